Context: an optimization exercise on an open-source flow, tuned for small area. The choices shown serve that exercise and are no tape-out recipe. At most, simulation tests tie the RTL to the original design; equivalence was not proved. Runs are listed by start time; runs that overlapped did not see each other's results, and the first one shown may already differ from the original design. The series may have gaps, and a smaller design here may also do less where the tests do not look. The RTL of run 1 was laid out without a check of its function. No activity file was given, so power comes from the tool's default toggle rates.

File: flow/design.v
`default_nettype none
module Inverter
#(
    parameter       WORD_WIDTH         = 0
)
(
    input   wire                       invert,
    input   wire    [WORD_WIDTH-1:0]   in,
    output  reg     [WORD_WIDTH-1:0]   out
);
    always @(*) begin
        out = (invert == 1'b1) ? ~in : in;
    end
endmodule
`default_nettype none
module Addressed_Mux
#(
    parameter       WORD_WIDTH          = 0,
    parameter       ADDR_WIDTH          = 0,
    parameter       INPUT_COUNT         = 0,
    parameter   TOTAL_WIDTH = WORD_WIDTH * INPUT_COUNT
)
(
    input   wire    [ADDR_WIDTH-1:0]    addr,    
    input   wire    [TOTAL_WIDTH-1:0]   in,
    output  reg     [WORD_WIDTH-1:0]    out
);
    integer i;
    always @(*) begin
        out = {WORD_WIDTH{1'b0}};
        for (i = 0; i < INPUT_COUNT; i = i + 1) begin
            if (addr == i[ADDR_WIDTH-1:0]) begin
                out = in[(i * WORD_WIDTH) +: WORD_WIDTH];
            end
        end
    end
endmodule
`default_nettype none
module Bitwise_2to1_Mux
#(
    parameter WORD_WIDTH = 0
)
(
    input   wire    [WORD_WIDTH-1:0]    select_mask,
    input   wire    [WORD_WIDTH-1:0]    in1,
    input   wire    [WORD_WIDTH-1:0]    in2,
    output  wire    [WORD_WIDTH-1:0]    out
);
    generate
        genvar j;
        for(j = 0; j < WORD_WIDTH; j = j+1) begin: per_bit
            Addressed_Mux
            #(
                .WORD_WIDTH     (1),
                .ADDR_WIDTH     (1),
                .INPUT_COUNT    (2)
            )
            Mux
            (
                .addr           (select_mask[j]),    
                .in             ({in2[j],in1[j]}),
                .out            (out[j])
            );
        end
    endgenerate
endmodule
`default_nettype none
module Dyadic_Boolean_Operator
#(
    parameter WORD_WIDTH                        = 0
)
(
    input   wire    [4-1:0]    op,
    input   wire    [WORD_WIDTH-1:0]            a,
    input   wire    [WORD_WIDTH-1:0]            b,
    output  wire    [WORD_WIDTH-1:0]            o
);
    generate
        genvar i;
        for(i = 0; i < WORD_WIDTH; i = i+1) begin: per_bit
            Addressed_Mux
            #(
                .WORD_WIDTH     (1),
                .ADDR_WIDTH     (2),
                .INPUT_COUNT    (4)
            )
            Operator
            (
                .addr           ({a[i],b[i]}),    
                .in             (op),
                .out            (o[i])
            );
        end
    endgenerate
endmodule
`default_nettype none
module Carryin_Calculator
#(
    parameter WORD_WIDTH = 0
)
(
    input   wire    [WORD_WIDTH-1:0]    A,
    input   wire    [WORD_WIDTH-1:0]    B,
    input   wire    [WORD_WIDTH-1:0]    S,
    output  reg     [WORD_WIDTH-1:0]    Cin
);
    always @(*) begin
        Cin = A ^ B ^ S;
    end
endmodule
`default_nettype none
module AddSub_Ripple_Carry_NoCarry
#(
    parameter               WORD_WIDTH          = 0
)
(
    input   wire    signed  [WORD_WIDTH-1:0]    A,
    input   wire                                A_negative,
    input   wire    signed  [WORD_WIDTH-1:0]    B,
    input   wire                                B_negative,
    output  reg     signed  [WORD_WIDTH-1:0]    sum,
    output  reg                                 carry_out,
    output  reg                                 overflow
);
    localparam ZERO = {WORD_WIDTH{1'b0}};
    wire [WORD_WIDTH-1:0] A_signed;
    wire [WORD_WIDTH-1:0] B_signed;
    Inverter
    #(
        .WORD_WIDTH (WORD_WIDTH)
    )
    A_inv
    (
        .invert     (A_negative),
        .in         (A),
        .out        (A_signed)
    );
    Inverter
    #(
        .WORD_WIDTH (WORD_WIDTH)
    )
    B_inv
    (
        .invert     (B_negative),
        .in         (B),
        .out        (B_signed)
    );
    reg [WORD_WIDTH-1:0] A_negative_ext;
    reg [WORD_WIDTH-1:0] B_negative_ext;
    always @(*) begin
        A_negative_ext = {{WORD_WIDTH-1{1'b0}},A_negative};
        B_negative_ext = {{WORD_WIDTH-1{1'b0}},B_negative};
    end
    always @(*) begin
        {carry_out,sum} = A_signed + B_signed + A_negative_ext + B_negative_ext;
    end
    wire carry_in;
    Carryin_Calculator
    #(
        .WORD_WIDTH (1)
    )
    MSB_Cin
    (
        .A          (A_signed[WORD_WIDTH-1]),
        .B          (B_signed[WORD_WIDTH-1]),
        .S          (sum     [WORD_WIDTH-1]),
        .Cin        (carry_in)
    );
    always @(*) begin
        overflow = carry_in ^ carry_out;  
    end
endmodule
`default_nettype none
module Delay_Line 
#(
    parameter       DEPTH           = 0, 
    parameter       WIDTH           = 0
) 
(
    /*verilator lint_off UNUSED*/
    input   wire                    clock,
    /*verilator lint_on UNUSED*/
    input   wire    [WIDTH-1:0]     in,
    output  reg     [WIDTH-1:0]     out
);
    localparam ZERO = {WIDTH{1'b0}};
    generate
        if (DEPTH == 0) begin
            always @(*) begin
                out = in;
            end
        end
        else begin
            integer i;
            reg [WIDTH-1:0] stage [DEPTH-1:0];
            always @(posedge clock) begin
                stage[0] <= in;
                for(i = 1; i < DEPTH; i = i + 1) begin
                    stage[i] <= stage[i-1];
                end
            end
            always @(*) begin
                out = stage[DEPTH-1];
            end
        end
    endgenerate
endmodule
`default_nettype none
module UpDown_Counter
#(
    parameter WORD_WIDTH      = 0,
    parameter INITIAL_COUNT   = 0   
)
(
    input   wire                        clock,
    input   wire                        up_down,         
    input   wire                        run,             
    input   wire                        wren,            
    input   wire    [WORD_WIDTH-1:0]    write_data,
    output  reg     [WORD_WIDTH-1:0]    count,
    output  reg     [WORD_WIDTH-1:0]    next_count       
);
    localparam ZERO         = {WORD_WIDTH{1'b0}};
    localparam ONE          = {{WORD_WIDTH-1{1'b0}},1'b1};
    localparam MINUS_ONE    = ~ZERO;
    reg [WORD_WIDTH-1:0] increment;
    always @(*) begin
        increment   = (up_down == 1'b1) ? ONE : MINUS_ONE;
        next_count  = (wren    == 1'b1) ? write_data : (count + increment);
    end
    always @(posedge clock) begin
        count <= ((run == 1'b1) || (wren == 1'b1)) ? next_count : count;
    end
endmodule
`default_nettype none
module Thread_Number
#(
    parameter   INITIAL_THREAD                  = 0,
    parameter   THREAD_COUNT                    = 0,
    parameter   THREAD_COUNT_WIDTH              = 0  
)
(
    input   wire                                clock,
    output  wire    [THREAD_COUNT_WIDTH-1:0]    current_thread,
    output  wire    [THREAD_COUNT_WIDTH-1:0]    next_thread
);
    localparam ZERO        = {THREAD_COUNT_WIDTH{1'b0}};
    localparam LAST_THREAD = THREAD_COUNT - 1;
    reg last_thread;
    always @(*) begin
        last_thread = (current_thread == LAST_THREAD [THREAD_COUNT_WIDTH-1:0]);
    end
    UpDown_Counter
    #(
        .WORD_WIDTH     (THREAD_COUNT_WIDTH),
        .INITIAL_COUNT  (INITIAL_THREAD)
    )
    Thread
    (
        .clock          (clock),
        .up_down        (1'b1),          
        .run            (1'b1),          
        .wren           (last_thread),   
        .write_data     (ZERO),
        .count          (current_thread),
        .next_count     (next_thread)
    );
endmodule
`default_nettype none
module RAM_SDP 
#(
    parameter       WORD_WIDTH          = 0,
    parameter       ADDR_WIDTH          = 0,
    parameter       DEPTH               = 0,
    parameter       RAMSTYLE            = "",
    parameter       READ_NEW_DATA       = 0,
    parameter       USE_INIT_FILE       = 0,
    parameter       INIT_FILE           = ""
)
(
    input  wire                         clock,
    input  wire                         wren,
    input  wire     [ADDR_WIDTH-1:0]    write_addr,
    input  wire     [WORD_WIDTH-1:0]    write_data,
    input  wire                         rden,
    input  wire     [ADDR_WIDTH-1:0]    read_addr, 
    output reg      [WORD_WIDTH-1:0]    read_data
);
    localparam ZERO = {WORD_WIDTH{1'b0}};
    reg [WORD_WIDTH-1:0] ram [DEPTH-1:0];
    generate
        if (READ_NEW_DATA == 0) begin
            always @(posedge clock) begin
                if(wren == 1'b1) begin
                    ram[write_addr] <= write_data;
                end
                if(rden == 1'b1) begin
                    read_data <= ram[read_addr];
                end
            end
        end
        /*verilator lint_off BLKSEQ*/
        else begin
            always @(posedge clock) begin
                if(wren == 1'b1) begin
                    ram[write_addr] = write_data;
                end
                if(rden == 1'b1) begin
                    read_data = ram[read_addr];
                end
            end
        end
        /*verilator lint_on BLKSEQ*/
    endgenerate
endmodule
`default_nettype none
module Address_Range_Decoder_Static
#(
    parameter       ADDR_WIDTH          = 0,
    parameter       ADDR_BASE           = 0,
    parameter       ADDR_BOUND          = 0
)
(
    input   wire                        enable,
    input   wire    [ADDR_WIDTH-1:0]    addr,
    output  reg                         hit 
);
    localparam ADDR_COUNT = ADDR_BOUND - ADDR_BASE + 1;
    localparam COUNT_ZERO = {ADDR_COUNT{1'b0}};
    integer                     i;
    reg     [ADDR_COUNT-1:0]    per_addr_match;
    always @(*) begin
        for(i = ADDR_BASE; i <= ADDR_BOUND; i = i + 1) begin : addr_decode
            per_addr_match[i-ADDR_BASE] = (addr == i[ADDR_WIDTH-1:0]);
        end
    end
    reg hit_raw;
    always @(*) begin : is_hit
        hit_raw = | per_addr_match;
        hit     = hit_raw & enable;
    end 
endmodule
`default_nettype none
module R_Flags
#(
    parameter WORD_WIDTH = 0
)
(
    input   wire  [WORD_WIDTH-1:0]  R,
    output  reg                     R_zero,
    output  reg                     R_negative
);
    always @(*) begin
        R_zero     = ~|R;
        R_negative = R[WORD_WIDTH-1];
    end
endmodule
`default_nettype none
module Triadic_ALU_Forward_Path
#(
    parameter       WORD_WIDTH                      = 0
)
(
    input   wire                                    clock,
    input   wire    [20-1:0]   control,     
    input   wire    [WORD_WIDTH-1:0]                A,           
    input   wire    [WORD_WIDTH-1:0]                B,           
    input   wire    [WORD_WIDTH-1:0]                R,           
    input   wire                                    R_zero,      
    input   wire                                    R_negative,  
    input   wire    [WORD_WIDTH-1:0]                S,           
    output  reg     [WORD_WIDTH-1:0]                Ra,          
    output  reg     [WORD_WIDTH-1:0]                Rb,          
    output  wire                                    carry_out,   
    output  wire                                    overflow     
);
    localparam PIPELINE_STAGES              = 4;
    localparam DYADIC_CTRL_WIDTH            = 4;
    localparam R_SELECTOR_CTRL_WIDTH        = 2;
    localparam R_SELECTOR_INPUT_COUNT       = 2**R_SELECTOR_CTRL_WIDTH;
    localparam ADD_SUB_CTRL_WIDTH           = 2;
    localparam ADD_SUB_PIPE_DEPTH           = 2;
    localparam SHIFT_SELECTOR_CTRL_WIDTH    = 2;
    localparam SHIFT_SELECTOR_INPUT_COUNT   = 2**SHIFT_SELECTOR_CTRL_WIDTH;
    localparam SPLIT_SELECTOR_CTRL_WIDTH    = 1;
    localparam SPLIT_SELECTOR_INPUT_COUNT   = 2**SPLIT_SELECTOR_CTRL_WIDTH;
    localparam TRIADIC_DUAL_WIDTH           = 1;
    integer i;
    reg [20-1:0] control_pipeline [PIPELINE_STAGES-1:0];
    always @(*) begin
        control_pipeline[0] = control;
    end
    always @(posedge clock) begin
        for(i = 1; i < PIPELINE_STAGES; i = i+1) begin
            control_pipeline[i] <= control_pipeline[i-1];
        end
    end
    reg [R_SELECTOR_CTRL_WIDTH-1:0]     R_selector      [PIPELINE_STAGES-1:0];
    reg [SPLIT_SELECTOR_CTRL_WIDTH-1:0] split_selector  [PIPELINE_STAGES-1:0];
    reg [SHIFT_SELECTOR_CTRL_WIDTH-1:0] shift_selector  [PIPELINE_STAGES-1:0];
    reg [DYADIC_CTRL_WIDTH-1:0]         dyadic_1        [PIPELINE_STAGES-1:0];
    reg [DYADIC_CTRL_WIDTH-1:0]         dyadic_2        [PIPELINE_STAGES-1:0];
    reg [DYADIC_CTRL_WIDTH-1:0]         dyadic_3        [PIPELINE_STAGES-1:0];
    reg [ADD_SUB_CTRL_WIDTH-1:0]        add_sub         [PIPELINE_STAGES-1:0];
    reg [TRIADIC_DUAL_WIDTH-1:0]        triadic_dual    [PIPELINE_STAGES-1:0];
    always @(*) begin
        for(i = 0; i < PIPELINE_STAGES; i = i+1) begin
            {split_selector[i],shift_selector[i],dyadic_3[i],add_sub[i],triadic_dual[i],dyadic_2[i],dyadic_1[i],R_selector[i]} = control_pipeline[i];
        end
    end
    reg [WORD_WIDTH-1:0] R_zero_mask;
    reg [WORD_WIDTH-1:0] R_negative_mask;
    always @(*) begin
        R_zero_mask     = {WORD_WIDTH{R_zero}};
        R_negative_mask = {WORD_WIDTH{R_negative}};
    end
    wire [WORD_WIDTH-1:0] selected_R_raw;
    Addressed_Mux
    #(
        .WORD_WIDTH     (WORD_WIDTH),
        .ADDR_WIDTH     (R_SELECTOR_CTRL_WIDTH),
        .INPUT_COUNT    (R_SELECTOR_INPUT_COUNT)
    )
    Select_R
    (
        .addr           (R_selector[0]),    
        .in             ({S,R_negative_mask,R_zero_mask,R}),
        .out            (selected_R_raw)
    );
    reg [WORD_WIDTH-1:0] selected_R;
    always @(posedge clock) begin
        selected_R <= selected_R_raw;
    end
    wire [WORD_WIDTH-1:0] D1_raw;
    Dyadic_Boolean_Operator
    #(
        .WORD_WIDTH     (WORD_WIDTH)
    )
    D1
    (
        .op             (dyadic_1[0]),
        .a              (A),
        .b              (B),
        .o              (D1_raw)
    );
    reg [WORD_WIDTH-1:0] D1_out;
    always @(posedge clock) begin
        D1_out <= D1_raw;
    end
    wire [WORD_WIDTH-1:0] D2_raw;
    Dyadic_Boolean_Operator
    #(
        .WORD_WIDTH     (WORD_WIDTH)
    )
    D2
    (
        .op             (dyadic_2[0]),
        .a              (A),
        .b              (B),
        .o              (D2_raw)
    );
    reg [WORD_WIDTH-1:0] D2_out;
    always @(posedge clock) begin
        D2_out <= D2_raw;
    end
    wire [WORD_WIDTH-1:0]   sum_raw;
    wire                    carry_out_raw;
    wire                    overflow_raw;
    AddSub_Ripple_Carry_NoCarry
    #(
        .WORD_WIDTH      (WORD_WIDTH)
    )
    AddSub
    (
        .A              (A),
        .A_negative     (add_sub[0][0]),
        .B              (B),
        .B_negative     (add_sub[0][1]),
        .sum            (sum_raw),
        .carry_out      (carry_out_raw),
        .overflow       (overflow_raw)
    );
    wire [WORD_WIDTH-1:0] sum;
    Delay_Line 
    #(
        .DEPTH  (ADD_SUB_PIPE_DEPTH), 
        .WIDTH  (WORD_WIDTH)
    ) 
    AddSub_pipeline
    (
        .clock  (clock),
        .in     (sum_raw),
        .out    (sum)
    );
    Delay_Line 
    #(
        .DEPTH  (PIPELINE_STAGES), 
        .WIDTH  (2)
    ) 
    Predicates_pipeline
    (
        .clock  (clock),
        .in     ({carry_out_raw,overflow_raw}),
        .out    ({carry_out,overflow})
    );
    wire [WORD_WIDTH-1:0] selected_dyadic_1_raw;
    Bitwise_2to1_Mux
    #(
        .WORD_WIDTH     (WORD_WIDTH)
    )
    SD1
    (
        .select_mask     (selected_R),
        .in1             (D1_out),
        .in2             (D2_out), 
        .out             (selected_dyadic_1_raw)
    );
    reg [WORD_WIDTH-1:0] selected_dyadic_1;
    always @(posedge clock) begin
        selected_dyadic_1 <= selected_dyadic_1_raw;
    end
    wire [WORD_WIDTH-1:0] selected_R_inverted;
    Inverter
    #(
        .WORD_WIDTH     (WORD_WIDTH)
    )
    Triadic_Mode
    (
        .invert (triadic_dual[1]),
        .in     (selected_R),
        .out    (selected_R_inverted)
    );
    wire [WORD_WIDTH-1:0] selected_dyadic_2_raw;
    Bitwise_2to1_Mux
    #(
        .WORD_WIDTH     (WORD_WIDTH)
    )
    SD2
    (
        .select_mask     (selected_R_inverted),
        .in1             (D1_out),
        .in2             (D2_out), 
        .out             (selected_dyadic_2_raw)
    );
    reg [WORD_WIDTH-1:0] selected_dyadic_2;
    always @(posedge clock) begin
        selected_dyadic_2 <= selected_dyadic_2_raw;
    end
    wire [WORD_WIDTH-1:0] D3_raw;
    Dyadic_Boolean_Operator
    #(
        .WORD_WIDTH     (WORD_WIDTH)
    )
    D3
    (
        .op             (dyadic_3[2]),
        .a              (selected_dyadic_2),
        .b              (sum),
        .o              (D3_raw)
    );
    reg [WORD_WIDTH-1:0] D3_out;
    always @(posedge clock) begin
        D3_out <= D3_raw;
    end
    reg [WORD_WIDTH-1:0] selected_dyadic_1_2;
    always @(posedge clock) begin
        selected_dyadic_1_2 <= selected_dyadic_1;
    end
    wire [WORD_WIDTH-1:0] D3_shifted;
    Addressed_Mux
    #(
        .WORD_WIDTH     (WORD_WIDTH),
        .ADDR_WIDTH     (SHIFT_SELECTOR_CTRL_WIDTH),
        .INPUT_COUNT    (SHIFT_SELECTOR_INPUT_COUNT)
    )
    Shift
    (
        .addr           (shift_selector[3]),    
        .in             ({D3_out << 1, $signed(D3_out) >>> 1, $unsigned(D3_out) >>> 1, D3_out}),
        .out            (D3_shifted)
    );
    always @(posedge clock) begin
        Rb <= D3_shifted;
    end
    wire [WORD_WIDTH-1:0] selected_dyadic_1_3;
    Addressed_Mux
    #(
        .WORD_WIDTH     (WORD_WIDTH),
        .ADDR_WIDTH     (SPLIT_SELECTOR_CTRL_WIDTH),
        .INPUT_COUNT    (SPLIT_SELECTOR_INPUT_COUNT)
    )
    Split
    (
        .addr           (split_selector[3]),    
        .in             ({selected_dyadic_1_2,D3_shifted}),
        .out            (selected_dyadic_1_3)
    );
    always @(posedge clock) begin
        Ra <= selected_dyadic_1_3;
    end
endmodule
`default_nettype none
module Triadic_ALU_Feedback_Path
#(
    parameter       WORD_WIDTH          = 0,
    parameter       ADDR_WIDTH          = 0,
    parameter       S_WRITE_ADDR        = 0,
    parameter       S_RAMSTYLE          = "",
    parameter       S_READ_NEW_DATA     = 0,
    parameter       THREAD_COUNT        = 0,
    parameter       THREAD_COUNT_WIDTH  = 0
)
(
    input   wire                        clock,
    input   wire    [WORD_WIDTH-1:0]    Ra,          
    input   wire    [WORD_WIDTH-1:0]    Rb,          
    input   wire    [ADDR_WIDTH-1:0]    DB,          
    input   wire                        IO_Ready,
    input   wire                        Cancel,
    output  wire    [WORD_WIDTH-1:0]    R,           
    output  wire                        R_zero,      
    output  wire                        R_negative,  
    output  wire    [WORD_WIDTH-1:0]    S            
);
    localparam INPUT_SYNC_DEPTH  = 2;
    localparam INPUT_SYNC_WIDTH  = 1 + 1 + ADDR_WIDTH + WORD_WIDTH + WORD_WIDTH;
    localparam OUTPUT_SYNC_DEPTH = 1;
    localparam OUTPUT_SYNC_WIDTH = 1 + 1 + WORD_WIDTH + WORD_WIDTH;
    wire                    IO_Ready_stage2;
    wire                    Cancel_stage2;
    wire [ADDR_WIDTH-1:0]   DB_stage2;
    wire [WORD_WIDTH-1:0]   Ra_stage2;
    wire [WORD_WIDTH-1:0]   Rb_stage2;
    Delay_Line 
    #(
        .DEPTH  (INPUT_SYNC_DEPTH-1), 
        .WIDTH  (INPUT_SYNC_WIDTH)
    ) 
    Input_Sync_Stage3
    (
        .clock  (clock),
        .in     ({IO_Ready,          Cancel,         DB,         Ra,         Rb}),
        .out    ({IO_Ready_stage2,   Cancel_stage2,  DB_stage2,  Ra_stage2,  Rb_stage2})
    );
    reg not_nop;
    always @(*) begin
        not_nop = (IO_Ready_stage2 == 1'b1) & (Cancel_stage2 == 1'b0);
    end
    wire S_wren_stage2;
    Address_Range_Decoder_Static
    #(
        .ADDR_WIDTH     (ADDR_WIDTH),
        .ADDR_BASE      (S_WRITE_ADDR),
        .ADDR_BOUND     (S_WRITE_ADDR) 
    )
    S_ADDR_MATCH
    (
        .enable         (not_nop),
        .addr           (DB_stage2),
        .hit            (S_wren_stage2)   
    );
    wire                    S_wren_stage1;
    wire [WORD_WIDTH-1:0]   Ra_stage1;
    wire [WORD_WIDTH-1:0]   Rb_stage1;
    Delay_Line 
    #(
        .DEPTH  (1), 
        .WIDTH  (WORD_WIDTH + WORD_WIDTH + 1)
    ) 
    Input_Sync_Stage2
    (
        .clock  (clock),
        .in     ({S_wren_stage2,  Ra_stage2,  Rb_stage2}),
        .out    ({S_wren_stage1,  Ra_stage1,  Rb_stage1})
    );
    wire [THREAD_COUNT_WIDTH-1:0] S_thread_write;
    wire [THREAD_COUNT_WIDTH-1:0] S_thread_read;
    Thread_Number
    #(
        .INITIAL_THREAD     (0),
        .THREAD_COUNT       (THREAD_COUNT),
        .THREAD_COUNT_WIDTH (THREAD_COUNT_WIDTH)
    )
    TN_S
    (
        .clock              (clock),
        .current_thread     (S_thread_write),
        .next_thread        (S_thread_read)
    );
    wire [WORD_WIDTH-1:0] S_stage0;
    RAM_SDP 
    #(
        .WORD_WIDTH     (WORD_WIDTH),
        .ADDR_WIDTH     (THREAD_COUNT_WIDTH),
        .DEPTH          (THREAD_COUNT),
        .RAMSTYLE       (S_RAMSTYLE),
        .READ_NEW_DATA  (S_READ_NEW_DATA),
        .USE_INIT_FILE  (0),
        .INIT_FILE      ()
    )
    S_Register
    (
        .clock          (clock),
        .wren           (S_wren_stage1),
        .write_addr     (S_thread_write),
        .write_data     (Rb_stage1),
        .rden           (1'b1),
        .read_addr      (S_thread_read), 
        .read_data      (S_stage0)
    );
    wire R_zero_raw;
    wire R_negative_raw;
    R_Flags
    #(
        .WORD_WIDTH (WORD_WIDTH)
    )
    R_Flags
    (
        .R          (Ra_stage1),
        .R_zero     (R_zero_raw),
        .R_negative (R_negative_raw)
    );
    reg  R_zero_stage0;
    reg  R_negative_stage0;
    always @(posedge clock) begin
        R_zero_stage0       <= R_zero_raw;
        R_negative_stage0   <= R_negative_raw;
    end
    reg [WORD_WIDTH-1:0] Ra_stage0;
    always @(posedge clock) begin
        Ra_stage0 <= Ra_stage1;
    end
    Delay_Line 
    #(
        .DEPTH  (OUTPUT_SYNC_DEPTH), 
        .WIDTH  (OUTPUT_SYNC_WIDTH)
    ) 
    Output_Sync
    (
        .clock  (clock),
        .in     ({Ra_stage0, R_zero_stage0,  R_negative_stage0,  S_stage0}),
        .out    ({R,         R_zero,         R_negative,         S})
    );
endmodule
`default_nettype none
module Triadic_ALU
#(
    parameter       WORD_WIDTH                      = 36,
    parameter       ADDR_WIDTH                      = 12,
    parameter       S_WRITE_ADDR                    = 3072,
    parameter       S_RAMSTYLE                      = "",
    parameter       S_READ_NEW_DATA                 = 0,
    parameter       THREAD_COUNT                    = 8,
    parameter       THREAD_COUNT_WIDTH              = 3,
    parameter       WRITE_RETIME_STAGES             = 3
)
(
    input   wire                                    clock,
    input   wire                                    IO_Ready,
    input   wire                                    Cancel,
    input   wire    [ADDR_WIDTH-1:0]                DB,          
    input   wire    [20-1:0]   control,     
    input   wire    [WORD_WIDTH-1:0]                A,           
    input   wire    [WORD_WIDTH-1:0]                B,           
    output  wire    [WORD_WIDTH-1:0]                Ra,          
    output  wire    [WORD_WIDTH-1:0]                Rb,          
    output  wire                                    carry_out,   
    output  wire                                    overflow     
);
    wire [WORD_WIDTH-1:0]   R;
    wire                    R_zero;
    wire                    R_negative;
    wire [WORD_WIDTH-1:0]   S;
    Triadic_ALU_Forward_Path
    #(
        .WORD_WIDTH  (WORD_WIDTH)
    )
    TALU_FWD
    (
        .clock      (clock),
        .control    (control),       
        .A          (A),             
        .B          (B),             
        .R          (R),             
        .R_zero     (R_zero),        
        .R_negative (R_negative),    
        .S          (S),             
        .Ra         (Ra),            
        .Rb         (Rb),            
        .carry_out  (carry_out),     
        .overflow   (overflow)       
    );
    wire [ADDR_WIDTH-1:0] DB_retimed;
    Delay_Line 
    #(
        .DEPTH  (WRITE_RETIME_STAGES), 
        .WIDTH  (ADDR_WIDTH)
    ) 
    DL_retime
    (
        .clock  (clock),
        .in     (DB),
        .out    (DB_retimed)
    );
    Triadic_ALU_Feedback_Path
    #(
        .WORD_WIDTH         (WORD_WIDTH),
        .ADDR_WIDTH         (ADDR_WIDTH),
        .S_WRITE_ADDR       (S_WRITE_ADDR),
        .S_RAMSTYLE         (S_RAMSTYLE),
        .S_READ_NEW_DATA    (S_READ_NEW_DATA),
        .THREAD_COUNT       (THREAD_COUNT),
        .THREAD_COUNT_WIDTH (THREAD_COUNT_WIDTH)
    )
    TALU_FBK
    (
        .clock          (clock),
        .Ra             (Ra),            
        .Rb             (Rb),            
        .DB             (DB_retimed),    
        .IO_Ready       (IO_Ready),
        .Cancel         (Cancel),
        .R              (R),             
        .R_zero         (R_zero),        
        .R_negative     (R_negative),    
        .S              (S)              
    );
endmodule
File: flow/run.sh
#!/bin/bash
# synth_recipe.tcl (not shown) runs the flow's synth.tcl, then flattens the netlist and writes it again
# the make line also repeats each setting of config.mk as NAME=value (left out here)
make -C /OpenROAD-flow-scripts/flow DESIGN_CONFIG=/design/flow/config.mk WORK_HOME=/design/flow/orfs CLKGATE_MAP_FILE= SYNTH_SCRIPT=/design/flow/synth_recipe.tcl finish
File: flow/config.mk
export PLATFORM = sky130hd
export DESIGN_NAME = Triadic_ALU
export DESIGN_NICKNAME = Triadic_ALU
export VERILOG_FILES = /design/flow/design.v
export SDC_FILE = /design/flow/constraint.sdc
export NUM_CORES = 4
export LEC_CHECK = 0
export CAP_MARGIN = 20
export CORE_MARGIN = 2
export CORE_UTILIZATION = 40
export SLEW_MARGIN = 20
File: flow/constraint.sdc
create_clock -name core_clock -period 3.7 [get_ports {clock}]
set_input_delay 0.7400 -clock core_clock [delete_from_list [all_inputs] [get_ports {clock}]]
set_output_delay 0.7400 -clock core_clock [all_outputs]
set_load 0.01 [all_outputs]
==> impl_metrics.tcl, run 1 <==
set metrics [dict create \
    finalSetupViolations 0 \
    utilization 0.496 \
    drtAntennaViolNets 0 \
    row_count 108 \
    critPathMaxFanout 4 \
    syn-mean-instance-area_um2 16.7 \
    status "no timing/DRC/antenna violations" \
    dr.pass1.iters 4 \
    synth_most_common_cell "dfxtp_1" \
    vias_per_cell 4.84 \
    holdCritPathClass "reg -> reg" \
    drt-wirelength-per-cell_um 20.1 \
    critPathKind "in -> reg" \
    drt-initial-drc-count 915 \
    slew_headroom 0.381 \
    die-area_um2 90300 \
    finalCritPeriodShare 0.947 \
    synthFlopType "dfxtp_1" \
    grt-busiest-layer "met2" \
    numPortBuffers 180 \
    nFillCells 7239 \
    root_buffer "clkbuf_16" \
    vdd_ir_drop_max_mv 0.337 \
    grt_antenna_before_repair 1 \
    use_met1 0.221 \
    yosys-top-cells-count "dfxtp_1 (766), edfxtp_1 (288), mux4_2 (213)" \
    cts_tree "done" \
    mappedNetlistArea_um2 35200 \
    yosys.area.top_type_share 0.436 \
    ios 181 \
    period_minus_slack_ns 3.50 \
    ys_seq_area_frac 0.682 \
    startpoint "B[0]" \
    die_w_um 301 \
    path_clk_slew_ns 0.06 \
    worstSetupEndpoint "TALU_FWD.Predicates_pipeline.genblk1.stage[0][0]" \
    numCtsBuffers 101 \
    maxSlewViolCount 0 \
    synthArstFlopShare 0 \
    rsz0062_at_grt "no" \
    tightest_slew_ns 0.929 \
    cp-end-kind "register" \
    wl_mm 74.5 \
    skew_ns 0.0227 \
    drv_cap 0 \
    htreeDepth 3 \
    synth_top_area_cell "dfxtp_1" \
    p_leak_nw 16.2 \
    track_usage 0.166 \
    yosys_warnings 44 \
    gp_congestion 0.868 \
    regToRegSetupSlack_ns 1.61 \
    clock_latency_ns 0.64 \
    dpl.hpwl_mm 52.3 \
    cts_sinks 1054 \
    cts_setup_buffers 0 \
    hold_violations 0 \
    synth_area_leaders "dfxtp_1 (44%), edfxtp_1 (25%), mux4_2 (14%)" \
    grt_use_met2 0.274 \
    dp.cells 3519 \
    r2r_cells 3 \
    drc 0 \
    cts_buffer_depth 3 \
    ys_types 55 \
    area_delta_synth_final_pct 22.8 \
    worst_ep_arrival_time_ns 4.03 \
    synthesis.nets 2291 \
    drive_gt1_frac 0.297 \
    max_freq_ghz 0.285 \
    required_ns 4.22 \
    ys_seq_elements 1054 \
    r2r_end "TALU_FBK.S_Register.read_data[15]" \
    grt_pass1_vias 19101 \
    overflow 0 \
    grtUsageMet3 0.0328 \
    cp-start-kind "input pin" \
    core-area_um2 87000 \
    start_util 0.404 \
    reg2reg_from "TALU_FBK.TN_S.Thread.count[0]" \
    powerDensity_nw_per_um2 684 \
    final_cells 3709 \
    synth-edff-count 288 \
    grt_max_degree 74 \
    final_nets 2651 \
    grt_pass1_wl_mm 114 \
    syn-instance-count 2107 \
    vias 17970 \
    die_height_um 301 \
]
[metal layers]
layer / vias to the layer above / routed length, µm
met1: 8895 / 33700
met3: 111 / 3540
met4: 0 / 1710
met2: 403 / 35600
li1: 8561 / -
met5: - / 0
[cell usage in the layout, fill, tap and decap left out, drive strengths merged, types with 23 or more instances in the layout]
master / n
dfxtp: 766
edfxtp: 288
mux4: 213
buf: 188
clkdlybuf4s50: 176
mux2: 145
clkbuf: 144
xor2: 119
o21ai: 91
ha: 76
a21oi: 48
nand2b: 37
o211ai: 34
nand2: 33
nor2: 25
clkinv: 24
xnor2: 23
[per-stage QoR]
step	hold slack, ns	setup slack (ns)	TNS (ns)	total power, mW	area, µm²
after floorplan	0.310	0.00164	0	17.2	35300
final	0.323	0.196	0	29.5	43200
after CTS	0.320	0.0912	0	29.8	43200
after global routing	0.325	0.0164	0	30.8	43200
after global placement	0.310	-0.488	-4.44	19.2	39600
after detailed placement	0.312	-0.589	-5.44	19.3	39700
[cells by family (layout without fill, tap and decap cells)]
kind of cell | Yosys count | in the layout | synth area share
simple gates | 139 | 139 | 0.0207
mux | 362 | 362 | 0.184
flops | 1054 | 1054 | 0.682
compound gates | 214 | 214 | 0.0373
xor+xnor | 143 | 143 | 0.0360
buf+inv | 118 | 564 | 0.0127
other cells | 0 | 1 | 0
fa+ha+maj | 77 | 77 | 0.0276
[repair_timing]
item                       in CTS  in global routing
setup endpoints to repair       0                  1
hold buffers                    0                  0
resized for setup               0                  3
[worst min-delay path by stage]
stage | cells past startpoint | start | endpoint
6_report | 0 | TALU_FBK.Input_Sync_Stage3.genblk1.stage[0][48] | TALU_FBK.Input_Sync_Stage2.genblk1.stage[0][48]
4_1_cts | 0 | TALU_FBK.Input_Sync_Stage3.genblk1.stage[0][56] | TALU_FBK.Input_Sync_Stage2.genblk1.stage[0][56]
3_3_place_gp | 0 | TALU_FBK.Input_Sync_Stage3.genblk1.stage[0][21] | TALU_FBK.Input_Sync_Stage2.genblk1.stage[0][21]
3_5_place_dp | 0 | TALU_FBK.R_zero_stage0 | TALU_FBK.Output_Sync.genblk1.stage[0][37]
5_1_grt | 0 | TALU_FBK.Input_Sync_Stage3.genblk1.stage[0][41] | TALU_FBK.Input_Sync_Stage2.genblk1.stage[0][41]
2_1_floorplan | 0 | DL_retime.genblk1.stage[0][0] | DL_retime.genblk1.stage[1][0]
[registers in the layout, summed over array words and instances, names as in the netlist, 8 cells and up]
name,flops
TALU_FWD.Rb,36
TALU_FBK.S_Register.read_data,36
TALU_FBK.Output_Sync.genblk1.stage,73
TALU_FWD.D1_out,36
TALU_FWD.AddSub_pipeline.genblk1.stage,72
TALU_FWD.selected_dyadic_2,36
DL_retime.genblk1.stage,36
TALU_FBK.Input_Sync_Stage2.genblk1.stage,73
TALU_FWD.selected_R,36
TALU_FBK.Ra_stage0,36
TALU_FWD.Ra,36
TALU_FWD.Predicates_pipeline.genblk1.stage,8
TALU_FWD.selected_dyadic_1,36
TALU_FBK.Input_Sync_Stage3.genblk1.stage,86
TALU_FWD.D2_out,36
TALU_FWD.selected_dyadic_1_2,36
TALU_FWD.D3_out,36
TALU_FBK.S_Register.ram,288
TALU_FWD.control_pipeline,18
[cell type report]
cell class                      count  area, µm²  area share
Inverter                           11       41.3    0.000956
Clock inverter                     45        507      0.0117
Multi-Input combinational cell    935      10900       0.252
Clock buffer                      144       3000      0.0695
Tap cell                         1155       1450      0.0335
Antenna cell                        1       2.50   0.0000579
Timing Repair Buffer              364       3300      0.0764
Sequential cell                  1054      24000       0.556
[critical path: stages]
cell and delay (ns):
clkdlybuf4s50_1 0.57, mux2_2 0.40, fa_2 0.38, a21oi_2 0.14, o21ai_1 0.14, a21oi_2 0.19
a211oi_2 0.09, buf_4 0.16, o311ai_4 0.29, nand2_2 0.15, a31oi_2 0.17, xnor2_1 0.17
xnor3_1 0.43
[power by group]
part	internal (mW)	switching (mW)
clock	6.25	4.25
combinational	2.21	1.50
sequential	14.1	1.28
==> run 2: changes to the inputs <==
--- a/flow/design.v
+++ b/flow/design.v
@@ -769,60 +769,73 @@
 );
-    wire [WORD_WIDTH-1:0]   R;
-    wire                    R_zero;
-    wire                    R_negative;
-    wire [WORD_WIDTH-1:0]   S;
-    Triadic_ALU_Forward_Path
-    #(
-        .WORD_WIDTH  (WORD_WIDTH)
-    )
-    TALU_FWD
-    (
-        .clock      (clock),
-        .control    (control),       
-        .A          (A),             
-        .B          (B),             
-        .R          (R),             
-        .R_zero     (R_zero),        
-        .R_negative (R_negative),    
-        .S          (S),             
-        .Ra         (Ra),            
-        .Rb         (Rb),            
-        .carry_out  (carry_out),     
-        .overflow   (overflow)       
-    );
-    wire [ADDR_WIDTH-1:0] DB_retimed;
-    Delay_Line 
-    #(
-        .DEPTH  (WRITE_RETIME_STAGES), 
-        .WIDTH  (ADDR_WIDTH)
-    ) 
-    DL_retime
-    (
-        .clock  (clock),
-        .in     (DB),
-        .out    (DB_retimed)
-    );
-    Triadic_ALU_Feedback_Path
-    #(
-        .WORD_WIDTH         (WORD_WIDTH),
-        .ADDR_WIDTH         (ADDR_WIDTH),
-        .S_WRITE_ADDR       (S_WRITE_ADDR),
-        .S_RAMSTYLE         (S_RAMSTYLE),
-        .S_READ_NEW_DATA    (S_READ_NEW_DATA),
-        .THREAD_COUNT       (THREAD_COUNT),
-        .THREAD_COUNT_WIDTH (THREAD_COUNT_WIDTH)
-    )
-    TALU_FBK
-    (
-        .clock          (clock),
-        .Ra             (Ra),            
-        .Rb             (Rb),            
-        .DB             (DB_retimed),    
-        .IO_Ready       (IO_Ready),
-        .Cancel         (Cancel),
-        .R              (R),             
-        .R_zero         (R_zero),        
-        .R_negative     (R_negative),    
-        .S              (S)              
-    );
+    localparam W = WORD_WIDTH;
+    wire [1:0]  R_selector   = control[1:0];
+    wire [3:0]  dyadic_1     = control[5:2];
+    wire [3:0]  dyadic_2     = control[9:6];
+    wire        triadic_dual = control[10];
+    wire [1:0]  add_sub      = control[12:11];
+    wire [3:0]  dyadic_3     = control[16:13];
+    wire [1:0]  shift        = control[18:17];
+    wire        split        = control[19];
+    reg [8*W-1:0]   Ra_line;     
+    reg [7*W-1:0]   Rb_line;     
+    reg [7:0]       pred_line;   
+    reg [8*W-1:0]   S_ring;      
+    reg [2:0]       S_addr_hit;  
+    reg [2:0]       S_wren;      
+    wire [W-1:0] R          = Ra_line[8*W-1:7*W];
+    wire         R_zero     = ~|R;
+    wire         R_negative = R[W-1];
+    wire [W-1:0] S          = S_ring[8*W-1:7*W];
+    reg [W-1:0] X;
+    always @(*) begin
+        case (R_selector)
+            2'd0:      X = R;
+            2'd1: X = {W{R_zero}};
+            2'd2:  X = {W{R_negative}};
+            default:        X = S;
+        endcase
+    end
+    reg [W-1:0] D1, D2, T1, T2, D3;
+    integer i;
+    always @(*) begin
+        for (i = 0; i < W; i = i + 1) begin
+            D1[i] = dyadic_1[{A[i], B[i]}];
+            D2[i] = dyadic_2[{A[i], B[i]}];
+        end
+        T1 = (D2 & X) | (D1 & ~X);
+        T2 = (D2 & (X ^ {W{triadic_dual}})) | (D1 & ~(X ^ {W{triadic_dual}}));
+    end
+    wire [W-1:0] A_signed = A ^ {W{add_sub[0]}};
+    wire [W-1:0] B_signed = B ^ {W{add_sub[1]}};
+    wire [W:0]   sum_full = A_signed + B_signed + add_sub[0] + add_sub[1];
+    wire [W-1:0] sum      = sum_full[W-1:0];
+    wire         co       = sum_full[W];
+    wire         ov       = A_signed[W-1] ^ B_signed[W-1] ^ sum[W-1] ^ co;
+    always @(*) begin
+        for (i = 0; i < W; i = i + 1) begin
+            D3[i] = dyadic_3[{T2[i], sum[i]}];
+        end
+    end
+    reg [W-1:0] D3_shifted;
+    always @(*) begin
+        case (shift)
+            2'd0:         D3_shifted = D3;
+            2'd1:        D3_shifted = {1'b0, D3[W-1:1]};
+            2'd2: D3_shifted = {D3[W-1], D3[W-1:1]};
+            default:             D3_shifted = {D3[W-2:0], 1'b0};
+        endcase
+    end
+    wire [W-1:0] Ra_new = split ? T1 : D3_shifted;
+    wire [W-1:0] Rb_new = D3_shifted;
+    always @(posedge clock) begin
+        Ra_line    <= {Ra_line[7*W-1:0], Ra_new};
+        Rb_line    <= {Rb_line[6*W-1:0], Rb_new};
+        pred_line  <= {pred_line[5:0], co, ov};
+        S_addr_hit <= {S_addr_hit[1:0], DB == S_WRITE_ADDR[ADDR_WIDTH-1:0]};
+        S_wren     <= {S_wren[1:0], S_addr_hit[2] & IO_Ready & ~Cancel};
+        S_ring     <= {S_ring[7*W-1:0], S_wren[2] ? Rb_line[7*W-1:6*W] : S};
+    end
+    assign Ra                   = Ra_line[4*W-1:3*W];
+    assign Rb                   = Rb_line[4*W-1:3*W];
+    assign {carry_out,overflow} = pred_line[7:6];
 endmodule
==> run 2 against run 1 <==
Now fails the layout checks on setup timing. Die area decreased by 21%. First-iteration DRC count decreased by 1.1%. Clock power decreased by 28%. Final area decreased by 14%. Flip-flop and latch count decreased by 212. Worst hold slack got worse by 0.014 ns. Critical endpoint is now Rb_line[34]. Largest power group unchanged.
==> impl_metrics.tcl, run 2 <==
set metrics [dict create \
    mappedNetlistArea_um2 27900 \
    ys_seq_area_frac 0.605 \
    grt_antenna_before_repair 2 \
    numPortBuffers 180 \
    die_w_um 268 \
    p_leak_nw 15.6 \
    cp-end-kind "register" \
    met2_length_mm 30.9 \
    syn-mean-instance-area_um2 12.5 \
    holdCritPathClass "reg -> reg" \
    drv_cap 0 \
    yosys.area.top_type_share 0.605 \
    wl_mm 67.3 \
    grt_pass1_vias 17657 \
    critPathMaxFanout 5 \
    regToRegSetupSlack_ns -0.06 \
    final_cells 3654 \
    fin_hold_ws_ns 0.309 \
    cts_tree "done" \
    core-area_um2 68700 \
    vias_per_cell 4.78 \
    die_height_um 268 \
    met3_length_mm 3.09 \
    highest_layer "met4" \
    grt_pass1_wl_mm 101 \
    path_buf_inv 2 \
    drive_gt1_frac 0.327 \
    area_delta_synth_final_pct 32.6 \
    critPathMaxStageDelay_ns 0.49 \
    setup_ws_ns -0.152 \
    so_faults "setup timing" \
    required_ns 4.18 \
    synth-edff-count 0 \
    clock_latency_ns 0.61 \
    row_count 96 \
    yosys-top-cells-count "dfxtp_1 (842), nand2_1 (133), xor2_1 (116)" \
    drc 0 \
    worst_ep_arrival_time_ns 4.33 \
    track_usage 0.186 \
    ios 181 \
    critPathKind "in -> reg" \
    powerDensity_nw_per_um2 680 \
    status "failed layout checks" \
    crit_family "compound AO/OA/AOI/OAI gates" \
    root_buffer "clkbuf_16" \
    skew_ns 0.0294 \
    cts.hold.buffers_added 0 \
    synthFlopType "dfxtp_1" \
    ys_types 76 \
    synth_most_common_cell "dfxtp_1" \
    synthArstFlopShare 0 \
    final_nets 2842 \
    synthesis.nets 2399 \
    drt-met1-wl_mm 32.1 \
    most-common-layout-cells "dfxtp_1 (841), buf_4 (344), clkdlybuf4s50_1 (121)" \
    synth_top_area_cell "dfxtp_1" \
    ys_seq_elements 842 \
    grt_max_degree 47 \
    dpl.hpwl_mm 51.4 \
    synth_area_leaders "dfxtp_1 (61%), mux4_2 (7.2%), mux2i_1 (3.9%)" \
    overflow 0 \
    start_util 0.405 \
    yosys_warnings 1 \
    max_freq_ghz 0.260 \
    drt-initial-drc-count 905 \
    post-route-cell-area_um2 36900 \
    finalCritPeriodShare 1.04 \
    path_clk_slew_ns 0.07 \
    maxSlewViolCount 0 \
    dr.pass1.iters 5 \
    dp.cells 3477 \
    htreeDepth 3 \
    cts_sinks 842 \
    reg.largest.list "Ra_line: 288 flops, S_ring: 288 flops, Rb_line: 252 flops" \
    layout_commonest_cell "dfxtp_1" \
    dpl_cell_area_um2 32700 \
    cp_cell_sequence "clkdlybuf4s50_1 -> xor2_1 -> ha_1 -> ha_4 -> nand4_1 -> nor2_4 -> nand3_1 -> o221ai_2 -> nor2_2 -> buf_4 -> o41a_1 -> mux2i_1 -> o2bb2a_4 -> and2_1 -> o32a_1" \
    slowest_stage "clkdlybuf4s50_1" \
    rsz0062_at_grt "yes" \
    period_minus_slack_ns 3.85 \
    utilization 0.537 \
    finalPower_mw 25.1 \
    die-area_um2 71800 \
    drtAntennaViolNets 0 \
    syn-instance-count 2220 \
    finalSetupViolations 27 \
    cp-start-kind "input pin" \
    slew_headroom 0.322 \
    gp_congestion 0.881 \
    vias 17477 \
    hold_violations 0 \
    vdd_ir_drop_max_mv 0.354 \
    tightest_slew_ns 1.02 \
    numCtsBuffers 73 \
    drt-wirelength-per-cell_um 18.4 \
    cts_buffer_depth 3 \
]
## run 2: cell types whose count changed after synthesis, sizes merged, moves of 64 or more
cell / before / now
nor2: 25 / 89
buf: 24 / 103
edfxtp: 288 / 0
nand2: 33 / 133
mux2: 145 / 62
mux4: 213 / 89
dfxtp: 766 / 842
mux2i: 4 / 109
## run 2: path summary, 6_finish.rpt
| path | from | end | depth (start not counted) |
|---|---|---|---|
| setup / recovery | B[22] | Rb_line[34] | 15 |
| hold / removal | Ra_line[51] | Ra_line[87] | 0 |
| setup reg to reg | Ra_line[256] | Ra_line[31] | 14 |
| hold reg to reg | Ra_line[51] | Ra_line[87] | 0 |
## run 2: logic make-up (layout without fill, tap and decap cells)
kind of cell / after synthesis / in the layout / synth area share
fa+ha+maj: 72 / 72 / 0.0326
mux: 260 / 260 / 0.136
buf+inv: 211 / 713 / 0.0396
xor+xnor: 138 / 138 / 0.0434
flops: 842 / 842 / 0.605
other cells: 0 / 1 / 0
compound gates: 302 / 302 / 0.0759
simple gates: 395 / 395 / 0.0671
## run 2: repair_timing
item | CTS | global route
pin swaps | 71 | 86
buffers inserted | 24 | 18
resized for setup | 143 | 179
cloned | 1 | 1
setup endpoints to repair | 58 | 58
## run 2: cell type report
cell class                 count  area (µm²)
fill                        5906       31800
sequential                   842       16900
multi-input combinational   1167       11400
timing repair buffer         562        4980
clock buffer                  99        2110
tap                          931        1160
clock inverter                35         367
inverter                      17        63.8
antenna                        1        2.50
## run 2: routing by layer
metal | up-vias | track usage
li1 | 8553 | -
met1 | 8470 | 0.258
met2 | 363 | 0.298
met3 | 91 | 0.0359
met4 | 0 | 0.0459
met5 | - | 0
## run 2: report_power, final
part	internal [mW]	switching, mW	leakage [nW]
sequential	10.8	0.581	6.99
combinational	3.27	2.88	7.38
clock	4.34	3.23	1.20
total	18.4	6.69	15.6
## run 2: stage by stage
stage                     setup TNS, ns  worst slack (ns)
after floorplan                   -7.37            -0.437
after global placement           -57.77             -1.29
after detailed placement         -61.12             -1.44
after CTS                         -5.26            -0.231
after global routing              -4.78            -0.254
final                             -2.18            -0.152
==> run 3: changes to the inputs <==
--- a/flow/design.v
+++ b/flow/design.v
@@ -778,4 +778,4 @@
     wire        split        = control[19];
-    reg [8*W-1:0]   Ra_line;     
-    reg [7*W-1:0]   Rb_line;     
+    reg [7*W-1:0]   Ra_line;     
+    reg [6*W-1:0]   Rb_line;     
     reg [7:0]       pred_line;   
@@ -784,3 +784,3 @@
     reg [2:0]       S_wren;      
-    wire [W-1:0] R          = Ra_line[8*W-1:7*W];
+    wire [W-1:0] R          = Ra_line[7*W-1:6*W];
     wire         R_zero     = ~|R;
@@ -818,16 +818,22 @@
     end
-    reg [W-1:0] D3_shifted;
+    reg [W-1:0] Ra_1, Rb_1;
+    reg [1:0]   shift_1;
+    reg         split_1;
+    reg [W-1:0] Rb_shifted;
     always @(*) begin
-        case (shift)
-            2'd0:         D3_shifted = D3;
-            2'd1:        D3_shifted = {1'b0, D3[W-1:1]};
-            2'd2: D3_shifted = {D3[W-1], D3[W-1:1]};
-            default:             D3_shifted = {D3[W-2:0], 1'b0};
+        case (shift_1)
+            2'd0:         Rb_shifted = Rb_1;
+            2'd1:        Rb_shifted = {1'b0, Rb_1[W-1:1]};
+            2'd2: Rb_shifted = {Rb_1[W-1], Rb_1[W-1:1]};
+            default:             Rb_shifted = {Rb_1[W-2:0], 1'b0};
         endcase
     end
-    wire [W-1:0] Ra_new = split ? T1 : D3_shifted;
-    wire [W-1:0] Rb_new = D3_shifted;
+    wire [W-1:0] Ra_2 = split_1 ? Ra_1 : Rb_shifted;
     always @(posedge clock) begin
-        Ra_line    <= {Ra_line[7*W-1:0], Ra_new};
-        Rb_line    <= {Rb_line[6*W-1:0], Rb_new};
+        Ra_1       <= T1;
+        Rb_1       <= D3;
+        shift_1    <= shift;
+        split_1    <= split;
+        Ra_line    <= {Ra_line[6*W-1:0], Ra_2};
+        Rb_line    <= {Rb_line[5*W-1:0], Rb_shifted};
         pred_line  <= {pred_line[5:0], co, ov};
@@ -835,6 +841,6 @@
         S_wren     <= {S_wren[1:0], S_addr_hit[2] & IO_Ready & ~Cancel};
-        S_ring     <= {S_ring[7*W-1:0], S_wren[2] ? Rb_line[7*W-1:6*W] : S};
+        S_ring     <= {S_ring[7*W-1:0], S_wren[2] ? Rb_line[6*W-1:5*W] : S};
     end
-    assign Ra                   = Ra_line[4*W-1:3*W];
-    assign Rb                   = Rb_line[4*W-1:3*W];
+    assign Ra                   = Ra_line[3*W-1:2*W];
+    assign Rb                   = Rb_line[3*W-1:2*W];
     assign {carry_out,overflow} = pred_line[7:6];
==> flow/flow/run.sh (new file) <==
#!/bin/bash
# The standard layout (standard.sh) with these changes, set through ORFS's
# own variables: input and output ports buffered with buf_1 instead of the
# default delay cell, and clock tree synthesis without dummy loads and with
# larger sink clusters. Each tool's output goes to orfs/logs; make's own output
# goes to make.log here.
set -euo pipefail
source flow/knobs.sh
bash standard.sh > make.log 2>&1
==> flow/flow/knobs.sh (new file) <==
export BUFFER_PORTS_ARGS="-buffer_cell sky130_fd_sc_hd__buf_1"
export CTS_ARGS="-sink_clustering_enable -repair_clock_nets -dont_use_dummy_load -sink_clustering_size 32 -sink_clustering_max_diameter 100"
==> flow/standard.sh (new file) <==
#!/bin/bash
# synth_recipe.tcl (not shown) runs the flow's synth.tcl, then flattens the netlist and writes it again
# the make line also repeats each setting of config.mk as NAME=value (left out here)
make -C /OpenROAD-flow-scripts/flow DESIGN_CONFIG=/design/flow/config.mk WORK_HOME=/design/flow/orfs CLKGATE_MAP_FILE= SYNTH_SCRIPT=/design/flow/synth_recipe.tcl "${@:-finish}"
removed: flow/run.sh
==> run 3 against run 2 <==
Routed wire length fell by 11%. Worst setup slack improved by 0.29 ns. Now clean on timing, DRC and antenna. Die area fell by 3.2%. Critical path depth did not move. Final area fell by 17%. Largest power group unchanged. Worst hold slack got worse by 0.059 ns. First-iteration DRC count fell by 3.1%. Global-route usage fell by 1.6 points. Register-to-register slack improved by 0.79 ns. Synthesized cell count fell by 6.9%. Critical path type unchanged. Flip-flop and latch count rose by 3. Via count fell by 13%.
==> impl_metrics.tcl, run 3 <==
set metrics [dict create \
    setup_ws_ns 0.138 \
    maxSlewViolCount 0 \
    cts_buffer_depth 3 \
    synth_xor_area_frac 0.0477 \
    dp_worst_setup_slack_ns -0.460 \
    htreeDepth 2 \
    yosys-top-cells-count "dfxtp_1 (845), xor2_1 (121), nand2_1 (100)" \
    die-area_um2 69400 \
    status "no timing/DRC/antenna violations" \
    die_w_um 264 \
    max_freq_ghz 0.281 \
    critPathKind "in -> reg" \
    vdd_ir_drop_max_mv 0.323 \
    start_util 0.403 \
    numCtsBuffers 35 \
    core-area_um2 66900 \
    largest-register "S_ring" \
    seq_power_share 0.584 \
    power.share.combinational 0.207 \
    synthAdderAreaFrac 0.0337 \
    layout_commonest_cell "dfxtp_1" \
    regArea_um2 16900 \
    yosys_warnings 1 \
    slew_headroom 0.315 \
    syn-mean-instance-area_um2 13.0 \
    finalSetupViolations 0 \
    drv_cap 0 \
    drtAntennaViolNets 0 \
    grt_max_degree 73 \
    synth_area_leaders "dfxtp_1 (63%), mux4_2 (7.3%), xor2_1 (3.9%)" \
    setup_tns_ns 0 \
    area_delta_synth_final_pct 13.6 \
    whs_path_depth 0 \
    ys_types 62 \
    synthFlopType "dfxtp_1" \
    nFillCells 6060 \
    p_switching_mw 5.45 \
    p_int_mw 14.7 \
    cp-end-kind "register" \
    dr.pass1.iters 7 \
    drive_gt1_frac 0.206 \
    cts_tree "done" \
    clock_latency_ns 0.58 \
    powerDensity_nw_per_um2 659 \
    regToRegSetupSlack_ns 0.73 \
    synth_top_area_cell "dfxtp_1" \
    synthArstFlopShare 0 \
    grt_pass1_wl_mm 90.8 \
    period_minus_slack_ns 3.56 \
    mappedNetlistArea_um2 26900 \
    dp.cells 3169 \
    overflow 0 \
    synth_most_common_cell "dfxtp_1" \
    p_leak_nw 12.6 \
    ys_seq_elements 845 \
    ys_seq_area_frac 0.628 \
    tightest_slew_ns 1.03 \
    wl_mm 59.9 \
    multi_input_area_um2 9170 \
    cts.hold.buffers_added 0 \
    holdCritPathClass "reg -> reg" \
    skew_ns 0.0915 \
    die_height_um 264 \
    synth_top_family_by_area "multiplexers" \
    drc 0 \
    largest_reg_flops 288 \
    p_clk_frac 0.210 \
    synth-edff-count 0 \
    cp-start-kind "input pin" \
    syn-instance-count 2067 \
    root_buffer "clkbuf_16" \
    final_cells 3207 \
    synth_mux_area_frac 0.133 \
    drt-wirelength-per-cell_um 18.7 \
    cts_sinks 845 \
    vias_per_cell 4.74 \
    gp_congestion 0.879 \
    critPathMaxFanout 13 \
    vias 15202 \
    finalCritPeriodShare 0.963 \
    path_clk_slew_ns 0.10 \
    worst_ep_arrival_time_ns 3.97 \
    required_ns 4.11 \
    grt_antenna_before_repair 1 \
    ios 181 \
    dpl.hpwl_mm 46.6 \
    utilization 0.457 \
    r2r_cells 10 \
    reg.largest.list "S_ring: 288 flops, Ra_line: 252 flops, Rb_line: 216 flops" \
    hold_violations 0 \
    fin_hold_ws_ns 0.250 \
    track_usage 0.170 \
    synth-compound-area-share 0.0611 \
    grt_pass1_vias 15233 \
    switching_share 0.270 \
    row_count 95 \
    diodes 0 \
    numPortBuffers 180 \
    drt-initial-drc-count 877 \
    final_nets 2515 \
    yosys.area.top_type_share 0.628 \
    synthesis.nets 2246 \
    most-common-layout-cells "dfxtp_1 (843), buf_4 (225), buf_1 (175)" \
    yosys.area_share.simple 0.0589 \
]
-- run 3: through the flow --
step / total power, mW / instance area [µm²]
after floorplan: 14.5 / 27100
after global placement: 16.1 / 29700
after detailed placement: 16.1 / 29700
after CTS: 20.3 / 30500
after global routing: 21.2 / 30600
final: 20.2 / 30600
-- run 3: cell families after synthesis --
group,Yosys count
xor+xnor,143
simple gates,335
compound gates,238
flops,845
mux,238
buf+inv,196
fa+ha+maj,72
-- run 3: power groups by stage --
stage	Combinational [mW]	Clock, mW	Sequential, mW
2_1_floorplan	2.82	0	11.6
3_5_place_dp	4.13	0	12.0
6_report	4.17	4.23	11.8
5_1_grt	4.53	4.68	12.0
4_1_cts	4.15	4.40	11.8
3_3_place_gp	4.10	0	12.0
-- run 3: per-layer routing --
metal,up-vias,global-route usage,part of all wire
met4,0,0.0445,0.024
li1,7595,-,-
met2,263,0.266,0.44
met3,67,0.0222,0.033
met1,7277,0.247,0.50
met5,-,0,0
-- run 3: final timing paths --
check,start,endpoint
setup / recovery,control[11],Rb_1[34]
setup reg to reg,Ra_line[237],Rb_1[24]
hold reg to reg,Ra_line[42],Ra_line[78]
hold / removal,Ra_line[42],Ra_line[78]
-- run 3: cell type report --
cell class | count | area share
tap | 873 | 0.0357
inverter | 17 | 0.00208
clock buffer | 35 | 0.0286
multi-input combinational | 1026 | 0.300
timing repair buffer | 411 | 0.0814
sequential | 845 | 0.553
-- run 3: repair_timing --
item	in CTS	in global routing
endpoints found under the setup margin	0	8
hold endpoints to repair	0	0
buffers inserted	0	3
resized for setup	0	11
-- run 3: worst max-delay path: stages --
cell	delay, ns
clkbuf_2	0.10
buf_12	0.15
xor2_1	0.16
ha_1	0.31
ha_1	0.35
nor2b_2	0.18
o2111ai_1	0.25
nand2_1	0.13
o41a_1	0.38
o21a_1	0.24
o2111a_1	0.26
a211oi_2	0.22
buf_4	0.18
mux2i_1	0.20
mux2i_1	0.09
==> run 4: changes to the inputs <==
--- a/flow/config.mk
+++ b/flow/config.mk
@@ -9,3 +9,4 @@
 export CORE_MARGIN = 2
-export CORE_UTILIZATION = 40
+export CORE_UTILIZATION = 60
+export PLACE_DENSITY = 0.75
 export SLEW_MARGIN = 20
==> run 4 against run 3 <==
Sequential share of layout area grew 0.36 points. Sequential power hardly changed. Still clean. Synthesized cell count unchanged. Critical path type unchanged. Combinational power is essentially flat. Largest power group unchanged. Register-to-register slack lost 0.08 ns.
==> impl_metrics.tcl, run 4 <==
set metrics [dict create \
    p_leak_nw 12.7 \
    synth-edff-count 0 \
    grt_pass1_vias 15547 \
    yosys-top-cells-count "dfxtp_1 (845), xor2_1 (121), nand2_1 (100)" \
    most-common-layout-cells "dfxtp_1 (843), buf_4 (228), buf_1 (166)" \
    yosys_warnings 1 \
    cts_tree "done" \
    track_usage 0.255 \
    vdd_ir_drop_max_mv 0.634 \
    die-area_um2 46600 \
    die_w_um 216 \
    synthFlopType "dfxtp_1" \
    yosys.area.top_type_share 0.628 \
    finalSetupViolations 0 \
    overflow 0 \
    clock_latency_ns 0.59 \
    drtAntennaViolNets 0 \
    synthesis.nets 2246 \
    cp_cell_sequence "buf_6 -> buf_12 -> buf_12 -> buf_4 -> xor2_1 -> ha_1 -> ha_1 -> a21oi_1 -> o21a_1 -> o22ai_2 -> a211o_4 -> a31oi_4 -> o41a_4 -> xnor2_4 -> mux4_2" \
    synth_area_leaders "dfxtp_1 (63%), mux4_2 (7.3%), xor2_1 (3.9%)" \
    cp-end-kind "register" \
    skew_ns 0.0955 \
    maxSlewViolCount 0 \
    vias_per_cell 5.32 \
    wl_mm 59.9 \
    synth_top_area_cell "dfxtp_1" \
    cp-start-kind "input pin" \
    area_delta_synth_final_pct 12.9 \
    drv_cap 0 \
    ys_types 62 \
    grt_max_degree 72 \
    synthArstFlopShare 0 \
    numPortBuffers 180 \
    die_height_um 216 \
    setup_tns_ns 0 \
    cts_buffer_depth 3 \
    tightest_slew_ns 1.04 \
    htreeDepth 2 \
    core-area_um2 44300 \
    syn-mean-instance-area_um2 13.0 \
    slowest_stage "o41a_4" \
    dr.pass1.iters 5 \
    dp_worst_setup_slack_ns -0.469 \
    holdCritPathClass "in -> reg" \
    drc 0 \
    ios 181 \
    gp_congestion 0.902 \
    vias 15612 \
    drive_gt1_frac 0.215 \
    critPathKind "in -> reg" \
    ys_seq_area_frac 0.628 \
    cts_sinks 845 \
    setup_ws_ns 0.0676 \
    numCtsBuffers 34 \
    reg.largest.list "S_ring: 288 flops, Ra_line: 252 flops, Rb_line: 216 flops" \
    layout_commonest_cell "dfxtp_1" \
    final_nets 2519 \
    multi_input_area_um2 9280 \
    largest-register "S_ring" \
    critPathMaxStageDelay_ns 0.52 \
    row_count 77 \
    status "no timing/DRC/antenna violations" \
    ys_seq_elements 845 \
    crit_family "compound AO/OA/AOI/OAI gates" \
    slew_headroom 0.305 \
    nFillCells 3161 \
    start_util 0.608 \
    grt_antenna_before_repair 4 \
    dpl.hpwl_mm 44.7 \
    regArea_um2 16900 \
    synth_most_common_cell "dfxtp_1" \
    powerDensity_nw_per_um2 663 \
    largest_reg_flops 288 \
    worst_ep_arrival_time_ns 4.00 \
    post-route-cell-area_um2 30400 \
    max_freq_ghz 0.275 \
    hold_violations 0 \
    mappedNetlistArea_um2 26900 \
    root_buffer "clkbuf_16" \
    required_ns 4.06 \
    syn-instance-count 2067 \
    drt-wirelength-per-cell_um 20.4 \
    period_minus_slack_ns 3.63 \
    dpl_cell_area_um2 29300 \
    finalCritPeriodShare 0.982 \
    path_buf_inv 4 \
    grt_pass1_wl_mm 90.2 \
    critPathMaxFanout 8 \
    path_clk_slew_ns 0.10 \
    drt-initial-drc-count 865 \
]
run 4: metal layers:
metal,GRT usage,up-vias,share of wire
li1,-,7598,-
met4,0.0692,4,0.021
met1,0.364,7569,0.47
met3,0.0379,73,0.047
met2,0.408,368,0.46
met5,0,-,0.00048
run 4: layout make-up:
type / instances / area share
Antenna cell: 2 / 0.000165
Clock buffer: 34 / 0.0280
Inverter: 17 / 0.00210
Multi-Input combinational cell: 1026 / 0.305
Sequential cell: 845 / 0.556
Tap cell: 592 / 0.0244
Timing Repair Buffer: 416 / 0.0842
run 4: cell families (layout without fill, tap and decap cells):
kind of cell | count (synthesis) | in the layout | synth area share
multiplexers | 238 | 238 | 0.133
AND/OR/NAND/NOR | 335 | 335 | 0.0589
other | 0 | 2 | 0
flip-flops | 845 | 845 | 0.628
AO/OA/AOI/OAI | 238 | 238 | 0.0611
XOR/XNOR | 143 | 143 | 0.0477
adder cells (fa/ha/maj) | 72 | 72 | 0.0337
buffers and inverters | 196 | 467 | 0.0380
run 4: final timing paths:
path / startpoint / endpoint / slack, ns / depth (start not counted)
max: control[12] / Rb_1[35] / 0.07 / 15
min: control[19] / split_1 / 0.28 / 1
max reg2reg: Ra_line[237] / Rb_1[21] / 0.65 / 11
min reg2reg: Ra_line[4] / Ra_line[40] / 0.30 / 0
run 4: what timing repair did:
| item | 4_1_cts | 5_1_grt |
|---|---|---|
| resized for setup | 0 | 32 |
| setup buffers | 0 | 10 |
| hold buffers | 0 | 0 |
| setup endpoints to repair | 0 | 5 |
| endpoints found under the hold margin | 0 | 0 |
run 4: report_power, final:
part           switching, mW  internal (mW)
sequential             0.773           11.0
combinational           2.17           2.03
clock                   2.48           1.67
total                   5.43           14.7
run 4: stage by stage:
step | util | power [mW] | instances | hold slack (ns)
2_1_floorplan | - | 14.5 | 2067 | 0.310
3_3_place_gp | 0.661 | 15.9 | 2886 | 0.309
3_5_place_dp | 0.661 | 16.1 | 2886 | 0.312
4_1_cts | 0.681 | 20.1 | 2920 | 0.256
5_1_grt | 0.686 | 21.0 | 2930 | 0.262
6_report | 0.686 | 20.2 | 2932 | 0.279
==> run 5: changes to the inputs <==
==> flow/flow/run.sh (replaced) <==
#!/bin/bash
# The standard layout (standard.sh) with these changes:
#  - after the standard synthesis, the combinational cells are mapped again by
#    ABC for area (flip-flops, their names and the ports are kept as they are);
#  - input and output ports buffered with buf_1 instead of the default delay cell;
#  - clock tree synthesis without dummy loads and with larger sink clusters.
# Logs: make_synth.log, remap.log and make.log here; each ORFS step in orfs/logs.
set -euo pipefail
source flow/knobs.sh
R=orfs/results/sky130hd/Triadic_ALU/base
bash standard.sh synth > make_synth.log 2>&1
cp $R/1_2_yosys.v $R/1_2_yosys_standard.v
yosys -l remap.log -s flow/remap.ys > /dev/null 2>&1
mv $R/1_2_yosys_remap.v $R/1_2_yosys.v
rm -f $R/1_synth.odb $R/1_synth.sdc
bash standard.sh > make.log 2>&1
==> flow/flow/knobs.sh (replaced) <==
export BUFFER_PORTS_ARGS="-buffer_cell sky130_fd_sc_hd__buf_1"
export CTS_ARGS="-sink_clustering_enable -repair_clock_nets -dont_use_dummy_load -sink_clustering_size 24 -sink_clustering_max_diameter 100"
==> flow/flow/remap.abc (new file) <==
&get -n
&st
&synch2
&nf
&put
==> flow/flow/remap.ys (new file) <==
# Map the standard synthesis's combinational logic again, for area. The
# flip-flop cells stay as they are (kept as submodules, then blackboxed), so
# their instance names, cell types and connections do not change.
read_liberty -ignore_miss_func /OpenROAD-flow-scripts/flow/platforms/sky130hd/lib/sky130_fd_sc_hd__tt_025C_1v80.lib
read_verilog orfs/results/sky130hd/Triadic_ALU/base/1_2_yosys_standard.v
hierarchy -top Triadic_ALU
setattr -mod -set keep_hierarchy 1 sky130_fd_sc_hd__df*
flatten
opt_clean
abc -script flow/remap.abc -liberty /OpenROAD-flow-scripts/flow/platforms/sky130hd/lib/sky130_fd_sc_hd__tt_025C_1v80.lib -dont_use sky130_fd_sc_hd__probe_p_8 -dont_use sky130_fd_sc_hd__probec_p_8 -dont_use sky130_fd_sc_hd__lpflow_bleeder_1 -dont_use sky130_fd_sc_hd__lpflow_clkbufkapwr_1 -dont_use sky130_fd_sc_hd__lpflow_clkbufkapwr_16 -dont_use sky130_fd_sc_hd__lpflow_clkbufkapwr_2 -dont_use sky130_fd_sc_hd__lpflow_clkbufkapwr_4 -dont_use sky130_fd_sc_hd__lpflow_clkbufkapwr_8 -dont_use sky130_fd_sc_hd__lpflow_clkinvkapwr_1 -dont_use sky130_fd_sc_hd__lpflow_clkinvkapwr_16 -dont_use sky130_fd_sc_hd__lpflow_clkinvkapwr_2 -dont_use sky130_fd_sc_hd__lpflow_clkinvkapwr_4 -dont_use sky130_fd_sc_hd__lpflow_clkinvkapwr_8 -dont_use sky130_fd_sc_hd__lpflow_decapkapwr_12 -dont_use sky130_fd_sc_hd__lpflow_decapkapwr_3 -dont_use sky130_fd_sc_hd__lpflow_decapkapwr_4 -dont_use sky130_fd_sc_hd__lpflow_decapkapwr_6 -dont_use sky130_fd_sc_hd__lpflow_decapkapwr_8 -dont_use sky130_fd_sc_hd__lpflow_inputiso0n_1 -dont_use sky130_fd_sc_hd__lpflow_inputiso0p_1 -dont_use sky130_fd_sc_hd__lpflow_inputiso1n_1 -dont_use sky130_fd_sc_hd__lpflow_inputiso1p_1 -dont_use sky130_fd_sc_hd__lpflow_inputisolatch_1 -dont_use sky130_fd_sc_hd__lpflow_isobufsrc_1 -dont_use sky130_fd_sc_hd__lpflow_isobufsrc_16 -dont_use sky130_fd_sc_hd__lpflow_isobufsrc_2 -dont_use sky130_fd_sc_hd__lpflow_isobufsrc_4 -dont_use sky130_fd_sc_hd__lpflow_isobufsrc_8 -dont_use sky130_fd_sc_hd__lpflow_isobufsrckapwr_16 -dont_use sky130_fd_sc_hd__lpflow_lsbuf_lh_hl_isowell_tap_1 -dont_use sky130_fd_sc_hd__lpflow_lsbuf_lh_hl_isowell_tap_2 -dont_use sky130_fd_sc_hd__lpflow_lsbuf_lh_hl_isowell_tap_4 -dont_use sky130_fd_sc_hd__lpflow_lsbuf_lh_isowell_4 -dont_use sky130_fd_sc_hd__lpflow_lsbuf_lh_isowell_tap_1 -dont_use sky130_fd_sc_hd__lpflow_lsbuf_lh_isowell_tap_2 -dont_use sky130_fd_sc_hd__lpflow_lsbuf_lh_isowell_tap_4
opt_clean -purge
hilomap -singleton -hicell sky130_fd_sc_hd__conb_1 HI -locell sky130_fd_sc_hd__conb_1 LO
blackbox sky130_fd_sc_hd__*
stat -liberty /OpenROAD-flow-scripts/flow/platforms/sky130hd/lib/sky130_fd_sc_hd__tt_025C_1v80.lib
write_verilog -noattr -noexpr -nohex -nodec orfs/results/sky130hd/Triadic_ALU/base/1_2_yosys_remap.v
--- a/flow/config.mk
+++ b/flow/config.mk
@@ -9,4 +9,3 @@
 export CORE_MARGIN = 2
-export CORE_UTILIZATION = 60
-export PLACE_DENSITY = 0.75
+export CORE_UTILIZATION = 40
 export SLEW_MARGIN = 20
==> run 5 against run 4 <==
Synthesized area shrank 5.3%. Sequential power is essentially flat. Die area grew 41%. Power grew 1.6%. Clock skew shrank 0.055 ns. Critical path depth grew 1. Non-clock buffer count grew 18. Via count grew 1.7%. Global-route usage shrank 6.9 points. Sequential share of layout area shrank 0.31 points. Critical endpoint is now Rb_1[31]. Largest power group unchanged.
==> impl_metrics.tcl, run 5 <==
set metrics [dict create \
    status "no timing/DRC/antenna violations" \
    syn-mean-instance-area_um2 13.3 \
    cts_buffer_depth 3 \
    maxSlewViolCount 0 \
    synthesis.nets 2027 \
    die_height_um 257 \
    cts_sinks 845 \
    die_w_um 257 \
    drt-initial-drc-count 893 \
    start_util 0.404 \
    grt_pass1_wl_mm 94.2 \
    numCtsBuffers 41 \
    drt-wirelength-per-cell_um 19.0 \
    area_delta_synth_final_pct 19.9 \
    largest_reg_flops 288 \
    slowest_stage "mux4_2" \
    utilization 0.485 \
    ios 181 \
    reg.largest.list "S_ring: 288 flops, Ra_line: 252 flops, Rb_line: 216 flops" \
    met3_length_mm 3.68 \
    core-area_um2 63100 \
    cts_tree "done" \
    hold_violations 0 \
    largest-register "S_ring" \
    layout_commonest_cell "dfxtp_1" \
    dr.pass1.iters 5 \
    final_cells 3244 \
    critPathMaxStageDelay_ns 0.52 \
    grt_pass1_vias 16350 \
    reg2reg_from "Ra_line[235]" \
    mappedNetlistArea_um2 25500 \
    required_ns 4.16 \
    root_buffer "clkbuf_16" \
    path_buf_inv 6 \
    cp_cell_sequence "clkbuf_2 -> buf_12 -> buf_6 -> xnor2_2 -> xnor2_2 -> xor2_1 -> or2_0 -> nor2_2 -> buf_4 -> clkinv_1 -> o41ai_2 -> buf_4 -> and2_0 -> a21oi_1 -> xnor2_1 -> mux4_2" \
    dpl.hpwl_mm 42.5 \
    drc 0 \
    startpoint "control[12]" \
    worst_ep_arrival_time_ns 3.96 \
    critPathMaxFanout 18 \
    wl_mm 61.8 \
    cp-start-kind "input pin" \
    row_count 92 \
    vias 15880 \
    powerDensity_nw_per_um2 670 \
    most-common-layout-cells "dfxtp_1 (843), buf_4 (245), buf_1 (176)" \
    max_freq_ghz 0.286 \
    vdd_ir_drop_max_mv 0.478 \
    dp.cells 3198 \
    final_nets 2504 \
    drive_gt1_frac 0.177 \
    tightest_slew_ns 1.02 \
    finalCritPeriodShare 0.947 \
    slew_headroom 0.320 \
    htreeDepth 2 \
    holdCritPathClass "in -> reg" \
    die-area_um2 65800 \
    p_leak_nw 12.2 \
    hold_start "control[19]" \
    nFillCells 5753 \
    drt-met1-wl_mm 26.8 \
    grt_max_degree 45 \
    overflow 0 \
    period_minus_slack_ns 3.50 \
    track_usage 0.186 \
    crit_family "buffers and inverters" \
    cts.hold.buffers_added 0 \
    finalSetupViolations 0 \
    drtAntennaViolNets 0 \
    clock_latency_ns 0.60 \
    gp_congestion 0.850 \
    met2_length_mm 28.9 \
    fin_hold_ws_ns 0.261 \
    numPortBuffers 180 \
    vias_per_cell 4.90 \
    cp-end-kind "register" \
    critPathKind "in -> reg" \
    syn-instance-count 1920 \
    yosys_warnings 1 \
    highest_layer "met5" \
    drv_cap 0 \
    grt_antenna_before_repair 14 \
    skew_ns 0.0406 \
    path_clk_slew_ns 0.09 \
]
-- run 5: power breakdown --
group          switching [mW]  leakage, nW  internal (mW)
registers               0.782         7.01           11.1
clock network            2.64        0.505           1.99
logic                    2.08         4.71           1.89
-- run 5: final cells by class --
class | instances | area (µm²) | area share
repair buffers | 434 | 2680 | 0.0877
inverters | 8 | 30.0 | 0.000982
clock buffers | 41 | 1030 | 0.0335
flip-flops and latches | 845 | 16900 | 0.553
diodes | 3 | 7.51 | 0.000245
multi-input cells | 1067 | 8860 | 0.290
well taps | 846 | 1060 | 0.0346
-- run 5: what timing repair did --
action / in CTS / in global routing
setup buffers: 0 / 1
gates resized for setup: 0 / 46
setup endpoints to repair: 0 / 8
-- run 5: final timing paths --
path                  to  slack [ns]  cells after the start
min reg2reg  S_ring[126]        0.31                      0
max reg2reg     Rb_1[18]        0.74                     13
max             Rb_1[31]        0.20                     16
min              split_1        0.26                      1
-- run 5: stage by stage --
step | TNS (ns) | setup WS (ns) | power [mW] | cell area [µm²]
final | 0 | 0.198 | 20.5 | 30600
after global routing | -0.0165 | -0.0165 | 21.5 | 30600
after CTS | 0 | 0.0181 | 20.6 | 30300
after detailed placement | -6.24 | -0.596 | 16.0 | 29200
after global placement | -3.80 | -0.513 | 15.9 | 29200
after floorplan | 0 | 0.0394 | 14.0 | 25500
-- run 5: worst register-to-register path, delay by kind of cell (launching register included) --
family,cells,cell delay [ns]
simple gates,6,0.74
compound gates,3,0.71
flops,1,0.52
mux,1,0.36
buf+inv,2,0.32
xor+xnor,1,0.20
-- run 5: layer usage --
metal | vias to the layer above | GRT usage
li1 | 7633 | -
met1 | 7677 | 0.234
met2 | 397 | 0.310
met4 | 22 | 0.0678
met3 | 151 | 0.0461
met5 | - | 0
==> run 6: changes to the inputs <==
--- a/flow/config.mk
+++ b/flow/config.mk
@@ -10,2 +10,4 @@
 export CORE_UTILIZATION = 40
+export GPL_TIMING_DRIVEN = 0
+export SETUP_SLACK_MARGIN = 0.1
 export SLEW_MARGIN = 20
==> run 6 against run 5 <==
Still clean. Combinational power down 7.6%. Final area down 1.9%. Synthesized area unchanged. First-iteration DRC count down 6.8%. Maximum frequency down 0.99%. Critical path type unchanged. Critical endpoint is now Rb_1[35]. Highest routed layer unchanged.
==> impl_metrics.tcl, run 6 <==
set metrics [dict create \
    status "no timing/DRC/antenna violations" \
    vias 15256 \
    p_clk_frac 0.231 \
    post-route-cell-area_um2 30000 \
    vias_per_cell 5.01 \
    whs_path_depth 1 \
    path_clk_slew_ns 0.09 \
    cts_buffer_depth 3 \
    largest_reg_flops 288 \
    die-area_um2 65800 \
    die_height_um 257 \
    critPathKind "in -> reg" \
    row_count 92 \
    crit_family "compound AO/OA/AOI/OAI gates" \
    seq_power_share 0.587 \
    drv_cap 0 \
    nFillCells 5614 \
    grt_pass1_vias 15557 \
    numPortBuffers 180 \
    r2r_cells 13 \
    required_ns 4.18 \
    gp_congestion 0.855 \
    vdd_ir_drop_max_mv 0.316 \
    grt_antenna_before_repair 22 \
    wl_mm 60.6 \
    critPathMaxFanout 19 \
    holdCritPathClass "in -> reg" \
    dr.pass1.iters 5 \
    p_switching_mw 5.45 \
    period_minus_slack_ns 3.54 \
    reg2reg_from "Ra_line[235]" \
    largest-register "S_ring" \
    max_freq_ghz 0.283 \
    path_buf_inv 3 \
    powerDensity_nw_per_um2 673 \
    r2r_end "Rb_1[14]" \
    core-area_um2 63100 \
    final_nets 2302 \
    most-common-layout-cells "dfxtp_1 (843), buf_1 (162), nor2_1 (161)" \
    grt_max_degree 45 \
    slew_headroom 0.460 \
    cp-end-kind "register" \
    drc 0 \
    cts_tree "done" \
    yosys_warnings 1 \
    mappedNetlistArea_um2 25500 \
    setup_tns_ns 0 \
    layout_commonest_cell "dfxtp_1" \
    hold_start "control[18]" \
    root_buffer "clkbuf_16" \
    slowest_stage "o31a_1" \
    power.share.combinational 0.182 \
    skew_ns 0.0379 \
    critPathMaxStageDelay_ns 0.39 \
    dpl.hpwl_mm 43.1 \
    htreeDepth 2 \
    cp-start-kind "input pin" \
    p_leak_nw 11.7 \
    regToRegSetupSlack_ns 0.35 \
    grt_pass1_wl_mm 91.5 \
    syn-mean-instance-area_um2 13.3 \
    syn-instance-count 1920 \
    tightest_slew_ns 0.803 \
    cts_sinks 845 \
    finalCritPeriodShare 0.956 \
    cp_cell_sequence "buf_12 -> buf_16 -> xnor2_2 -> xnor2_2 -> xor2_2 -> buf_4 -> nor3_2 -> nand3_1 -> a21oi_2 -> nor2_1 -> o211a_1 -> o31a_1 -> o31ai_4 -> xnor2_2 -> mux2i_2" \
    reg.largest.list "S_ring: 288 flops, Ra_line: 252 flops, Rb_line: 216 flops" \
    area_delta_synth_final_pct 17.6 \
    hold_violations 0 \
    clock_latency_ns 0.58 \
    cp_common_cell "xnor2_2" \
    drive_gt1_frac 0.134 \
    p_int_mw 14.7 \
    maxSlewViolCount 0 \
    drt-initial-drc-count 832 \
    start_util 0.404 \
    switching_share 0.270 \
    rsz0062_at_grt "yes" \
    overflow 0 \
    utilization 0.476 \
    dpl_cell_area_um2 28000 \
    worst_ep_arrival_time_ns 4.01 \
    finalPower_mw 20.2 \
    track_usage 0.182 \
    min_to "shift_1[1]" \
    numCtsBuffers 42 \
    synthesis.nets 2027 \
    die_w_um 257 \
    drtAntennaViolNets 0 \
    drt-wirelength-per-cell_um 19.9 \
    finalSetupViolations 0 \
    ios 181 \
]
[run 6: how the worst max path moves through the flow]
stage	from	end	cells after the start	slack, ns
global placement	control[0]	Rb_1[18]	9	-3.59
detailed placement	control[11]	Rb_1[23]	14	-1.15
global route	control[12]	pred_line[0]	15	0.04
floorplan	A[1]	Rb_1[23]	12	0.10
CTS	control[11]	Rb_1[29]	13	0.1
finish	control[12]	Rb_1[35]	15	0.16
[run 6: area by class of cell]
| class | count | area, µm² | share of cell area |
|---|---|---|---|
| Tap cell | 846 | 1060 | 0.0353 |
| Antenna cell | 7 | 17.5 | 0.000584 |
| Inverter | 8 | 30.0 | 0.00100 |
| Clock buffer | 42 | 1050 | 0.0350 |
| Sequential cell | 845 | 16900 | 0.564 |
| Timing Repair Buffer | 231 | 1630 | 0.0542 |
| Multi-Input combinational cell | 1067 | 9290 | 0.310 |
[run 6: metal layers]
| metal | part of all wire | global-route usage |
|---|---|---|
| met1 | 0.43 | 0.228 |
| met2 | 0.48 | 0.304 |
| met5 | 0.0029 | 0 |
| met4 | 0.031 | 0.0694 |
| met3 | 0.060 | 0.0430 |
[run 6: stage by stage]
step                setup slack [ns]  cells  hold slack (ns)
CTS                           0.0991   3025            0.235
detailed placement             -1.15   2971            0.312
finish                         0.163   3046            0.268
floorplan                      0.104   1920            0.310
global route                  0.0378   3045            0.240
global placement               -3.59   2946            0.310
[run 6: power groups by stage]
stage	registers, mW	clock network [mW]	logic, mW
floorplan	11.9	0	2.11
global placement	12.0	0	3.19
detailed placement	12.1	0	3.31
CTS	11.9	4.81	3.48
global route	12.1	5.15	3.99
finish	11.9	4.66	3.67
[run 6: timing repair]
item,4_1_cts,5_1_grt
gates resized for setup,43,72
setup endpoints to repair,24,16
hold buffers,0,0
buffers inserted,10,13
hold endpoints to repair,0,0
pin swaps,13,21
cloned,2,1
==> run 7: changes to the inputs <==
==> flow/flow/knobs.sh (replaced) <==
export BUFFER_PORTS_ARGS="-buffer_cell sky130_fd_sc_hd__buf_1"
export CTS_ARGS="-sink_clustering_enable -repair_clock_nets -dont_use_dummy_load -sink_clustering_size 24 -sink_clustering_max_diameter 100"
export GLOBAL_PLACEMENT_ARGS="-keep_resize_below_overflow 0"
--- a/flow/config.mk
+++ b/flow/config.mk
@@ -9,5 +9,4 @@
 export CORE_MARGIN = 2
-export CORE_UTILIZATION = 40
-export GPL_TIMING_DRIVEN = 0
-export SETUP_SLACK_MARGIN = 0.1
+export CORE_UTILIZATION = 55
+export SETUP_SLACK_MARGIN = 0.05
 export SLEW_MARGIN = 20
==> run 7 against run 6 <==
Still clean. Routed wire length is 7.3% lower. Utilization is 16 points higher. Sequential share of layout area is 1.7 points higher. Count of clock-buffer cells in the layout is 1 lower. Clock power is 2% lower. Via count is 2.3% lower.
==> impl_metrics.tcl, run 7 <==
set metrics [dict create \
    status "no timing/DRC/antenna violations" \
    critPathKind "in -> reg" \
    area_delta_synth_final_pct 14.2 \
    rsz0062_at_grt "yes" \
    wl_mm 56.2 \
    core-area_um2 45600 \
    slew_headroom 0.409 \
    cp_common_cell "xnor2_1" \
    numPortBuffers 180 \
    finalCritPeriodShare 0.960 \
    final_nets 2286 \
    crit_family "XOR/XNOR gates" \
    use_met1 0.304 \
    layout_commonest_cell "dfxtp_1" \
    grt-busiest-layer "met2" \
    cp-start-kind "input pin" \
    ios 181 \
    required_ns 4.17 \
    yosys_warnings 1 \
    hold_violations 0 \
    start_util 0.560 \
    cp-end-kind "register" \
    drive_gt1_frac 0.108 \
    vias 14899 \
    drt-initial-drc-count 806 \
    grt_antenna_before_repair 6 \
    syn-mean-instance-area_um2 13.3 \
    dp_worst_setup_slack_ns -1.17 \
    path_clk_slew_ns 0.09 \
    grtUsageMet3 0.0449 \
    setup_tns_ns 0 \
    dpl_cell_area_um2 27600 \
    row_count 78 \
    cts_sinks 845 \
    setup_ws_ns 0.146 \
    hold_start "control[18]" \
    cts.hold.buffers_added 0 \
    cp_cell_sequence "buf_12 -> bufbuf_16 -> xnor2_1 -> xnor2_1 -> xor2_1 -> or2_0 -> nor2_1 -> a211oi_1 -> and3b_1 -> o41ai_4 -> and2_4 -> a21oi_1 -> xnor2_1 -> mux4_2" \
    drv_cap 0 \
    root_buffer "clkbuf_16" \
    die_w_um 219 \
    drc 0 \
    synthesis.nets 2027 \
    grt_pass1_wl_mm 83.9 \
    grt_pass1_vias 14837 \
    reg2reg_from "Ra_line[226]" \
    vdd_ir_drop_max_mv 0.637 \
    startpoint "control[11]" \
    dpl.hpwl_mm 40.3 \
    cts_tree "done" \
    critPathMaxFanout 20 \
    holdCritPathClass "in -> reg" \
    mappedNetlistArea_um2 25500 \
    period_minus_slack_ns 3.55 \
    finalPower_mw 19.9 \
    numCtsBuffers 41 \
    path_buf_inv 2 \
    drtAntennaViolNets 0 \
    cts_buffer_depth 3 \
    die_height_um 219 \
    critPathMaxStageDelay_ns 0.51 \
    tightest_slew_ns 0.878 \
    worst_ep_arrival_time_ns 4.03 \
    track_usage 0.232 \
    htreeDepth 2 \
    powerDensity_nw_per_um2 683 \
    most-common-layout-cells "dfxtp_1 (843), buf_1 (164), nor2_1 (162)" \
    final_cells 2781 \
    overflow 0 \
    dp.cells 2723 \
    grt_use_met2 0.385 \
    syn-instance-count 1920 \
    dr.pass1.iters 5 \
    maxSlewViolCount 0 \
    skew_ns 0.0400 \
    vias_per_cell 5.36 \
    clock_latency_ns 0.59 \
    post-route-cell-area_um2 29100 \
    grt_max_degree 40 \
    slowest_stage "mux4_2" \
    p_leak_nw 11.4 \
    finalSetupViolations 0 \
    drt-wirelength-per-cell_um 20.2 \
    largest_reg_flops 288 \
    max_freq_ghz 0.281 \
    gp_congestion 0.894 \
    reg.largest.list "S_ring: 288 flops, Ra_line: 252 flops, Rb_line: 216 flops" \
    largest-register "S_ring" \
    die-area_um2 48100 \
]
run 7: worst paths after layout:
check | end | slack [ns] | cells past startpoint
worst max-delay path | Rb_1[31] | 0.15 | 14
worst max register to register | Rb_1[0] | 0.41 | 12
worst min register to register | S_ring[215] | 0.29 | 0
worst min-delay path | shift_1[1] | 0.25 | 1
run 7: area by class of cell:
type	instances	area (µm²)
multi-input combinational	1067	8940
fill	3510	16400
inverter	8	30.0
tap	600	751
antenna	4	10.0
clock buffer	41	1030
sequential	845	16900
timing repair buffer	216	1450
run 7: timing repair:
| item | CTS | global route |
|---|---|---|
| resized for setup | 17 | 49 |
| setup buffers | 5 | 6 |
| hold endpoints to repair | 0 | 0 |
| endpoints found under the setup margin | 25 | 13 |
| cloned | 1 | 1 |
| pin swaps | 6 | 14 |
run 7: power breakdown:
part	switching (mW)	internal (mW)
combinational	1.94	1.49
sequential	0.788	11.1
clock	2.59	1.99
run 7: per-layer routing:
metal | wire (µm) | up-vias
li1 | - | 7204
met1 | 24700 | 7196
met2 | 26300 | 389
met3 | 3370 | 104
met4 | 1690 | 6
met5 | 41 | -
run 7: per-stage QoR:
stage | utilization | hold slack [ns]
2_1_floorplan | - | 0.310
3_3_place_gp | 0.591 | 0.310
3_5_place_dp | 0.605 | 0.312
4_1_cts | 0.631 | 0.221
5_1_grt | 0.639 | 0.233
6_report | 0.639 | 0.254
==> run 8: changes to the inputs <==
--- a/flow/config.mk
+++ b/flow/config.mk
@@ -9,3 +9,3 @@
 export CORE_MARGIN = 2
-export CORE_UTILIZATION = 55
+export CORE_UTILIZATION = 40
 export SETUP_SLACK_MARGIN = 0.05
==> run 8 against run 7 <==
Sequential share of layout area shrank 0.35 points. Synthesized cell count unchanged. Synthesized area stayed put. Sequential power about the same. Power grew 0.11%. Register-to-register slack worse by 0.09 ns. Utilization fell by 17 points. Critical endpoint is now Rb_1[29]. Clock power is essentially flat. Highest routed layer unchanged. Worst hold slack gained 0.0072 ns.
==> impl_metrics.tcl, run 8 <==
set metrics [dict create \
    die-area_um2 65800 \
    cts_sinks 845 \
    drt-met1-wl_mm 26.1 \
    vdd_ir_drop_max_mv 0.332 \
    p_switching_mw 5.38 \
    grt_pass1_vias 15315 \
    cp_cell_sequence "buf_8 -> xnor2_1 -> xnor2_2 -> xor2_2 -> o211ai_1 -> a31oi_2 -> o211ai_1 -> a31oi_4 -> o21a_2 -> a211oi_4 -> o31ai_1 -> xnor2_1 -> mux4_2" \
    drt-wirelength-per-cell_um 19.7 \
    dr.pass1.iters 5 \
    slowest_stage "mux4_2" \
    start_util 0.404 \
    highest_layer "met5" \
    slew_headroom 0.512 \
    cp-end-kind "register" \
    critPathKind "in -> reg" \
    drive_gt1_frac 0.0958 \
    hold_violations 0 \
    dp_worst_setup_slack_ns -1.06 \
    dpl.hpwl_mm 43.4 \
    finalCritPeriodShare 0.946 \
    cp-start-kind "input pin" \
    die_w_um 257 \
    overflow 0 \
    reg.largest.list "S_ring: 288 flops, Ra_line: 252 flops, Rb_line: 216 flops" \
    largest_reg_flops 288 \
    grt_pass1_wl_mm 90.4 \
    vias_per_cell 5.02 \
    ios 181 \
    die_height_um 257 \
    power.share.combinational 0.172 \
    htreeDepth 2 \
    vias 15203 \
    setup_ws_ns 0.200 \
    final_nets 2281 \
    row_count 92 \
    cts.hold.buffers_added 0 \
    critPathMaxFanout 18 \
    core-area_um2 63100 \
    synthesis.nets 2027 \
    skew_ns 0.0434 \
    numPortBuffers 180 \
    powerDensity_nw_per_um2 680 \
    cts_buffer_depth 3 \
    area_delta_synth_final_pct 14.9 \
    met2_length_mm 27.8 \
    syn-instance-count 1920 \
    drc 0 \
    holdCritPathClass "in -> reg" \
    gp_congestion 0.910 \
    switching_share 0.270 \
    syn-mean-instance-area_um2 13.3 \
    worst_ep_arrival_time_ns 3.97 \
    utilization 0.465 \
    largest-register "S_ring" \
    max_freq_ghz 0.286 \
    drtAntennaViolNets 0 \
    period_minus_slack_ns 3.50 \
    p_int_mw 14.6 \
    path_clk_slew_ns 0.10 \
    tightest_slew_ns 0.727 \
    layout_commonest_cell "dfxtp_1" \
    status "no timing/DRC/antenna violations" \
    critPathMaxStageDelay_ns 0.52 \
    root_buffer "clkbuf_16" \
    required_ns 4.17 \
    maxSlewViolCount 0 \
    wl_mm 59.6 \
    grt_antenna_before_repair 24 \
    p_clk_frac 0.231 \
    yosys_warnings 1 \
    numCtsBuffers 41 \
    p_leak_nw 11.3 \
    clock_latency_ns 0.59 \
    track_usage 0.179 \
    cts_tree "done" \
    rsz0062_at_grt "yes" \
    drt-initial-drc-count 933 \
    seq_power_share 0.596 \
    most-common-layout-cells "dfxtp_1 (843), xnor2_1 (164), nor2_1 (164), buf_1 (164), a21oi_1 (125)" \
    setup_tns_ns 0 \
    finalSetupViolations 0 \
    mappedNetlistArea_um2 25500 \
    grt_max_degree 41 \
    met3_length_mm 3.50 \
    drv_cap 0 \
]
==> run 8: layer usage <==
metal,GRT usage,vias up
li1,-,7206
met1,0.227,7450
met2,0.292,380
met3,0.0462,135
met4,0.0707,32
met5,0,-
==> run 8: path summary, 6_finish.rpt <==
kind                startpoint           to  slack, ns  cells after the start
hold reg to reg     S_ring[89]  S_ring[125]       0.29                      0
setup / recovery   control[11]     Rb_1[29]       0.20                     13
setup reg to reg  Ra_line[240]     Rb_1[27]       0.32                     13
hold / removal     control[17]   shift_1[0]       0.26                      1
==> run 8: power by group through the flow <==
stage	Clock (mW)	Sequential [mW]	Combinational (mW)
floorplan	0	11.9	2.10
global placement	0	12.0	3.18
detailed placement	0	12.1	3.30
CTS	4.76	11.9	3.37
global route	5.08	12.1	3.76
finish	4.61	11.9	3.44
==> run 8: through the flow <==
stage / cells / total power [mW] / area (µm²) / hold WS, ns
after floorplan: 1920 / 14.0 / 25500 / 0.310
after global placement: 2946 / 15.2 / 27200 / 0.310
after detailed placement: 2972 / 15.4 / 28000 / 0.312
after CTS: 3015 / 20.0 / 29100 / 0.240
after global routing: 3026 / 20.9 / 29300 / 0.244
final: 3026 / 19.9 / 29300 / 0.262
==> run 8: critical path, delay by kind of cell <==
family	cells	cell delay (ns)
AO/OA/AOI/OAI	7	1.57
multiplexers	1	0.52
buffers and inverters	1	0.16
XOR/XNOR	4	0.96
==> run 8: area by class of cell <==
cell class | count | area (µm²)
antenna | 8 | 20.0
clock buffer | 41 | 1030
fill | 5693 | 33800
inverter | 8 | 30.0
multi-input combinational | 1067 | 8800
sequential | 845 | 16900
tap | 846 | 1060
timing repair buffer | 211 | 1450
==> run 8: repair_timing <==
item | in CTS | in global routing
gates resized for setup | 15 | 28
pin swaps | 2 | 9
setup buffers | 1 | 2
endpoints found under the hold margin | 0 | 0
gates cloned | 1 | 1
endpoints found under the setup margin | 17 | 19
==> run 9: changes to the inputs <==
==> flow/flow/remap.abc (replaced) <==
&get -n
&st
&dch
&nf
&st
&dch
&nf
&put
==> run 9 against run 8 <==
Still clean. Clock power rose by 0.9%. First-iteration DRC count shrank 19%. Worst hold slack worse by 0.012 ns. Final cell count is 2.2% higher. Flip-flop and latch count unchanged. Utilization is 1.2 points higher. Die area increased by 0.84%. Synthesized area increased by 0.85%. Highest routed layer unchanged.
==> impl_metrics.tcl, run 9 <==
set metrics [dict create \
    status "no timing/DRC/antenna violations" \
    mappedNetlistArea_um2 25700 \
    drtAntennaViolNets 0 \
    grt_pass1_vias 15559 \
    finalSetupViolations 0 \
    hold_violations 0 \
    slowest_stage "a311oi_2" \
    reg.largest.list "S_ring: 288 flops, Ra_line: 252 flops, Rb_line: 216 flops" \
    cts_tree "done" \
    p_leak_nw 11.8 \
    seq_power_share 0.588 \
    grt_pass1_wl_mm 89.8 \
    gp_congestion 0.871 \
    core-area_um2 63300 \
    start_util 0.406 \
    syn-instance-count 1960 \
    tightest_slew_ns 0.802 \
    grt_max_degree 40 \
    power.share.combinational 0.180 \
    wl_mm 59.3 \
    numPortBuffers 180 \
    critPathKind "in -> reg" \
    period_minus_slack_ns 3.54 \
    p_clk_frac 0.232 \
    p_switching_mw 5.37 \
    die-area_um2 66300 \
    max_freq_ghz 0.283 \
    overflow 0 \
    numCtsBuffers 42 \
    slew_headroom 0.461 \
    yosys_warnings 1 \
    htreeDepth 2 \
    final_nets 2347 \
    drive_gt1_frac 0.136 \
    worst_ep_arrival_time_ns 4.02 \
    layout_commonest_cell "dfxtp_1" \
    required_ns 4.18 \
    cts.hold.buffers_added 0 \
    drt-wirelength-per-cell_um 19.2 \
    largest-register "S_ring" \
    dr.pass1.iters 5 \
    cp_cell_sequence "buf_16 -> buf_16 -> xnor2_4 -> xor2_2 -> xnor2_2 -> nor4_4 -> buf_4 -> a211oi_4 -> o211a_1 -> o21ai_2 -> a311oi_2 -> a211oi_2 -> or2_1 -> o2111ai_2 -> nor2_1 -> o32ai_1" \
    switching_share 0.268 \
    dpl_cell_area_um2 28000 \
    setup_tns_ns 0 \
    rsz0062_at_grt "yes" \
    vias_per_cell 4.99 \
    p_int_mw 14.6 \
    final_cells 3093 \
    path_clk_slew_ns 0.08 \
    vias 15420 \
    die_w_um 258 \
    nFillCells 5657 \
    skew_ns 0.0481 \
    cp-start-kind "input pin" \
    root_buffer "clkbuf_16" \
    vdd_ir_drop_max_mv 0.287 \
    area_delta_synth_final_pct 17.2 \
    finalCritPeriodShare 0.956 \
    holdCritPathClass "in -> reg" \
    finalPower_mw 20.0 \
    fin_hold_ws_ns 0.250 \
    setup_ws_ns 0.163 \
    cts_sinks 845 \
    dp.cells 3009 \
    ios 181 \
    cts_buffer_depth 3 \
    grt_antenna_before_repair 21 \
    cp-end-kind "register" \
    syn-mean-instance-area_um2 13.1 \
    cp_common_cell "buf_16" \
    drc 0 \
    drt-initial-drc-count 759 \
    die_height_um 258 \
    critPathMaxFanout 6 \
    post-route-cell-area_um2 30100 \
    clock_latency_ns 0.59 \
    largest_reg_flops 288 \
    dpl.hpwl_mm 41.0 \
    powerDensity_nw_per_um2 664 \
    track_usage 0.175 \
    maxSlewViolCount 0 \
    drv_cap 0 \
    critPathMaxStageDelay_ns 0.37 \
    utilization 0.476 \
    synthesis.nets 2067 \
    dp_worst_setup_slack_ns -1.40 \
    row_count 92 \
    most-common-layout-cells "dfxtp_1 (843), nor2_1 (180), buf_1 (160)" \
]
-- run 9: layer usage --
metal / GRT usage / vias to the layer above / share of wire
met3: 0.0450 / 149 / 0.057
met4: 0.0637 / 24 / 0.032
met5: 0 / - / 0.0025
li1: - / 7379 / -
met2: 0.281 / 378 / 0.46
met1: 0.228 / 7490 / 0.44
-- run 9: critical path: cells and delay by family --
family                 cells  cell delay (ns)
AND/OR/NAND/NOR            3             0.47
XOR/XNOR                   3             0.72
AO/OA/AOI/OAI              7             1.65
buffers and inverters      3             0.43
-- run 9: path summary, 6_finish.rpt --
path | from | to | slack (ns) | cells past startpoint
max reg2reg | Ra_line[218] | Rb_1[24] | 0.31 | 11
max | control[11] | Rb_1[34] | 0.16 | 16
min reg2reg | Rb_line[109] | Rb_line[145] | 0.31 | 0
min | control[19] | split_1 | 0.25 | 1
-- run 9: power groups by stage --
| stage | registers (mW) | logic (mW) | clock network [mW] |
|---|---|---|---|
| 6_report | 11.8 | 3.60 | 4.65 |
| 5_1_grt | 12.0 | 3.95 | 5.16 |
| 4_1_cts | 11.8 | 3.41 | 4.84 |
| 3_5_place_dp | 12.0 | 3.25 | 0 |
| 3_3_place_gp | 11.9 | 3.17 | 0 |
| 2_1_floorplan | 11.8 | 2.10 | 0 |
-- run 9: cell type report --
| class | count | area [µm²] | area share |
|---|---|---|---|
| multi-input combinational | 1107 | 9440 | 0.313 |
| clock buffer | 42 | 1050 | 0.0349 |
| antenna | 9 | 22.5 | 0.000747 |
| tap | 846 | 1060 | 0.0351 |
| inverter | 8 | 30.0 | 0.000996 |
| sequential | 845 | 16900 | 0.561 |
| timing repair buffer | 236 | 1620 | 0.0539 |
-- run 9: timing repair --
| item | 4_1_cts | 5_1_grt |
|---|---|---|
| gates resized for setup | 52 | 76 |
| hold endpoints to repair | 0 | 0 |
| endpoints found under the setup margin | 24 | 16 |
| gates cloned | 0 | 5 |
| buffers inserted | 15 | 13 |
| pin swaps | 16 | 33 |
==> run 10: changes to the inputs <==
==> flow/flow/knobs.sh (replaced) <==
export BUFFER_PORTS_ARGS="-buffer_cell sky130_fd_sc_hd__buf_1"
export CTS_ARGS="-sink_clustering_enable -repair_clock_nets -dont_use_dummy_load -sink_clustering_size 16 -sink_clustering_max_diameter 60 -buf_list sky130_fd_sc_hd__clkbuf_8"
export GLOBAL_PLACEMENT_ARGS="-keep_resize_below_overflow 0"
==> flow/flow/remap.abc (replaced) <==
&get -n
&st
&synch2
&nf
&put
==> run 10 against run 9 <==
Power fell by 2.0%. Largest power group unchanged. Critical path depth decreased by 3. Via count is 0.67% lower. Final cell count decreased by 1.3%. Still clean. Synthesized area is 0.84% lower.
==> impl_metrics.tcl, run 10 <==
set metrics [dict create \
    cts_tree "done" \
    post-route-cell-area_um2 29200 \
    regArea_um2 16900 \
    multi_input_area_um2 8790 \
    final_nets 2308 \
    syn-instance-count 1920 \
    layout_commonest_cell "dfxtp_1" \
    vdd_ir_drop_max_mv 0.265 \
    hold_violations 0 \
    largest-register "S_ring" \
    start_util 0.404 \
    grt_pass1_vias 15528 \
    tightest_slew_ns 1.05 \
    dr.pass1.iters 5 \
    syn-mean-instance-area_um2 13.3 \
    die-area_um2 65800 \
    wl_mm 60.0 \
    nFillCells 5725 \
    dpl.hpwl_mm 43.4 \
    die_w_um 257 \
    p_leak_nw 11.3 \
    drv_cap 0 \
    path_clk_slew_ns 0.09 \
    skew_ns 0.0665 \
    track_usage 0.181 \
    cp-end-kind "register" \
    drt-initial-drc-count 889 \
    dpl_cell_area_um2 28000 \
    drive_gt1_frac 0.106 \
    critPathMaxFanout 15 \
    cts.hold.buffers_added 0 \
    slew_headroom 0.292 \
    required_ns 4.18 \
    finalCritPeriodShare 0.966 \
    gp_congestion 0.910 \
    grt_max_degree 41 \
    die_height_um 257 \
    setup_ws_ns 0.127 \
    numCtsBuffers 68 \
    most-common-layout-cells "dfxtp_1 (843), xnor2_1 (164), nor2_1 (164), buf_1 (164), a21oi_1 (126)" \
    row_count 92 \
    p_switching_mw 5.41 \
    seq_power_share 0.605 \
    critPathKind "reg -> reg" \
    status "no timing/DRC/antenna violations" \
    drc 0 \
    worst_ep_arrival_time_ns 4.06 \
    vias_per_cell 5.02 \
    dp_worst_setup_slack_ns -1.06 \
    numPortBuffers 180 \
    cts_sinks 845 \
    area_delta_synth_final_pct 14.5 \
    period_minus_slack_ns 3.57 \
    root_buffer "clkbuf_8" \
    switching_share 0.276 \
    power.share.combinational 0.175 \
    maxSlewViolCount 0 \
    drt-wirelength-per-cell_um 19.6 \
    reg.largest.list "S_ring: 288 flops, Ra_line: 252 flops, Rb_line: 216 flops" \
    htreeDepth 3 \
    mappedNetlistArea_um2 25500 \
    grt_pass1_wl_mm 91.2 \
    yosys_warnings 1 \
    synthesis.nets 2027 \
    grt_antenna_before_repair 23 \
    max_freq_ghz 0.280 \
    powerDensity_nw_per_um2 672 \
    ios 181 \
    cp-start-kind "register" \
    holdCritPathClass "in -> reg" \
    drtAntennaViolNets 0 \
    rsz0062_at_grt "yes" \
    finalSetupViolations 0 \
    vias 15317 \
    p_int_mw 14.2 \
    cts_buffer_depth 3 \
    clock_latency_ns 0.67 \
    largest_reg_flops 288 \
    p_clk_frac 0.220 \
    core-area_um2 63100 \
    overflow 0 \
]
-- run 10: power by group through the flow --
| stage | clock (mW) | sequential, mW | combinational [mW] |
|---|---|---|---|
| after floorplan | 0 | 11.9 | 2.10 |
| after global placement | 0 | 12.0 | 3.18 |
| after detailed placement | 0 | 12.1 | 3.30 |
| after CTS | 4.49 | 11.9 | 3.36 |
| after global routing | 4.81 | 12.1 | 3.76 |
| final | 4.32 | 11.9 | 3.42 |
-- run 10: stage by stage --
stage	hold WS (ns)	TNS [ns]	utilization	power [mW]	std cells
6_report	0.181	0	0.463	19.6	3053
4_1_cts	0.122	0	0.459	19.8	3042
5_1_grt	0.168	-0.0163	0.463	20.7	3053
3_5_place_dp	0.312	-21.31	0.443	15.4	2972
2_1_floorplan	0.310	0	-	14.0	1920
3_3_place_gp	0.310	-328.93	0.432	15.2	2946
-- run 10: path summary, 6_finish.rpt --
check / start / end / slack, ns / depth (start not counted)
setup / recovery: Ra_line[221] / Rb_1[27] / 0.13 / 13
hold / removal: control[17] / shift_1[0] / 0.18 / 1
setup reg to reg: Ra_line[221] / Rb_1[27] / 0.13 / 13
hold reg to reg: Ra_line[215] / Ra_line[251] / 0.27 / 0
-- run 10: per-layer routing --
| metal | vias to the layer above | part of all wire | track usage |
|---|---|---|---|
| met5 | - | 0.0031 | 0 |
| met4 | 30 | 0.032 | 0.0809 |
| met3 | 142 | 0.064 | 0.0456 |
| met2 | 445 | 0.47 | 0.294 |
| met1 | 7456 | 0.43 | 0.229 |
| li1 | 7244 | - | - |
-- run 10: timing repair --
action / in CTS / in global routing
gates resized for setup: 11 / 30
pin swaps: 2 / 10
endpoints found under the setup margin: 14 / 15
cloned: 1 / 1
buffers inserted: 1 / 2
-- run 10: cell type report --
class | count | area share
multi-input combinational | 1067 | 0.301
timing repair buffer | 211 | 0.0498
inverter | 8 | 0.00103
sequential | 845 | 0.579
tap | 846 | 0.0362
antenna | 8 | 0.000685
clock buffer | 68 | 0.0320
-- run 10: worst max-delay path, cell delays in order (launching register included) --
cell	delay, ns
dfxtp_1	0.32
nor4_1	0.90
nand4_1	0.21
nor3_2	0.27
nor2_4	0.15
buf_16	0.20
buf_16	0.16
nor2_1	0.13
a21oi_1	0.09
xnor2_1	0.20
mux2i_1	0.35
nor2b_1	0.08
a211oi_1	0.24
a21oi_1	0.07
==> run 11: changes to the inputs <==
==> flow/flow/knobs.sh (replaced) <==
export BUFFER_PORTS_ARGS="-buffer_cell sky130_fd_sc_hd__buf_1"
export CTS_ARGS="-sink_clustering_enable -repair_clock_nets -dont_use_dummy_load -sink_clustering_size 24 -sink_clustering_max_diameter 100"
export GLOBAL_PLACEMENT_ARGS="-keep_resize_below_overflow 0"
--- a/flow/config.mk
+++ b/flow/config.mk
@@ -7,3 +7,3 @@
 export LEC_CHECK = 0
-export CAP_MARGIN = 20
+export CAP_MARGIN = 0
 export CORE_MARGIN = 2
@@ -11,2 +11,2 @@
 export SETUP_SLACK_MARGIN = 0.05
-export SLEW_MARGIN = 20
+export SLEW_MARGIN = 0
==> run 11 against run 10 <==
Still clean. Utilization down 0.23 points. Final area down 0.50%. Flip-flop and latch count did not move. Sequential power hardly changed. Register-to-register slack better by 0.23 ns. Critical path type is now in -> reg. Critical endpoint is now Rb_1[31]. Largest cell class unchanged. Largest power group unchanged.
==> impl_metrics.tcl, run 11 <==
set metrics [dict create \
    cp-end-kind "register" \
    hold_violations 0 \
    largest-register "S_ring" \
    p_int_mw 14.6 \
    holdCritPathClass "in -> reg" \
    p_switching_mw 5.39 \
    grt_pass1_wl_mm 89.6 \
    powerDensity_nw_per_um2 687 \
    cts_tree "done" \
    slew_headroom 0.347 \
    vias 15117 \
    grt_pass1_vias 15017 \
    syn-instance-count 1920 \
    period_minus_slack_ns 3.53 \
    layout_commonest_cell "dfxtp_1" \
    min_to "split_1" \
    reg.largest.list "S_ring: 288 flops, Ra_line: 252 flops, Rb_line: 216 flops" \
    maxSlewViolCount 0 \
    drc 0 \
    critPathKind "in -> reg" \
    skew_ns 0.0573 \
    area_delta_synth_final_pct 14.0 \
    clock_latency_ns 0.59 \
    numCtsBuffers 42 \
    switching_share 0.270 \
    grt_antenna_before_repair 19 \
    gp_congestion 0.910 \
    dpl_cell_area_um2 27500 \
    r2r_end "Rb_1[0]" \
    hold_start "control[19]" \
    regToRegSetupSlack_ns 0.36 \
    root_buffer "clkbuf_16" \
    dp.cells 2956 \
    drtAntennaViolNets 0 \
    track_usage 0.178 \
    yosys_warnings 1 \
    required_ns 4.11 \
    wl_mm 59.7 \
    ios 181 \
    power.share.combinational 0.171 \
    cts.hold.buffers_added 0 \
    die-area_um2 65800 \
    grt_max_degree 41 \
    final_cells 3015 \
    p_clk_frac 0.234 \
    seq_power_share 0.595 \
    overflow 0 \
    post-route-cell-area_um2 29100 \
    whs_path_depth 1 \
    row_count 92 \
    critPathMaxFanout 15 \
    syn-mean-instance-area_um2 13.3 \
    fin_hold_ws_ns 0.266 \
    setup_ws_ns 0.168 \
    p_leak_nw 11.2 \
    core-area_um2 63100 \
    numPortBuffers 180 \
    drt-wirelength-per-cell_um 19.8 \
    cts_buffer_depth 3 \
    final_nets 2272 \
    dp_worst_setup_slack_ns -0.996 \
    largest_reg_flops 288 \
    dr.pass1.iters 5 \
    drv_cap 0 \
    status "no timing/DRC/antenna violations" \
    max_freq_ghz 0.283 \
    reg2reg_from "Ra_line[221]" \
    path_clk_slew_ns 0.09 \
    cp-start-kind "input pin" \
    drive_gt1_frac 0.0975 \
    synthesis.nets 2027 \
    rsz0062_at_grt "yes" \
    mappedNetlistArea_um2 25500 \
    most-common-layout-cells "dfxtp_1 (843), nor2_1 (163), buf_1 (163)" \
    finalPower_mw 20.0 \
    finalSetupViolations 0 \
    setup_tns_ns 0 \
    vias_per_cell 5.01 \
    tightest_slew_ns 0.977 \
    drt-initial-drc-count 806 \
    die_w_um 257 \
    r2r_cells 12 \
    vdd_ir_drop_max_mv 0.298 \
    worst_ep_arrival_time_ns 3.95 \
    die_height_um 257 \
    dpl.hpwl_mm 40.7 \
    cts_sinks 845 \
    utilization 0.461 \
    finalCritPeriodShare 0.955 \
    htreeDepth 2 \
    start_util 0.404 \
]
run 11: repair_timing:
item                                    4_1_cts  5_1_grt
gates resized for setup                      17       38
pin swaps                                     4       12
buffers inserted                              1        6
gates cloned                                  2        2
endpoints found under the setup margin       13       20
hold endpoints to repair                      0        0
run 11: per-layer routing:
layer	wire, µm	vias to the layer above	track usage	share of wire
met5	176	-	0	0.0029
met2	27700	410	0.288	0.46
li1	-	7170	-	-
met1	26100	7377	0.227	0.44
met3	3920	132	0.0485	0.066
met4	1800	28	0.0652	0.030
run 11: worst max path at each step:
stage                 from       end  cells past startpoint
3_5_place_dp   control[12]  Rb_1[31]                     14
5_1_grt        control[12]  Rb_1[31]                     14
6_report       control[12]  Rb_1[31]                     14
2_1_floorplan         A[1]  Rb_1[31]                     12
4_1_cts        control[11]  Rb_1[31]                     14
3_3_place_gp    control[0]   Rb_1[9]                      9
run 11: power by group through the flow:
stage | Clock, mW | Combinational (mW) | Sequential [mW]
2_1_floorplan | 0 | 2.10 | 11.9
3_3_place_gp | 0 | 3.18 | 12.0
4_1_cts | 4.82 | 3.31 | 11.9
6_report | 4.67 | 3.41 | 11.9
3_5_place_dp | 0 | 3.24 | 12.1
5_1_grt | 5.15 | 3.73 | 12.1
run 11: worst max-delay path: stages:
cell and delay [ns]:
buf_8 0.16, buf_12 0.17, xnor2_1 0.21, xor2_1 0.31, xnor2_2 0.16, o21ai_4 0.22
a21oi_2 0.11, o211ai_1 0.26, a31oi_4 0.18, o41ai_4 0.41, and2_4 0.22, a21oi_1 0.07
xnor2_1 0.22, mux4_2 0.51
run 11: layout make-up:
type                       instances  area, µm²
antenna                            6       15.0
clock buffer                      42       1050
fill                            5764      34000
inverter                           8       30.0
multi-input combinational       1067       8880
sequential                       845      16900
tap                              846       1060
timing repair buffer             201       1110
==> run 12: changes to the inputs <==
==> flow/flow/knobs.sh (replaced) <==
export BUFFER_PORTS_ARGS="-buffer_cell sky130_fd_sc_hd__buf_1"
export CTS_ARGS="-sink_clustering_enable -repair_clock_nets -dont_use_dummy_load -sink_clustering_size 10 -sink_clustering_max_diameter 50 -buf_list sky130_fd_sc_hd__clkbuf_4"
export GLOBAL_PLACEMENT_ARGS="-keep_resize_below_overflow 0"
--- a/flow/config.mk
+++ b/flow/config.mk
@@ -7,3 +7,3 @@
 export LEC_CHECK = 0
-export CAP_MARGIN = 0
+export CAP_MARGIN = 20
 export CORE_MARGIN = 2
@@ -11,2 +11,2 @@
 export SETUP_SLACK_MARGIN = 0.05
-export SLEW_MARGIN = 0
+export SLEW_MARGIN = 20
==> run 12 against run 11 <==
Worst hold slack better by 0.0022 ns. Maximum frequency increased by 2.2%. Flip-flop and latch count stayed put. Clock skew rose by 0.047 ns. Worst setup slack improved by 0.075 ns. Sequential share of layout area is 0.27 points higher. First-iteration DRC count increased by 13%. Synthesized cell count did not move. Register-to-register slack worse by 0.08 ns. Utilization is 0.20 points lower. Synthesized area did not move. Via count is 2.2% higher.
==> impl_metrics.tcl, run 12 <==
set metrics [dict create \
    maxSlewViolCount 0 \
    drtAntennaViolNets 0 \
    die_height_um 257 \
    rsz0062_at_grt "no" \
    cp_common_cell "buf_16" \
    finalPower_mw 19.1 \
    ios 181 \
    syn-mean-instance-area_um2 13.3 \
    syn-instance-count 1920 \
    powerDensity_nw_per_um2 660 \
    gp_congestion 0.910 \
    dr.pass1.iters 5 \
    hold_violations 0 \
    final_cells 3090 \
    regArea_um2 16900 \
    finalSetupViolations 0 \
    grtUsageMet3 0.0508 \
    required_ns 4.38 \
    dpl.hpwl_mm 43.4 \
    vdd_ir_drop_max_mv 0.255 \
    vias_per_cell 5.00 \
    drt-initial-drc-count 908 \
    multi_input_area_um2 8690 \
    numPortBuffers 180 \
    tightest_slew_ns 0.727 \
    clock_latency_ns 0.90 \
    wl_mm 59.6 \
    cp-end-kind "register" \
    grt_max_degree 41 \
    row_count 92 \
    max_freq_ghz 0.289 \
    die-area_um2 65800 \
    grt_pass1_wl_mm 91.5 \
    grt_antenna_before_repair 26 \
    period_minus_slack_ns 3.46 \
    overflow 0 \
    most-common-layout-cells "dfxtp_1 (843), xnor2_1 (172), nor2_1 (164), buf_1 (164), a21oi_1 (128)" \
    numCtsBuffers 100 \
    grt_pass1_vias 15765 \
    drt-wirelength-per-cell_um 19.3 \
    final_nets 2344 \
    layout_commonest_cell "dfxtp_1" \
    use_met1 0.226 \
    holdCritPathClass "reg -> reg" \
    skew_ns 0.105 \
    nFillCells 5777 \
    status "no timing/DRC/antenna violations" \
    track_usage 0.182 \
    critPathMaxFanout 20 \
    grt_use_met2 0.294 \
    largest-register "S_ring" \
    critPathMaxStageDelay_ns 0.47 \
    drive_gt1_frac 0.111 \
    cts_buffer_depth 3 \
    drv_cap 0 \
    cts_sinks 845 \
    core-area_um2 63100 \
    area_delta_synth_final_pct 13.5 \
    die_w_um 257 \
    dp.cells 2972 \
    synthesis.nets 2027 \
    reg.largest.list "S_ring: 288 flops, Ra_line: 252 flops, Rb_line: 216 flops" \
    worst_ep_arrival_time_ns 4.13 \
    htreeDepth 3 \
    cts_tree "done" \
    setup_ws_ns 0.242 \
    path_clk_slew_ns 0.11 \
    grt-busiest-layer "met2" \
    slowest_stage "nor4b_1" \
    regToRegSetupSlack_ns 0.28 \
    finalCritPeriodShare 0.935 \
    start_util 0.404 \
    yosys_warnings 1 \
    mappedNetlistArea_um2 25500 \
    setup_tns_ns 0 \
    dp_worst_setup_slack_ns -1.06 \
    utilization 0.459 \
    root_buffer "clkbuf_4" \
    drc 0 \
    cp_cell_sequence "clkbuf_4 -> buf_16 -> nor4b_1 -> nand4_1 -> nor3_2 -> nor2_4 -> buf_16 -> buf_16 -> nor2_1 -> a21oi_1 -> xnor2_1 -> mux2i_1 -> nor2b_1 -> a211oi_1 -> a21oi_1" \
    p_leak_nw 11.2 \
    largest_reg_flops 288 \
    cp-start-kind "input pin" \
    critPathKind "in -> reg" \
    vias 15453 \
    slew_headroom 0.514 \
]
## run 12: worst paths after layout
kind	start	endpoint	cells after the start
setup / recovery	control[0]	Rb_1[27]	15
hold / removal	Rb_line[71]	Rb_line[107]	0
setup reg to reg	Ra_line[240]	Rb_1[27]	13
hold reg to reg	Rb_line[71]	Rb_line[107]	0
## run 12: through the flow
| step | hold slack [ns] | area (µm²) |
|---|---|---|
| 2_1_floorplan | 0.310 | 25500 |
| 3_3_place_gp | 0.310 | 27200 |
| 3_5_place_dp | 0.312 | 28000 |
| 4_1_cts | 0.274 | 28800 |
| 5_1_grt | 0.282 | 28900 |
| 6_report | 0.269 | 28900 |
## run 12: cell type report
type                            instances  area share
Sequential cell                       845       0.585
Multi-Input combinational cell       1067       0.300
Timing Repair Buffer                  215      0.0505
Tap cell                              846      0.0366
Clock buffer                          100      0.0259
Inverter                                8     0.00104
Antenna cell                            9    0.000778
## run 12: per-layer routing
layer / up-vias / share of wire
met5: - / 0.0037
met4: 34 / 0.036
met1: 7481 / 0.43
met3: 153 / 0.063
met2: 429 / 0.46
li1: 7356 / -
## run 12: critical path, delay by kind of cell
kind / cells / cell delay (ns)
AND/OR/NAND/NOR: 6 / 1.46
XOR/XNOR: 1 / 0.20
buffers and inverters: 4 / 0.90
AO/OA/AOI/OAI: 3 / 0.41
multiplexers: 1 / 0.36
## run 12: where the power goes
group          switching (mW)  internal (mW)  total [mW]
clock network            2.62           1.24        3.86
registers               0.772           11.1        11.9
logic                    1.95           1.42        3.37
total                    5.34           13.8        19.1
## run 12: repair_timing
action / in CTS / in global routing
hold buffers: 7 / 0
gates cloned: 0 / 1
resized for setup: 5 / 14
pin swaps: 0 / 2
buffers inserted: 0 / 1
endpoints found under the hold margin: 5 / 0
endpoints found under the setup margin: 10 / 13
==> run 13: changes to the inputs <==
==> flow/flow/knobs.sh (replaced) <==
export BUFFER_PORTS_ARGS="-buffer_cell sky130_fd_sc_hd__buf_1"
export CTS_ARGS="-sink_clustering_enable -repair_clock_nets -dont_use_dummy_load -sink_clustering_size 16 -sink_clustering_max_diameter 60 -buf_list sky130_fd_sc_hd__clkbuf_8"
export GLOBAL_PLACEMENT_ARGS="-keep_resize_below_overflow 0"
--- a/flow/config.mk
+++ b/flow/config.mk
@@ -7,3 +7,3 @@
 export LEC_CHECK = 0
-export CAP_MARGIN = 20
+export CAP_MARGIN = 0
 export CORE_MARGIN = 2
@@ -11,2 +11,2 @@
 export SETUP_SLACK_MARGIN = 0.05
-export SLEW_MARGIN = 20
+export SLEW_MARGIN = 0
==> run 13 against run 12 <==
Flip-flop and latch count unchanged. Sequential power barely moved. Combinational power about the same. Sequential share of layout area rose by 0.40 points. Still clean. Clock skew fell by 0.040 ns. Die area stayed put. Clock power up 11%. Final area down 0.70%.
==> impl_metrics.tcl, run 13 <==
set metrics [dict create \
    status "no timing/DRC/antenna violations" \
    cp-end-kind "register" \
    skew_ns 0.0646 \
    largest_reg_flops 288 \
    max_freq_ghz 0.286 \
    area_delta_synth_final_pct 12.7 \
    syn-instance-count 1920 \
    grt_antenna_before_repair 18 \
    reg.largest.list "S_ring: 288 flops, Ra_line: 252 flops, Rb_line: 216 flops" \
    cts_buffer_depth 3 \
    hold_violations 0 \
    cp-start-kind "input pin" \
    holdCritPathClass "in -> reg" \
    setup_tns_ns 0 \
    grt_pass1_vias 15268 \
    row_count 92 \
    gp_congestion 0.910 \
    period_minus_slack_ns 3.50 \
    vias 15236 \
    vdd_ir_drop_max_mv 0.341 \
    slew_headroom 0.316 \
    cts_tree "done" \
    critPathKind "in -> reg" \
    dr.pass1.iters 5 \
    p_leak_nw 11.1 \
    grt_pass1_wl_mm 90.4 \
    drtAntennaViolNets 0 \
    largest-register "S_ring" \
    numCtsBuffers 67 \
    most-common-layout-cells "dfxtp_1 (843), xnor2_1 (167), nor2_1 (164), buf_1 (164), a21oi_1 (127)" \
    finalPower_mw 19.5 \
    layout_commonest_cell "dfxtp_1" \
    drive_gt1_frac 0.0976 \
    required_ns 4.25 \
    die-area_um2 65800 \
    root_buffer "clkbuf_8" \
    core-area_um2 63100 \
    overflow 0 \
    critPathMaxFanout 16 \
    drc 0 \
    synthesis.nets 2027 \
    dpl_cell_area_um2 27500 \
    cts_sinks 845 \
    finalCritPeriodShare 0.946 \
    powerDensity_nw_per_um2 679 \
    die_height_um 257 \
    drt-initial-drc-count 825 \
    yosys_warnings 1 \
    die_w_um 257 \
    dpl.hpwl_mm 40.7 \
    worst_ep_arrival_time_ns 4.05 \
    mappedNetlistArea_um2 25500 \
    clock_latency_ns 0.67 \
    post-route-cell-area_um2 28700 \
    maxSlewViolCount 0 \
    grt_max_degree 41 \
    rsz0062_at_grt "yes" \
    drt-wirelength-per-cell_um 19.7 \
    numPortBuffers 180 \
    final_nets 2292 \
    start_util 0.404 \
    tightest_slew_ns 1.02 \
    wl_mm 59.7 \
    vias_per_cell 5.02 \
    fin_hold_ws_ns 0.182 \
    ios 181 \
    path_clk_slew_ns 0.09 \
    syn-mean-instance-area_um2 13.3 \
    track_usage 0.180 \
    finalSetupViolations 0 \
    drv_cap 0 \
    htreeDepth 3 \
]
[run 13: layout make-up]
type                    instances  area [µm²]
flip-flops and latches        845       16900
multi-input cells            1067        8760
repair buffers                196        1030
diodes                          5        12.5
well taps                     846        1060
fillers                      5803       34300
clock buffers                  67         922
inverters                       8        30.0
[run 13: through the flow]
stage / std cells / utilization / setup WS, ns
3_3_place_gp: 2946 / 0.432 / -3.69
4_1_cts: 3025 / 0.453 / 0.0740
6_report: 3034 / 0.455 / 0.200
2_1_floorplan: 1920 / - / 0.0394
3_5_place_dp: 2956 / 0.436 / -0.996
5_1_grt: 3033 / 0.455 / -0.0217
[run 13: final timing paths]
path | startpoint | to | slack, ns | cells after the start
worst max-delay path | control[11] | Rb_1[23] | 0.20 | 14
worst min register to register | Ra_line[179] | Ra_line[215] | 0.29 | 0
worst min-delay path | control[18] | shift_1[1] | 0.18 | 1
worst max register to register | Ra_line[240] | Rb_1[15] | 0.42 | 12
[run 13: critical path, cell delays in order]
cell,delay [ns]
buf_6,0.20
buf_12,0.20
xnor2_1,0.17
xnor2_1,0.14
maj3_2,0.36
o21ai_4,0.20
a21oi_2,0.10
o211ai_1,0.27
a31oi_4,0.19
o21a_2,0.28
o21ai_0,0.32
a21oi_1,0.14
xnor2_1,0.20
mux4_2,0.51
[run 13: power breakdown]
group,total (mW),internal [mW],switching (mW),leakage [nW]
Combinational,3.35,1.40,1.95,3.57
Sequential,11.9,11.1,0.778,7.01
Clock,4.28,1.63,2.65,0.482
Total,19.5,14.1,5.38,11.1
[run 13: layer usage]
| metal | vias up | global-route usage | part of all wire |
|---|---|---|---|
| met5 | - | 0 | 0.0030 |
| met4 | 28 | 0.0801 | 0.036 |
| met3 | 151 | 0.0470 | 0.062 |
| met2 | 442 | 0.290 | 0.46 |
| met1 | 7414 | 0.227 | 0.44 |
| li1 | 7201 | - | - |
[run 13: repair_timing]
item                       in CTS  in global routing
setup buffers                   0                  4
cloned                          2                  0
setup endpoints to repair       9                 22
resized for setup               8                 25
pin swaps                       0                 10
hold buffers                    0                  0
==> run 14: changes to the inputs <==
==> flow/flow/knobs.sh (replaced) <==
export BUFFER_PORTS_ARGS="-buffer_cell sky130_fd_sc_hd__buf_1"
export CTS_ARGS="-sink_clustering_enable -repair_clock_nets -dont_use_dummy_load -sink_clustering_size 9 -sink_clustering_max_diameter 50 -buf_list sky130_fd_sc_hd__clkbuf_4"
export GLOBAL_PLACEMENT_ARGS="-keep_resize_below_overflow 0"
==> run 14 against run 13 <==
Routed wire length up 0.15%. Critical path depth unchanged. Global-route usage up 0.087 points. Sequential power about the same. Via count up 1.5%. Worst hold slack better by 0.085 ns. Worst setup slack better by 0.056 ns. Count of clock-buffer cells in the layout up 43.
==> impl_metrics.tcl, run 14 <==
set metrics [dict create \
    status "no timing/DRC/antenna violations" \
    largest_reg_flops 288 \
    cts_sinks 845 \
    die_height_um 257 \
    hold_violations 0 \
    clock_latency_ns 0.90 \
    finalCritPeriodShare 0.931 \
    htreeDepth 3 \
    die_w_um 257 \
    worst_ep_arrival_time_ns 4.20 \
    skew_ns 0.0929 \
    layout_commonest_cell "dfxtp_1" \
    drive_gt1_frac 0.110 \
    die-area_um2 65800 \
    max_freq_ghz 0.290 \
    syn-mean-instance-area_um2 13.3 \
    period_minus_slack_ns 3.44 \
    p_leak_nw 11.1 \
    vdd_ir_drop_max_mv 0.299 \
    dpl.hpwl_mm 40.7 \
    reg.largest.list "S_ring: 288 flops, Ra_line: 252 flops, Rb_line: 216 flops" \
    dr.pass1.iters 5 \
    most-common-layout-cells "dfxtp_1 (843), xnor2_1 (172), nor2_1 (164), buf_1 (164), a21oi_1 (127)" \
    vias 15462 \
    grt_pass1_wl_mm 91.1 \
    cp-end-kind "register" \
    root_buffer "clkbuf_4" \
    maxSlewViolCount 0 \
    setup_tns_ns 0 \
    drc 0 \
    ios 181 \
    yosys_warnings 1 \
    row_count 92 \
    gp_congestion 0.910 \
    mappedNetlistArea_um2 25500 \
    grt_pass1_vias 15717 \
    wl_mm 59.8 \
    drt-wirelength-per-cell_um 19.4 \
    path_clk_slew_ns 0.09 \
    cp-start-kind "input pin" \
    holdCritPathClass "reg -> reg" \
    drt-initial-drc-count 792 \
    slew_headroom 0.300 \
    numCtsBuffers 110 \
    rsz0062_at_grt "no" \
    dp_worst_setup_slack_ns -0.996 \
    start_util 0.404 \
    critPathMaxFanout 16 \
    vias_per_cell 5.01 \
    required_ns 4.46 \
    largest-register "S_ring" \
    finalSetupViolations 0 \
    tightest_slew_ns 1.05 \
    critPathKind "in -> reg" \
    overflow 0 \
    numPortBuffers 180 \
    core-area_um2 63100 \
    final_nets 2340 \
    drtAntennaViolNets 0 \
    area_delta_synth_final_pct 12.2 \
    grt_max_degree 41 \
    grt_antenna_before_repair 22 \
    track_usage 0.181 \
    cts_tree "done" \
    syn-instance-count 1920 \
    drv_cap 0 \
    powerDensity_nw_per_um2 672 \
    synthesis.nets 2027 \
    cts_buffer_depth 3 \
    setup_ws_ns 0.255 \
]
## run 14: routing by layer
metal	share of wire	vias up	global-route usage	routed length (µm)
met3	0.072	146	0.0536	4280
met1	0.43	7465	0.225	25800
li1	-	7348	-	-
met2	0.46	473	0.291	27600
met5	0.0032	-	0	190
met4	0.033	30	0.0816	1960
## run 14: area by class of cell
class / instances / area, µm²
repair buffers: 201 / 1060
fillers: 5861 / 34500
multi-input cells: 1067 / 8710
flip-flops and latches: 845 / 16900
well taps: 846 / 1060
clock buffers: 110 / 826
diodes: 7 / 17.5
inverters: 8 / 30.0
## run 14: worst max-delay path: stages
cell	delay, ns
buf_4	0.29
buf_12	0.21
xnor2_1	0.17
xnor2_1	0.14
maj3_1	0.43
o21ai_4	0.21
a21oi_2	0.11
o211ai_1	0.27
a31oi_4	0.20
o41ai_4	0.40
and2_1	0.22
a21oi_1	0.09
xnor2_1	0.20
mux4_2	0.51
## run 14: what timing repair did
action | in CTS | in global routing
gates cloned | 0 | 2
hold buffers | 8 | 0
hold endpoints to repair | 5 | 0
setup buffers | 0 | 1
gates resized for setup | 2 | 23
endpoints found under the setup margin | 3 | 18
pin swaps | 0 | 4
## run 14: metrics by stage
stage / cells / power [mW] / cell area (µm²) / utilization / hold slack (ns)
after CTS: 3074 / 19.4 / 28400 / 0.451 / 0.255
after detailed placement: 2956 / 15.3 / 27500 / 0.436 / 0.312
after global routing: 3084 / 20.3 / 28600 / 0.454 / 0.268
final: 3084 / 19.2 / 28600 / 0.454 / 0.267
after floorplan: 1920 / 14.0 / 25500 / - / 0.310
after global placement: 2946 / 15.2 / 27200 / 0.432 / 0.310
## run 14: power breakdown
part	internal [mW]	total, mW	switching (mW)
registers	11.1	11.9	0.774
clock network	1.36	4.03	2.67
logic	1.38	3.32	1.94
total	13.8	19.2	5.38
## run 14: final timing paths
path | start | endpoint | slack [ns] | cells after the start
worst min register to register | Rb_line[0] | Rb_line[36] | 0.27 | 0
worst min-delay path | Rb_line[0] | Rb_line[36] | 0.27 | 0
worst max register to register | Ra_line[236] | Rb_1[9] | 0.26 | 12
worst max-delay path | control[11] | Rb_1[31] | 0.26 | 14
==> run 15: changes to the inputs <==
==> flow/flow/remap.abc (replaced) <==
&get -n
&st
&dc2
&synch2
&nf
&put
--- a/flow/config.mk
+++ b/flow/config.mk
@@ -10,2 +10,3 @@
 export CORE_UTILIZATION = 40
+export PLACE_DENSITY = 0.8
 export SETUP_SLACK_MARGIN = 0.05
==> run 15 against run 14 <==
Routed wire length about the same. Clock skew up 0.017 ns. Critical path depth up 2. Final area about the same. Largest cell class unchanged. Final cell count down 2.5%. Worst setup slack worse by 0.13 ns. Flip-flop and latch count unchanged. Sequential power about the same. Highest routed layer unchanged. Synthesized area down 0.66%. Largest power group unchanged.
==> impl_metrics.tcl, run 15 <==
set metrics [dict create \
    p_leak_nw 11.1 \
    power.share.combinational 0.173 \
    die_height_um 256 \
    root_buffer "clkbuf_4" \
    vdd_ir_drop_max_mv 0.457 \
    max_freq_ghz 0.280 \
    drv_cap 0 \
    largest_reg_flops 288 \
    layout_commonest_cell "dfxtp_1" \
    overflow 0 \
    slowest_stage "mux4_2" \
    yosys_warnings 1 \
    fin_hold_ws_ns 0.0932 \
    largest-register "S_ring" \
    die-area_um2 65400 \
    setup_tns_ns 0 \
    rsz0062_at_grt "yes" \
    finalSetupViolations 0 \
    skew_ns 0.110 \
    most-common-layout-cells "dfxtp_1 (843), nor2_1 (173), buf_1 (162)" \
    numPortBuffers 180 \
    finalCritPeriodShare 0.965 \
    numCtsBuffers 107 \
    row_count 92 \
    grt_pass1_vias 15271 \
    cts_buffer_depth 3 \
    core-area_um2 62900 \
    htreeDepth 3 \
    tightest_slew_ns 0.878 \
    switching_share 0.276 \
    drive_gt1_frac 0.134 \
    p_switching_mw 5.31 \
    dpl.hpwl_mm 41.2 \
    cts_sinks 845 \
    drc 0 \
    slew_headroom 0.413 \
    grt_max_degree 37 \
    worst_ep_arrival_time_ns 4.31 \
    critPathMaxFanout 16 \
    cp-start-kind "input pin" \
    clock_latency_ns 0.91 \
    wl_mm 59.7 \
    cp_cell_sequence "buf_12 -> buf_12 -> buf_4 -> xnor2_1 -> xnor2_2 -> xor2_1 -> nand3_1 -> o21a_1 -> o21ai_2 -> a41oi_1 -> o31ai_2 -> nand2_1 -> a41oi_2 -> a31oi_1 -> xnor2_1 -> mux4_2" \
    grt_pass1_wl_mm 90.9 \
    holdCritPathClass "in -> reg" \
    start_util 0.403 \
    grt_antenna_before_repair 14 \
    hold_violations 0 \
    syn-instance-count 1844 \
    die_w_um 256 \
    ios 181 \
    drt-initial-drc-count 1280 \
    cts_tree "done" \
    dr.pass1.iters 5 \
    maxSlewViolCount 0 \
    final_nets 2264 \
    drt-wirelength-per-cell_um 19.9 \
    vias 15145 \
    p_clk_frac 0.206 \
    critPathMaxStageDelay_ns 0.53 \
    required_ns 4.44 \
    gp_congestion 0.919 \
    nFillCells 5554 \
    period_minus_slack_ns 3.57 \
    drtAntennaViolNets 0 \
    reg.largest.list "S_ring: 288 flops, Ra_line: 252 flops, Rb_line: 216 flops" \
    powerDensity_nw_per_um2 672 \
    critPathKind "in -> reg" \
    mappedNetlistArea_um2 25300 \
    cp-end-kind "register" \
    vias_per_cell 5.04 \
    seq_power_share 0.620 \
    status "no timing/DRC/antenna violations" \
    path_clk_slew_ns 0.09 \
    syn-mean-instance-area_um2 13.7 \
    area_delta_synth_final_pct 13.1 \
    p_int_mw 13.9 \
    synthesis.nets 1951 \
    track_usage 0.180 \
]
## run 15: worst paths after layout
| path | start | to | slack [ns] | cells past startpoint |
|---|---|---|---|---|
| setup reg to reg | Ra_line[248] | Rb_1[10] | 0.32 | 12 |
| hold reg to reg | Rb_line[45] | Rb_line[81] | 0.24 | 0 |
| setup / recovery | control[12] | Rb_1[29] | 0.13 | 16 |
| hold / removal | IO_Ready | S_wren[0] | 0.09 | 2 |
## run 15: layout make-up
cell class,instances,area (µm²),area share
clock buffers,107,803,0.0280
flip-flops and latches,845,16900,0.591
multi-input cells,987,8660,0.302
repair buffers,204,1140,0.0399
inverters,12,45.0,0.00157
diodes,6,15.0,0.000524
well taps,846,1060,0.0369
## run 15: routing by layer
layer	vias up	routed length [µm]	GRT usage
li1	7034	-	-
met1	7335	25500	0.238
met2	617	27000	0.283
met3	143	5590	0.0609
met4	16	1520	0.0515
met5	-	103	0
## run 15: repair_timing
item / 4_1_cts / 5_1_grt
endpoints found under the hold margin: 2 / 0
buffers inserted: 0 / 6
setup endpoints to repair: 19 / 9
resized for setup: 9 / 23
pin swaps: 0 / 6
hold buffers: 4 / 0
cloned: 2 / 2
## run 15: stage by stage
stage	setup slack, ns	power [mW]	cell area, µm²	util	std cells
floorplan	-0.233	14.0	25400	-	1844
global placement	-3.32	15.2	27200	0.433	2870
detailed placement	-1.31	15.4	27400	0.437	2880
CTS	0.0199	19.3	28400	0.452	2993
global route	-0.0372	20.2	28600	0.456	3004
finish	0.128	19.3	28600	0.456	3007
## run 15: power by group through the flow
stage	clock (mW)	combinational, mW	sequential, mW
finish	3.97	3.34	11.9
global route	4.48	3.62	12.1
floorplan	0	2.02	12.0
global placement	0	3.15	12.0
CTS	4.08	3.27	12.0
detailed placement	0	3.23	12.1
## run 15: worst max-delay path, delay by kind of cell
family	cells	cell delay, ns
AO/OA/AOI/OAI	6	1.30
XOR/XNOR	4	1.00
AND/OR/NAND/NOR	2	0.28
multiplexers	1	0.53
buffers and inverters	3	0.44
==> run 16: changes to the inputs <==
--- a/flow/flow/run.sh
+++ b/flow/flow/run.sh
@@ -2,3 +2,5 @@
 # The standard layout (standard.sh) with these changes:
-#  - after the standard synthesis, the combinational cells are mapped again by
+#  - synthesis with yosys's default (Brent-Kung) carry lookahead instead of
+#    ORFS's Kogge-Stone (SYNTH_OPERATIONS_ARGS set, so the extra map is dropped);
+#  - after the synthesis, the combinational cells are mapped again by
 #    ABC for area (flip-flops, their names and the ports are kept as they are);
--- a/flow/flow/knobs.sh
+++ b/flow/flow/knobs.sh
@@ -3 +3,2 @@
 export GLOBAL_PLACEMENT_ARGS="-keep_resize_below_overflow 0"
+export SYNTH_OPERATIONS_ARGS="-booth"
==> flow/flow/remap.abc (replaced) <==
&get -n
&st
&synch2
&nf
&put
==> run 16 against run 15 <==
Still clean. Global-route usage rose by 0.20 points. Count of clock-buffer cells in the layout fell by 1. Combinational power fell by 3%. Synthesized cell count fell by 1.5%. Maximum frequency fell by 1.2%. Power fell by 2.1%. Critical path type unchanged. Critical endpoint is now Rb_1[35]. Largest cell class unchanged. Highest routed layer unchanged.
==> impl_metrics.tcl, run 16 <==
set metrics [dict create \
    reg2reg_from "Ra_line[240]" \
    slew_headroom 0.252 \
    vias_per_cell 5.12 \
    row_count 92 \
    min_to "S_wren[0]" \
    finalSetupViolations 0 \
    grt_pass1_vias 15685 \
    reg.largest.list "S_ring: 288 flops, Ra_line: 252 flops, Rb_line: 216 flops" \
    syn-instance-count 1817 \
    hold_start "IO_Ready" \
    utilization 0.456 \
    powerDensity_nw_per_um2 657 \
    critPathMaxFanout 18 \
    die_w_um 256 \
    cts_buffer_depth 3 \
    critPathKind "in -> reg" \
    die-area_um2 65300 \
    period_minus_slack_ns 3.62 \
    vdd_ir_drop_max_mv 0.407 \
    ios 181 \
    start_util 0.403 \
    core-area_um2 62900 \
    drtAntennaViolNets 0 \
    most-common-layout-cells "dfxtp_1 (841), buf_1 (163), nor2_1 (149)" \
    regToRegSetupSlack_ns 0.22 \
    drt-wirelength-per-cell_um 20.4 \
    largest-register "S_ring" \
    mappedNetlistArea_um2 25300 \
    rsz0062_at_grt "yes" \
    path_clk_slew_ns 0.09 \
    status "no timing/DRC/antenna violations" \
    area_delta_synth_final_pct 13.3 \
    finalCritPeriodShare 0.977 \
    syn-mean-instance-area_um2 13.9 \
    wl_mm 60.8 \
    die_height_um 256 \
    grt_antenna_before_repair 12 \
    drc 0 \
    p_leak_nw 11.1 \
    cts_sinks 845 \
    cp-end-kind "register" \
    grt_pass1_wl_mm 91.3 \
    final_cells 2979 \
    r2r_cells 12 \
    drt-initial-drc-count 1284 \
    root_buffer "clkbuf_4" \
    worst_ep_arrival_time_ns 4.37 \
    dr.pass1.iters 5 \
    track_usage 0.183 \
    cts_tree "done" \
    tightest_slew_ns 1.12 \
    dpl.hpwl_mm 41.0 \
    whs_path_depth 3 \
    largest_reg_flops 288 \
    numCtsBuffers 106 \
    r2r_end "Rb_1[34]" \
    nFillCells 5585 \
    grt_max_degree 42 \
    vias 15239 \
    drive_gt1_frac 0.132 \
    numPortBuffers 180 \
    final_nets 2234 \
    overflow 0 \
    yosys_warnings 1 \
    clock_latency_ns 0.89 \
    synthesis.nets 1924 \
    maxSlewViolCount 0 \
    max_freq_ghz 0.277 \
    gp_congestion 0.808 \
    drv_cap 0 \
    layout_commonest_cell "dfxtp_1" \
    required_ns 4.46 \
    skew_ns 0.0766 \
    dp.cells 2852 \
    finalPower_mw 18.9 \
    htreeDepth 3 \
    cp-start-kind "input pin" \
    holdCritPathClass "in -> reg" \
    hold_violations 0 \
]
[run 16: repair_timing]
action                                 in CTS  in global routing
cloned                                      0                  2
hold buffers                                4                  0
resized for setup                          13                 35
endpoints found under the hold margin       4                  0
pin swaps                                   3                  5
buffers inserted                            3                  4
setup endpoints to repair                  47                 41
[run 16: worst max path at each step]
stage                startpoint        to  slack, ns  cells past startpoint
finish              control[11]  Rb_1[35]       0.08                     15
global placement     control[0]   Rb_1[1]      -3.69                     11
detailed placement   control[0]   Rb_1[1]      -2.20                     12
CTS                 control[11]  Rb_1[31]       0.06                     15
floorplan           control[12]  Rb_1[31]      -0.12                     13
global route        control[12]  Rb_1[31]      -0.06                     15
[run 16: layout make-up]
type                       instances  area (µm²)  share of cell area
sequential                       845       16900               0.590
clock buffer                     106         796              0.0278
antenna                            8        20.0            0.000698
multi-input combinational        962        8750               0.305
timing repair buffer             202        1080              0.0378
inverter                          10        41.3             0.00144
tap                              846        1060              0.0369
[run 16: stage by stage]
stage          hold WS [ns]  area (µm²)  setup WS [ns]  setup TNS (ns)
6_report              0.124       28700         0.0848               0
5_1_grt              0.0600       28700        -0.0571         -0.0668
4_1_cts             0.00643       28300         0.0635               0
3_5_place_dp          0.312       27400          -2.20          -85.80
3_3_place_gp          0.310       27200          -3.69         -228.20
2_1_floorplan         0.310       25400         -0.119          -0.232
[run 16: where the power goes]
part	total [mW]	internal [mW]	switching, mW	leakage [nW]
Sequential	11.6	11.0	0.638	7.02
Clock	3.99	1.31	2.68	0.488
Combinational	3.25	1.36	1.89	3.62
Total	18.9	13.6	5.20	11.1
[run 16: critical path, cell delays in order]
cell     delay, ns
buf_8         0.22
buf_16        0.22
xor2_1        0.26
xnor2_1       0.18
nand2_1       0.15
nor3b_1       0.21
a221o_1       0.35
a21bo_1       0.19
a21o_1        0.22
a211o_1       0.40
a21o_1        0.24
a21o_1        0.21
maj3_2        0.33
xnor2_2       0.22
mux2i_1       0.20
[run 16: layer usage]
| layer | vias to the layer above | wire length (µm) | global-route usage |
|---|---|---|---|
| li1 | 6961 | - | - |
| met1 | 7421 | 25200 | 0.233 |
| met2 | 708 | 28400 | 0.297 |
| met3 | 141 | 5420 | 0.0498 |
| met4 | 8 | 1650 | 0.0656 |
| met5 | - | 57 | 0 |
==> run 17: changes to the inputs <==
--- a/flow/flow/run.sh
+++ b/flow/flow/run.sh
@@ -2,5 +2,3 @@
 # The standard layout (standard.sh) with these changes:
-#  - synthesis with yosys's default (Brent-Kung) carry lookahead instead of
-#    ORFS's Kogge-Stone (SYNTH_OPERATIONS_ARGS set, so the extra map is dropped);
-#  - after the synthesis, the combinational cells are mapped again by
+#  - after the standard synthesis, the combinational cells are mapped again by
 #    ABC for area (flip-flops, their names and the ports are kept as they are);
--- a/flow/flow/knobs.sh
+++ b/flow/flow/knobs.sh
@@ -3,2 +3 @@
 export GLOBAL_PLACEMENT_ARGS="-keep_resize_below_overflow 0"
-export SYNTH_OPERATIONS_ARGS="-booth"
==> run 17 against run 16 <==
Count of clock-buffer cells in the layout decreased by 1. Critical endpoint is now Rb_1[29]. Worst setup slack better by 0.13 ns. Via count increased by 2.7%. Routed wire length is 0.92% lower. Sequential power about the same. Synthesized cell count grew 5.7%. Worst hold slack worse by 0.0079 ns. First-iteration DRC count decreased by 26%. Still clean. Largest cell class unchanged. Critical path depth fell by 1. Synthesized area grew 0.80%. Largest power group unchanged. Sequential share of layout area increased by 0.17 points.
==> impl_metrics.tcl, run 17 <==
set metrics [dict create \
    status "no timing/DRC/antenna violations" \
    met2_length_mm 29.1 \
    powerDensity_nw_per_um2 672 \
    largest-register "S_ring" \
    rsz0062_at_grt "yes" \
    start_util 0.404 \
    drt-met1-wl_mm 23.8 \
    layout_commonest_cell "dfxtp_1" \
    cts_tree "done" \
    dp_worst_setup_slack_ns -1.27 \
    grt_max_degree 49 \
    slew_headroom 0.314 \
    overflow 0 \
    ios 181 \
    track_usage 0.181 \
    max_freq_ghz 0.287 \
    reg2reg_from "Ra_line[235]" \
    root_buffer "clkbuf_4" \
    p_leak_nw 11.1 \
    setup_tns_ns 0 \
    yosys_warnings 1 \
    gp_congestion 0.879 \
    die-area_um2 65800 \
    hold_start "DB[11]" \
    syn-mean-instance-area_um2 13.3 \
    die_height_um 257 \
    worst_ep_arrival_time_ns 4.24 \
    clock_latency_ns 0.88 \
    whs_path_depth 3 \
    most-common-layout-cells "dfxtp_1 (843), xnor2_1 (170), nor2_1 (164)" \
    drc 0 \
    drt-initial-drc-count 954 \
    mappedNetlistArea_um2 25500 \
    grt_pass1_wl_mm 91.4 \
    drt-wirelength-per-cell_um 19.5 \
    tightest_slew_ns 1.03 \
    area_delta_synth_final_pct 12.1 \
    cp-start-kind "input pin" \
    syn-instance-count 1920 \
    finalCritPeriodShare 0.942 \
    drv_cap 0 \
    path_clk_slew_ns 0.10 \
    reg.largest.list "S_ring: 288 flops, Ra_line: 252 flops, Rb_line: 216 flops" \
    cts_buffer_depth 3 \
    numPortBuffers 180 \
    dpl.hpwl_mm 42.0 \
    holdCritPathClass "in -> reg" \
    htreeDepth 3 \
    largest_reg_flops 288 \
    period_minus_slack_ns 3.49 \
    drtAntennaViolNets 0 \
    r2r_end "Rb_1[27]" \
    min_to "S_addr_hit[0]" \
    synthesis.nets 2027 \
    setup_ws_ns 0.214 \
    cts_sinks 845 \
    nFillCells 5625 \
    vias_per_cell 5.08 \
    row_count 92 \
    required_ns 4.45 \
    core-area_um2 63100 \
    drive_gt1_frac 0.107 \
    final_nets 2332 \
    regToRegSetupSlack_ns 0.23 \
    dp.cells 2956 \
    critPathMaxFanout 14 \
    r2r_cells 12 \
    final_cells 3082 \
    wl_mm 60.2 \
    maxSlewViolCount 0 \
    vias 15647 \
    critPathKind "in -> reg" \
    highest_layer "met5" \
    finalSetupViolations 0 \
    hold_violations 0 \
    grt_antenna_before_repair 30 \
    utilization 0.453 \
    die_w_um 257 \
    met3_length_mm 4.28 \
    vdd_ir_drop_max_mv 0.252 \
    dr.pass1.iters 5 \
    numCtsBuffers 105 \
    grt_pass1_vias 16248 \
    cp-end-kind "register" \
    skew_ns 0.115 \
]
## run 17: per-stage QoR
step / power [mW] / area [µm²] / hold slack [ns]
after floorplan: 14.0 / 25500 / 0.310
after global placement: 15.2 / 27200 / 0.309
after detailed placement: 15.4 / 27500 / 0.312
after CTS: 19.3 / 28400 / 0.0212
after global routing: 20.2 / 28600 / 0.0726
final: 19.2 / 28600 / 0.116
## run 17: worst max-delay path, stage by stage
cell and delay [ns]:
buf_6 0.19, buf_12 0.20, xnor2_1 0.11, nor2_1 0.23, xor2_2 0.31, o211ai_1 0.16, a31oi_2 0.31, o211ai_1 0.21
a31oi_4 0.35, o21a_1 0.25, a211oi_1 0.12, o31ai_1 0.31, xnor2_1 0.19, mux4_2 0.52
## run 17: metal layers
metal / vias to the layer above / global-route usage
met5: - / 0
met4: 32 / 0.103
met3: 221 / 0.0481
met2: 553 / 0.308
met1: 7517 / 0.204
li1: 7324 / -
## run 17: how the worst max path moves through the flow
stage / start / depth (start not counted) / end / slack (ns)
floorplan: A[1] / 12 / Rb_1[31] / 0.04
global placement: control[0] / 9 / Rb_1[27] / -3.31
detailed placement: control[0] / 13 / Rb_1[27] / -1.27
CTS: control[11] / 14 / Rb_1[29] / 0.09
global route: B[12] / 13 / Rb_1[31] / 0.05
finish: control[12] / 14 / Rb_1[29] / 0.21
## run 17: final cells by class
type,instances,area (µm²),share of cell area
tap,846,1060,0.0370
multi-input combinational,1067,8710,0.305
timing repair buffer,198,1050,0.0367
antenna,13,32.5,0.00114
clock buffer,105,788,0.0276
sequential,845,16900,0.592
inverter,8,30.0,0.00105
## run 17: power by group
| part | total [mW] | switching [mW] | internal [mW] |
|---|---|---|---|
| combinational | 3.36 | 1.97 | 1.39 |
| clock | 3.94 | 2.64 | 1.30 |
| sequential | 11.9 | 0.796 | 11.1 |
## run 17: what timing repair did
action                                 CTS  global route
gates resized for setup                  9            14
pin swaps                                0             3
setup endpoints to repair               32            16
hold buffers                             4             0
setup buffers                            0             2
cloned                                   0             2
endpoints found under the hold margin    4             0
==> run 18: changes to the inputs <==
==> flow/flow/knobs.sh (replaced) <==
export BUFFER_PORTS_ARGS="-buffer_cell sky130_fd_sc_hd__buf_1"
export CTS_ARGS="-sink_clustering_enable -repair_clock_nets -dont_use_dummy_load -sink_clustering_size 12 -sink_clustering_max_diameter 35 -buf_list sky130_fd_sc_hd__clkbuf_4"
export GLOBAL_PLACEMENT_ARGS="-keep_resize_below_overflow 0"
==> run 18 against run 17 <==
Count of clock-buffer cells in the layout fell by 14. Maximum frequency fell by 1.0%. Routed wire length fell by 0.51%. Via count fell by 0.44%. Final area fell by 0.20%. Clock skew fell by 0.0028 ns. Synthesized cell count did not move. Clock power fell by 5.8%. Global-route usage barely moved. Utilization fell by 0.091 points. Power fell by 1.1%. Die area did not move. Largest power group unchanged. Highest routed layer unchanged.
==> impl_metrics.tcl, run 18 <==
set metrics [dict create \
    status "no timing/DRC/antenna violations" \
    path_clk_slew_ns 0.12 \
    ios 181 \
    numPortBuffers 180 \
    finalSetupViolations 0 \
    most-common-layout-cells "dfxtp_1 (843), xnor2_1 (169), nor2_1 (163), buf_1 (163), a21oi_1 (128)" \
    nFillCells 5641 \
    numCtsBuffers 91 \
    dpl.hpwl_mm 42.0 \
    root_buffer "clkbuf_4" \
    setup_ws_ns 0.177 \
    syn-instance-count 1920 \
    period_minus_slack_ns 3.52 \
    slowest_stage "xor2_1" \
    critPathKind "in -> reg" \
    grt_pass1_vias 16163 \
    final_nets 2321 \
    overflow 0 \
    setup_tns_ns 0 \
    cp-end-kind "register" \
    powerDensity_nw_per_um2 665 \
    required_ns 4.33 \
    drt-wirelength-per-cell_um 19.5 \
    syn-mean-instance-area_um2 13.3 \
    worst_ep_arrival_time_ns 4.15 \
    gp_congestion 0.879 \
    cp_cell_sequence "buf_1 -> xor2_1 -> xnor2_1 -> xor2_1 -> a211oi_1 -> a211o_1 -> a31oi_4 -> o21a_1 -> a211oi_2 -> o31ai_1 -> xnor2_1 -> mux4_2" \
    maxSlewViolCount 0 \
    rsz0062_at_grt "no" \
    grt_antenna_before_repair 30 \
    grt_pass1_wl_mm 91.3 \
    mappedNetlistArea_um2 25500 \
    hold_violations 0 \
    area_delta_synth_final_pct 11.9 \
    cp-start-kind "input pin" \
    hold_start "DB[11]" \
    grt_max_degree 49 \
    final_cells 3071 \
    largest-register "S_ring" \
    drive_gt1_frac 0.104 \
    vdd_ir_drop_max_mv 0.241 \
    finalCritPeriodShare 0.952 \
    die_w_um 257 \
    reg2reg_from "Ra_line[235]" \
    cts_buffer_depth 3 \
    layout_commonest_cell "dfxtp_1" \
    start_util 0.404 \
    utilization 0.452 \
    vias_per_cell 5.07 \
    track_usage 0.180 \
    core-area_um2 63100 \
    slew_headroom 0.332 \
    synthesis.nets 2027 \
    htreeDepth 3 \
    drt-initial-drc-count 943 \
    holdCritPathClass "in -> reg" \
    drv_cap 0 \
    critPathMaxFanout 7 \
    clock_latency_ns 0.85 \
    die-area_um2 65800 \
    tightest_slew_ns 0.999 \
    dr.pass1.iters 5 \
    drtAntennaViolNets 0 \
    critPathMaxStageDelay_ns 0.59 \
    yosys_warnings 1 \
    skew_ns 0.113 \
    p_leak_nw 11.0 \
    die_height_um 257 \
    row_count 92 \
    dp.cells 2956 \
    cts_sinks 845 \
    dp_worst_setup_slack_ns -1.27 \
    cts_tree "done" \
    largest_reg_flops 288 \
    reg.largest.list "S_ring: 288 flops, Ra_line: 252 flops, Rb_line: 216 flops" \
    drc 0 \
    wl_mm 59.9 \
    startpoint "B[17]" \
    max_freq_ghz 0.284 \
    vias 15578 \
]
## run 18: critical path, delay by kind of cell
| kind | cells | cell delay (ns) |
|---|---|---|
| xor gates and xnor gates | 4 | 1.21 |
| buffers and inverters | 1 | 0.22 |
| AOI/OAI and AO/OA | 6 | 1.45 |
| muxes | 1 | 0.52 |
## run 18: what timing repair did
| item | CTS | global route |
|---|---|---|
| pin swaps | 1 | 3 |
| resized for setup | 12 | 14 |
| hold buffers | 5 | 0 |
| endpoints found under the hold margin | 4 | 0 |
| setup endpoints to repair | 34 | 18 |
| cloned | 1 | 1 |
| setup buffers | 0 | 4 |
## run 18: path summary, 6_finish.rpt
| path | endpoint | slack, ns | cells after the start |
|---|---|---|---|
| setup / recovery | Rb_1[29] | 0.18 | 12 |
| hold / removal | S_addr_hit[0] | 0.10 | 3 |
| setup reg to reg | Rb_1[27] | 0.25 | 12 |
| hold reg to reg | S_ring[134] | 0.28 | 0 |
## run 18: cell type report
class	instances	area, µm²	area share
sequential	845	16900	0.593
multi-input combinational	1067	8720	0.306
timing repair buffer	201	1080	0.0379
tap	846	1060	0.0371
clock buffer	91	683	0.0239
antenna	13	32.5	0.00114
inverter	8	30.0	0.00105
## run 18: report_power, final
part           leakage [nW]  switching (mW)  internal (mW)
Sequential             7.01           0.791           11.1
Clock                 0.419            2.58           1.13
Combinational          3.59            1.98           1.40
## run 18: layer usage
layer | global-route usage | up-vias | part of all wire
met1 | 0.205 | 7518 | 0.40
li1 | - | 7305 | -
met2 | 0.307 | 536 | 0.49
met3 | 0.0488 | 187 | 0.070
met4 | 0.102 | 32 | 0.041
met5 | 0 | - | 0.0032
## run 18: stage by stage
| stage | hold slack [ns] | power, mW | area, µm² |
|---|---|---|---|
| 5_1_grt | 0.0367 | 19.9 | 28500 |
| 6_report | 0.101 | 19.0 | 28500 |
| 2_1_floorplan | 0.310 | 14.0 | 25500 |
| 3_3_place_gp | 0.309 | 15.2 | 27200 |
| 3_5_place_dp | 0.312 | 15.4 | 27500 |
| 4_1_cts | 0.0000142 | 19.1 | 28400 |
==> run 19: changes to the inputs <==
==> flow/flow/knobs.sh (replaced) <==
export BUFFER_PORTS_ARGS="-buffer_cell sky130_fd_sc_hd__buf_1"
export CTS_ARGS="-sink_clustering_enable -repair_clock_nets -dont_use_dummy_load -sink_clustering_size 9 -sink_clustering_max_diameter 50 -buf_list sky130_fd_sc_hd__clkbuf_4"
export GLOBAL_PLACEMENT_ARGS="-keep_resize_below_overflow 0"
--- a/flow/config.mk
+++ b/flow/config.mk
@@ -11,3 +11,3 @@
 export PLACE_DENSITY = 0.8
-export SETUP_SLACK_MARGIN = 0.05
+export SETUP_SLACK_MARGIN = 0.02
 export SLEW_MARGIN = 0
==> run 19 against run 18 <==
Still clean on timing, DRC and antenna. Die area unchanged. First-iteration DRC count fell by 6.0%. Sequential share of layout area is 0.17 points lower. Utilization increased by 0.13 points. Final cell count up 0.36%. Clock skew is 0.047 ns higher. Worst setup slack worse by 0.017 ns. Critical path depth increased by 2. Routed wire length grew 1.5%. Clock power grew 7.0%. Flip-flop and latch count unchanged. Largest cell class unchanged.
==> impl_metrics.tcl, run 19 <==
set metrics [dict create \
    path_buf_inv 2 \
    startpoint "control[11]" \
    cp_num_cells 14 \
    syn-mean-instance-area_um2 13.3 \
    cts_buffer_depth 3 \
    grt_max_degree 54 \
    slowest_stage "mux4_2" \
    yosys_warnings 1 \
    p_int_mw 13.8 \
    die_w_um 257 \
    drv_cap 0 \
    cp_cell_sequence "buf_6 -> buf_16 -> xnor2_1 -> xor2_1 -> xor2_1 -> a22o_1 -> a21oi_1 -> o211ai_1 -> a31oi_4 -> o21a_1 -> a211oi_2 -> o31ai_1 -> xnor2_1 -> mux4_2" \
    critPathKind "in -> reg" \
    htreeDepth 3 \
    worstSetupEndpoint "Rb_1[29]" \
    largest_reg_flops 288 \
    root_buffer "clkbuf_4" \
    grt_pass1_wl_mm 91.9 \
    reg.largest.list "S_ring: 288 flops, Ra_line: 252 flops, Rb_line: 216 flops" \
    die_height_um 257 \
    post-route-cell-area_um2 28600 \
    power.share.combinational 0.174 \
    drt-wirelength-per-cell_um 19.7 \
    finalCritPeriodShare 0.957 \
    critPathMaxFanout 16 \
    maxSlewViolCount 0 \
    most-common-layout-cells "dfxtp_1 (843), xnor2_1 (170), nor2_1 (164), buf_1 (164), a21oi_1 (129)" \
    worst_ep_arrival_time_ns 4.22 \
    dp.cells 2957 \
    seq_power_share 0.619 \
    grt_antenna_before_repair 25 \
    tightest_slew_ns 1.02 \
    slew_headroom 0.323 \
    skew_ns 0.160 \
    cp-start-kind "input pin" \
    drc 0 \
    path_clk_slew_ns 0.09 \
    mappedNetlistArea_um2 25500 \
    track_usage 0.182 \
    holdCritPathClass "in -> reg" \
    syn-instance-count 1920 \
    vdd_ir_drop_max_mv 0.259 \
    r2r_cells 12 \
    synthesis.nets 2027 \
    largest-register "S_ring" \
    core-area_um2 63100 \
    final_cells 3082 \
    dr.pass1.iters 5 \
    area_delta_synth_final_pct 12.2 \
    regToRegSetupSlack_ns 0.27 \
    overflow 0 \
    max_freq_ghz 0.282 \
    p_leak_nw 11.1 \
    p_switching_mw 5.44 \
    clock_latency_ns 0.92 \
    dpl.hpwl_mm 42.3 \
    drive_gt1_frac 0.108 \
    layout_commonest_cell "dfxtp_1" \
    status "no timing/DRC/antenna violations" \
    p_clk_frac 0.206 \
    r2r_end "Rb_1[18]" \
    rsz0062_at_grt "no" \
    period_minus_slack_ns 3.54 \
    gp_congestion 0.866 \
    dpl_cell_area_um2 27500 \
    critPathMaxStageDelay_ns 0.51 \
    start_util 0.404 \
    drtAntennaViolNets 0 \
    utilization 0.454 \
    powerDensity_nw_per_um2 673 \
    required_ns 4.38 \
    vias_per_cell 5.08 \
    vias 15650 \
    reg2reg_from "Ra_line[217]" \
    finalSetupViolations 0 \
    crit_family "compound AO/OA/AOI/OAI gates" \
    grt_pass1_vias 16125 \
    switching_share 0.283 \
    cts_sinks 845 \
    numPortBuffers 180 \
    cts_tree "done" \
    numCtsBuffers 106 \
    die-area_um2 65800 \
    wl_mm 60.8 \
    row_count 92 \
    ios 181 \
    cp-end-kind "register" \
    final_nets 2334 \
    hold_violations 0 \
    drt-initial-drc-count 886 \
]
-- run 19: routing by layer --
| metal | share of wire | track usage |
|---|---|---|
| met1 | 0.39 | 0.203 |
| met2 | 0.49 | 0.308 |
| met3 | 0.073 | 0.0622 |
| met4 | 0.041 | 0.0980 |
| met5 | 0.0026 | 0 |
-- run 19: worst min path at each step --
stage                       startpoint           end  slack, ns  cells after the start
after CTS                     IO_Ready     S_wren[0]       0.03                      3
after global routing          IO_Ready     S_wren[0]       0.07                      3
after global placement     Ra_line[44]   Ra_line[80]       0.31                      0
after detailed placement  Ra_line[111]  Ra_line[147]       0.31                      0
after floorplan            Ra_line[64]  Ra_line[100]       0.31                      0
final                         IO_Ready     S_wren[0]       0.11                      3
-- run 19: cell type report --
cell class	count	area (µm²)
inverters	8	30.0
repair buffers	199	1080
well taps	846	1060
diodes	11	27.5
multi-input cells	1067	8700
fillers	5642	34500
flip-flops and latches	845	16900
clock buffers	106	796
-- run 19: per-stage QoR --
| stage | TNS (ns) | worst slack (ns) | power (mW) | hold slack (ns) |
|---|---|---|---|---|
| after floorplan | 0 | 0.0394 | 14.0 | 0.310 |
| after global placement | -304.01 | -3.29 | 15.2 | 0.310 |
| after detailed placement | -50.67 | -1.18 | 15.4 | 0.312 |
| after CTS | 0 | 0.0618 | 19.4 | 0.0259 |
| after global routing | 0 | 0.0248 | 20.2 | 0.0666 |
| final | 0 | 0.159 | 19.2 | 0.113 |
-- run 19: timing repair --
| item | 4_1_cts | 5_1_grt |
|---|---|---|
| setup endpoints to repair | 26 | 7 |
| pin swaps | 0 | 4 |
| endpoints found under the hold margin | 4 | 0 |
| hold buffers | 4 | 0 |
| setup buffers | 0 | 2 |
| gates resized for setup | 9 | 12 |
| cloned | 0 | 2 |
-- run 19: tightest hold or removal path: stages --
cell	delay [ns]
buf_1	0.07
nand2_1	0.05
nor2_1	0.03
-- run 19: power by group through the flow --
stage / registers [mW] / clock network [mW] / logic (mW)
after floorplan: 11.9 / 0 / 2.10
after global placement: 12.1 / 0 / 3.19
after detailed placement: 12.1 / 0 / 3.27
after CTS: 11.9 / 4.12 / 3.31
after global routing: 12.1 / 4.46 / 3.64
final: 11.9 / 3.97 / 3.35
==> run 20: changes to the inputs <==
--- a/flow/config.mk
+++ b/flow/config.mk
@@ -11,3 +11,4 @@
 export PLACE_DENSITY = 0.8
-export SETUP_SLACK_MARGIN = 0.02
+export SETUP_SLACK_MARGIN = 0.05
 export SLEW_MARGIN = 0
+export TNS_END_PERCENT = 30
==> run 20 against run 19 <==
Still clean on timing, DRC and antenna. Final cell count is essentially flat. Clock skew grew 0.0081 ns. Final area is essentially flat. Critical path depth did not move. Register-to-register slack got worse by 0.07 ns. Synthesized area is the same. Critical path type unchanged. Largest power group unchanged. Synthesized cell count is the same. Critical endpoint unchanged. Largest cell class unchanged.
==> impl_metrics.tcl, run 20 <==
set metrics [dict create \
    htreeDepth 3 \
    cp-end-kind "register" \
    skew_ns 0.168 \
    die_height_um 257 \
    start_util 0.404 \
    use_met1 0.203 \
    whs_path_depth 3 \
    finalCritPeriodShare 0.957 \
    yosys_warnings 1 \
    regToRegSetupSlack_ns 0.20 \
    overflow 0 \
    row_count 92 \
    cts_tree "done" \
    utilization 0.454 \
    cts_sinks 845 \
    largest_reg_flops 288 \
    numCtsBuffers 106 \
    maxSlewViolCount 0 \
    seq_power_share 0.619 \
    r2r_end "Rb_1[18]" \
    ios 181 \
    mappedNetlistArea_um2 25500 \
    syn-instance-count 1920 \
    die_w_um 257 \
    wl_mm 60.9 \
    gp_congestion 0.866 \
    grtUsageMet3 0.0622 \
    reg2reg_from "Ra_line[216]" \
    cts_buffer_depth 3 \
    holdCritPathClass "in -> reg" \
    synthesis.nets 2027 \
    powerDensity_nw_per_um2 673 \
    drtAntennaViolNets 0 \
    p_clk_frac 0.206 \
    r2r_cells 12 \
    track_usage 0.182 \
    p_leak_nw 11.1 \
    grt-busiest-layer "met2" \
    drt-wirelength-per-cell_um 19.7 \
    dp_worst_setup_slack_ns -1.18 \
    core-area_um2 63100 \
    final_cells 3084 \
    p_int_mw 13.8 \
    grt_use_met2 0.308 \
    required_ns 4.38 \
    period_minus_slack_ns 3.54 \
    critPathKind "in -> reg" \
    reg.largest.list "S_ring: 288 flops, Ra_line: 252 flops, Rb_line: 216 flops" \
    grt_antenna_before_repair 25 \
    drc 0 \
    root_buffer "clkbuf_4" \
    status "no timing/DRC/antenna violations" \
    setup_ws_ns 0.158 \
    layout_commonest_cell "dfxtp_1" \
    hold_violations 0 \
    tightest_slew_ns 0.997 \
    vdd_ir_drop_max_mv 0.257 \
    grt_pass1_vias 16125 \
    numPortBuffers 180 \
    setup_tns_ns 0 \
    final_nets 2336 \
    worst_ep_arrival_time_ns 4.23 \
    min_to "S_wren[0]" \
    dpl.hpwl_mm 42.3 \
    slew_headroom 0.335 \
    critPathMaxFanout 16 \
    drv_cap 0 \
    p_switching_mw 5.45 \
    syn-mean-instance-area_um2 13.3 \
    finalSetupViolations 0 \
    nFillCells 5646 \
    cp-start-kind "input pin" \
    most-common-layout-cells "dfxtp_1 (843), xnor2_1 (170), nor2_1 (164), buf_1 (164), a21oi_1 (129)" \
    max_freq_ghz 0.282 \
    grt_pass1_wl_mm 91.9 \
    rsz0062_at_grt "yes" \
    clock_latency_ns 0.93 \
    area_delta_synth_final_pct 12.2 \
    path_clk_slew_ns 0.09 \
    vias_per_cell 5.07 \
    drt-initial-drc-count 907 \
    die-area_um2 65800 \
    hold_start "IO_Ready" \
    dp.cells 2957 \
    dr.pass1.iters 5 \
    power.share.combinational 0.175 \
    largest-register "S_ring" \
    drive_gt1_frac 0.109 \
    vias 15630 \
    switching_share 0.283 \
    grt_max_degree 54 \
]
==> run 20: worst max path at each step <==
stage	startpoint	endpoint	slack (ns)	cells after the start
floorplan	A[1]	Rb_1[31]	0.04	12
global route	control[11]	Rb_1[29]	0.04	14
global placement	control[0]	Rb_1[27]	-3.29	9
CTS	control[11]	Rb_1[29]	0.06	14
finish	control[11]	Rb_1[29]	0.16	14
detailed placement	control[11]	Rb_1[29]	-1.18	14
==> run 20: power groups by stage <==
stage          combinational, mW  sequential (mW)  clock [mW]
5_1_grt                     3.65             12.1        4.46
2_1_floorplan               2.10             11.9           0
4_1_cts                     3.31             11.9        4.12
3_3_place_gp                3.19             12.1           0
6_report                    3.37             11.9        3.97
3_5_place_dp                3.27             12.1           0
==> run 20: repair_timing <==
| item | CTS | global route |
|---|---|---|
| endpoints found under the hold margin | 4 | 0 |
| gates cloned | 0 | 2 |
| endpoints found under the setup margin | 28 | 8 |
| resized for setup | 9 | 12 |
| hold buffers | 4 | 0 |
| pin swaps | 0 | 4 |
| buffers inserted | 0 | 4 |
==> run 20: worst max-delay path, stage by stage <==
cell,delay (ns)
buf_6,0.21
buf_16,0.21
xnor2_1,0.17
xor2_1,0.32
xor2_1,0.16
a22o_1,0.22
a21oi_1,0.31
o211ai_1,0.21
a31oi_4,0.28
o21a_1,0.25
a211oi_2,0.11
o31ai_1,0.31
xnor2_1,0.19
mux4_2,0.51
==> run 20: per-layer routing <==
layer / part of all wire / wire length, µm
met5: 0.0027 / 166
met1: 0.39 / 23800
met2: 0.49 / 29900
met3: 0.075 / 4560
met4: 0.039 / 2350
==> run 20: layout make-up <==
| cell class | count | area (µm²) | area share |
|---|---|---|---|
| Tap cell | 846 | 1060 | 0.0370 |
| Clock buffer | 106 | 796 | 0.0278 |
| Antenna cell | 11 | 27.5 | 0.000962 |
| Sequential cell | 845 | 16900 | 0.591 |
| Timing Repair Buffer | 201 | 1090 | 0.0382 |
| Multi-Input combinational cell | 1067 | 8700 | 0.304 |
| Inverter | 8 | 30.0 | 0.00105 |
==> run 20: metrics by stage <==
step	area, µm²	power (mW)	hold WS, ns
6_report	28600	19.3	0.116
3_5_place_dp	27500	15.4	0.312
3_3_place_gp	27200	15.2	0.310
2_1_floorplan	25500	14.0	0.310
4_1_cts	28400	19.4	0.0259
5_1_grt	28600	20.2	0.0666
==> run 21: changes to the inputs <==
--- a/flow/flow/run.sh
+++ b/flow/flow/run.sh
@@ -3,5 +3,8 @@
 #  - after the standard synthesis, the combinational cells are mapped again by
-#    ABC for area (flip-flops, their names and the ports are kept as they are);
+#    ABC for area (flow/remap.ys, flow/remap.abc); the flip-flops, their names
+#    and cell types, and the ports are kept as they are;
 #  - input and output ports buffered with buf_1 instead of the default delay cell;
-#  - clock tree synthesis without dummy loads and with larger sink clusters.
+#  - clock tree synthesis with clkbuf_4 buffers and no dummy loads;
+#  - timing-driven global placement that does not keep its trial buffers.
+# The ORFS variables for these are in flow/knobs.sh; the rest is in config.mk.
 # Logs: make_synth.log, remap.log and make.log here; each ORFS step in orfs/logs.
--- a/flow/config.mk
+++ b/flow/config.mk
@@ -13,2 +13 @@
 export SLEW_MARGIN = 0
-export TNS_END_PERCENT = 30
==> run 21 against run 20 <==
Synthesized area is the same. Routed wire length shrank 1.1%. Clock skew fell by 0.052 ns. Sequential power about the same. Synthesized cell count unchanged. Critical path depth is the same. Critical endpoint unchanged.
==> impl_metrics.tcl, run 21 <==
set metrics [dict create \
    grt_pass1_vias 16248 \
    row_count 92 \
    cts_sinks 845 \
    status "no timing/DRC/antenna violations" \
    slowest_stage "mux4_2" \
    critPathKind "in -> reg" \
    maxSlewViolCount 0 \
    period_minus_slack_ns 3.49 \
    dpl.hpwl_mm 42.0 \
    cp-end-kind "register" \
    seq_power_share 0.620 \
    drv_cap 0 \
    numCtsBuffers 105 \
    gp_congestion 0.879 \
    track_usage 0.181 \
    vdd_ir_drop_max_mv 0.252 \
    finalCritPeriodShare 0.942 \
    largest_reg_flops 288 \
    vias_per_cell 5.08 \
    rsz0062_at_grt "yes" \
    mappedNetlistArea_um2 25500 \
    drive_gt1_frac 0.107 \
    nFillCells 5625 \
    overflow 0 \
    max_freq_ghz 0.287 \
    drt-initial-drc-count 954 \
    skew_ns 0.115 \
    largest-register "S_ring" \
    ios 181 \
    drt-wirelength-per-cell_um 19.5 \
    power.share.combinational 0.175 \
    htreeDepth 3 \
    finalSetupViolations 0 \
    dr.pass1.iters 5 \
    final_nets 2332 \
    worst_ep_arrival_time_ns 4.24 \
    syn-mean-instance-area_um2 13.3 \
    dpl_cell_area_um2 27500 \
    clock_latency_ns 0.88 \
    multi_input_area_um2 8710 \
    crit_family "compound AO/OA/AOI/OAI gates" \
    setup_tns_ns 0 \
    powerDensity_nw_per_um2 672 \
    drtAntennaViolNets 0 \
    most-common-layout-cells "dfxtp_1 (843), xnor2_1 (170), nor2_1 (164)" \
    holdCritPathClass "in -> reg" \
    p_leak_nw 11.1 \
    numPortBuffers 180 \
    tightest_slew_ns 1.03 \
    regArea_um2 16900 \
    area_delta_synth_final_pct 12.1 \
    die-area_um2 65800 \
    grt_pass1_wl_mm 91.4 \
    cp_cell_sequence "buf_6 -> buf_12 -> xnor2_1 -> nor2_1 -> xor2_2 -> o211ai_1 -> a31oi_2 -> o211ai_1 -> a31oi_4 -> o21a_1 -> a211oi_1 -> o31ai_1 -> xnor2_1 -> mux4_2" \
    die_w_um 257 \
    critPathMaxStageDelay_ns 0.52 \
    cts_tree "done" \
    required_ns 4.45 \
    p_switching_mw 5.40 \
    setup_ws_ns 0.214 \
    slew_headroom 0.314 \
    root_buffer "clkbuf_4" \
    synthesis.nets 2027 \
    critPathMaxFanout 14 \
    grt_max_degree 49 \
    syn-instance-count 1920 \
    die_height_um 257 \
    post-route-cell-area_um2 28600 \
    core-area_um2 63100 \
    layout_commonest_cell "dfxtp_1" \
    switching_share 0.281 \
    path_buf_inv 2 \
    grt_antenna_before_repair 30 \
    p_int_mw 13.8 \
    yosys_warnings 1 \
    reg.largest.list "S_ring: 288 flops, Ra_line: 252 flops, Rb_line: 216 flops" \
    path_clk_slew_ns 0.10 \
    drc 0 \
    utilization 0.453 \
    cp-start-kind "input pin" \
    cts_buffer_depth 3 \
    hold_violations 0 \
    p_clk_frac 0.205 \
    start_util 0.404 \
    dp_worst_setup_slack_ns -1.27 \
    vias 15647 \
    wl_mm 60.2 \
]
==> run 21: worst paths after layout <==
path / endpoint / slack, ns / depth (start not counted) / start
worst max-delay path: Rb_1[29] / 0.21 / 14 / control[12]
worst min-delay path: S_addr_hit[0] / 0.12 / 3 / DB[11]
worst max register to register: Rb_1[27] / 0.23 / 12 / Ra_line[235]
worst min register to register: Ra_line[39] / 0.25 / 0 / Ra_line[3]
==> run 21: power groups by stage <==
stage | clock, mW | combinational [mW] | sequential (mW)
finish | 3.94 | 3.36 | 11.9
global placement | 0 | 3.19 | 12.0
floorplan | 0 | 2.10 | 11.9
CTS | 4.09 | 3.31 | 11.9
detailed placement | 0 | 3.27 | 12.1
global route | 4.43 | 3.65 | 12.1
==> run 21: worst register-to-register path, delay by kind of cell, from the launching register on <==
family / cells / cell delay (ns)
mux: 1 / 0.37
buf+inv: 1 / 0.23
simple gates: 6 / 1.70
flops: 1 / 0.38
compound gates: 3 / 0.43
xor+xnor: 1 / 0.22
==> run 21: repair_timing <==
action                     in CTS  in global routing
resized for setup               9                 14
pin swaps                       0                  3
hold endpoints to repair        4                  0
setup buffers                   0                  2
cloned                          0                  2
setup endpoints to repair      32                 16
hold buffers                    4                  0
==> run 21: stage by stage <==
step / hold WS (ns) / power (mW) / cells
floorplan: 0.310 / 14.0 / 1920
global placement: 0.309 / 15.2 / 2946
detailed placement: 0.312 / 15.4 / 2956
CTS: 0.0212 / 19.3 / 3065
global route: 0.0726 / 20.2 / 3081
finish: 0.116 / 19.2 / 3082
==> run 21: layout make-up <==
type,instances,area share
antenna,13,0.00114
clock buffer,105,0.0276
inverter,8,0.00105
multi-input combinational,1067,0.305
sequential,845,0.592
tap,846,0.0370
timing repair buffer,198,0.0367
==> run 21: metal layers <==
layer	wire [µm]	vias to the layer above	GRT usage
met3	4280	221	0.0481
li1	-	7324	-
met5	189	-	0
met1	23800	7517	0.204
met4	2800	32	0.103
met2	29100	553	0.308
==> run 22: changes to the inputs <==
--- a/flow/config.mk
+++ b/flow/config.mk
@@ -9,4 +9,4 @@
 export CORE_MARGIN = 2
-export CORE_UTILIZATION = 40
-export PLACE_DENSITY = 0.8
+export CORE_UTILIZATION = 55
+export PLACE_DENSITY = 0.85
 export SETUP_SLACK_MARGIN = 0.05
==> run 22 against run 21 <==
Final area shrank 1.2%. Routed wire length shrank 3.5%. Non-clock buffer count rose by 5. Critical path depth unchanged. Global-route usage up 6.1 points. Worst hold slack improved by 0.15 ns. Power barely moved. Flip-flop and latch count unchanged. Synthesized cell count did not move. Worst setup slack worse by 0.0065 ns. Sequential share of layout area up 0.70 points. Clock power about the same. Critical path type unchanged.
==> impl_metrics.tcl, run 22 <==
set metrics [dict create \
    clock_latency_ns 0.89 \
    drive_gt1_frac 0.108 \
    dr.pass1.iters 5 \
    required_ns 4.46 \
    critPathKind "in -> reg" \
    skew_ns 0.0827 \
    start_util 0.560 \
    drc 0 \
    critPathMaxFanout 14 \
    die-area_um2 48100 \
    ios 181 \
    gp_congestion 0.891 \
    status "no timing/DRC/antenna violations" \
    syn-instance-count 1920 \
    vdd_ir_drop_max_mv 0.317 \
    cts_buffer_depth 3 \
    overflow 0 \
    row_count 78 \
    finalSetupViolations 0 \
    yosys_warnings 1 \
    final_cells 2841 \
    numPortBuffers 180 \
    most-common-layout-cells "dfxtp_1 (843), xnor2_1 (168), nor2_1 (164), buf_1 (164), a21oi_1 (129)" \
    cts_sinks 845 \
    track_usage 0.241 \
    drv_cap 0 \
    p_leak_nw 11.0 \
    synthesis.nets 2027 \
    layout_commonest_cell "dfxtp_1" \
    fin_hold_ws_ns 0.270 \
    hold_violations 0 \
    core-area_um2 45600 \
    vias_per_cell 5.54 \
    regToRegSetupSlack_ns 0.31 \
    mappedNetlistArea_um2 25500 \
    die_height_um 219 \
    root_buffer "clkbuf_4" \
    drtAntennaViolNets 0 \
    cp-start-kind "input pin" \
    tightest_slew_ns 1.05 \
    grt_pass1_vias 15948 \
    powerDensity_nw_per_um2 679 \
    cts_tree "done" \
    grt_max_degree 45 \
    drt-wirelength-per-cell_um 20.4 \
    vias 15731 \
    largest-register "S_ring" \
    drt-initial-drc-count 1397 \
    die_w_um 219 \
    slew_headroom 0.298 \
    largest_reg_flops 288 \
    htreeDepth 3 \
    area_delta_synth_final_pct 10.8 \
    syn-mean-instance-area_um2 13.3 \
    max_freq_ghz 0.286 \
    wl_mm 58.1 \
    grt_pass1_wl_mm 87.8 \
    dpl.hpwl_mm 38.4 \
    maxSlewViolCount 0 \
    numCtsBuffers 105 \
    holdCritPathClass "reg -> reg" \
    dp.cells 2707 \
    final_nets 2337 \
    period_minus_slack_ns 3.49 \
    reg.largest.list "S_ring: 288 flops, Ra_line: 252 flops, Rb_line: 216 flops" \
    path_clk_slew_ns 0.09 \
    finalCritPeriodShare 0.944 \
    worst_ep_arrival_time_ns 4.25 \
    cp-end-kind "register" \
    grt_antenna_before_repair 13 \
]
==> run 22: what timing repair did <==
item                                   4_1_cts  5_1_grt
pin swaps                                    0        4
endpoints found under the hold margin        5        0
setup endpoints to repair                    9       23
hold buffers                                 8        0
gates resized for setup                      6       14
setup buffers                                0        7
cloned                                       0        1
==> run 22: critical path, stage by stage <==
cell and delay [ns]:
buf_4 0.28, buf_12 0.21, xnor2_1 0.14, xnor2_1 0.37
nor3_1 0.11, a21oi_1 0.28, a211oi_1 0.12, a211o_1 0.35
a31oi_4 0.27, o21a_1 0.25, a211oi_1 0.12, o31ai_1 0.30
xnor2_1 0.18, mux4_2 0.51
==> run 22: final timing paths <==
path                start  depth (start not counted)     endpoint
min            S_ring[75]                          0  S_ring[111]
min reg2reg    S_ring[75]                          0  S_ring[111]
max           control[12]                         14     Rb_1[29]
max reg2reg  Ra_line[241]                         12     Rb_1[19]
==> run 22: layout make-up <==
type,count,area (µm²)
timing repair buffer,203,1020
fill,3352,17300
inverter,8,30.0
clock buffer,105,788
sequential,845,16900
multi-input combinational,1067,8710
antenna,13,32.5
tap,600,751
==> run 22: power by group <==
group | switching, mW | internal (mW)
clock | 2.64 | 1.30
sequential | 0.784 | 11.1
combinational | 1.97 | 1.39
total | 5.39 | 13.8
==> run 22: through the flow <==
step	power [mW]	area [µm²]	setup TNS [ns]	utilization	setup slack, ns
after floorplan	14.0	25500	0	-	0.0394
after global placement	15.1	26900	-276.86	0.591	-3.10
after detailed placement	15.3	27100	-28.48	0.596	-1.17
after CTS	19.2	28000	0	0.615	0.0761
after global routing	20.1	28200	-0.00289	0.620	-0.00289
final	19.2	28300	0	0.620	0.207
==> run 22: per-layer routing <==
metal	track usage	routed length [µm]	share of wire	up-vias
met5	0	36	0.00062	-
met4	0.0953	1740	0.030	6
met3	0.0572	4380	0.075	120
met2	0.402	28100	0.48	655
met1	0.303	23800	0.41	7615
li1	-	-	-	7335

-- what the ideal ports hide --
Ports are ideal in the flow. The routed layouts listed here were re-timed in OpenROAD. Step 1, drivers: a clkbuf_16 drives clock and a buf_2 each remaining input, both assumed. Step 2 times the ports against the registers' clock, not the clock port: input delays grow and output delays shrink by t, the midpoint of the rising clock arrivals with the driver on. Three values: no drivers, after step 1, after step 2; two values: the first two.
| run | shift t [ns] | slack for setup (ns) | cell pins on the clock port's net |
|---|---|---|---|
| run 1 | 0.698 | 0.196 / 0.244 / -0.454 | 1 |
| run 2 | 0.656 | -0.152 / -0.184 / -0.840 | 1 |
| run 3 | 0.604 | 0.138 / 0.179 / -0.425 | 1 |
| run 4 | 0.603 | 0.068 / 0.099 / -0.503 | 1 |
| run 5 | 0.637 | 0.198 / 0.228 / -0.410 | 1 |
| run 6 | 0.630 | 0.163 / 0.148 / -0.482 | 1 |
| run 7 | 0.635 | 0.146 / 0.140 / -0.495 | 1 |
| run 8 | 0.629 | 0.200 / 0.186 / -0.444 | 1 |
| run 9 | 0.625 | 0.163 / 0.018 / -0.607 | 1 |
| run 10 | 0.700 | 0.127 / 0.126 / -0.501 | 1 |
| run 11 | 0.630 | 0.168 / 0.142 / -0.488 | 1 |
| run 12 | 0.897 | 0.242 / 0.239 / -0.658 | 1 |
| run 13 | 0.694 | 0.200 / 0.187 / -0.507 | 1 |
| run 14 | 0.912 | 0.255 / 0.254 / -0.658 | 1 |
| run 15 | 0.909 | 0.128 / 0.090 / -0.820 | 1 |
| run 16 | 0.898 | 0.085 / 0.086 / -0.812 | 1 |
| run 17 | 0.881 | 0.214 / 0.191 / -0.690 | 1 |
| run 18 | 0.848 | 0.177 / 0.180 / -0.668 | 1 |
| run 19 | 0.896 | 0.159 / 0.165 / -0.731 | 1 |
| run 20 | 0.896 | 0.158 / 0.163 / -0.733 | 1 |
| run 21 | 0.881 | 0.214 / 0.191 / -0.690 | 1 |
| run 22 | 0.899 | 0.207 / 0.230 / -0.670 | 1 |
Met with ideal ports but missed after step 2: setup timing in 21 of these runs. The setup slack of run 15, which loses most, moves by -0.038 ns with the drivers and by -0.948 ns with both steps.
